Context: an optimization exercise on an open-source flow, tuned for small area. The choices shown serve that exercise and are no tape-out recipe. RTL that was checked went through simulation tests only; none was proved equivalent to the original. Order is by start time. A run may have started before the one above it ended, and the first run may already hold edits. Some runs may be left out. An edit can pass the tests and still lose a function that they never use. For runs 4, 5 and 11, only the layout was checked, not whether the RTL still works. No activity file was given, so power comes from the tool's default toggle rates.

$ cat flow/run.sh
#!/bin/bash
# synth_recipe.tcl (not shown) runs the flow's synth.tcl, then flattens the netlist and writes it again
# the make line also repeats each setting of config.mk as NAME=value (left out here)
make -C /OpenROAD-flow-scripts/flow DESIGN_CONFIG=/design/flow/config.mk WORK_HOME=/design/flow/orfs CLKGATE_MAP_FILE= SYNTH_SCRIPT=/design/flow/synth_recipe.tcl finish
$ cat flow/config.mk
export PLATFORM = sky130hd
export DESIGN_NAME = fast_detector
export DESIGN_NICKNAME = fast_detector
export VERILOG_FILES = /design/flow/design.v
export SDC_FILE = /design/flow/constraint.sdc
export NUM_CORES = 4
export LEC_CHECK = 0
export CAP_MARGIN = 20
export CORE_MARGIN = 2
export CORE_UTILIZATION = 40
export SLEW_MARGIN = 20
$ cat flow/constraint.sdc
create_clock -name core_clock -period 5.0 [get_ports {clk}]
set_input_delay 1.0000 -clock core_clock [delete_from_list [all_inputs] [get_ports {clk}]]
set_output_delay 1.0000 -clock core_clock [all_outputs]
set_load 0.01 [all_outputs]
$ cat flow/design.v
`timescale 1ns / 1ps
module fast_detector(
    input clk,
    input en,
    input [7:0] row_cnt,
    input [8:0] col_cnt,
    input [7:0] f_6,
    input [7:0] f_5,
    input [7:0] f_4,
    input [7:0] f_3,
    input [7:0] f_2,
    input [7:0] f_1,
    input [7:0] f_0,
    output is_FAST
    );
parameter WIDTH = 8;
parameter ROW = 240;
parameter COL = 376;
parameter TH = 25;
reg [7:0] fast_row_cnt;
reg [8:0] fast_col_cnt;
reg start_cnt;
always @(posedge clk or negedge en) begin
    if (!en) begin
        fast_row_cnt <= 8'd7;
        fast_col_cnt <= 9'd6;
        start_cnt <= 1'b0;
    end
    else begin
        if (start_cnt) begin
            fast_col_cnt <= fast_col_cnt + 1'b1;
            if (fast_col_cnt == COL - 1) begin
                fast_col_cnt <= 1'b0;
            end
            else begin
                fast_col_cnt <= fast_col_cnt + 1'b1;
            end
            if (fast_row_cnt == ROW - 1 && fast_col_cnt == COL - 1) begin  
                fast_row_cnt <= 1'b0;    
                start_cnt <= 1'b0;
            end
            else begin
                if (fast_col_cnt == COL - 1) begin
                    fast_row_cnt <= fast_row_cnt + 1'b1;
                end
                else begin
                    fast_row_cnt <= fast_row_cnt;
                end
            end
        end
        else if (row_cnt == 8'd1 && col_cnt == 9'd33) begin
            fast_col_cnt <= 9'd7;
            start_cnt <= 1'b1;
        end
    end
end
reg [WIDTH-1:0] kernel [48:0];
always @(posedge clk or negedge en) begin
    if (!en) 
    begin: kernel_rst
        integer i;
        for(i=0;i<49;i=i+1) begin
            kernel[i] <= 1'b0;
        end
    end
    else 
        begin: kernel_inst
        integer i;
        kernel[48] <= f_6;
        kernel[41] <= f_5;
        kernel[34] <= f_4;
        kernel[27] <= f_3;
        kernel[20] <= f_2;
        kernel[13] <= f_1;
        kernel[6]  <= f_0;
        for(i=0;i<6;i=i+1) begin
            kernel[48-i-1] <= kernel[48-i];
            kernel[41-i-1] <= kernel[41-i];
            kernel[34-i-1] <= kernel[34-i];
            kernel[27-i-1] <= kernel[27-i];
            kernel[20-i-1] <= kernel[20-i];
            kernel[13-i-1] <= kernel[13-i];
            kernel[6-i-1]  <= kernel[6-i];
        end
    end
end
reg is_fast_before_8;
reg is_fast_before_9;
reg is_fast_before_10;
reg is_fast_before_11;
reg is_fast_before_12;
reg is_fast_before_13;
reg is_fast_before_14;
reg is_fast_before_15;
reg is_fast_before_16;
reg is_fast_before_17;
reg is_fast_before_18;
reg is_fast_before_19;
reg is_fast_before_20;
reg is_fast_before_21;
reg is_fast_before_22;
reg is_fast_before_23;
wire [7:0] pixel [15:0];
wire [7:0] center;
assign center = kernel[24];
assign pixel[0]  =  kernel[3];
assign pixel[1]  =  kernel[4];
assign pixel[2]  =  kernel[12];
assign pixel[3]  =  kernel[20];
assign pixel[4]  = kernel[27];
assign pixel[5]  = kernel[34];
assign pixel[6]  = kernel[40];
assign pixel[7]  = kernel[46];
assign pixel[8]  = kernel[45];
assign pixel[9]  = kernel[44];
assign pixel[10] = kernel[36];
assign pixel[11] = kernel[28];
assign pixel[12] = kernel[21];
assign pixel[13] = kernel[14];
assign pixel[14] = kernel[8];
assign pixel[15] = kernel[2];
wire [7:0] center_bright;
wire [7:0] center_dark;
assign center_bright = (8'd255 - TH) >= center ? (center + TH) : 8'd255;
assign center_dark = center >= TH ? (center - TH) : 8'd0;
reg [4:0] judge_cnt_0;
always @(posedge clk or negedge en) begin
    if (!en) begin
        judge_cnt_0 <= 1'b0;
    end
    else begin
        if (pixel[0] > center_bright || pixel[0] < center_dark) begin
            judge_cnt_0 <= 1'b1;
        end
        else begin
            judge_cnt_0 <= 1'b0;
        end
    end
end
reg [7:0] pixel_1[15:0];
reg [7:0] center_1;
reg [4:0] judge_cnt_1;
wire [7:0] center_bright_1;
wire [7:0] center_dark_1;
assign center_bright_1 = (8'd255 - TH) >= center_1 ? (center_1 + TH) : 8'd255;
assign center_dark_1 = center_1 >= TH ? (center_1 - TH) : 8'd0;
always @(posedge clk or negedge en) begin
    if (!en) begin: pipe_1
        integer i;
        for(i=0;i<16;i=i+1) begin
            pixel_1[i] <= 1'b0;
        end
    end
    else begin: pi_1
        integer i;
        for(i=0;i<16;i=i+1) begin
            pixel_1[i] <= pixel[i];
        end
    end
end
always @(posedge clk or negedge en) begin
    if (!en) begin
        judge_cnt_1 <= 1'b0;
    end
    else begin
        if ((judge_cnt_0 == 1'b0 && (pixel_1[1] > center_bright_1 || pixel_1[1] < center_dark_1)) || (pixel_1[0] < center_dark_1 && pixel_1[1] < center_dark_1) || (pixel_1[0] > center_bright_1 && pixel_1[1] > center_bright_1)) begin
            judge_cnt_1 <= judge_cnt_0 + 1'b1;
        end
        else begin
            judge_cnt_1 <= 1'b0;
        end
    end
end
reg [7:0] pixel_2[15:0];
reg [7:0] center_2;
reg [4:0] judge_cnt_2;
wire [7:0] center_bright_2;
wire [7:0] center_dark_2;
assign center_bright_2 = (8'd255 - TH) >= center_2 ? (center_2 + TH) : 8'd255;
assign center_dark_2 = center_2 >= TH ? (center_2 - TH) : 8'd0;
always @(posedge clk or negedge en) begin
    if (!en) begin: pipe_2
        integer i;
        for(i=0;i<16;i=i+1) begin
            pixel_2[i] <= 1'b0;
        end
    end
    else begin: pi_2
        integer i;
        for(i=0;i<16;i=i+1) begin
            pixel_2[i] <= pixel_1[i];
        end
    end
end
always @(posedge clk or negedge en) begin
    if (!en) begin
        judge_cnt_2 <= 1'b0;
    end
    else begin
        if ((judge_cnt_1 == 1'b0 && (pixel_2[2] > center_bright_2 || pixel_2[2] < center_dark_2)) || (pixel_2[1] < center_dark_2 && pixel_2[2] < center_dark_2) || (pixel_2[1] > center_bright_2 && pixel_2[2] > center_bright_2)) begin
            judge_cnt_2 <= judge_cnt_1 + 1'b1;
        end
        else begin
            judge_cnt_2 <= 1'b0;
        end
    end
end
reg [7:0] pixel_3[15:0];
reg [7:0] center_3;
reg [4:0] judge_cnt_3;
wire [7:0] center_bright_3;
wire [7:0] center_dark_3;
assign center_bright_3 = (8'd255 - TH) >= center_3 ? (center_3 + TH) : 8'd255;
assign center_dark_3 = center_3 >= TH ? (center_3 - TH) : 8'd0;
always @(posedge clk or negedge en) begin
    if (!en) begin: pipe_3
        integer i;
        for(i=0;i<16;i=i+1) begin
            pixel_3[i] <= 1'b0;
        end
    end
    else begin: pi_3
        integer i;
        for(i=0;i<16;i=i+1) begin
            pixel_3[i] <= pixel_2[i];
        end
    end
end
always @(posedge clk or negedge en) begin
    if (!en) begin
        judge_cnt_3 <= 1'b0;
    end
    else begin
        if ((judge_cnt_2 == 1'b0 && (pixel_3[3] > center_bright_3 || pixel_3[3] < center_dark_3)) || (pixel_3[2] < center_dark_3 && pixel_3[3] < center_dark_3) || (pixel_3[2] > center_bright_3 && pixel_3[3] > center_bright_3)) begin
            judge_cnt_3 <= judge_cnt_2 + 1'b1;
        end
        else begin
            judge_cnt_3 <= 1'b0;
        end
    end
end
reg [7:0] pixel_4[15:0];
reg [7:0] center_4;
reg [4:0] judge_cnt_4;
wire [7:0] center_bright_4;
wire [7:0] center_dark_4;
assign center_bright_4 = (8'd255 - TH) >= center_4 ? (center_4 + TH) : 8'd255;
assign center_dark_4 = center_4 >= TH ? (center_4 - TH) : 8'd0;
always @(posedge clk or negedge en) begin
    if (!en) begin: pipe_4
        integer i;
        for(i=0;i<16;i=i+1) begin
            pixel_4[i] <= 1'b0;
        end
    end
    else begin: pi_4
        integer i;
        for(i=0;i<16;i=i+1) begin
            pixel_4[i] <= pixel_3[i];
        end
    end
end
always @(posedge clk or negedge en) begin
    if (!en) begin
        judge_cnt_4 <= 1'b0;
    end
    else begin
        if ((judge_cnt_3 == 1'b0 && (pixel_4[4] > center_bright_4 || pixel_4[4] < center_dark_4)) || (pixel_4[3] < center_dark_4 && pixel_4[4] < center_dark_4) || (pixel_4[3] > center_bright_4 && pixel_4[4] > center_bright_4)) begin
            judge_cnt_4 <= judge_cnt_3 + 1'b1;
        end
        else begin
            judge_cnt_4 <= 1'b0;
        end
    end
end
reg [7:0] pixel_5[15:0];
reg [7:0] center_5;
reg [4:0] judge_cnt_5;
wire [7:0] center_bright_5;
wire [7:0] center_dark_5;
assign center_bright_5 = (8'd255 - TH) >= center_5 ? (center_5 + TH) : 8'd255;
assign center_dark_5 = center_5 >= TH ? (center_5 - TH) : 8'd0;
always @(posedge clk or negedge en) begin
    if (!en) begin: pipe_5
        integer i;
        for(i=0;i<16;i=i+1) begin
            pixel_5[i] <= 1'b0;
        end
    end
    else begin: pi_5
        integer i;
        for(i=0;i<16;i=i+1) begin
            pixel_5[i] <= pixel_4[i];
        end
    end
end
always @(posedge clk or negedge en) begin
    if (!en) begin
        judge_cnt_5 <= 1'b0;
    end
    else begin
        if ((judge_cnt_4 == 1'b0 && (pixel_5[5] > center_bright_5 || pixel_5[5] < center_dark_5)) || (pixel_5[4] < center_dark_5 && pixel_5[5] < center_dark_5) || (pixel_5[4] > center_bright_5 && pixel_5[5] > center_bright_5)) begin
            judge_cnt_5 <= judge_cnt_4 + 1'b1;
        end
        else begin
            judge_cnt_5 <= 1'b0;
        end
    end
end
reg [7:0] pixel_6[15:0];
reg [7:0] center_6;
reg [4:0] judge_cnt_6;
wire [7:0] center_bright_6;
wire [7:0] center_dark_6;
assign center_bright_6 = (8'd255 - TH) >= center_6 ? (center_6 + TH) : 8'd255;
assign center_dark_6 = center_6 >= TH ? (center_6 - TH) : 8'd0;
always @(posedge clk or negedge en) begin
    if (!en) begin: pipe_6
        integer i;
        for(i=0;i<16;i=i+1) begin
            pixel_6[i] <= 1'b0;
        end
    end
    else begin: pi_6
        integer i;
        for(i=0;i<16;i=i+1) begin
            pixel_6[i] <= pixel_5[i];
        end
    end
end
always @(posedge clk or negedge en) begin
    if (!en) begin
        judge_cnt_6 <= 1'b0;
    end
    else begin
        if ((judge_cnt_5 == 1'b0 && (pixel_6[6] > center_bright_6 || pixel_6[6] < center_dark_6)) || (pixel_6[5] < center_dark_6 && pixel_6[6] < center_dark_6) || (pixel_6[5] > center_bright_6 && pixel_6[6] > center_bright_6)) begin
            judge_cnt_6 <= judge_cnt_5 + 1'b1;
        end
        else begin
            judge_cnt_6 <= 1'b0;
        end
    end
end
reg [7:0] pixel_7[15:0];
reg [7:0] center_7;
reg [4:0] judge_cnt_7;
wire [7:0] center_bright_7;
wire [7:0] center_dark_7;
assign center_bright_7 = (8'd255 - TH) >= center_7 ? (center_7 + TH) : 8'd255;
assign center_dark_7 = center_7 >= TH ? (center_7 - TH) : 8'd0;
always @(posedge clk or negedge en) begin
    if (!en) begin: pipe_7
        integer i;
        for(i=0;i<16;i=i+1) begin
            pixel_7[i] <= 1'b0;
        end
    end
    else begin: pi_7
        integer i;
        for(i=0;i<16;i=i+1) begin
            pixel_7[i] <= pixel_6[i];
        end
    end
end
always @(posedge clk or negedge en) begin
    if (!en) begin
        judge_cnt_7 <= 1'b0;
    end
    else begin
        if ((judge_cnt_6 == 1'b0 && (pixel_7[7] > center_bright_7 || pixel_7[7] < center_dark_7)) || (pixel_7[6] < center_dark_7 && pixel_7[7] < center_dark_7) || (pixel_7[6] > center_bright_7 && pixel_7[7] > center_bright_7)) begin
            judge_cnt_7 <= judge_cnt_6 + 1'b1;
        end
        else begin
            judge_cnt_7 <= 1'b0;
        end
    end
end
reg [7:0] pixel_8[15:0];
reg [7:0] center_8;
reg [4:0] judge_cnt_8;
wire [7:0] center_bright_8;
wire [7:0] center_dark_8;
assign center_bright_8 = (8'd255 - TH) >= center_8 ? (center_8 + TH) : 8'd255;
assign center_dark_8 = center_8 >= TH ? (center_8 - TH) : 8'd0;
always @(posedge clk or negedge en) begin
    if (!en) begin: pipe_8
        integer i;
        for(i=0;i<16;i=i+1) begin
            pixel_8[i] <= 1'b0;
        end
    end
    else begin: pi_8
        integer i;
        for(i=0;i<16;i=i+1) begin
            pixel_8[i] <= pixel_7[i];
        end
    end
end
always @(posedge clk or negedge en) begin
    if (!en) begin
        judge_cnt_8 <= 1'b0;
        is_fast_before_8 <= 1'b0;
    end
    else begin
        if ((judge_cnt_7 == 1'b0 && (pixel_8[8] > center_bright_8 || pixel_8[8] < center_dark_8)) || (pixel_8[7] < center_dark_8 && pixel_8[8] < center_dark_8) || (pixel_8[7] > center_bright_8 && pixel_8[8] > center_bright_8)) begin
            judge_cnt_8 <= judge_cnt_7 + 1'b1;
            if (judge_cnt_7 + 1'b1 >= 4'd9) begin
                is_fast_before_8 <= 1'b1;
            end
            else begin
                is_fast_before_8 <= 1'b0;
            end
        end
        else begin
            is_fast_before_8 <= 1'b0;
            judge_cnt_8 <= 1'b0;
        end
    end
end
reg [7:0] pixel_9[15:0];
reg [7:0] center_9;
reg [4:0] judge_cnt_9;
wire [7:0] center_bright_9;
wire [7:0] center_dark_9;
assign center_bright_9 = (8'd255 - TH) >= center_9 ? (center_9 + TH) : 8'd255;
assign center_dark_9 = center_9 >= TH ? (center_9 - TH) : 8'd0;
always @(posedge clk or negedge en) begin
    if (!en) begin: pipe_9
        integer i;
        for(i=0;i<16;i=i+1) begin
            pixel_9[i] <= 1'b0;
        end
    end
    else begin: pi_9
        integer i;
        for(i=0;i<16;i=i+1) begin
            pixel_9[i] <= pixel_8[i];
        end
    end
end
always @(posedge clk or negedge en) begin
    if (!en) begin
        judge_cnt_9 <= 1'b0;
        is_fast_before_9 <= 1'b0;
    end
    else begin
        if ((judge_cnt_8 == 1'b0 && (pixel_9[9] > center_bright_9 || pixel_9[9] < center_dark_9)) || (pixel_9[8] < center_dark_9 && pixel_9[9] < center_dark_9) || (pixel_9[8] > center_bright_9 && pixel_9[9] > center_bright_9)) begin
            judge_cnt_9 <= judge_cnt_8 + 1'b1;
            if (judge_cnt_8 + 1'b1 >= 4'd9 || is_fast_before_8 == 1'b1) begin
                is_fast_before_9 <= 1'b1;
            end
            else begin
                is_fast_before_9 <= 1'b0;
            end
        end
        else begin
            if (is_fast_before_8 == 1'b1) begin
                is_fast_before_9 <= 1'b1;
            end
            else begin
                is_fast_before_9 <= 1'b0;
            end
            judge_cnt_9 <= 1'b0;
        end
    end
end
reg [7:0] pixel_10[15:0];
reg [7:0] center_10;
reg [4:0] judge_cnt_10;
wire [7:0] center_bright_10;
wire [7:0] center_dark_10;
assign center_bright_10 = (8'd255 - TH) >= center_10 ? (center_10 + TH) : 8'd255;
assign center_dark_10 = center_10 >= TH ? (center_10 - TH) : 8'd0;
always @(posedge clk or negedge en) begin
    if (!en) begin: pipe_10
        integer i;
        for(i=0;i<16;i=i+1) begin
            pixel_10[i] <= 1'b0;
        end
    end
    else begin: pi_10
        integer i;
        for(i=0;i<16;i=i+1) begin
            pixel_10[i] <= pixel_9[i];
        end
    end
end
always @(posedge clk or negedge en) begin
    if (!en) begin
        judge_cnt_10 <= 1'b0;
        is_fast_before_10 <= 1'b0;
    end
    else begin
        if ((judge_cnt_9 == 1'b0 && (pixel_10[10] > center_bright_10 || pixel_10[10] < center_dark_10)) || (pixel_10[9] < center_dark_10 && pixel_10[10] < center_dark_10) || (pixel_10[9] > center_bright_10 && pixel_10[10] > center_bright_10)) begin
            judge_cnt_10 <= judge_cnt_9 + 1'b1;
            if (judge_cnt_9 + 1'b1 >= 4'd9 || is_fast_before_9 == 1'b1) begin
                is_fast_before_10 <= 1'b1;
            end
            else begin
                is_fast_before_10 <= 1'b0;
            end
        end
        else begin
            if (is_fast_before_9 == 1'b1) begin
                is_fast_before_10 <= 1'b1;
            end
            else begin
                is_fast_before_10 <= 1'b0;
            end
            judge_cnt_10 <= 1'b0;
        end
    end
end
reg [7:0] pixel_11[15:0];
reg [7:0] center_11;
reg [4:0] judge_cnt_11;
wire [7:0] center_bright_11;
wire [7:0] center_dark_11;
assign center_bright_11 = (8'd255 - TH) >= center_11 ? (center_11 + TH) : 8'd255;
assign center_dark_11 = center_11 >= TH ? (center_11 - TH) : 8'd0;
always @(posedge clk or negedge en) begin
    if (!en) begin: pipe_11
        integer i;
        for(i=0;i<16;i=i+1) begin
            pixel_11[i] <= 1'b0;
        end
    end
    else begin: pi_11
        integer i;
        for(i=0;i<16;i=i+1) begin
            pixel_11[i] <= pixel_10[i];
        end
    end
end
always @(posedge clk or negedge en) begin
    if (!en) begin
        judge_cnt_11 <= 1'b0;
        is_fast_before_11 <= 1'b0;
    end
    else begin
        if ((judge_cnt_10 == 1'b0 && (pixel_11[11] > center_bright_11 || pixel_11[11] < center_dark_11)) || (pixel_11[10] < center_dark_11 && pixel_11[11] < center_dark_11) || (pixel_11[10] > center_bright_11 && pixel_11[11] > center_bright_11)) begin
            judge_cnt_11 <= judge_cnt_10 + 1'b1;
            if (judge_cnt_10 + 1'b1 >= 4'd9 || is_fast_before_10 == 1'b1) begin
                is_fast_before_11 <= 1'b1;
            end
            else begin
                is_fast_before_11 <= 1'b0;
            end
        end
        else begin
            if (is_fast_before_10 == 1'b1) begin
                is_fast_before_11 <= 1'b1;
            end
            else begin
                is_fast_before_11 <= 1'b0;
            end
            judge_cnt_11 <= 1'b0;
        end
    end
end
reg [7:0] pixel_12[15:0];
reg [7:0] center_12;
reg [4:0] judge_cnt_12;
wire [7:0] center_bright_12;
wire [7:0] center_dark_12;
assign center_bright_12 = (8'd255 - TH) >= center_12 ? (center_12 + TH) : 8'd255;
assign center_dark_12 = center_12 >= TH ? (center_12 - TH) : 8'd0;
always @(posedge clk or negedge en) begin
    if (!en) begin: pipe_12
        integer i;
        for(i=0;i<16;i=i+1) begin
            pixel_12[i] <= 1'b0;
        end
    end
    else begin: pi_12
        integer i;
        for(i=0;i<16;i=i+1) begin
            pixel_12[i] <= pixel_11[i];
        end
    end
end
always @(posedge clk or negedge en) begin
    if (!en) begin
        judge_cnt_12 <= 1'b0;
        is_fast_before_12 <= 1'b0;
    end
    else begin
        if ((judge_cnt_11 == 1'b0 && (pixel_12[12] > center_bright_12 || pixel_12[12] < center_dark_12)) || (pixel_12[11] < center_dark_12 && pixel_12[12] < center_dark_12) || (pixel_12[11] > center_bright_12 && pixel_12[12] > center_bright_12)) begin
            judge_cnt_12 <= judge_cnt_11 + 1'b1;
            if (judge_cnt_11 + 1'b1 >= 4'd9 || is_fast_before_11 == 1'b1) begin
                is_fast_before_12 <= 1'b1;
            end
            else begin
                is_fast_before_12 <= 1'b0;
            end
        end
        else begin
            if (is_fast_before_11 == 1'b1) begin
                is_fast_before_12 <= 1'b1;
            end
            else begin
                is_fast_before_12 <= 1'b0;
            end
            judge_cnt_12 <= 1'b0;
        end
    end
end
reg [7:0] pixel_13[15:0];
reg [7:0] center_13;
reg [4:0] judge_cnt_13;
wire [7:0] center_bright_13;
wire [7:0] center_dark_13;
assign center_bright_13 = (8'd255 - TH) >= center_13 ? (center_13 + TH) : 8'd255;
assign center_dark_13 = center_13 >= TH ? (center_13 - TH) : 8'd0;
always @(posedge clk or negedge en) begin
    if (!en) begin: pipe_13
        integer i;
        for(i=0;i<16;i=i+1) begin
            pixel_13[i] <= 1'b0;
        end
    end
    else begin: pi_13
        integer i;
        for(i=0;i<16;i=i+1) begin
            pixel_13[i] <= pixel_12[i];
        end
    end
end
always @(posedge clk or negedge en) begin
    if (!en) begin
        judge_cnt_13 <= 1'b0;
        is_fast_before_13 <= 1'b0;
    end
    else begin
        if ((judge_cnt_12 == 1'b0 && (pixel_13[13] > center_bright_13 || pixel_13[13] < center_dark_13)) || (pixel_13[12] < center_dark_13 && pixel_13[13] < center_dark_13) || (pixel_13[12] > center_bright_13 && pixel_13[13] > center_bright_13)) begin
            judge_cnt_13 <= judge_cnt_12 + 1'b1;
            if (judge_cnt_12 + 1'b1 >= 4'd9 || is_fast_before_12 == 1'b1) begin
                is_fast_before_13 <= 1'b1;
            end
            else begin
                is_fast_before_13 <= 1'b0;
            end
        end
        else begin
            if (is_fast_before_12 == 1'b1) begin
                is_fast_before_13 <= 1'b1;
            end
            else begin
                is_fast_before_13 <= 1'b0;
            end
            judge_cnt_13 <= 1'b0;
        end
    end
end
reg [7:0] pixel_14[15:0];
reg [7:0] center_14;
reg [4:0] judge_cnt_14;
wire [7:0] center_bright_14;
wire [7:0] center_dark_14;
assign center_bright_14 = (8'd255 - TH) >= center_14 ? (center_14 + TH) : 8'd255;
assign center_dark_14 = center_14 >= TH ? (center_14 - TH) : 8'd0;
always @(posedge clk or negedge en) begin
    if (!en) begin: pipe_14
        integer i;
        for(i=0;i<16;i=i+1) begin
            pixel_14[i] <= 1'b0;
        end
    end
    else begin: pi_14
        integer i;
        for(i=0;i<16;i=i+1) begin
            pixel_14[i] <= pixel_13[i];
        end
    end
end
always @(posedge clk or negedge en) begin
    if (!en) begin
        judge_cnt_14 <= 1'b0;
        is_fast_before_14 <= 1'b0;
    end
    else begin
        if ((judge_cnt_13 == 1'b0 && (pixel_14[14] > center_bright_14 || pixel_14[14] < center_dark_14)) || (pixel_14[13] < center_dark_14 && pixel_14[14] < center_dark_14) || (pixel_14[13] > center_bright_14 && pixel_14[14] > center_bright_14)) begin
            judge_cnt_14 <= judge_cnt_13 + 1'b1;
            if (judge_cnt_13 + 1'b1 >= 4'd9 || is_fast_before_13 == 1'b1) begin
                is_fast_before_14 <= 1'b1;
            end
            else begin
                is_fast_before_14 <= 1'b0;
            end
        end
        else begin
            if (is_fast_before_13 == 1'b1) begin
                is_fast_before_14 <= 1'b1;
            end
            else begin
                is_fast_before_14 <= 1'b0;
            end
            judge_cnt_14 <= 1'b0;
        end
    end
end
reg [7:0] pixel_15[15:0];
reg [7:0] center_15;
reg [4:0] judge_cnt_15;
wire [7:0] center_bright_15;
wire [7:0] center_dark_15;
assign center_bright_15 = (8'd255 - TH) >= center_15 ? (center_15 + TH) : 8'd255;
assign center_dark_15 = center_15 >= TH ? (center_15 - TH) : 8'd0;
always @(posedge clk or negedge en) begin
    if (!en) begin: pipe_15
        integer i;
        for(i=0;i<16;i=i+1) begin
            pixel_15[i] <= 1'b0;
        end
    end
    else begin: pi_15
        integer i;
        for(i=0;i<16;i=i+1) begin
            pixel_15[i] <= pixel_14[i];
        end
    end
end
always @(posedge clk or negedge en) begin
    if (!en) begin
        judge_cnt_15 <= 1'b0;
        is_fast_before_15 <= 1'b0;
    end
    else begin
        if ((judge_cnt_14 == 1'b0 && (pixel_15[15] > center_bright_15 || pixel_15[15] < center_dark_15)) || (pixel_15[14] < center_dark_15 && pixel_15[15] < center_dark_15) || (pixel_15[14] > center_bright_15 && pixel_15[15] > center_bright_15)) begin
            judge_cnt_15 <= judge_cnt_14 + 1'b1;
            if (judge_cnt_14 + 1'b1 >= 4'd9 || is_fast_before_14 == 1'b1) begin
                is_fast_before_15 <= 1'b1;
            end
            else begin
                is_fast_before_15 <= 1'b0;
            end
        end
        else begin
            if (is_fast_before_14 == 1'b1) begin
                is_fast_before_15 <= 1'b1;
            end
            else begin
                is_fast_before_15 <= 1'b0;
            end
            judge_cnt_15 <= 1'b0;
        end
    end
end
reg [7:0] pixel_16[15:0];
reg [7:0] center_16;
reg [4:0] judge_cnt_16;
wire [7:0] center_bright_16;
wire [7:0] center_dark_16;
assign center_bright_16 = (8'd255 - TH) >= center_16 ? (center_16 + TH) : 8'd255;
assign center_dark_16 = center_16 >= TH ? (center_16 - TH) : 8'd0;
always @(posedge clk or negedge en) begin
    if (!en) begin: pipe_16
        integer i;
        for(i=0;i<16;i=i+1) begin
            pixel_16[i] <= 1'b0;
        end
    end
    else begin: pi_16
        integer i;
        for(i=0;i<16;i=i+1) begin
            pixel_16[i] <= pixel_15[i];
        end
    end
end
always @(posedge clk or negedge en) begin
    if (!en) begin
        judge_cnt_16 <= 1'b0;
        is_fast_before_16 <= 1'b0;
    end
    else begin
        if ((judge_cnt_15 == 1'b0 && (pixel_16[0] > center_bright_16 || pixel_16[0] < center_dark_16)) || (pixel_16[15] < center_dark_16 && pixel_16[0] < center_dark_16) || (pixel_16[15] > center_bright_16 && pixel_16[0] > center_bright_16)) begin
            judge_cnt_16 <= judge_cnt_15 + 1'b1;
            if (judge_cnt_15 + 1'b1 >= 4'd9 || is_fast_before_15 == 1'b1) begin
                is_fast_before_16 <= 1'b1;
            end
            else begin
                is_fast_before_16 <= 1'b0;
            end
        end
        else begin
            if (is_fast_before_15 == 1'b1) begin
                is_fast_before_16 <= 1'b1;
            end
            else begin
                is_fast_before_16 <= 1'b0;
            end
            judge_cnt_16 <= 1'b0;
        end
    end
end
reg [7:0] pixel_17[15:0];
reg [7:0] center_17;
reg [4:0] judge_cnt_17;
wire [7:0] center_bright_17;
wire [7:0] center_dark_17;
assign center_bright_17 = (8'd255 - TH) >= center_17 ? (center_17 + TH) : 8'd255;
assign center_dark_17 = center_17 >= TH ? (center_17 - TH) : 8'd0;
always @(posedge clk or negedge en) begin
    if (!en) begin: pipe_17
        integer i;
        for(i=0;i<16;i=i+1) begin
            pixel_17[i] <= 1'b0;
        end
    end
    else begin: pi_17
        integer i;
        for(i=0;i<16;i=i+1) begin
            pixel_17[i] <= pixel_16[i];
        end
    end
end
always @(posedge clk or negedge en) begin
    if (!en) begin
        judge_cnt_17 <= 1'b0;
        is_fast_before_17 <= 1'b0;
    end
    else begin
        if ((judge_cnt_16 == 1'b0 && (pixel_17[1] > center_bright_17 || pixel_17[1] < center_dark_17)) || (pixel_17[0] < center_dark_17 && pixel_17[1] < center_dark_17) || (pixel_17[0] > center_bright_17 && pixel_17[1] > center_bright_17)) begin
            judge_cnt_17 <= judge_cnt_16 + 1'b1;
            if (judge_cnt_16 + 1'b1 >= 4'd9 || is_fast_before_16 == 1'b1) begin
                is_fast_before_17 <= 1'b1;
            end
            else begin
                is_fast_before_17 <= 1'b0;
            end
        end
        else begin
            if (is_fast_before_16 == 1'b1) begin
                is_fast_before_17 <= 1'b1;
            end
            else begin
                is_fast_before_17 <= 1'b0;
            end
            judge_cnt_17 <= 1'b0;
        end
    end
end
reg [7:0] pixel_18[15:0];
reg [7:0] center_18;
reg [4:0] judge_cnt_18;
wire [7:0] center_bright_18;
wire [7:0] center_dark_18;
assign center_bright_18 = (8'd255 - TH) >= center_18 ? (center_18 + TH) : 8'd255;
assign center_dark_18 = center_18 >= TH ? (center_18 - TH) : 8'd0;
always @(posedge clk or negedge en) begin
    if (!en) begin: pipe_18
        integer i;
        for(i=0;i<16;i=i+1) begin
            pixel_18[i] <= 1'b0;
        end
    end
    else begin: pi_18
        integer i;
        for(i=0;i<16;i=i+1) begin
            pixel_18[i] <= pixel_17[i];
        end
    end
end
always @(posedge clk or negedge en) begin
    if (!en) begin
        judge_cnt_18 <= 1'b0;
        is_fast_before_18 <= 1'b0;
    end
    else begin
        if ((judge_cnt_17 == 1'b0 && (pixel_18[2] > center_bright_18 || pixel_18[2] < center_dark_18)) || (pixel_18[1] < center_dark_18 && pixel_18[2] < center_dark_18) || (pixel_18[1] > center_bright_18 && pixel_18[2] > center_bright_18)) begin
            judge_cnt_18 <= judge_cnt_17 + 1'b1;
            if (judge_cnt_17 + 1'b1 >= 4'd9 || is_fast_before_17 == 1'b1) begin
                is_fast_before_18 <= 1'b1;
            end
            else begin
                is_fast_before_18 <= 1'b0;
            end
        end
        else begin
            if (is_fast_before_17 == 1'b1) begin
                is_fast_before_18 <= 1'b1;
            end
            else begin
                is_fast_before_18 <= 1'b0;
            end
            judge_cnt_18 <= 1'b0;
        end
    end
end
reg [7:0] pixel_19[15:0];
reg [7:0] center_19;
reg [4:0] judge_cnt_19;
wire [7:0] center_bright_19;
wire [7:0] center_dark_19;
assign center_bright_19 = (8'd255 - TH) >= center_19 ? (center_19 + TH) : 8'd255;
assign center_dark_19 = center_19 >= TH ? (center_19 - TH) : 8'd0;
always @(posedge clk or negedge en) begin
    if (!en) begin: pipe_19
        integer i;
        for(i=0;i<16;i=i+1) begin
            pixel_19[i] <= 1'b0;
        end
    end
    else begin: pi_19
        integer i;
        for(i=0;i<16;i=i+1) begin
            pixel_19[i] <= pixel_18[i];
        end
    end
end
always @(posedge clk or negedge en) begin
    if (!en) begin
        judge_cnt_19 <= 1'b0;
        is_fast_before_19 <= 1'b0;
    end
    else begin
        if ((judge_cnt_18 == 1'b0 && (pixel_19[3] > center_bright_19 || pixel_19[3] < center_dark_19)) || (pixel_19[2] < center_dark_19 && pixel_19[3] < center_dark_19) || (pixel_19[2] > center_bright_19 && pixel_19[3] > center_bright_19)) begin
            judge_cnt_19 <= judge_cnt_18 + 1'b1;
            if (judge_cnt_18 + 1'b1 >= 4'd9 || is_fast_before_18 == 1'b1) begin
                is_fast_before_19 <= 1'b1;
            end
            else begin
                is_fast_before_19 <= 1'b0;
            end
        end
        else begin
            if (is_fast_before_18 == 1'b1) begin
                is_fast_before_19 <= 1'b1;
            end
            else begin
                is_fast_before_19 <= 1'b0;
            end
            judge_cnt_19 <= 1'b0;
        end
    end
end
reg [7:0] pixel_20[15:0];
reg [7:0] center_20;
reg [4:0] judge_cnt_20;
wire [7:0] center_bright_20;
wire [7:0] center_dark_20;
assign center_bright_20 = (8'd255 - TH) >= center_20 ? (center_20 + TH) : 8'd255;
assign center_dark_20 = center_20 >= TH ? (center_20 - TH) : 8'd0;
always @(posedge clk or negedge en) begin
    if (!en) begin: pipe_20
        integer i;
        for(i=0;i<16;i=i+1) begin
            pixel_20[i] <= 1'b0;
        end
    end
    else begin: pi_20
        integer i;
        for(i=0;i<16;i=i+1) begin
            pixel_20[i] <= pixel_19[i];
        end
    end
end
always @(posedge clk or negedge en) begin
    if (!en) begin
        judge_cnt_20 <= 1'b0;
        is_fast_before_20 <= 1'b0;
    end
    else begin
        if ((judge_cnt_19 == 1'b0 && (pixel_20[4] > center_bright_20 || pixel_20[4] < center_dark_20)) || (pixel_20[3] < center_dark_20 && pixel_20[4] < center_dark_20) || (pixel_20[3] > center_bright_20 && pixel_20[4] > center_bright_20)) begin
            judge_cnt_20 <= judge_cnt_19 + 1'b1;
            if (judge_cnt_19 + 1'b1 >= 4'd9 || is_fast_before_19 == 1'b1) begin
                is_fast_before_20 <= 1'b1;
            end
            else begin
                is_fast_before_20 <= 1'b0;
            end
        end
        else begin
            if (is_fast_before_19 == 1'b1) begin
                is_fast_before_20 <= 1'b1;
            end
            else begin
                is_fast_before_20 <= 1'b0;
            end
            judge_cnt_20 <= 1'b0;
        end
    end
end
reg [7:0] pixel_21[15:0];
reg [7:0] center_21;
reg [4:0] judge_cnt_21;
wire [7:0] center_bright_21;
wire [7:0] center_dark_21;
assign center_bright_21 = (8'd255 - TH) >= center_21 ? (center_21 + TH) : 8'd255;
assign center_dark_21 = center_21 >= TH ? (center_21 - TH) : 8'd0;
always @(posedge clk or negedge en) begin
    if (!en) begin: pipe_21
        integer i;
        for(i=0;i<16;i=i+1) begin
            pixel_21[i] <= 1'b0;
        end
    end
    else begin: pi_21
        integer i;
        for(i=0;i<16;i=i+1) begin
            pixel_21[i] <= pixel_20[i];
        end
    end
end
always @(posedge clk or negedge en) begin
    if (!en) begin
        judge_cnt_21 <= 1'b0;
        is_fast_before_21 <= 1'b0;
    end
    else begin
        if ((judge_cnt_20 == 1'b0 && (pixel_21[5] > center_bright_21 || pixel_21[5] < center_dark_21)) || (pixel_21[4] < center_dark_21 && pixel_21[5] < center_dark_21) || (pixel_21[4] > center_bright_21 && pixel_21[5] > center_bright_21)) begin
            judge_cnt_21 <= judge_cnt_20 + 1'b1;
            if (judge_cnt_20 + 1'b1 >= 4'd9 || is_fast_before_20 == 1'b1) begin
                is_fast_before_21 <= 1'b1;
            end
            else begin
                is_fast_before_21 <= 1'b0;
            end
        end
        else begin
            if (is_fast_before_20 == 1'b1) begin
                is_fast_before_21 <= 1'b1;
            end
            else begin
                is_fast_before_21 <= 1'b0;
            end
            judge_cnt_21 <= 1'b0;
        end
    end
end
reg [7:0] pixel_22[15:0];
reg [7:0] center_22;
reg [4:0] judge_cnt_22;
wire [7:0] center_bright_22;
wire [7:0] center_dark_22;
assign center_bright_22 = (8'd255 - TH) >= center_22 ? (center_22 + TH) : 8'd255;
assign center_dark_22 = center_22 >= TH ? (center_22 - TH) : 8'd0;
always @(posedge clk or negedge en) begin
    if (!en) begin: pipe_22
        integer i;
        for(i=0;i<16;i=i+1) begin
            pixel_22[i] <= 1'b0;
        end
    end
    else begin: pi_22
        integer i;
        for(i=0;i<16;i=i+1) begin
            pixel_22[i] <= pixel_21[i];
        end
    end
end
always @(posedge clk or negedge en) begin
    if (!en) begin
        judge_cnt_22 <= 1'b0;
        is_fast_before_22 <= 1'b0;
    end
    else begin
        if ((judge_cnt_21 == 1'b0 && (pixel_22[6] > center_bright_22 || pixel_22[6] < center_dark_22)) || (pixel_22[5] < center_dark_22 && pixel_22[6] < center_dark_22) || (pixel_22[5] > center_bright_22 && pixel_22[6] > center_bright_22)) begin
            judge_cnt_22 <= judge_cnt_21 + 1'b1;
            if (judge_cnt_21 + 1'b1 >= 4'd9 || is_fast_before_21 == 1'b1) begin
                is_fast_before_22 <= 1'b1;
            end
            else begin
                is_fast_before_22 <= 1'b0;
            end
        end
        else begin
            if (is_fast_before_21 == 1'b1) begin
                is_fast_before_22 <= 1'b1;
            end
            else begin
                is_fast_before_22 <= 1'b0;
            end
            judge_cnt_22 <= 1'b0;
        end
    end
end
reg [7:0] pixel_23[15:0];
reg [7:0] center_23;
reg [4:0] judge_cnt_23;
wire [7:0] center_bright_23;
wire [7:0] center_dark_23;
assign center_bright_23 = (8'd255 - TH) >= center_23 ? (center_23 + TH) : 8'd255;
assign center_dark_23 = center_23 >= TH ? (center_23 - TH) : 8'd0;
always @(posedge clk or negedge en) begin
    if (!en) begin: pipe_23
        integer i;
        for(i=0;i<16;i=i+1) begin
            pixel_23[i] <= 1'b0;
        end
    end
    else begin: pi_23
        integer i;
        for(i=0;i<16;i=i+1) begin
            pixel_23[i] <= pixel_22[i];
        end
    end
end
always @(posedge clk or negedge en) begin
    if (!en) begin
        judge_cnt_23 <= 1'b0;
        is_fast_before_23 <= 1'b0;
    end
    else begin
        if ((judge_cnt_22 == 1'b0 && (pixel_23[7] > center_bright_23 || pixel_23[7] < center_dark_23)) || (pixel_23[6] < center_dark_23 && pixel_23[7] < center_dark_23) || (pixel_23[6] > center_bright_23 && pixel_23[7] > center_bright_23)) begin
            judge_cnt_23 <= judge_cnt_22 + 1'b1;
            if (judge_cnt_22 + 1'b1 >= 4'd9 || is_fast_before_22 == 1'b1) begin
                is_fast_before_23 <= 1'b1;
            end
            else begin
                is_fast_before_23 <= 1'b0;
            end
        end
        else begin
            if (is_fast_before_22 == 1'b1) begin
                is_fast_before_23 <= 1'b1;
            end
            else begin
                is_fast_before_23 <= 1'b0;
            end
            judge_cnt_23 <= 1'b0;
        end
    end
end
always @(posedge clk or negedge en) begin
    if (!en) begin
        center_1 <= 1'b0;
        center_2 <= 1'b0;
        center_3 <= 1'b0;
        center_4 <= 1'b0;
        center_5 <= 1'b0;
        center_6 <= 1'b0;
        center_7 <= 1'b0;
        center_8 <= 1'b0;
        center_9 <= 1'b0;
        center_10 <= 1'b0;
        center_11 <= 1'b0;
        center_12 <= 1'b0;
        center_13 <= 1'b0;
        center_14 <= 1'b0;
        center_15 <= 1'b0;
        center_16 <= 1'b0;
        center_17 <= 1'b0;
        center_18 <= 1'b0;
        center_19 <= 1'b0;
        center_20 <= 1'b0;
        center_21 <= 1'b0;
        center_22 <= 1'b0;
        center_23 <= 1'b0;
    end
    else begin
        center_1 <= center;
        center_2 <= center_1;
        center_3 <= center_2;
        center_4 <= center_3;
        center_5 <= center_4;
        center_6 <= center_5;
        center_7 <= center_6;
        center_8 <= center_7;
        center_9 <= center_8;
        center_10 <= center_9;
        center_11 <= center_10;
        center_12 <= center_11;
        center_13 <= center_12;
        center_14 <= center_13;
        center_15 <= center_14;
        center_16 <= center_15;
        center_17 <= center_16;
        center_18 <= center_17;
        center_19 <= center_18;
        center_20 <= center_19;
        center_21 <= center_20;
        center_22 <= center_21;
        center_23 <= center_22;
    end
end
assign is_FAST = (is_fast_before_23 || judge_cnt_23 >= 4'd9) && (fast_row_cnt >= 8'd7 && fast_row_cnt <= 8'd231 && fast_col_cnt >= 9'd7 && fast_col_cnt <= 9'd367) ? 1'b1 : 1'b0;
endmodule
==> impl_metrics.ini, run 1 <==
[run_status]
status = timing/DRC/antenna clean

[synth]
synth_ff_type = dfrtp_1
ys_seq_area_frac = 0.565
async_flop_share = 1.00
synth_top_area_cell = dfrtp_1
synth_area_leaders = dfrtp_1 56%, ha_1 16%, nor2_1 2.3%
yosysWarningCount = 25
synth_fp_nets = 6239
synth_edf_count = 0
syn_inst = 5340
synth_area_sq_um = 64500
avgSynthCellArea_sq_um = 12.1
yosys.area.top_type_share = 0.563
synth_seq_cells = 1456
ys_types = 102

[worst_setup_path]
critPathKind = reg2reg
critPathMostFrequentCell = ha_1
worst_ep_arrival_time_ps = 4500
cp_cell_sequence = inv_1, ha_1, nand3b_1, a211oi_2, nor2_1, ha_1, a21o_1, a21oi_1, nor2b_1, a2111oi_0, a22oi_1, a32oi_2, o21bai_1
critPathBufInv = 1
cp-start-kind = flop
crit_path_end_kind = flop
cp.required_ps = 5610
slowest_stage = dfrtp_1
max_stage_delay_ps = 610
crit_family = compound AO/OA/AOI/OAI gates
worstPathMaxFanout = 9

[routing]
drc = 0
routedWlPerCell_um = 16.6
avgViaCountPerCell = 5.06
first_pass_iters = 7
first_iter_violations = 2193
wirelength_um = 130000
via_count = 39500
antenna_left = 0

[floorplanning]
fp.coreArea_sq_um = 160000
start_util = 0.402
dieArea_sq_um = 165000
pin_count = 76
die_h_um = 406
fp-row-count = 147
die_w_um = 406

[finish]
multi_input_area_sq_um = 26900
final_nets = 6430
seq_area_sq_um = 36400
layout-area-overhead-vs-synth_pct = 13.5
fillers = 14500
layout-drive-gt1-share = 0.0653
post-route-util = 0.457

[cts]
htree_num_levels = 4
postCtsResizedCells = 0
clockBufferDepth = 3
clock_latency_ps = 780
hold_buffers = 0
cts_tree = done
cts_buffers = 153
clock_sinks = 1456
cts_root_buffer = clkbuf_16
clk_pin_slew_ps = 60
post_cts_buffers = 0

[timing]
rsz0062_at_grt = false
slew_headroom = 0.226
finalHoldViolCount = 0
fin_skew_ps = 30.3
finalMaxSlewViolations = 0
fmax_mhz = 257
hold_ws_ps = 254
final.setup.tns_ps = 0
timing.final.crit_period_ps = 3890
layout_worst_path_cycle_share = 0.779
tightest_slew_ps = 1140
setup_viol = 0
timing.final.ws_setup_ps = 1110

[placed_design]
gp_congestion = 0.880
dpl.hpwl_um = 95900
place_ws_ps = 1140
port_buffers = 75

[power]
switching_share = 0.274
leakage_uw = 0.0338
p_seq_frac = 0.460
powerDensity_nw_per_um2 = 396
pwr-share-clk = 0.392
internal-power_uw = 21100
ir_worst_vdd_uv = 361
p_comb_frac = 0.147
p_switching_uw = 7940

[global_routing]
grt_pass1_wl_um = 214000
grt_antenna_before_repair = 5
grt_max_degree = 144
grt_pass1_vias = 40500
gr-total-overflow = 0
grtUsageTotal = 0.162

[job]
max-cap-violations = 0

[worst_hold_path]
hold_path.class = in2async
[path summary, 6_finish.rpt]
| check | to | slack, ps | cells past startpoint | start |
|---|---|---|---|---|
| worst max-delay path | is_fast_before_18 | 1110 | 13 | center_18[0] |
| worst min-delay path | pixel_16[2][7] | 250 | 1 | en |
| worst max register to register | is_fast_before_18 | 1110 | 13 | center_18[0] |
| worst min register to register | pixel_16[7][1] | 330 | 0 | pixel_15[7][1] |
| max in group asynchronous | pixel_8[7][6] | 3530 | 2 | en |
| min in group core_clock | pixel_16[7][1] | 330 | 0 | pixel_15[7][1] |
[cell type report]
| type | instances | share of cell area |
|---|---|---|
| clock buffer | 206 | 0.0591 |
| antenna | 1 | 0.0000342 |
| multi-input combinational | 3575 | 0.367 |
| tap | 2160 | 0.0369 |
| inverter | 241 | 0.0124 |
| timing repair buffer | 104 | 0.0152 |
| sequential | 1456 | 0.498 |
| clock inverter | 68 | 0.0122 |
[layout by cell type (no fill, tap or decap), types with 39 or more instances in the layout]
cell and n:
nand2_1 348, nand3_1 167, dfrtp_1 1451, nor3_1 128
nand2b_1 56, o21ai_0 193, a211oi_1 39, xnor2_1 160
a21o_1 112, xor2_1 109, a21oi_1 238, ha_1 824
nor2b_1 123, nand4_1 52, o211ai_1 39, inv_1 241
a31oi_1 45, clkdlybuf4s50_1 74, nor2_1 395, clkbuf_16 155
[sequential cells by signal, summed over array words and instances, names as in the netlist, 16 cells and up]
signal / flops
pixel_22: 24
pixel_15: 24
pixel_19: 40
pixel_6: 64
pixel_20: 32
pixel_18: 40
pixel_23: 16
pixel_7: 40
pixel_13: 32
pixel_10: 32
pixel_4: 56
pixel_9: 64
pixel_14: 40
pixel_12: 48
kernel: 192
pixel_17: 48
pixel_11: 24
pixel_1: 48
pixel_8: 40
pixel_5: 56
pixel_16: 56
pixel_3: 88
pixel_2: 56
pixel_21: 24
[cells in the mapped netlist (29+ instances only)]
cell type  count
inv_1        241
a31oi_1       45
nor3_1       128
nand3_1      167
xor2_1       109
a21o_1       112
o211ai_1      39
nand4_1       52
a21oi_1      238
ha_1         824
and2_1        36
nor2_1       395
a211oi_1      39
dfrtp_1     1451
nor2b_1      123
o21ai_0      193
and4_1        33
maj3_1        30
buf_2         30
nand2b_1      56
o21a_1        29
xnor2_1      160
nand2_1      348
clkbuf_1      34
[cell families (layout without fill, tap and decap cells)]
logic type,Yosys count,count (layout),share of synthesized area
muxes,20,20,0.00314
xor gates and xnor gates,269,269,0.0365
adders and majority gates,858,858,0.165
DFF,1456,1456,0.565
AOI/OAI and AO/OA,930,930,0.0963
buffers and inverters,309,619,0.0189
and+or+nand+nor,1498,1498,0.115
other,0,1,0
[stage by stage]
step	instance area, sq um	power [uW]	instances
detailed placement	68000	17800	7536
floorplan	64500	16300	5340
global placement	68000	17700	7536
finish	73200	29000	7811
CTS	73200	29500	7810
global route	73200	30700	7810
[layer usage]
metal | wire length, um | track usage | part of all wire | up-vias
li1 | - | - | - | 19200
met1 | 59900 | 0.219 | 0.46 | 19400
met2 | 61300 | 0.267 | 0.47 | 665
met3 | 5000 | 0.0265 | 0.039 | 247
met4 | 3600 | 0.0533 | 0.028 | 0
met5 | 0 | 0 | 0 | -
[power by group through the flow]
stage / sequential, uW / combinational (uW) / clock, uW
3_3_place_gp: 13500 / 4140 / 0
5_1_grt: 13500 / 4920 / 12300
4_1_cts: 13400 / 4310 / 11800
3_5_place_dp: 13600 / 4270 / 0
2_1_floorplan: 13200 / 3050 / 0
6_report: 13400 / 4260 / 11400
==> inputs of run 2 (changes only) <==
==> flow/design.v (replaced) <==
`timescale 1ns / 1ps
module fast_detector(
    input clk,
    input en,
    input [7:0] row_cnt,
    input [8:0] col_cnt,
    input [7:0] f_6,
    input [7:0] f_5,
    input [7:0] f_4,
    input [7:0] f_3,
    input [7:0] f_2,
    input [7:0] f_1,
    input [7:0] f_0,
    output is_FAST
    );
parameter ROW = 240;
parameter COL = 376;
reg [7:0] fast_row_cnt;
reg [8:0] fast_col_cnt;
reg start_cnt;
always @(posedge clk or negedge en) begin
    if (!en) begin
        fast_row_cnt <= 8'd7;
        fast_col_cnt <= 9'd6;
        start_cnt <= 1'b0;
    end
    else begin
        if (start_cnt) begin
            if (fast_col_cnt == COL - 1)
                fast_col_cnt <= 9'd0;
            else
                fast_col_cnt <= fast_col_cnt + 1'b1;
            if (fast_row_cnt == ROW - 1 && fast_col_cnt == COL - 1) begin
                fast_row_cnt <= 8'd0;
                start_cnt <= 1'b0;
            end
            else if (fast_col_cnt == COL - 1)
                fast_row_cnt <= fast_row_cnt + 1'b1;
        end
        else if (row_cnt == 8'd1 && col_cnt == 9'd33) begin
            fast_col_cnt <= 9'd7;
            start_cnt <= 1'b1;
        end
    end
end
reg [7:0] r0_1, r6_1;
reg [7:0] r1_1, r1_2, r5_1, r5_2;
reg [7:0] r2_1, r2_2, r2_3, r3_1, r3_2, r3_3, r4_1, r4_2, r4_3;
always @(posedge clk or negedge en) begin
    if (!en) begin
        r0_1 <= 8'd0; r6_1 <= 8'd0;
        r1_1 <= 8'd0; r1_2 <= 8'd0; r5_1 <= 8'd0; r5_2 <= 8'd0;
        r2_1 <= 8'd0; r2_2 <= 8'd0; r2_3 <= 8'd0;
        r3_1 <= 8'd0; r3_2 <= 8'd0; r3_3 <= 8'd0;
        r4_1 <= 8'd0; r4_2 <= 8'd0; r4_3 <= 8'd0;
    end
    else begin
        r0_1 <= f_0; r6_1 <= f_6;
        r1_1 <= f_1; r1_2 <= r1_1; r5_1 <= f_5; r5_2 <= r5_1;
        r2_1 <= f_2; r2_2 <= r2_1; r2_3 <= r2_2;
        r3_1 <= f_3; r3_2 <= r3_1; r3_3 <= r3_2;
        r4_1 <= f_4; r4_2 <= r4_1; r4_3 <= r4_2;
    end
end
function [1:0] cls;    
    input [7:0] p;
    input [7:0] c;
    begin
        cls[1] = {1'b0, p} > ({1'b0, c} + 9'd25);
        cls[0] = ({1'b0, p} + 9'd25) < {1'b0, c};
    end
endfunction
wire [1:0] k0  = cls(f_0,  f_3);
wire [1:0] k8  = cls(f_6,  f_3);
wire [1:0] k9  = cls(r6_1, f_3);
wire [1:0] k15 = cls(r0_1, f_3);
wire [1:0] k10 = cls(r5_2, f_3);
wire [1:0] k14 = cls(r1_2, f_3);
wire [1:0] k11 = cls(r4_3, f_3);
wire [1:0] k12 = cls(r3_3, f_3);
wire [1:0] k13 = cls(r2_3, f_3);
wire [1:0] k1  = cls(f_0, r3_1);
wire [1:0] k7  = cls(f_6, r3_1);
wire [1:0] k2  = cls(f_1, r3_2);
wire [1:0] k6  = cls(f_5, r3_2);
wire [1:0] k3  = cls(f_2, r3_3);
wire [1:0] k4  = cls(f_3, r3_3);
wire [1:0] k5  = cls(f_4, r3_3);
reg [17:0] s0_1, s0_2, s0_3;    
reg [3:0]  s1_1, s1_2;          
reg [3:0]  s2_1;                
always @(posedge clk or negedge en) begin
    if (!en) begin
        s0_1 <= 18'd0; s0_2 <= 18'd0; s0_3 <= 18'd0;
        s1_1 <= 4'd0; s1_2 <= 4'd0; s2_1 <= 4'd0;
    end
    else begin
        s0_1 <= {k0, k15, k14, k13, k12, k11, k10, k9, k8};
        s0_2 <= s0_1; s0_3 <= s0_2;
        s1_1 <= {k7, k1}; s1_2 <= s1_1;
        s2_1 <= {k6, k2};
    end
end
wire [31:0] ring_w;
assign ring_w[1:0]   = s0_3[17:16];
assign ring_w[3:2]   = s1_2[1:0];
assign ring_w[5:4]   = s2_1[1:0];
assign ring_w[7:6]   = k3;
assign ring_w[9:8]   = k4;
assign ring_w[11:10] = k5;
assign ring_w[13:12] = s2_1[3:2];
assign ring_w[15:14] = s1_2[3:2];
assign ring_w[31:16] = s0_3[15:0];
wire [15:0] rb, rd;
genvar gi;
generate for (gi = 0; gi < 16; gi = gi + 1) begin: g_unpack
    assign rb[gi] = ring_w[2*gi+1];
    assign rd[gi] = ring_w[2*gi];
end endgenerate
function fast_f;
    input [15:0] b;
    input [15:0] d;
    integer j;
    reg [3:0] cnt;
    reg pb, pd, cb, cd, hit;
    begin
        cnt = 4'd0; hit = 1'b0; pb = 1'b0; pd = 1'b0;
        for (j = 0; j < 24; j = j + 1) begin
            cb = b[j % 16]; cd = d[j % 16];
            if (((cnt == 4'd0) && (cb | cd)) || (pb && cb) || (pd && cd))
                cnt = (cnt == 4'd9) ? 4'd9 : cnt + 4'd1;
            else
                cnt = 4'd0;
            if (cnt == 4'd9) hit = 1'b1;
            pb = cb; pd = cd;
        end
        fast_f = hit;
    end
endfunction
wire corner = fast_f(rb, rd);
reg [24:0] dly;
always @(posedge clk or negedge en) begin
    if (!en) dly <= 25'd0;
    else dly <= {dly[23:0], corner};
end
assign is_FAST = dly[24] && (fast_row_cnt >= 8'd7 && fast_row_cnt <= 8'd231 && fast_col_cnt >= 9'd7 && fast_col_cnt <= 9'd367);
endmodule
==> run 2 against run 1 <==
Net effect:
- via count shrank 59%
- register-to-register slack lost 14000 ps
- count of clock-buffer cells in the layout shrank 176
- synthesized cell count shrank 66%
- final cell count fell by 62%
- die area decreased by 72%
- worst setup slack lost 14000 ps
- sequential share of layout area shrank 27 points
- wire length is 59% lower
- global-route usage increased by 6.6 points
- sequential cell count shrank 1227
- highest routed layer unchanged
- critical path depth is 94 higher
- now fails the layout checks on negative setup slack
- critical endpoint is now dly[0]
==> impl_metrics.ini, run 2 <==
[run_status]
status = complete, but fails checks
failed_checks = negative setup slack

[worst_setup_path]
cp-startpoint = s1_2[0]
cp-start-kind = flop
ff2ff_setup_slack_ps = -12680
r2r_start = s1_2[0]
worst_ep_arrival_time_ps = 18140
worstPathMaxFanout = 6
slowest_stage = dfrtp_2
critPathKind = reg2reg
cp.required_ps = 5470
r2r-end = dly[0]
reg2reg_depth = 107
critPathMostFrequentCell = buf_4
crit_path_end_kind = flop
max_stage_delay_ps = 440

[routing]
avgViaCountPerCell = 5.39
first_iter_violations = 882
antenna_left = 0
routedWlPerCell_um = 17.7
via_count = 16100
drc = 0
first_pass_iters = 6
wirelength_um = 52900

[cts]
hold_buffers = 0
cts_tree = done
clock_latency_ps = 560
clk_pin_slew_ps = 70
clockBufferDepth = 3
htree_num_levels = 1
cts_root_buffer = clkbuf_16
cts_buffers = 25
clock_sinks = 229

[floorplanning]
start_util = 0.404
fp-row-count = 77
pin_count = 76
die_w_um = 215
die_h_um = 215
dieArea_sq_um = 46300
fp.coreArea_sq_um = 44100

[timing]
setup_viol = 1
finalMaxSlewViolations = 0
timing.final.crit_period_ps = 17680
fin_skew_ps = 20.8
timing.final.ws_setup_ps = -12680
finalHoldViolCount = 0
slew_headroom = 0.508
tightest_slew_ps = 731
layout_worst_path_cycle_share = 3.54
rsz0062_at_grt = true
fmax_mhz = 56.6

[finish]
layout-area-overhead-vs-synth_pct = 39.4
regMostFlops = dly
layout_common_cells = 461 x buf_4, 274 x ha_1, 220 x dfrtp_1, 101 x inv_1, 91 x o21ai_0
largest_register_ffs = 25
final_nets = 2763
final_common_cell = buf_4
fillers = 3906
layout-drive-gt1-share = 0.322
antenna_cells = 0
post-route-util = 0.563

[synth]
ys_types = 125
async_flop_share = 1.00
synth_area_sq_um = 17800
yosysWarningCount = 1
synth_area_leaders = dfrtp_1 31%, ha_1 21%, o21ai_0 2.9%
synth_top_area_cell = dfrtp_1
synth_ff_type = dfrtp_1
synth_common_cells = 303 x ha_1, 224 x dfrtp_1, 108 x inv_1, 104 x o21ai_0, 103 x a21oi_1
yosys.area.top_type_share = 0.314
synth_edf_count = 0
synth_fp_nets = 2203
yosysMostFrequentCell = ha_1
ys_seq_area_frac = 0.322
syn_inst = 1825
synth_seq_cells = 229
avgSynthCellArea_sq_um = 9.78

[job]
max-cap-violations = 0

[placed_design]
gp_congestion = 0.910
port_buffers = 75
dpl.hpwl_um = 41200
place_ws_ps = -13870

[worst_hold_path]
min_path_cells = 0
hold_path.class = reg2reg
min_to = s0_3[17]
holdCritStartpoint = s0_2[17]

[global_routing]
grt_max_degree = 104
grtUsageTotal = 0.228
grt_pass1_vias = 16900
grt_pass1_wl_um = 85700
grt_antenna_before_repair = 0
gr-total-overflow = 0
## run 2: kinds of logic (layout without fill, tap and decap cells)
kind of cell | after synthesis | count (layout) | share of synthesized area
muxes | 13 | 13 | 0.00870
DFF | 229 | 229 | 0.322
adders and majority gates | 303 | 303 | 0.212
buffers and inverters | 124 | 702 | 0.0268
xor gates and xnor gates | 118 | 118 | 0.0595
and+or+nand+nor | 559 | 559 | 0.176
AOI/OAI and AO/OA | 479 | 479 | 0.195
## run 2: worst max-delay path by stage
stage / to / slack [ps] / depth (start not counted)
6_report: dly[0] / -12680 / 107
5_1_grt: dly[0] / -13580 / 104
3_5_place_dp: dly[0] / -13870 / 99
2_1_floorplan: dly[0] / -13030 / 105
4_1_cts: dly[0] / -12460 / 103
3_3_place_gp: dly[0] / -13310 / 103
## run 2: repair_timing
| action | in CTS | in global routing |
|---|---|---|
| setup buffers | 62 | 5 |
| pin swaps | 85 | 39 |
| setup endpoints to repair | 1 | 1 |
| gates resized for setup | 99 | 31 |
## run 2: layout make-up
class | count | area (sq um) | share of cell area
sequential | 229 | 5740 | 0.231
clock buffer | 30 | 684 | 0.0275
clock inverter | 15 | 216 | 0.00871
inverter | 113 | 430 | 0.0173
timing repair buffer | 544 | 4300 | 0.173
multi-input combinational | 1472 | 12700 | 0.513
tap | 592 | 741 | 0.0298
## run 2: worst max-delay path, delay by kind of cell, from the launching register on
family / cells / cell delay [ps]
flops: 1 / 440
mux: 1 / 200
simple gates: 31 / 4630
fa+ha+maj: 13 / 2680
compound gates: 33 / 6310
buf+inv: 29 / 3260
## run 2: layer usage
metal / track usage / up-vias / wire length, um
met2: 0.408 / 347 / 25900
met1: 0.277 / 7754 / 22600
met5: 0 / - / 0
met4: 0.0966 / 0 / 2300
met3: 0.0259 / 127 / 2080
li1: - / 7918 / -
## run 2: stage by stage
| stage | instances | TNS, ps | hold slack (ps) | cell area (sq um) |
|---|---|---|---|---|
| floorplan | 1825 | -13030 | 331 | 18500 |
| global route | 2995 | -13580 | 353 | 24900 |
| CTS | 2990 | -12460 | 345 | 24700 |
| detailed placement | 2884 | -13870 | 335 | 23000 |
| finish | 2995 | -12680 | 343 | 24900 |
| global placement | 2884 | -13310 | 332 | 23000 |
Power of run 2 is left out: the tool's default activity adds up to more than one toggle a clock period on the data nets, which glitch-free logic cannot reach.
==> inputs of run 3 (changes only) <==
--- a/flow/design.v
+++ b/flow/design.v
@@ -62,30 +62,55 @@
         r4_1 <= f_4; r4_2 <= r4_1; r4_3 <= r4_2;
     end
 end
+function gt8;
+    input [7:0] a;
+    input [7:0] b;
+    integer i;
+    reg g;
+    begin
+        g = 1'b0;
+        for (i = 0; i < 8; i = i + 1)
+            g = (a[i] & ~b[i]) | ((a[i] | ~b[i]) & g);
+        gt8 = g;
+    end
+endfunction
+function [17:0] thr;
+    input [7:0] c;
+    reg [8:0] tb, td;
+    begin
+        tb = {1'b0, c} + 9'd25;
+        td = {1'b0, c} - 9'd26;
+        thr = {~tb[8], tb[7:0], ~td[8], td[7:0]};
+    end
+endfunction
 function [1:0] cls;    
     input [7:0] p;
-    input [7:0] c;
+    input [17:0] t;
     begin
-        cls[1] = {1'b0, p} > ({1'b0, c} + 9'd25);
-        cls[0] = ({1'b0, p} + 9'd25) < {1'b0, c};
+        cls[1] = t[17] & gt8(p, t[16:9]);
+        cls[0] = t[8] & ~gt8(p, t[7:0]);
     end
 endfunction
-wire [1:0] k0  = cls(f_0,  f_3);
-wire [1:0] k8  = cls(f_6,  f_3);
-wire [1:0] k9  = cls(r6_1, f_3);
-wire [1:0] k15 = cls(r0_1, f_3);
-wire [1:0] k10 = cls(r5_2, f_3);
-wire [1:0] k14 = cls(r1_2, f_3);
-wire [1:0] k11 = cls(r4_3, f_3);
-wire [1:0] k12 = cls(r3_3, f_3);
-wire [1:0] k13 = cls(r2_3, f_3);
-wire [1:0] k1  = cls(f_0, r3_1);
-wire [1:0] k7  = cls(f_6, r3_1);
-wire [1:0] k2  = cls(f_1, r3_2);
-wire [1:0] k6  = cls(f_5, r3_2);
-wire [1:0] k3  = cls(f_2, r3_3);
-wire [1:0] k4  = cls(f_3, r3_3);
-wire [1:0] k5  = cls(f_4, r3_3);
+wire [17:0] t0 = thr(f_3);
+wire [17:0] t1 = thr(r3_1);
+wire [17:0] t2 = thr(r3_2);
+wire [17:0] t3 = thr(r3_3);
+wire [1:0] k0  = cls(f_0, t0);
+wire [1:0] k8  = cls(f_6, t0);
+wire [1:0] k9  = cls(r6_1, t0);
+wire [1:0] k15 = cls(r0_1, t0);
+wire [1:0] k10 = cls(r5_2, t0);
+wire [1:0] k14 = cls(r1_2, t0);
+wire [1:0] k11 = cls(r4_3, t0);
+wire [1:0] k12 = cls(r3_3, t0);
+wire [1:0] k13 = cls(r2_3, t0);
+wire [1:0] k1  = cls(f_0, t1);
+wire [1:0] k7  = cls(f_6, t1);
+wire [1:0] k2  = cls(f_1, t2);
+wire [1:0] k6  = cls(f_5, t2);
+wire [1:0] k3  = cls(f_2, t3);
+wire [1:0] k4  = cls(f_3, t3);
+wire [1:0] k5  = cls(f_4, t3);
 reg [17:0] s0_1, s0_2, s0_3;    
 reg [3:0]  s1_1, s1_2;          
 reg [3:0]  s2_1;                
@@ -120,19 +145,22 @@
 function fast_f;
     input [15:0] b;
     input [15:0] d;
-    integer j;
-    reg [3:0] cnt;
-    reg pb, pd, cb, cd, hit;
+    integer i, j;
+    reg a, hit, allb, alld;
     begin
-        cnt = 4'd0; hit = 1'b0; pb = 1'b0; pd = 1'b0;
-        for (j = 0; j < 24; j = j + 1) begin
-            cb = b[j % 16]; cd = d[j % 16];
-            if (((cnt == 4'd0) && (cb | cd)) || (pb && cb) || (pd && cd))
-                cnt = (cnt == 4'd9) ? 4'd9 : cnt + 4'd1;
+        hit = 1'b0;
+        a = 1'b0;
+        for (i = 0; i < 16; i = i + 1) begin
+            if (i == 0)
+                a = b[0] | d[0];
             else
-                cnt = 4'd0;
-            if (cnt == 4'd9) hit = 1'b1;
-            pb = cb; pd = cd;
+                a = (b[i] | d[i]) & ~(a & ((b[i-1] & d[i]) | (d[i-1] & b[i])));
+            allb = 1'b1; alld = 1'b1;
+            for (j = 0; j < 9; j = j + 1) begin
+                allb = allb & b[(i + j) % 16];
+                alld = alld & d[(i + j) % 16];
+            end
+            hit = hit | (a & (allb | alld));
         end
         fast_f = hit;
     end
==> run 3 against run 2 <==
Net effect:
- now clean on timing, DRC and antenna
- via count decreased by 51%
- final cell count decreased by 51%
- core utilization decreased by 8.5 points
- sequential cell count unchanged
- clock skew decreased by 10 ps
- critical path depth decreased by 95
- maximum frequency increased to 4.1 times the previous value
- non-clock buffer count decreased by 457
- register-to-register slack improved by 13000 ps
- largest cell class is now flip-flops and latches
- highest routed layer unchanged
==> impl_metrics.ini, run 3 <==
[run_status]
status = timing/DRC/antenna clean

[synth]
synth_edf_count = 0
ys_seq_area_frac = 0.512
synth_common_cells = 224 x dfrtp_1, 109 x maj3_1, 73 x nand2_1, 66 x a21oi_1, 60 x nor2_1
async_flop_share = 1.00
synth_fp_nets = 1088
synth_ff_type = dfrtp_1
synth_top_area_cell = dfrtp_1
avgSynthCellArea_sq_um = 11.2
yosys.area.top_type_share = 0.501
yosysMostFrequentCell = dfrtp_1
synth_area_sq_um = 11200
synth_seq_cells = 229
synth_area_leaders = dfrtp_1 50%, maj3_1 9.7%, maj3_2 4.0%
yosysWarningCount = 1
syn_inst = 999
ys_types = 91

[finish]
regMostFlops = dly
final_area_sq_um = 13300
layout_common_cells = 224 x dfrtp_1, 109 x maj3_1, 74 x clkdlybuf4s50_1, 73 x nand2_1, 66 x a21oi_1
final_common_cell = dfrtp_1
antenna_cells = 0
layout-area-overhead-vs-synth_pct = 18.4
finalNonFillerCells = 1481
layout-drive-gt1-share = 0.132
final_nets = 1173
largest_register_ffs = 25

[cts]
clock_sinks = 229
cts_tree = done
post_cts_buffers = 0
cts_buffers = 27
clk_pin_slew_ps = 70
clockBufferDepth = 3
htree_num_levels = 1
hold_buffers = 0
postCtsResizedCells = 0
clock_latency_ps = 520
cts_root_buffer = clkbuf_16

[routing]
first_pass_iters = 5
via_count = 7933
wirelength_um = 27100
drc = 0
avgViaCountPerCell = 5.36
routedWlPerCell_um = 18.3
first_iter_violations = 508
antenna_left = 0

[timing]
finalMaxSlewViolations = 0
finalHoldViolCount = 0
timing.final.crit_period_ps = 4270
slew_headroom = 0.304
rsz0062_at_grt = false
fin_skew_ps = 10.7
final.setup.tns_ps = 0
setup_viol = 0
fmax_mhz = 234
layout_worst_path_cycle_share = 0.854
tightest_slew_ps = 1040

[power]
ir_worst_vdd_uv = 299
leakage_uw = 0.00522
powerDensity_nw_per_um2 = 380

[floorplanning]
die_w_um = 171
fp-row-count = 61
fp.coreArea_sq_um = 27700
die_h_um = 171
start_util = 0.404
pin_count = 76
dieArea_sq_um = 29400

[worst_setup_path]
worst_ep_arrival_time_ps = 4650
critPathKind = reg2reg
worstPathMaxFanout = 15
cp.required_ps = 5370
cp-start-kind = flop
crit_path_end_kind = flop

[global_routing]
grt_antenna_before_repair = 0
grt_pass1_wl_um = 43600
grt_max_degree = 116
gr-total-overflow = 0
grtUsageTotal = 0.189
grt_pass1_vias = 7911

[placed_design]
placed_cell_area_sq_um = 12300
dpl.hpwl_um = 20600
gp_congestion = 0.869
port_buffers = 75
dp_cells = 1433

[job]
max-cap-violations = 0

[worst_hold_path]
hold_path.class = reg2reg
-- run 3: cell types whose count changed after synthesis, sizes merged, moves of 48 or more --
| cell | previous run | this run |
|---|---|---|
| ha | 303 | 14 |
| inv | 111 | 19 |
| maj3 | 0 | 149 |
| nand2b | 67 | 4 |
| nor2b | 62 | 14 |
| o21ai | 115 | 43 |
-- run 3: final cells by class --
class | instances | area [sq um]
fillers | 2493 | 14400
flip-flops and latches | 229 | 5740
multi-input cells | 720 | 5200
repair buffers | 87 | 858
clock buffers | 30 | 697
well taps | 378 | 473
clock inverters | 18 | 228
inverters | 19 | 71.3
-- run 3: cell families after synthesis --
group                      Yosys count  synth area share
buffers and inverters               50            0.0238
muxes                                3           0.00279
DFF                                229             0.512
and+or+nand+nor                    271             0.124
AOI/OAI and AO/OA                  237             0.148
xor gates and xnor gates            46            0.0366
adders and majority gates          163             0.153
-- run 3: worst max-delay path, cell delays in order (launching register included) --
cell,delay (ps)
dfrtp_1,680
ha_1,390
a21oi_1,120
xnor2_1,530
maj3_1,260
o21ai_0,290
a221oi_4,590
a22o_2,270
o211ai_1,140
a2111oi_2,340
o211ai_1,150
nor4_1,250
o211ai_1,130
-- run 3: report_power, final --
group,internal [uW],switching (uW)
Clock,1220,770
Sequential,2090,174
Combinational,363,414
Total,3670,1360
-- run 3: final timing paths --
| kind | start | to | slack [ps] | cells after the start |
|---|---|---|---|---|
| min in group asynchronous | en | fast_row_cnt[4] | 540 | 1 |
| worst max-delay path | r3_3[1] | dly[0] | 730 | 12 |
| worst max register to register | r3_3[1] | dly[0] | 730 | 12 |
| worst min register to register | s0_2[12] | s0_3[12] | 340 | 0 |
| max in group asynchronous | en | r2_2[5] | 3460 | 2 |
| worst min-delay path | s0_2[12] | s0_3[12] | 340 | 0 |
-- run 3: stage by stage --
stage	power [uW]	util	hold WS, ps	setup slack [ps]
after global placement	3060	0.445	332	437
after detailed placement	3070	0.445	335	415
after floorplan	2760	-	331	1170
after CTS	5090	0.479	345	847
final	5030	0.479	342	728
after global routing	5270	0.479	350	517
-- run 3: per-layer routing --
metal / wire length (um) / global-route usage
met1: 11900 / 0.241
met2: 13200 / 0.328
met3: 1030 / 0.0274
met4: 1000 / 0.0693
met5: 0 / 0
==> inputs of run 4 (changes only) <==
--- a/flow/design.v
+++ b/flow/design.v
@@ -62,7 +62,7 @@
         r4_1 <= f_4; r4_2 <= r4_1; r4_3 <= r4_2;
     end
 end
-function gt8;
+function cy8;
     input [7:0] a;
     input [7:0] b;
     integer i;
@@ -70,8 +70,8 @@
     begin
         g = 1'b0;
         for (i = 0; i < 8; i = i + 1)
-            g = (a[i] & ~b[i]) | ((a[i] | ~b[i]) & g);
-        gt8 = g;
+            g = (a[i] & b[i]) | ((a[i] | b[i]) & g);
+        cy8 = g;
     end
 endfunction
 function [17:0] thr;
@@ -80,15 +80,15 @@
     begin
         tb = {1'b0, c} + 9'd25;
         td = {1'b0, c} - 9'd26;
-        thr = {~tb[8], tb[7:0], ~td[8], td[7:0]};
+        thr = {~tb[8], ~tb[7:0], ~td[8], ~td[7:0]};
     end
 endfunction
 function [1:0] cls;    
     input [7:0] p;
     input [17:0] t;
     begin
-        cls[1] = t[17] & gt8(p, t[16:9]);
-        cls[0] = t[8] & ~gt8(p, t[7:0]);
+        cls[1] = t[17] & cy8(p, t[16:9]);
+        cls[0] = t[8] & ~cy8(p, t[7:0]);
     end
 endfunction
 wire [17:0] t0 = thr(f_3);
@@ -102,7 +102,7 @@
 wire [1:0] k10 = cls(r5_2, t0);
 wire [1:0] k14 = cls(r1_2, t0);
 wire [1:0] k11 = cls(r4_3, t0);
-wire [1:0] k12 = cls(r3_3, t0);
+wire [1:0] k12;            
 wire [1:0] k13 = cls(r2_3, t0);
 wire [1:0] k1  = cls(f_0, t1);
 wire [1:0] k7  = cls(f_6, t1);
@@ -110,6 +110,7 @@
 wire [1:0] k6  = cls(f_5, t2);
 wire [1:0] k3  = cls(f_2, t3);
 wire [1:0] k4  = cls(f_3, t3);
+assign k12 = {k4[0], k4[1]};
 wire [1:0] k5  = cls(f_4, t3);
 reg [17:0] s0_1, s0_2, s0_3;    
 reg [3:0]  s1_1, s1_2;          
==> run 4 against run 3 <==
Net effect:
- largest power group unchanged
- via count grew 2.7%
- combinational power shrank 2.7%
- sequential share of layout area grew 0.44 points
- design area shrank 1.0%
- register-to-register slack lost 20 ps
- worst hold slack lost 0.50 ps
- count of clock-buffer cells in the layout shrank 1
- highest routed layer unchanged
- still clean
- power shrank 5.4%
- clock power shrank 9%
- clock skew shrank 3.4 ps
- critical endpoint unchanged
==> impl_metrics.ini, run 4 <==
[synth]
synth_area_sq_um = 11100
synth_edf_count = 0
yosys.area.top_type_share = 0.506
ys_seq_area_frac = 0.518
avgSynthCellArea_sq_um = 10.8
syn_inst = 1029
yosysMostFrequentCell = dfrtp_1
synth_fp_nets = 1118
synth_area_leaders = dfrtp_1 51%, maj3_1 12%, a21oi_1 3.2%
yosysWarningCount = 1
synth_top_area_cell = dfrtp_1
synth_seq_cells = 229
async_flop_share = 1.00
ys_types = 75
synth_common_cells = 224 x dfrtp_1, 130 x maj3_1, 83 x nand2_1, 71 x a21oi_1, 65 x nor2_1
synth_ff_type = dfrtp_1

[timing]
fmax_mhz = 231
rsz0062_at_grt = false
layout_worst_path_cycle_share = 0.867
final.setup.tns_ps = 0
setup_viol = 0
tightest_slew_ps = 955
finalMaxSlewViolations = 0
finalHoldViolCount = 0
fin_skew_ps = 7.28
timing.final.crit_period_ps = 4340
timing.final.ws_setup_ps = 664
slew_headroom = 0.362

[floorplanning]
fp.coreArea_sq_um = 27100
start_util = 0.408
die_w_um = 170
pin_count = 76
fp-row-count = 60
die_h_um = 170
dieArea_sq_um = 29000

[global_routing]
grtUsageTotal = 0.185
gr-total-overflow = 0
grt_antenna_before_repair = 0
grt_max_degree = 142
grt_pass1_wl_um = 43400
grt_pass1_vias = 8194

[routing]
drt-met1-wl_um = 11700
dr_wl_met2_um = 12500
routedWlPerCell_um = 17.3
maxUsedRoutingLayer = met4
first_pass_iters = 5
antenna_left = 0
avgViaCountPerCell = 5.41
wirelength_um = 26000
via_count = 8149
drc = 0
first_iter_violations = 536
met3RoutedLength_um = 1090

[power]
powerDensity_nw_per_um2 = 363
p_total_uw = 4760
leakage_uw = 0.00519
ir_worst_vdd_uv = 285

[finish]
largest_register_ffs = 25
fillers = 2504
antenna_cells = 0
layout-drive-gt1-share = 0.0741
layout_common_cells = 224 x dfrtp_1, 130 x maj3_1, 83 x nand2_1, 74 x clkdlybuf4s50_1, 71 x a21oi_1
final_common_cell = dfrtp_1
final_nets = 1206
regMostFlops = dly
layout-area-overhead-vs-synth_pct = 18.6

[worst_setup_path]
worst_ep_arrival_time_ps = 4710
crit_path_end_kind = flop
worstPathMaxFanout = 6
cp-start-kind = input pin
critPathKind = in2reg
cp.required_ps = 5370

[cts]
htree_num_levels = 1
cts_root_buffer = clkbuf_16
clock_sinks = 229
clk_pin_slew_ps = 60
hold_buffers = 0
cts_tree = done
postCtsResizedCells = 0
post_cts_buffers = 0
clockBufferDepth = 3
cts_buffers = 25
clock_latency_ps = 510

[placed_design]
port_buffers = 75
dpl.hpwl_um = 19400
gp_congestion = 0.962
place_ws_ps = 249

[worst_hold_path]
hold_path.class = reg2reg

[job]
max-cap-violations = 0

[run_status]
status = timing/DRC/antenna clean
-- run 4: cell types whose count changed after synthesis, sizes merged, moves of 5 or more --
cell | previous run | this run
a21oi | 66 | 71
nand3b | 9 | 4
nand4 | 18 | 9
and3 | 16 | 11
nor4 | 6 | 13
o221ai | 2 | 8
inv | 19 | 29
nor3 | 12 | 18
nand3 | 22 | 35
maj3 | 149 | 139
nand2 | 73 | 83
a22o | 8 | 3
-- run 4: cell families after synthesis --
group / after synthesis / share of synthesized area
AND/OR/NAND/NOR: 294 / 0.131
AO/OA/AOI/OAI: 243 / 0.143
flip-flops: 229 / 0.518
adder cells (fa/ha/maj): 153 / 0.143
buffers and inverters: 57 / 0.0214
XOR/XNOR: 48 / 0.0387
multiplexers: 5 / 0.00509
-- run 4: report_power, final --
group	internal [uW]	switching, uW	total [uW]
clock	1060	751	1820
combinational	340	416	756
sequential	2050	144	2190
-- run 4: metal layers --
metal / vias to the layer above / track usage
met5: - / 0
met1: 3947 / 0.251
met2: 205 / 0.313
met3: 47 / 0.0233
li1: 3950 / -
met4: 0 / 0.0531
-- run 4: layout make-up --
type / instances / area, sq um / area share
timing repair buffer: 89 / 893 / 0.0681
multi-input combinational: 743 / 5100 / 0.388
sequential: 229 / 5740 / 0.437
inverter: 29 / 109 / 0.00829
clock inverter: 15 / 165 / 0.0126
clock buffer: 29 / 661 / 0.0503
tap: 372 / 465 / 0.0355
-- run 4: path summary, 6_finish.rpt --
path | endpoint | depth (start not counted) | slack, ps | startpoint
min | s1_2[2] | 0 | 340 | s1_1[2]
min in group asynchronous | fast_row_cnt[7] | 1 | 430 | en
min reg2reg | s1_2[2] | 0 | 340 | s1_1[2]
max | dly[0] | 12 | 660 | f_2[0]
max in group asynchronous | fast_row_cnt[2] | 2 | 3740 | en
max reg2reg | dly[0] | 12 | 710 | r3_3[2]
-- run 4: critical path, stage by stage --
cell and delay (ps):
clkdlybuf4s50_1 480, nor2b_1 160, o221a_2 220, a2111oi_0 570
nor2_1 160, o41ai_1 710, nor2_1 290, o21bai_1 350
a211oi_4 110, o31ai_1 330, mux2i_1 230, nand4_1 110
-- run 4: metrics by stage --
stage / cells / cell area (sq um) / utilization / hold slack (ps)
2_1_floorplan: 1029 / 11100 / - / 331
3_3_place_gp: 1461 / 12300 / 0.453 / 331
3_5_place_dp: 1461 / 12300 / 0.453 / 335
4_1_cts: 1505 / 13100 / 0.483 / 346
5_1_grt: 1506 / 13100 / 0.484 / 350
6_report: 1506 / 13100 / 0.484 / 341
==> inputs of run 5 (changes only) <==
--- a/flow/config.mk
+++ b/flow/config.mk
@@ -8,4 +8,5 @@
 export CAP_MARGIN = 20
 export CORE_MARGIN = 2
 export CORE_UTILIZATION = 40
+export CTS_BUF_LIST = sky130_fd_sc_hd__clkbuf_4
 export SLEW_MARGIN = 20
==> run 5 against run 4 <==
Net effect:
- maximum frequency hardly changed
- global-route usage increased by 0.23 points
- register-to-register slack got worse by 40 ps
- worst setup slack gained 1.1 ps
- core utilization is 0.31 points lower
- critical endpoint unchanged
- largest cell class unchanged
- largest power group unchanged
- highest routed layer unchanged
==> impl_metrics.ini, run 5 <==
[worst_setup_path]
crit_family = compound AO/OA/AOI/OAI gates
slowest_stage = o41ai_1
reg2reg_depth = 12
critPathMostFrequentCell = nor2_1
critical_path_cell_count = 12
cp-startpoint = r3_3[2]
critPathKind = reg2reg
cp.required_ps = 5510
ff2ff_setup_slack_ps = 670
critPathBufInv = 1
r2r-end = dly[0]
worstPathMaxFanout = 9
crit_path_end_kind = flop
cp_cell_sequence = inv_1, ha_1, o221a_2, a2111oi_0, nor2_1, o41ai_1, nor2_1, o21bai_1, a211oi_4, o31ai_1, mux2i_1, nand4_1
max_stage_delay_ps = 710
worstSetupEndpoint = dly[0]
r2r_start = r3_3[2]
worst_ep_arrival_time_ps = 4840
cp-start-kind = flop

[routing]
wirelength_um = 26100
first_pass_iters = 5
via_count = 8356
antenna_left = 0
avgViaCountPerCell = 5.34
routedWlPerCell_um = 16.7
drc = 0
first_iter_violations = 538

[timing]
fmax_mhz = 231
layout_worst_path_cycle_share = 0.867
timing.final.crit_period_ps = 4330
finalHoldViolCount = 0
setup_viol = 0
final.setup.tns_ps = 0
finalMaxSlewViolations = 0
rsz0062_at_grt = false
tightest_slew_ps = 958
slew_headroom = 0.360
fin_skew_ps = 29.9

[cts]
postCtsResizedCells = 0
htree_num_levels = 2
clockBufferDepth = 3
cts_tree = done
cts_root_buffer = clkbuf_4
clk_pin_slew_ps = 70
clock_sinks = 229
clock_latency_ps = 670
post_cts_buffers = 0
hold_buffers = 0
cts_buffers = 59

[job]
max-cap-violations = 0

[synth]
synth_fp_nets = 1118
synth_top_area_cell = dfrtp_1
avgSynthCellArea_sq_um = 10.8
synth_ff_type = dfrtp_1
synth_area_leaders = dfrtp_1 51%, maj3_1 12%, a21oi_1 3.2%
yosysMostFrequentCell = dfrtp_1
async_flop_share = 1.00
ys_seq_area_frac = 0.518
yosysWarningCount = 1
synth_common_cells = 224 x dfrtp_1, 130 x maj3_1, 83 x nand2_1, 71 x a21oi_1, 65 x nor2_1
syn_inst = 1029
ys_types = 75
synth_edf_count = 0
synth_seq_cells = 229
yosys.area.top_type_share = 0.506
synth_area_sq_um = 11100

[floorplanning]
start_util = 0.408
fp.coreArea_sq_um = 27100
die_w_um = 170
die_h_um = 170
dieArea_sq_um = 29000
pin_count = 76
fp-row-count = 60

[global_routing]
gr-total-overflow = 0
grt_max_degree = 142
grt_pass1_vias = 8451
grtUsageTotal = 0.188
grt_antenna_before_repair = 0
grt_pass1_wl_um = 43700

[power]
leakage_uw = 0.00525
p_total_uw = 4480
ir_worst_vdd_uv = 191
powerDensity_nw_per_um2 = 344

[worst_hold_path]
hold_path.class = in2async

[placed_design]
dpl.hpwl_um = 19400
port_buffers = 75
gp_congestion = 0.962

[finish]
layout_common_cells = 224 x dfrtp_1, 130 x maj3_1, 90 x clkbuf_4, 83 x nand2_1, 74 x clkdlybuf4s50_1
layout-area-overhead-vs-synth_pct = 17.8
final_nets = 1240
regMostFlops = dly
layout-drive-gt1-share = 0.116
largest_register_ffs = 25
antenna_cells = 0
final_common_cell = dfrtp_1

[run_status]
status = timing/DRC/antenna clean
[run 5: changes by cell type in the layout (fill, tap and decap cells not counted), sizes merged]
cell / delta
bufinv: -2
clkinvlp: -5
clkbuf: +61
clkinv: +10
inv: -4
[run 5: worst min-delay path by stage]
| stage | startpoint | endpoint | slack [ps] | cells past startpoint |
|---|---|---|---|---|
| 6_report | en | fast_col_cnt[8] | 210 | 1 |
| 5_1_grt | en | fast_col_cnt[8] | 170 | 1 |
| 4_1_cts | dly[21] | dly[22] | 320 | 0 |
| 3_5_place_dp | dly[19] | dly[20] | 330 | 0 |
| 3_3_place_gp | r4_2[2] | r4_3[2] | 330 | 0 |
| 2_1_floorplan | dly[9] | dly[10] | 330 | 0 |
[run 5: through the flow]
stage | cells | utilization | instance area, sq um | setup WS [ps] | hold slack (ps)
2_1_floorplan | 1029 | - | 11100 | 1250 | 331
3_3_place_gp | 1461 | 0.453 | 12300 | 238 | 331
3_5_place_dp | 1461 | 0.453 | 12300 | 249 | 335
4_1_cts | 1565 | 0.480 | 13000 | 709 | 321
5_1_grt | 1566 | 0.481 | 13000 | 378 | 169
6_report | 1566 | 0.481 | 13000 | 665 | 205
[run 5: per-layer routing]
| layer | GRT usage | routed length, um | vias up |
|---|---|---|---|
| met1 | 0.248 | 11700 | 4005 |
| met5 | 0 | 0 | - |
| met2 | 0.312 | 12600 | 236 |
| li1 | - | - | 4060 |
| met4 | 0.0647 | 657 | 0 |
| met3 | 0.0319 | 1200 | 55 |
[run 5: where the power goes]
| group | total [uW] | switching [uW] | internal (uW) |
|---|---|---|---|
| Combinational | 756 | 416 | 340 |
| Clock | 1540 | 719 | 817 |
| Sequential | 2190 | 144 | 2050 |
[run 5: final cells by class]
| class | count | area (sq um) |
|---|---|---|
| Timing Repair Buffer | 89 | 893 |
| Sequential cell | 229 | 5740 |
| Clock buffer | 90 | 676 |
| Tap cell | 372 | 465 |
| Fill cell | 2571 | 14100 |
| Inverter | 29 | 109 |
| Clock inverter | 14 | 66.3 |
| Multi-Input combinational cell | 743 | 5100 |
[run 5: cells by family after synthesis]
logic type	Yosys count	synth area share
buf+inv	57	0.0214
fa+ha+maj	153	0.143
flops	229	0.518
mux	5	0.00509
xor+xnor	48	0.0387
simple gates	294	0.131
compound gates	243	0.143
==> inputs of run 6 (changes only) <==
--- a/flow/design.v
+++ b/flow/design.v
@@ -93,7 +93,6 @@
 endfunction
 wire [17:0] t0 = thr(f_3);
 wire [17:0] t1 = thr(r3_1);
-wire [17:0] t2 = thr(r3_2);
 wire [17:0] t3 = thr(r3_3);
 wire [1:0] k0  = cls(f_0, t0);
 wire [1:0] k8  = cls(f_6, t0);
@@ -106,35 +105,33 @@
 wire [1:0] k13 = cls(r2_3, t0);
 wire [1:0] k1  = cls(f_0, t1);
 wire [1:0] k7  = cls(f_6, t1);
-wire [1:0] k2  = cls(f_1, t2);
-wire [1:0] k6  = cls(f_5, t2);
+wire [1:0] k2  = cls(r1_1, t3);
+wire [1:0] k6  = cls(r5_1, t3);
 wire [1:0] k3  = cls(f_2, t3);
 wire [1:0] k4  = cls(f_3, t3);
 assign k12 = {k4[0], k4[1]};
 wire [1:0] k5  = cls(f_4, t3);
 reg [17:0] s0_1, s0_2, s0_3;    
 reg [3:0]  s1_1, s1_2;          
-reg [3:0]  s2_1;                
 always @(posedge clk or negedge en) begin
     if (!en) begin
         s0_1 <= 18'd0; s0_2 <= 18'd0; s0_3 <= 18'd0;
-        s1_1 <= 4'd0; s1_2 <= 4'd0; s2_1 <= 4'd0;
+        s1_1 <= 4'd0; s1_2 <= 4'd0;
     end
     else begin
         s0_1 <= {k0, k15, k14, k13, k12, k11, k10, k9, k8};
         s0_2 <= s0_1; s0_3 <= s0_2;
         s1_1 <= {k7, k1}; s1_2 <= s1_1;
-        s2_1 <= {k6, k2};
     end
 end
 wire [31:0] ring_w;
 assign ring_w[1:0]   = s0_3[17:16];
 assign ring_w[3:2]   = s1_2[1:0];
-assign ring_w[5:4]   = s2_1[1:0];
+assign ring_w[5:4]   = k2;
 assign ring_w[7:6]   = k3;
 assign ring_w[9:8]   = k4;
 assign ring_w[11:10] = k5;
-assign ring_w[13:12] = s2_1[3:2];
+assign ring_w[13:12] = k6;
 assign ring_w[15:14] = s1_2[3:2];
 assign ring_w[31:16] = s0_3[15:0];
 wire [15:0] rb, rd;
@@ -143,25 +140,42 @@
     assign rb[gi] = ring_w[2*gi+1];
     assign rd[gi] = ring_w[2*gi];
 end endgenerate
+function [15:0] all9;
+    input [15:0] v;
+    reg [7:0] sa, pb, sb, pa;    
+    integer i;
+    begin
+        sa[7] = v[7];  pa[0] = v[0];
+        sb[7] = v[15]; pb[0] = v[8];
+        for (i = 6; i >= 0; i = i - 1) begin
+            sa[i] = sa[i+1] & v[i];
+            sb[i] = sb[i+1] & v[i+8];
+        end
+        for (i = 1; i < 8; i = i + 1) begin
+            pa[i] = pa[i-1] & v[i];
+            pb[i] = pb[i-1] & v[i+8];
+        end
+        for (i = 0; i < 8; i = i + 1) begin
+            all9[i]   = sa[i] & pb[i];
+            all9[i+8] = sb[i] & pa[i];
+        end
+    end
+endfunction
 function fast_f;
     input [15:0] b;
     input [15:0] d;
-    integer i, j;
-    reg a, hit, allb, alld;
+    integer i;
+    reg [15:0] run, a;
+    reg hit;
     begin
+        run = all9(b) | all9(d);
         hit = 1'b0;
-        a = 1'b0;
         for (i = 0; i < 16; i = i + 1) begin
             if (i == 0)
-                a = b[0] | d[0];
+                a[i] = b[0] | d[0];
             else
-                a = (b[i] | d[i]) & ~(a & ((b[i-1] & d[i]) | (d[i-1] & b[i])));
-            allb = 1'b1; alld = 1'b1;
-            for (j = 0; j < 9; j = j + 1) begin
-                allb = allb & b[(i + j) % 16];
-                alld = alld & d[(i + j) % 16];
-            end
-            hit = hit | (a & (allb | alld));
+                a[i] = (b[i] | d[i]) & ~(a[i-1] & ((b[i-1] & d[i]) | (d[i-1] & b[i])));
+            hit = hit | (a[i] & run[i]);
         end
         fast_f = hit;
     end
==> flow/flow/run.sh (new file) <==
#!/bin/bash
# Standard layout, with two changes to how it is built:
#  - ports are buffered with the smallest buffer (buf_1) instead of the default pick
#  - clock tree: sink clusters sized for the flop clock-pin slew limit, no dummy loads
set -euo pipefail
export BUFFER_PORTS_ARGS="-buffer_cell sky130_fd_sc_hd__buf_1"
export CTS_ARGS="-sink_clustering_enable -repair_clock_nets -dont_use_dummy_load -buf_list sky130_fd_sc_hd__clkbuf_16 -sink_clustering_size 28 -sink_clustering_max_diameter 80"
bash standard.sh finish > standard_flow.log 2>&1
==> flow/standard.sh (new file) <==
#!/bin/bash
# synth_recipe.tcl (not shown) runs the flow's synth.tcl, then flattens the netlist and writes it again
# the make line also repeats each setting of config.mk as NAME=value (left out here)
make -C /OpenROAD-flow-scripts/flow DESIGN_CONFIG=/design/flow/config.mk WORK_HOME=/design/flow/orfs CLKGATE_MAP_FILE= SYNTH_SCRIPT=/design/flow/synth_recipe.tcl "${@:-finish}"
--- a/flow/config.mk
+++ b/flow/config.mk
@@ -8,5 +8,4 @@
 export CAP_MARGIN = 20
 export CORE_MARGIN = 2
 export CORE_UTILIZATION = 40
-export CTS_BUF_LIST = sky130_fd_sc_hd__clkbuf_4
 export SLEW_MARGIN = 20
removed: flow/run.sh
==> run 6 against run 5 <==
Net effect:
- clock power is 27% lower
- final cell count is 9.3% lower
- critical path depth is 1 higher
- critical endpoint unchanged
- power is 10% lower
- core utilization is 3.6 points lower
- critical path type unchanged
- register-to-register slack worse by 180 ps
- first-iteration DRC count is 18% lower
- via count is 3.9% lower
- still clean on timing, DRC and antenna
- largest cell class unchanged
- wire length is 2.6% higher
==> impl_metrics.ini, run 6 <==
[run_status]
status = timing/DRC/antenna clean

[synth]
ys_seq_area_frac = 0.516
synth_seq_cells = 225
synth_area_leaders = dfrtp_1 50%, maj3_1 11%, nand2_1 2.9%
ys_types = 92
avgSynthCellArea_sq_um = 10.8
synth_area_sq_um = 10900
async_flop_share = 1.00
synth_top_area_cell = dfrtp_1
synth_edf_count = 0
yosysWarningCount = 1
yosysMostFrequentCell = dfrtp_1
synth_ff_type = dfrtp_1
synth_fp_nets = 1100
yosys.area.top_type_share = 0.504
syn_inst = 1014
synth_common_cells = 220 x dfrtp_1, 115 x maj3_1, 85 x nand2_1, 71 x nor2_1, 57 x a21oi_1

[cts]
clk_pin_slew_ps = 100
clock_sinks = 225
htree_num_levels = 1
cts_buffers = 15
cts_tree = done
clockBufferDepth = 3
post_cts_buffers = 0
postCtsResizedCells = 0
cts_root_buffer = clkbuf_16
hold_buffers = 0
clock_latency_ps = 500

[routing]
antenna_left = 0
avgViaCountPerCell = 5.65
via_count = 8032
routedWlPerCell_um = 18.9
first_pass_iters = 6
drc = 0
wirelength_um = 26800
first_iter_violations = 443

[timing]
finalHoldViolCount = 0
fmax_mhz = 221
layout_worst_path_cycle_share = 0.904
final.setup.tns_ps = 0
slew_headroom = 0.321
fin_skew_ps = 52.0
finalMaxSlewViolations = 0
hold_ws_ps = 330
timing.final.crit_period_ps = 4520
tightest_slew_ps = 1010
setup_viol = 0
rsz0062_at_grt = false

[floorplanning]
die_w_um = 169
pin_count = 76
fp.coreArea_sq_um = 26900
dieArea_sq_um = 28600
die_h_um = 169
start_util = 0.406
fp-row-count = 60

[worst_setup_path]
critPathBufInv = 0
ff2ff_setup_slack_ps = 480
crit_path_end_kind = flop
slowest_stage = xnor2_1
crit_family = compound AO/OA/AOI/OAI gates
r2r-end = dly[0]
worst_ep_arrival_time_ps = 4890
r2r_start = r3_3[3]
critPathKind = reg2reg
reg2reg_depth = 13
cp_cell_sequence = o21ai_1, xnor2_1, nor2_1, a221oi_2, a21oi_2, and4b_1, o32a_1, a31o_1, a21oi_4, nor3_2, o311ai_4, mux2_2, o311ai_2
cp-start-kind = flop
cp.required_ps = 5370
worstPathMaxFanout = 14
max_stage_delay_ps = 780

[finish]
layout_common_cells = 220 x dfrtp_1, 115 x maj3_1, 85 x nand2_1, 74 x buf_1, 71 x nor2_1
antenna_cells = 0
final_common_cell = dfrtp_1
layout-area-overhead-vs-synth_pct = 9.65
final_nets = 1168
regMostFlops = dly
largest_register_ffs = 25
layout-drive-gt1-share = 0.0667

[global_routing]
grt_max_degree = 114
grt_antenna_before_repair = 0
grt_pass1_vias = 7864
grtUsageTotal = 0.192
grt_pass1_wl_um = 43600
gr-total-overflow = 0

[worst_hold_path]
hold_path.class = reg2reg
min_to = dly[10]
min_path_cells = 0
holdCritStartpoint = dly[9]

[placed_design]
port_buffers = 75
dpl.hpwl_um = 20200
gp_congestion = 0.881

[job]
max-cap-violations = 0

[power]
powerDensity_nw_per_um2 = 335
ir_worst_vdd_uv = 293
leakage_uw = 0.00478
## run 6: cell types whose count changed after synthesis, moves of 8 or more
cell,change
nand3_1,-16
maj3_1,-15
a21oi_1,-14
o22ai_1,-13
inv_1,+10
a22oi_1,+8
maj3_2,-8
## run 6: per-layer routing
metal	wire length, um	global-route usage	share of wire
met5	0	0	0
met4	794	0.0598	0.030
met3	1280	0.0280	0.048
met2	13000	0.322	0.49
met1	11700	0.257	0.44
## run 6: where the power goes
part | leakage (uW) | switching [uW] | total (uW) | internal (uW)
Sequential | 0.00266 | 146 | 2160 | 2020
Clock | 0.000185 | 582 | 1120 | 535
Combinational | 0.00193 | 431 | 732 | 300
## run 6: metrics by stage
stage / instance area [sq um] / std cells / utilization / setup slack [ps] / total power, uW
2_1_floorplan: 10900 / 1014 / - / 922 / 2660
3_3_place_gp: 11600 / 1406 / 0.430 / 467 / 2920
3_5_place_dp: 11600 / 1406 / 0.431 / 287 / 2930
4_1_cts: 12000 / 1421 / 0.445 / 243 / 4060
5_1_grt: 12000 / 1421 / 0.445 / 83.6 / 4230
6_report: 12000 / 1421 / 0.445 / 481 / 4010
## run 6: cell families after synthesis
kind of cell               synth area share
AOI/OAI and AO/OA                     0.172
xor gates and xnor gates             0.0333
adders and majority gates             0.119
buffers and inverters                0.0274
DFF                                   0.516
muxes                               0.00676
and+or+nand+nor                       0.125
## run 6: final cells by class
| class | instances | area [sq um] |
|---|---|---|
| Multi-Input combinational cell | 716 | 5010 |
| Sequential cell | 225 | 5640 |
| Fill cell | 2560 | 14900 |
| Timing Repair Buffer | 86 | 380 |
| Clock buffer | 15 | 375 |
| Tap cell | 341 | 427 |
| Inverter | 38 | 143 |
## run 6: worst max path at each step
stage / from / to / slack (ps) / depth (start not counted)
5_1_grt: r3_3[1] / dly[0] / 80 / 13
6_report: r3_3[3] / dly[0] / 480 / 13
2_1_floorplan: f_3[1] / s0_1[0] / 920 / 11
3_5_place_dp: r3_3[1] / dly[0] / 290 / 15
3_3_place_gp: r3_3[1] / dly[0] / 470 / 15
4_1_cts: r3_3[1] / dly[0] / 240 / 15
==> inputs of run 7 (changes only) <==
==> flow/flow/run.sh (replaced) <==
#!/bin/bash
# Standard layout, with two changes to how it is built:
#  - ports are buffered with the smallest buffer (buf_1) instead of the default pick
#  - clock tree: sink clusters sized for the flop clock-pin slew limit, no dummy loads
set -euo pipefail
export BUFFER_PORTS_ARGS="-buffer_cell sky130_fd_sc_hd__buf_1"
export CTS_ARGS="-sink_clustering_enable -repair_clock_nets -dont_use_dummy_load -buf_list sky130_fd_sc_hd__clkbuf_8 -sink_clustering_size 16 -sink_clustering_max_diameter 60"
bash standard.sh finish > standard_flow.log 2>&1
==> run 7 against run 6 <==
Net effect:
- still clean
- synthesized cell count unchanged
- first-iteration DRC count rose by 18%
- critical path depth up 2
- die area unchanged
- count of clock-buffer cells in the layout up 9
- critical endpoint unchanged
==> impl_metrics.ini, run 7 <==
[run_status]
status = timing/DRC/antenna clean

[routing]
routedWlPerCell_um = 18.9
drc = 0
via_count = 8059
avgViaCountPerCell = 5.64
first_pass_iters = 6
first_iter_violations = 524
wirelength_um = 27000
antenna_left = 0

[synth]
synth_seq_cells = 225
yosysWarningCount = 1
yosys.area.top_type_share = 0.504
synth_top_area_cell = dfrtp_1
ys_types = 92
synth_ff_type = dfrtp_1
yosysMostFrequentCell = dfrtp_1
synth_area_sq_um = 10900
async_flop_share = 1.00
synth_fp_nets = 1100
synth_area_leaders = dfrtp_1 50%, maj3_1 11%, nand2_1 2.9%
syn_inst = 1014
ys_seq_area_frac = 0.516
synth_edf_count = 0
avgSynthCellArea_sq_um = 10.8
synth_common_cells = 220 x dfrtp_1, 115 x maj3_1, 85 x nand2_1, 71 x nor2_1, 57 x a21oi_1

[placed_design]
place_ws_ps = 287
gp_congestion = 0.881
port_buffers = 75
dpl.hpwl_um = 20200

[cts]
cts_buffers = 24
clock_latency_ps = 570
hold_buffers = 0
cts_tree = done
clk_pin_slew_ps = 100
clockBufferDepth = 3
htree_num_levels = 1
cts_root_buffer = clkbuf_8
postCtsResizedCells = 0
post_cts_buffers = 0
clock_sinks = 225

[worst_setup_path]
worst_ep_arrival_time_ps = 4930
crit_path_end_kind = flop
cp-start-kind = flop
cp.required_ps = 5430
r2r_start = r3_3[2]
critPathKind = reg2reg
cp-startpoint = r3_3[2]
worstPathMaxFanout = 12

[floorplanning]
fp-row-count = 60
pin_count = 76
start_util = 0.406
die_w_um = 169
dieArea_sq_um = 28600
fp.coreArea_sq_um = 26900
die_h_um = 169

[global_routing]
gr-total-overflow = 0
grt_pass1_wl_um = 43900
grt_pass1_vias = 7915
grtUsageTotal = 0.193
grt_antenna_before_repair = 0
grt_max_degree = 114

[worst_hold_path]
hold_path.class = reg2reg
holdCritStartpoint = r4_2[7]

[finish]
antenna_cells = 0
seq_area_sq_um = 5640
layout-drive-gt1-share = 0.0744
layout-area-overhead-vs-synth_pct = 9.24
largest_register_ffs = 25
fillers = 2579
multi_input_area_sq_um = 5010
final_nets = 1177
regMostFlops = dly
final_common_cell = dfrtp_1
layout_common_cells = 220 x dfrtp_1, 115 x maj3_1, 85 x nand2_1, 74 x buf_1, 71 x nor2_1

[power]
leakage_uw = 0.00477
internal-power_uw = 2740
p_switching_uw = 1160
powerDensity_nw_per_um2 = 327
pwr-share-clk = 0.258
p_comb_frac = 0.187
ir_worst_vdd_uv = 265
p_seq_frac = 0.555
switching_share = 0.297

[timing]
setup_viol = 0
timing.final.crit_period_ps = 4500
final.setup.tns_ps = 0
finalHoldViolCount = 0
fmax_mhz = 222
layout_worst_path_cycle_share = 0.900
finalMaxSlewViolations = 0
timing.final.ws_setup_ps = 501
rsz0062_at_grt = false
fin_skew_ps = 62.2
tightest_slew_ps = 1020
slew_headroom = 0.317

[job]
max-cap-violations = 0
## run 7: cell counts after synthesis
Identical to the previous run, type by type.
## run 7: final timing paths
check	end	slack (ps)	cells past startpoint
worst max register to register	dly[0]	500	15
worst min-delay path	r4_3[7]	300	0
worst max-delay path	dly[0]	500	15
max in group asynchronous	r3_3[5]	3620	2
min in group asynchronous	fast_col_cnt[3]	370	1
worst min register to register	r4_3[7]	300	0
## run 7: per-layer routing
| layer | global-route usage | up-vias | wire length [um] |
|---|---|---|---|
| li1 | - | 3850 | - |
| met1 | 0.258 | 3937 | 11700 |
| met2 | 0.325 | 212 | 13100 |
| met3 | 0.0245 | 60 | 1240 |
| met4 | 0.0647 | 0 | 902 |
| met5 | 0 | - | 0 |
## run 7: stage by stage
stage | std cells | util | hold WS (ps) | cell area (sq um) | total power [uW]
5_1_grt | 1430 | 0.444 | 296 | 11900 | 4130
4_1_cts | 1430 | 0.443 | 294 | 11900 | 3960
6_report | 1430 | 0.444 | 300 | 11900 | 3900
2_1_floorplan | 1014 | - | 331 | 10900 | 2660
3_3_place_gp | 1406 | 0.430 | 331 | 11600 | 2920
3_5_place_dp | 1406 | 0.431 | 335 | 11600 | 2930
## run 7: cells by family after synthesis
| group | count (synthesis) | share of synthesized area |
|---|---|---|
| AO/OA/AOI/OAI | 264 | 0.172 |
| adder cells (fa/ha/maj) | 127 | 0.119 |
| multiplexers | 7 | 0.00676 |
| buffers and inverters | 73 | 0.0274 |
| AND/OR/NAND/NOR | 279 | 0.125 |
| XOR/XNOR | 39 | 0.0333 |
| flip-flops | 225 | 0.516 |
## run 7: critical path, stage by stage (launching register included)
cell       delay, ps
dfrtp_1          560
inv_1             80
ha_1             280
nand3b_2         320
xnor2_2          530
a211oi_1         150
a2111oi_0        510
a211oi_2         240
o21bai_1         230
o311a_1          150
a31o_1           250
a21oi_4          220
nor3_2           110
o311ai_4         320
mux2_2           380
o311ai_2          70
## run 7: layout make-up
cell class                      instances  area share
Timing Repair Buffer                   86      0.0319
Inverter                               38      0.0120
Multi-Input combinational cell        716       0.420
Clock buffer                           24      0.0277
Tap cell                              341      0.0358
Sequential cell                       225       0.473
## run 7: power groups by stage
| stage | clock network [uW] | registers [uW] | logic, uW |
|---|---|---|---|
| floorplan | 0 | 2120 | 532 |
| global placement | 0 | 2200 | 717 |
| detailed placement | 0 | 2200 | 726 |
| CTS | 1060 | 2170 | 729 |
| global route | 1130 | 2190 | 807 |
| finish | 1010 | 2160 | 730 |
==> inputs of run 8 (changes only) <==
==> flow/flow/run.sh (replaced) <==
#!/bin/bash
# Standard layout, with two changes to how it is built:
#  - ports are buffered with the smallest buffer (buf_1) instead of the default pick
#  - cells on paths with slack are downsized after global routing
#  - clock tree: sink clusters sized for the flop clock-pin slew limit, no dummy loads
set -euo pipefail
export BUFFER_PORTS_ARGS="-buffer_cell sky130_fd_sc_hd__buf_1"
export CTS_ARGS="-sink_clustering_enable -repair_clock_nets -dont_use_dummy_load -buf_list sky130_fd_sc_hd__clkbuf_8 -sink_clustering_size 16 -sink_clustering_max_diameter 60"
export RECOVER_POWER=100
bash standard.sh finish > standard_flow.log 2>&1
==> run 8 against run 7 <==
Net effect:
- now fails the layout checks on max-capacitance violations, max-slew violations
- synthesized area stayed put
- synthesized cell count stayed put
- die area stayed put
- maximum frequency is 1.7% lower
- sequential power hardly changed
==> impl_metrics.ini, run 8 <==
[run_status]
status = complete, but fails checks
failed_checks = max-capacitance violations, max-slew violations

[worst_setup_path]
critPathKind = reg2reg
r2r-end = dly[0]
cp-start-kind = flop
worst_ep_arrival_time_ps = 5010
ff2ff_setup_slack_ps = 420
cp.required_ps = 5430
reg2reg_depth = 14
worstPathMaxFanout = 12
crit_path_end_kind = flop
worstSetupEndpoint = dly[0]
r2r_start = r3_3[1]
cp-startpoint = r3_3[1]

[floorplanning]
pin_count = 76
die_h_um = 169
dieArea_sq_um = 28600
fp.coreArea_sq_um = 26900
start_util = 0.406
fp-row-count = 60
die_w_um = 169

[timing]
fin_skew_ps = 65.1
fmax_mhz = 219
rsz0062_at_grt = false
tightest_slew_ps = 2430
setup_viol = 0
layout_worst_path_cycle_share = 0.915
slew_headroom = -0.620
timing.final.crit_period_ps = 4580
finalMaxSlewViolations = 232
finalHoldViolCount = 0
final.setup.tns_ps = 0

[synth]
ys_seq_area_frac = 0.516
synth_top_family_by_area = compound AO/OA/AOI/OAI gates
avgSynthCellArea_sq_um = 10.8
syn_inst = 1014
synth_area_sq_um = 10900
async_flop_share = 1.00
yosys.area.top_type_share = 0.504
synth_edf_count = 0
synth_xor_xnor_area_share = 0.0333
synth_common_cells = 220 x dfrtp_1, 115 x maj3_1, 85 x nand2_1, 71 x nor2_1, 57 x a21oi_1
synth_area_leaders = dfrtp_1 50%, maj3_1 11%, nand2_1 2.9%
synthMuxAreaShare = 0.00676
synth_ff_type = dfrtp_1
yosysMostFrequentCell = dfrtp_1
synth-adder-area-share = 0.119
synth_top_area_cell = dfrtp_1
synth_seq_cells = 225
yosys.area_share.simple = 0.125
ys_types = 92
synth_compound_area_frac = 0.172
yosysWarningCount = 1
synth_fp_nets = 1100

[finish]
finalNonFillerCells = 1430
multi_input_area_sq_um = 4990
largest_register_ffs = 25
final_common_cell = dfrtp_1
fillers = 2594
seq_area_sq_um = 5640
layout-drive-gt1-share = 0.0661
layout-area-overhead-vs-synth_pct = 8.76
final_nets = 1177
regMostFlops = dly
layout_common_cells = 220 x dfrtp_1, 115 x maj3_1, 85 x nand2_1, 71 x nor2_1, 58 x a21oi_1
antenna_cells = 0

[power]
p_total_uw = 3900
ir_worst_vdd_uv = 266
powerDensity_nw_per_um2 = 328
leakage_uw = 0.00474

[routing]
first_iter_violations = 481
wirelength_um = 27000
antenna_left = 0
drc = 0
first_pass_iters = 5
avgViaCountPerCell = 5.67
via_count = 8108
routedWlPerCell_um = 18.9

[placed_design]
port_buffers = 75
gp_congestion = 0.881
dpl.hpwl_um = 20200
dp_cells = 1406

[global_routing]
gr-total-overflow = 0
grt_antenna_before_repair = 0
grtUsageTotal = 0.193
grt_pass1_vias = 7915
grt_pass1_wl_um = 43900
grt_max_degree = 114

[cts]
cts_tree = done
cts_root_buffer = clkbuf_8
clock_latency_ps = 570
clk_pin_slew_ps = 100
clockBufferDepth = 3
cts_buffers = 24
htree_num_levels = 1
clock_sinks = 225
post_cts_buffers = 0

[worst_hold_path]
hold_path.class = reg2reg
min_path_cells = 0

[job]
max-cap-violations = 4
run 8: metrics by stage:
| stage | util | setup WS [ps] | area (sq um) | hold slack, ps |
|---|---|---|---|---|
| 4_1_cts | 0.443 | 288 | 11900 | 294 |
| 3_3_place_gp | 0.430 | 467 | 11600 | 331 |
| 3_5_place_dp | 0.431 | 287 | 11600 | 335 |
| 6_report | 0.442 | 423 | 11900 | 298 |
| 2_1_floorplan | - | 922 | 10900 | 331 |
| 5_1_grt | 0.442 | 60.8 | 11900 | 296 |
run 8: layout make-up:
cell class,instances,share of cell area
Sequential cell,225,0.475
Tap cell,341,0.0359
Timing Repair Buffer,86,0.0292
Inverter,38,0.0120
Multi-Input combinational cell,716,0.420
Clock buffer,24,0.0278
run 8: power by group:
| part | internal, uW | total, uW | switching, uW |
|---|---|---|---|
| clock | 425 | 1010 | 584 |
| sequential | 2020 | 2160 | 147 |
| combinational | 296 | 724 | 428 |
run 8: cell families (layout without fill, tap and decap cells):
family	after synthesis	count (layout)
AO/OA/AOI/OAI	264	264
XOR/XNOR	39	39
adder cells (fa/ha/maj)	127	127
buffers and inverters	73	148
flip-flops	225	225
multiplexers	7	7
AND/OR/NAND/NOR	279	279
run 8: worst min path at each step:
stage | from | end
detailed placement | dly[21] | dly[22]
CTS | r4_2[7] | r4_3[7]
global route | r4_1[4] | r4_2[4]
floorplan | dly[9] | dly[10]
global placement | s0_2[7] | s0_3[7]
finish | r4_2[7] | r4_3[7]
run 8: critical path: stages, from the launching register on:
cell and delay, ps:
dfrtp_1 550, ha_1 300, a21oi_1 140, xnor2_1 850, o22ai_1 190, o221ai_1 290
a32oi_1 260, nand2b_1 290, o31a_1 280, a31o_1 230, a21oi_4 220, nor3_2 110
o311ai_4 320, mux2_2 380, o311ai_2 70
run 8: metal layers:
| layer | global-route usage | vias to the layer above | share of wire |
|---|---|---|---|
| met5 | 0 | - | 0 |
| met4 | 0.0647 | 0 | 0.031 |
| met3 | 0.0245 | 55 | 0.045 |
| met2 | 0.325 | 218 | 0.49 |
| met1 | 0.258 | 3982 | 0.43 |
| li1 | - | 3853 | - |
run 8: repair_timing:
action,4_1_cts,5_1_grt
resized for setup,0,1
hold buffers,0,0
hold endpoints to repair,0,0
setup endpoints to repair,0,1
==> inputs of run 9 (changes only) <==
--- a/flow/design.v
+++ b/flow/design.v
@@ -140,41 +140,40 @@
     assign rb[gi] = ring_w[2*gi+1];
     assign rd[gi] = ring_w[2*gi];
 end endgenerate
-function [15:0] all9;
-    input [15:0] v;
-    reg [7:0] sa, pb, sb, pa;    
-    integer i;
-    begin
-        sa[7] = v[7];  pa[0] = v[0];
-        sb[7] = v[15]; pb[0] = v[8];
-        for (i = 6; i >= 0; i = i - 1) begin
-            sa[i] = sa[i+1] & v[i];
-            sb[i] = sb[i+1] & v[i+8];
-        end
-        for (i = 1; i < 8; i = i + 1) begin
-            pa[i] = pa[i-1] & v[i];
-            pb[i] = pb[i-1] & v[i+8];
-        end
-        for (i = 0; i < 8; i = i + 1) begin
-            all9[i]   = sa[i] & pb[i];
-            all9[i+8] = sb[i] & pa[i];
-        end
-    end
-endfunction
 function fast_f;
     input [15:0] b;
     input [15:0] d;
     integer i;
-    reg [15:0] run, a;
+    reg [15:0] n, e, a, run;
+    reg [7:0] sa, pb, sb, pa;    
     reg hit;
     begin
-        run = all9(b) | all9(d);
+        for (i = 0; i < 16; i = i + 1) begin
+            n[i] = b[i] | d[i];
+            e[i] = (b[i] & b[(i + 1) % 16]) | (d[i] & d[(i + 1) % 16]);
+        end
+        sa[7] = e[7];  pa[0] = e[0];
+        sb[7] = e[15]; pb[0] = e[8];
+        for (i = 6; i >= 0; i = i - 1) begin
+            sa[i] = sa[i+1] & e[i];
+            sb[i] = sb[i+1] & e[i+8];
+        end
+        for (i = 1; i < 8; i = i + 1) begin
+            pa[i] = pa[i-1] & e[i];
+            pb[i] = pb[i-1] & e[i+8];
+        end
+        run[0] = pa[7];
+        run[8] = pb[7];
+        for (i = 1; i < 8; i = i + 1) begin
+            run[i]   = sa[i] & pb[i-1];
+            run[i+8] = sb[i] & pa[i-1];
+        end
         hit = 1'b0;
         for (i = 0; i < 16; i = i + 1) begin
             if (i == 0)
-                a[i] = b[0] | d[0];
+                a[i] = n[0];
             else
-                a[i] = (b[i] | d[i]) & ~(a[i-1] & ((b[i-1] & d[i]) | (d[i-1] & b[i])));
+                a[i] = n[i] & (e[i-1] | ~a[i-1]);
             hit = hit | (a[i] & run[i]);
         end
         fast_f = hit;
==> flow/flow/run.sh (replaced) <==
#!/bin/bash
# Standard layout with these changes to how it is built:
#  - after the standard synthesis, its combinational logic is re-mapped for
#    area with ABC (registers, their names and cells are left untouched)
#  - ports are buffered with the smallest buffer (buf_1) instead of the default pick
#  - clock tree: sink clusters sized for the flop clock-pin slew limit, no dummy loads
set -euo pipefail
here=$(pwd)
res=$here/orfs/results/$FLOW_PLATFORM/fast_detector/base
lib=$FLOW_HOME/platforms/$FLOW_PLATFORM/lib/sky130_fd_sc_hd__tt_025C_1v80.lib
yosys_bin=$FLOW_HOME/../tools/install/yosys/bin/yosys
[ -x "$yosys_bin" ] || yosys_bin=yosys

export BUFFER_PORTS_ARGS="-buffer_cell sky130_fd_sc_hd__buf_1"
export CTS_ARGS="-sink_clustering_enable -repair_clock_nets -dont_use_dummy_load -buf_list sky130_fd_sc_hd__clkbuf_8 -sink_clustering_size 16 -sink_clustering_max_diameter 60"

# 1. standard synthesis
bash standard.sh synth > synth_flow.log 2>&1

# 2. area re-mapping of the combinational logic
cp "$res/1_2_yosys.v" "$here/standard_synth.v"
sed -e "s#LIBFILE#$lib#g" -e "s#INFILE#$here/standard_synth.v#" \
    -e "s#ABCSCRIPT#$here/flow/abc_area.script#" -e "s#OUTFILE#$here/resynth.v#" \
    -e "s#TOPNAME#$FLOW_TOP#" flow/resynth.ys > resynth_run.ys
"$yosys_bin" -s resynth_run.ys > resynth.log 2>&1
cp "$here/resynth.v" "$res/1_2_yosys.v"
rm -f "$res/1_synth.odb" "$res/1_synth.sdc"
touch "$res/1_2_yosys.v"

# 3. the rest of the standard layout on the re-mapped netlist
bash standard.sh finish > layout_flow.log 2>&1
==> flow/flow/abc_area.script (new file) <==
strash
&get -n
&st
&deepsyn -T 60
&put
dc2
&get -n
&st
&dch -f
&nf -a
&st
&dch -f
&nf -a
&put
topo
dnsize
==> flow/flow/resynth.ys (new file) <==
# Re-map the combinational logic of the standard synthesis netlist for area.
# Registers (and tie cells) are kept as they are: same instances, names and cells.
read_liberty -ignore_miss_func LIBFILE
read_verilog INFILE
hierarchy -top TOPNAME
setattr -mod -set keep_hierarchy 1 sky130_fd_sc_hd__df* sky130_fd_sc_hd__conb*
flatten
opt_clean -purge
techmap
opt -fast -purge
abc -liberty LIBFILE -script ABCSCRIPT -dont_use sky130_fd_sc_hd__lpflow_bleeder_1 -dont_use sky130_fd_sc_hd__lpflow_clkbufkapwr_1 -dont_use sky130_fd_sc_hd__lpflow_clkbufkapwr_16 -dont_use sky130_fd_sc_hd__lpflow_clkbufkapwr_2 -dont_use sky130_fd_sc_hd__lpflow_clkbufkapwr_4 -dont_use sky130_fd_sc_hd__lpflow_clkbufkapwr_8 -dont_use sky130_fd_sc_hd__lpflow_clkinvkapwr_1 -dont_use sky130_fd_sc_hd__lpflow_clkinvkapwr_16 -dont_use sky130_fd_sc_hd__lpflow_clkinvkapwr_2 -dont_use sky130_fd_sc_hd__lpflow_clkinvkapwr_4 -dont_use sky130_fd_sc_hd__lpflow_clkinvkapwr_8 -dont_use sky130_fd_sc_hd__lpflow_decapkapwr_12 -dont_use sky130_fd_sc_hd__lpflow_decapkapwr_3 -dont_use sky130_fd_sc_hd__lpflow_decapkapwr_4 -dont_use sky130_fd_sc_hd__lpflow_decapkapwr_6 -dont_use sky130_fd_sc_hd__lpflow_decapkapwr_8 -dont_use sky130_fd_sc_hd__lpflow_inputiso0n_1 -dont_use sky130_fd_sc_hd__lpflow_inputiso0p_1 -dont_use sky130_fd_sc_hd__lpflow_inputiso1n_1 -dont_use sky130_fd_sc_hd__lpflow_inputiso1p_1 -dont_use sky130_fd_sc_hd__lpflow_inputisolatch_1 -dont_use sky130_fd_sc_hd__lpflow_isobufsrc_1 -dont_use sky130_fd_sc_hd__lpflow_isobufsrc_16 -dont_use sky130_fd_sc_hd__lpflow_isobufsrc_2 -dont_use sky130_fd_sc_hd__lpflow_isobufsrc_4 -dont_use sky130_fd_sc_hd__lpflow_isobufsrc_8 -dont_use sky130_fd_sc_hd__lpflow_isobufsrckapwr_16 -dont_use sky130_fd_sc_hd__lpflow_lsbuf_lh_hl_isowell_tap_1 -dont_use sky130_fd_sc_hd__lpflow_lsbuf_lh_hl_isowell_tap_2 -dont_use sky130_fd_sc_hd__lpflow_lsbuf_lh_hl_isowell_tap_4 -dont_use sky130_fd_sc_hd__lpflow_lsbuf_lh_isowell_4 -dont_use sky130_fd_sc_hd__lpflow_lsbuf_lh_isowell_tap_1 -dont_use sky130_fd_sc_hd__lpflow_lsbuf_lh_isowell_tap_2 -dont_use sky130_fd_sc_hd__lpflow_lsbuf_lh_isowell_tap_4 -dont_use sky130_fd_sc_hd__probe_p_8 -dont_use sky130_fd_sc_hd__probec_p_8 
opt_clean -purge
hilomap -singleton -hicell sky130_fd_sc_hd__conb_1 HI -locell sky130_fd_sc_hd__conb_1 LO
insbuf -buf sky130_fd_sc_hd__buf_4 A X
splitnets
opt_clean -purge
blackbox sky130_fd_sc_hd__*
stat -liberty LIBFILE
write_verilog -noattr -nohex -nodec OUTFILE
==> run 9 against run 8 <==
Net effect:
- synthesized area down 14%
- die area down 14%
- worst setup slack worse by 76 ps
- maximum frequency down 1.6%
- now clean on timing, DRC and antenna
- register-to-register slack worse by 80 ps
- clock skew down 37 ps
- synthesized cell count down 18%
- critical path type unchanged
==> impl_metrics.ini, run 9 <==
[run_status]
status = timing/DRC/antenna clean

[cts]
clock_latency_ps = 520
clockBufferDepth = 3
htree_num_levels = 1
cts_tree = done
hold_buffers = 0
clock_sinks = 225
cts_buffers = 20
cts_root_buffer = clkbuf_8
clk_pin_slew_ps = 80

[floorplanning]
start_util = 0.404
fp-row-count = 56
pin_count = 76
die_h_um = 157
die_w_um = 157
fp.coreArea_sq_um = 23300
dieArea_sq_um = 24800

[worst_hold_path]
hold_path.class = reg2reg

[timing]
layout_worst_path_cycle_share = 0.931
fin_skew_ps = 28.1
final.setup.tns_ps = 0
timing.final.crit_period_ps = 4650
hold_ws_ps = 331
slew_headroom = 0.356
finalHoldViolCount = 0
setup_viol = 0
finalMaxSlewViolations = 0
fmax_mhz = 215
tightest_slew_ps = 963

[worst_setup_path]
critPathKind = reg2reg
crit_family = compound AO/OA/AOI/OAI gates
cp-start-kind = flop
crit_path_end_kind = flop
cp-startpoint = r3_3[1]
r2r-end = dly[0]
critical_path_cell_count = 19
reg2reg_depth = 19
slowest_stage = dfrtp_2
r2r_start = r3_3[1]
cp.required_ps = 5400
worstSetupEndpoint = dly[0]
worst_ep_arrival_time_ps = 5050
worstPathMaxFanout = 13
max_stage_delay_ps = 490
critPathBufInv = 1
ff2ff_setup_slack_ps = 350
cp_cell_sequence = buf_4, nand3_1, nand2_1, maj3_1, a21oi_1, a2bb2oi_1, o21ai_0, a222oi_1, o21ai_1, a21o_1, a21o_1, a211o_1, a31o_1, a21oi_2, o21ai_0, a22oi_2, o221ai_1, a21bo_1, a311o_1

[finish]
fillers = 2240
regMostFlops = dly
largest_register_ffs = 25
multi_input_area_sq_um = 3720
final_nets = 1032
antenna_cells = 0
final_common_cell = dfrtp_1
layout_common_cells = 218 x dfrtp_1, 74 x buf_1, 69 x nand2_1, 68 x o21ai_0, 58 x a21oi_1
seq_area_sq_um = 5640
layout-area-overhead-vs-synth_pct = 12.9
layout-drive-gt1-share = 0.0639
post-route-util = 0.456

[synth]
syn_inst = 832
avgSynthCellArea_sq_um = 11.3
synth_fp_nets = 907
yosysWarningCount = 1
synth_area_sq_um = 9410

[power]
p_comb_frac = 0.168
leakage_uw = 0.00423
internal-power_uw = 2550
powerDensity_nw_per_um2 = 333
switching_share = 0.280
ir_worst_vdd_uv = 187
p_seq_frac = 0.578
p_switching_uw = 993
pwr-share-clk = 0.254

[global_routing]
grt_max_degree = 123
grtUsageTotal = 0.184
grt_pass1_wl_um = 36100
grt_antenna_before_repair = 0
gr-total-overflow = 0
grt_pass1_vias = 6565

[routing]
avgViaCountPerCell = 5.53
drc = 0
first_iter_violations = 524
wirelength_um = 22500
via_count = 7048
routedWlPerCell_um = 17.6
first_pass_iters = 8
antenna_left = 0

[job]
max-cap-violations = 0

[placed_design]
gp_congestion = 0.891
dpl.hpwl_um = 16400
port_buffers = 75
[run 9: final cells by class]
cell class / count / share of cell area
inverter: 21 / 0.00742
clock buffer: 20 / 0.0259
multi-input combinational: 586 / 0.350
sequential: 225 / 0.531
timing repair buffer: 103 / 0.0478
tap: 319 / 0.0376
[run 9: power groups by stage]
| stage | logic [uW] | registers (uW) | clock network (uW) |
|---|---|---|---|
| 2_1_floorplan | 370 | 2040 | 0 |
| 3_3_place_gp | 579 | 2080 | 0 |
| 3_5_place_dp | 583 | 2080 | 0 |
| 4_1_cts | 587 | 2050 | 945 |
| 5_1_grt | 666 | 2060 | 1030 |
| 6_report | 596 | 2040 | 899 |
[run 9: worst register-to-register path, stage by stage (launching register included)]
cell and delay [ps]:
dfrtp_2 490, buf_4 200, nand3_1 100, nand2_1 150, maj3_1 370, a21oi_1 130
a2bb2oi_1 220, o21ai_0 150, a222oi_1 440, o21ai_1 160, a21o_1 200, a21o_1 190
a211o_1 300, a31o_1 220, a21oi_2 180, o21ai_0 130, a22oi_2 230, o221ai_1 150
a21bo_1 230, a311o_1 310
[run 9: how the worst min path moves through the flow]
stage,start,end,slack [ps],cells past startpoint
2_1_floorplan,dly[9],dly[10],330,0
3_3_place_gp,r4_2[3],r4_3[3],330,0
3_5_place_dp,r2_1[4],r2_2[4],330,0
4_1_cts,s0_2[9],s0_3[9],320,0
5_1_grt,s0_2[9],s0_3[9],340,0
6_report,s0_2[9],s0_3[9],330,0
[run 9: metrics by stage]
stage / cells / worst slack [ps] / cell area [sq um] / total power, uW
detailed placement: 1254 / 164 / 10300 / 2670
finish: 1274 / 347 / 10600 / 3540
CTS: 1274 / 176 / 10600 / 3580
global route: 1274 / -14.2 / 10600 / 3760
global placement: 1254 / 270 / 10300 / 2660
floorplan: 832 / 571 / 9410 / 2410
[run 9: repair_timing]
item | 4_1_cts | 5_1_grt
resized for setup | 0 | 8
hold endpoints to repair | 0 | 0
setup buffers | 0 | 0
setup endpoints to repair | 0 | 1
[run 9: per-layer routing]
layer / vias up / GRT usage / part of all wire
li1: 3427 / - / -
met4: 0 / 0.0411 / 0.020
met3: 29 / 0.0242 / 0.042
met1: 3396 / 0.258 / 0.45
met5: - / 0 / 0
met2: 196 / 0.308 / 0.49
==> inputs of run 10 (changes only) <==
--- a/flow/config.mk
+++ b/flow/config.mk
@@ -8,4 +8,5 @@
 export CAP_MARGIN = 20
 export CORE_MARGIN = 2
 export CORE_UTILIZATION = 40
+export GPL_TIMING_DRIVEN = 0
 export SLEW_MARGIN = 20
==> run 10 against run 9 <==
Net effect:
- still clean
- worst hold slack lost 21 ps
- core utilization grew 0.44 points
- clock skew is 29 ps higher
- combinational power up 0.8%
- via count decreased by 0.26%
- global-route usage is 0.20 points lower
- synthesized cell count unchanged
==> impl_metrics.ini, run 10 <==
[run_status]
status = timing/DRC/antenna clean

[power]
ir_worst_vdd_uv = 227
p_comb_frac = 0.168
internal-power_uw = 2570
switching_share = 0.283
p_switching_uw = 1010
p_seq_frac = 0.570
powerDensity_nw_per_um2 = 334
leakage_uw = 0.00426
pwr-share-clk = 0.262
p_total_uw = 3580

[routing]
first_pass_iters = 5
antenna_left = 0
wirelength_um = 22000
routedWlPerCell_um = 17.5
via_count = 7030
avgViaCountPerCell = 5.57
drc = 0
first_iter_violations = 626

[worst_setup_path]
cp.required_ps = 5420
critPathKind = reg2reg
crit_path_end_kind = flop
worstPathMaxFanout = 14
worst_ep_arrival_time_ps = 5140
cp-start-kind = flop

[global_routing]
grtUsageTotal = 0.182
grt_max_degree = 35
grt_antenna_before_repair = 0
grt_pass1_vias = 6653
grt_pass1_wl_um = 35800
gr-total-overflow = 0

[floorplanning]
die_w_um = 157
pin_count = 76
start_util = 0.404
fp.coreArea_sq_um = 23300
dieArea_sq_um = 24800
die_h_um = 157
fp-row-count = 56

[cts]
clock_sinks = 225
hold_buffers = 0
clock_latency_ps = 530
cts_root_buffer = clkbuf_8
cts_buffers = 21
clockBufferDepth = 3
clk_pin_slew_ps = 100
cts_tree = done
htree_num_levels = 1

[finish]
layout-drive-gt1-share = 0.0700
final_nets = 1020
largest_register_ffs = 25
layout_common_cells = 217 x dfrtp_1, 72 x buf_1, 68 x nand2_1, 66 x o21ai_0, 58 x a21oi_1
regMostFlops = dly
fillers = 2204
antenna_cells = 0
layout-area-overhead-vs-synth_pct = 14.0
final_common_cell = dfrtp_1

[placed_design]
dpl.hpwl_um = 15900
place_ws_ps = -564
gp_congestion = 0.798
port_buffers = 75

[timing]
fin_skew_ps = 57.6
tightest_slew_ps = 1020
fmax_mhz = 212
timing.final.ws_setup_ps = 279
slew_headroom = 0.322
setup_viol = 0
final.setup.tns_ps = 0
finalMaxSlewViolations = 0
timing.final.crit_period_ps = 4720
layout_worst_path_cycle_share = 0.944
finalHoldViolCount = 0

[synth]
synth_area_sq_um = 9410
syn_inst = 832
synth_fp_nets = 907
avgSynthCellArea_sq_um = 11.3
yosysWarningCount = 1

[job]
max-cap-violations = 0

[worst_hold_path]
hold_path.class = reg2reg
[run 10: stage by stage]
step	util	cells	hold slack, ps	instance area [sq um]
floorplan	-	832	331	9410
global placement	0.434	1226	331	10100
detailed placement	0.442	1233	335	10300
CTS	0.456	1254	301	10600
global route	0.461	1262	303	10700
finish	0.461	1262	310	10700
[run 10: path summary, 6_finish.rpt]
path | slack [ps] | startpoint | to | cells past startpoint
max in group asynchronous | 3450 | en | r5_1[0] | 4
hold reg to reg | 310 | r3_2[6] | r3_3[6] | 0
setup / recovery | 280 | r3_3[1] | dly[0] | 19
setup reg to reg | 280 | r3_3[1] | dly[0] | 19
hold / removal | 310 | r3_2[6] | r3_3[6] | 0
min in group asynchronous | 480 | en | dly[24] | 1
[run 10: power groups by stage]
stage	Clock, uW	Sequential [uW]	Combinational [uW]
CTS	980	2040	581
floorplan	0	2040	370
global placement	0	2070	550
detailed placement	0	2080	575
finish	936	2040	601
global route	1050	2060	669
[run 10: worst max-delay path: stages (launching register included)]
cell      delay [ps]
dfrtp_4          570
o211ai_1         320
buf_4            180
xnor2_2          180
o22ai_1          140
a21o_1           180
a21oi_1          210
o22ai_2          150
a222oi_1         320
o21ai_1          150
a21o_1           210
a21o_1           190
a211o_1          300
a31o_1           230
a21oi_2          190
o21ai_0          120
a22oi_1          270
o221ai_1         190
a21bo_1          220
a311o_1          300
[run 10: layer usage]
metal	GRT usage	wire [um]	vias up
li1	-	-	3421
met1	0.258	10200	3398
met2	0.302	10500	182
met3	0.0259	965	29
met4	0.0355	376	0
met5	0	0	-
[run 10: timing repair]
action,in CTS,in global routing
setup endpoints to repair,1,1
resized for setup,5,19
buffers inserted,0,8
pin swaps,0,5
[run 10: final cells by class]
| type | count | area [sq um] | share of cell area |
|---|---|---|---|
| Timing Repair Buffer | 90 | 493 | 0.0460 |
| Sequential cell | 225 | 5640 | 0.526 |
| Multi-Input combinational cell | 586 | 3820 | 0.356 |
| Tap cell | 319 | 399 | 0.0372 |
| Inverter | 21 | 78.8 | 0.00735 |
| Clock buffer | 21 | 289 | 0.0270 |
==> inputs of run 11 (changes only) <==
--- a/flow/design.v
+++ b/flow/design.v
@@ -18,6 +18,9 @@
 reg [7:0] fast_row_cnt;
 reg [8:0] fast_col_cnt;
 reg start_cnt;
+wire col_end = (fast_col_cnt == COL - 1);
+wire row_end = (fast_row_cnt == ROW - 1);
+wire trig = (row_cnt == 8'd1) && (col_cnt == 9'd33);
 always @(posedge clk or negedge en) begin
     if (!en) begin
         fast_row_cnt <= 8'd7;
@@ -25,22 +28,24 @@
         start_cnt <= 1'b0;
     end
     else begin
+        if (!start_cnt && trig)
+            fast_col_cnt <= 9'd7;
+        else if (col_end)
+            fast_col_cnt <= 9'd0;
+        else
+            fast_col_cnt <= fast_col_cnt + 1'b1;
         if (start_cnt) begin
-            if (fast_col_cnt == COL - 1)
-                fast_col_cnt <= 9'd0;
-            else
-                fast_col_cnt <= fast_col_cnt + 1'b1;
-            if (fast_row_cnt == ROW - 1 && fast_col_cnt == COL - 1) begin
-                fast_row_cnt <= 8'd0;
-                start_cnt <= 1'b0;
+            if (col_end) begin
+                if (row_end) begin
+                    fast_row_cnt <= 8'd0;
+                    start_cnt <= 1'b0;
+                end
+                else
+                    fast_row_cnt <= fast_row_cnt + 1'b1;
             end
-            else if (fast_col_cnt == COL - 1)
-                fast_row_cnt <= fast_row_cnt + 1'b1;
         end
-        else if (row_cnt == 8'd1 && col_cnt == 9'd33) begin
-            fast_col_cnt <= 9'd7;
+        else if (trig)
             start_cnt <= 1'b1;
-        end
     end
 end
 reg [7:0] r0_1, r6_1;
@@ -185,5 +190,5 @@
     if (!en) dly <= 25'd0;
     else dly <= {dly[23:0], corner};
 end
-assign is_FAST = dly[24] && (fast_row_cnt >= 8'd7 && fast_row_cnt <= 8'd231 && fast_col_cnt >= 9'd7 && fast_col_cnt <= 9'd367);
+assign is_FAST = dly[24] && start_cnt && (fast_row_cnt >= 8'd7 && fast_row_cnt <= 8'd231 && fast_col_cnt >= 9'd7 && fast_col_cnt <= 9'd367);
 endmodule
==> flow/flow/run.sh (replaced) <==
#!/bin/bash
# Standard layout with these changes to how it is built:
#  - the netlist is our own Yosys synthesis of the RTL (-nofsm -noshare,
#    flattened), mapped for area with ABC; its registers get the names of the
#    standard synthesis's registers (paired by the RTL register bit on their Q
#    pin, same cell types).  If they do not pair up one to one, the standard
#    synthesis netlist is used, with only its combinational logic re-mapped.
#  - ports are buffered with the smallest buffer (buf_1) instead of the default pick
#  - clock tree: sink clusters sized for the flop clock-pin slew limit, no dummy loads
set -euo pipefail
here=$(pwd)
res=$here/orfs/results/$FLOW_PLATFORM/fast_detector/base
lib=$FLOW_HOME/platforms/$FLOW_PLATFORM/lib/sky130_fd_sc_hd__tt_025C_1v80.lib
yosys_bin=$FLOW_HOME/../tools/install/yosys/bin/yosys
[ -x "$yosys_bin" ] || yosys_bin=yosys

export BUFFER_PORTS_ARGS="-buffer_cell sky130_fd_sc_hd__buf_1"
export CTS_ARGS="-sink_clustering_enable -repair_clock_nets -dont_use_dummy_load -buf_list sky130_fd_sc_hd__clkbuf_8 -sink_clustering_size 16 -sink_clustering_max_diameter 60"

bash standard.sh synth > synth_flow.log 2>&1
cp "$res/1_2_yosys.v" "$here/standard_synth.v"

subst() {
  sed -e "s#LIBFILE#$lib#g" -e "s#INFILE#$here/standard_synth.v#" \
      -e "s#DESIGNFILE#$FLOW_DESIGN#" -e "s#ABCSCRIPT#$here/flow/abc_area.script#" \
      -e "s#OUTFILE#$2#" -e "s#TOPNAME#$FLOW_TOP#g" "$1"
}

# 2a. own synthesis from the RTL, registers renamed to the standard names
use=""
subst flow/ownsynth.ys "$here/own_synth.v" > ownsynth_run.ys
if "$yosys_bin" -s ownsynth_run.ys > ownsynth.log 2>&1 &&
   python3 flow/rename_regs.py "$here/standard_synth.v" "$here/own_synth.v" "$here/own_renamed.v" > rename.log 2>&1; then
  use="$here/own_renamed.v"
fi
# 2b. fallback: re-map only the combinational logic of the standard netlist
if [ -z "$use" ]; then
  subst flow/resynth.ys "$here/resynth.v" > resynth_run.ys
  "$yosys_bin" -s resynth_run.ys > resynth.log 2>&1
  use="$here/resynth.v"
fi
echo "netlist used: $use" > netlist_choice.log
cp "$use" "$res/1_2_yosys.v"
rm -f "$res/1_synth.odb" "$res/1_synth.sdc"
touch "$res/1_2_yosys.v"

# 3. the rest of the standard layout on that netlist
bash standard.sh finish > layout_flow.log 2>&1
==> flow/flow/ownsynth.ys (new file) <==
# Our own synthesis of the design straight from the RTL, mapped for area.
# Register names are then matched to the standard synthesis (rename_regs.py).
read_verilog -defer DESIGNFILE
hierarchy -check -top TOPNAME
synth -top TOPNAME -flatten -nofsm -noshare
opt_clean -purge
dfflibmap -liberty LIBFILE -dont_use sky130_fd_sc_hd__lpflow_bleeder_1 -dont_use sky130_fd_sc_hd__lpflow_clkbufkapwr_1 -dont_use sky130_fd_sc_hd__lpflow_clkbufkapwr_16 -dont_use sky130_fd_sc_hd__lpflow_clkbufkapwr_2 -dont_use sky130_fd_sc_hd__lpflow_clkbufkapwr_4 -dont_use sky130_fd_sc_hd__lpflow_clkbufkapwr_8 -dont_use sky130_fd_sc_hd__lpflow_clkinvkapwr_1 -dont_use sky130_fd_sc_hd__lpflow_clkinvkapwr_16 -dont_use sky130_fd_sc_hd__lpflow_clkinvkapwr_2 -dont_use sky130_fd_sc_hd__lpflow_clkinvkapwr_4 -dont_use sky130_fd_sc_hd__lpflow_clkinvkapwr_8 -dont_use sky130_fd_sc_hd__lpflow_decapkapwr_12 -dont_use sky130_fd_sc_hd__lpflow_decapkapwr_3 -dont_use sky130_fd_sc_hd__lpflow_decapkapwr_4 -dont_use sky130_fd_sc_hd__lpflow_decapkapwr_6 -dont_use sky130_fd_sc_hd__lpflow_decapkapwr_8 -dont_use sky130_fd_sc_hd__lpflow_inputiso0n_1 -dont_use sky130_fd_sc_hd__lpflow_inputiso0p_1 -dont_use sky130_fd_sc_hd__lpflow_inputiso1n_1 -dont_use sky130_fd_sc_hd__lpflow_inputiso1p_1 -dont_use sky130_fd_sc_hd__lpflow_inputisolatch_1 -dont_use sky130_fd_sc_hd__lpflow_isobufsrc_1 -dont_use sky130_fd_sc_hd__lpflow_isobufsrc_16 -dont_use sky130_fd_sc_hd__lpflow_isobufsrc_2 -dont_use sky130_fd_sc_hd__lpflow_isobufsrc_4 -dont_use sky130_fd_sc_hd__lpflow_isobufsrc_8 -dont_use sky130_fd_sc_hd__lpflow_isobufsrckapwr_16 -dont_use sky130_fd_sc_hd__lpflow_lsbuf_lh_hl_isowell_tap_1 -dont_use sky130_fd_sc_hd__lpflow_lsbuf_lh_hl_isowell_tap_2 -dont_use sky130_fd_sc_hd__lpflow_lsbuf_lh_hl_isowell_tap_4 -dont_use sky130_fd_sc_hd__lpflow_lsbuf_lh_isowell_4 -dont_use sky130_fd_sc_hd__lpflow_lsbuf_lh_isowell_tap_1 -dont_use sky130_fd_sc_hd__lpflow_lsbuf_lh_isowell_tap_2 -dont_use sky130_fd_sc_hd__lpflow_lsbuf_lh_isowell_tap_4 -dont_use sky130_fd_sc_hd__probe_p_8 -dont_use sky130_fd_sc_hd__probec_p_8 
opt
abc -liberty LIBFILE -script ABCSCRIPT -dont_use sky130_fd_sc_hd__lpflow_bleeder_1 -dont_use sky130_fd_sc_hd__lpflow_clkbufkapwr_1 -dont_use sky130_fd_sc_hd__lpflow_clkbufkapwr_16 -dont_use sky130_fd_sc_hd__lpflow_clkbufkapwr_2 -dont_use sky130_fd_sc_hd__lpflow_clkbufkapwr_4 -dont_use sky130_fd_sc_hd__lpflow_clkbufkapwr_8 -dont_use sky130_fd_sc_hd__lpflow_clkinvkapwr_1 -dont_use sky130_fd_sc_hd__lpflow_clkinvkapwr_16 -dont_use sky130_fd_sc_hd__lpflow_clkinvkapwr_2 -dont_use sky130_fd_sc_hd__lpflow_clkinvkapwr_4 -dont_use sky130_fd_sc_hd__lpflow_clkinvkapwr_8 -dont_use sky130_fd_sc_hd__lpflow_decapkapwr_12 -dont_use sky130_fd_sc_hd__lpflow_decapkapwr_3 -dont_use sky130_fd_sc_hd__lpflow_decapkapwr_4 -dont_use sky130_fd_sc_hd__lpflow_decapkapwr_6 -dont_use sky130_fd_sc_hd__lpflow_decapkapwr_8 -dont_use sky130_fd_sc_hd__lpflow_inputiso0n_1 -dont_use sky130_fd_sc_hd__lpflow_inputiso0p_1 -dont_use sky130_fd_sc_hd__lpflow_inputiso1n_1 -dont_use sky130_fd_sc_hd__lpflow_inputiso1p_1 -dont_use sky130_fd_sc_hd__lpflow_inputisolatch_1 -dont_use sky130_fd_sc_hd__lpflow_isobufsrc_1 -dont_use sky130_fd_sc_hd__lpflow_isobufsrc_16 -dont_use sky130_fd_sc_hd__lpflow_isobufsrc_2 -dont_use sky130_fd_sc_hd__lpflow_isobufsrc_4 -dont_use sky130_fd_sc_hd__lpflow_isobufsrc_8 -dont_use sky130_fd_sc_hd__lpflow_isobufsrckapwr_16 -dont_use sky130_fd_sc_hd__lpflow_lsbuf_lh_hl_isowell_tap_1 -dont_use sky130_fd_sc_hd__lpflow_lsbuf_lh_hl_isowell_tap_2 -dont_use sky130_fd_sc_hd__lpflow_lsbuf_lh_hl_isowell_tap_4 -dont_use sky130_fd_sc_hd__lpflow_lsbuf_lh_isowell_4 -dont_use sky130_fd_sc_hd__lpflow_lsbuf_lh_isowell_tap_1 -dont_use sky130_fd_sc_hd__lpflow_lsbuf_lh_isowell_tap_2 -dont_use sky130_fd_sc_hd__lpflow_lsbuf_lh_isowell_tap_4 -dont_use sky130_fd_sc_hd__probe_p_8 -dont_use sky130_fd_sc_hd__probec_p_8 
opt_clean -purge
setundef -zero
hilomap -singleton -hicell sky130_fd_sc_hd__conb_1 HI -locell sky130_fd_sc_hd__conb_1 LO
insbuf -buf sky130_fd_sc_hd__buf_4 A X
splitnets
opt_clean -purge
rename -hide w:*$func$*
stat -liberty LIBFILE
write_verilog -noattr -nohex -nodec OUTFILE
==> flow/flow/rename_regs.py (new file) <==
#!/usr/bin/env python3
"""Give the registers of our own synthesis netlist the instance names the
standard synthesis gave them, matching each register by the net on its Q pin
(both netlists name it after the RTL register bit).  Refuses (exit 1) unless
the registers pair up one to one with the same cell type (drive strength may
differ)."""
import re, sys

CELL = re.compile(r'^\s*(sky130_fd_sc_hd__\w+)\s+(\\\S+\s|\S+)\s*\((.*?)\);', re.M | re.S)
PIN = re.compile(r'\.(\w+)\(\s*([^()]*?)\s*\)')

def norm(n):
    n = n.strip()
    if n.startswith('\\'):
        n = n[1:]
    return n.strip()

def regs(text):
    out = {}
    for m in CELL.finditer(text):
        cell, inst, body = m.group(1), m.group(2), m.group(3)
        if not re.match(r'sky130_fd_sc_hd__(df|sdf|edf|dl)', cell):
            continue
        pins = dict((p, v) for p, v in PIN.findall(body))
        q = pins.get('Q') or pins.get('Q_N')
        if q is None:
            raise SystemExit('register without Q: %s' % inst)
        key = norm(q)
        if key in out:
            raise SystemExit('two registers drive %s' % key)
        out[key] = (cell, inst, m.start(2), m.end(2))
    return out

def base(cell):
    return re.sub(r'_\d+$', '', cell)

std = open(sys.argv[1]).read()
own = open(sys.argv[2]).read()
rs, ro = regs(std), regs(own)
if set(rs) != set(ro):
    print('register sets differ: only standard %s, only own %s' % (sorted(set(rs) - set(ro))[:10], sorted(set(ro) - set(rs))[:10]))
    sys.exit(1)
for k in rs:
    if base(rs[k][0]) != base(ro[k][0]):
        print('cell type differs for %s: %s vs %s' % (k, rs[k][0], ro[k][0]))
        sys.exit(1)
# rename from the end so that offsets stay valid
edits = sorted(((ro[k][2], ro[k][3], rs[k][1]) for k in ro), reverse=True)
names = set(m.group(2).strip() for m in CELL.finditer(own))
for s, e, new in edits:
    own = own[:s] + new.rstrip() + ' ' + own[e:]
# no other instance may already carry one of the new names
newnames = set(rs[k][1].strip() for k in rs)
oldregnames = set(ro[k][1].strip() for k in ro)
if (names - oldregnames) & newnames:
    print('name clash')
    sys.exit(1)
if re.search(r'\\[^\s]*[/:]', own):
    print('identifier with / or : left')
    sys.exit(1)
open(sys.argv[3], 'w').write(own)
print('renamed %d registers' % len(rs))
--- a/flow/config.mk
+++ b/flow/config.mk
@@ -8,5 +8,4 @@
 export CAP_MARGIN = 20
 export CORE_MARGIN = 2
 export CORE_UTILIZATION = 40
-export GPL_TIMING_DRIVEN = 0
 export SLEW_MARGIN = 20
==> run 11 against run 10 <==
Net effect:
- sequential power hardly changed
- still clean on timing, DRC and antenna
- worst setup slack worse by 43 ps
- register-to-register slack got worse by 40 ps
- via count shrank 0.27%
- maximum frequency is 0.90% lower
- combinational power rose by 6.0%
- non-clock buffer count up 21
- critical endpoint unchanged
- clock skew up 1.3 ps
- core utilization increased by 0.75 points
- worst hold slack lost 8.2 ps
- power up 0.85%
==> impl_metrics.ini, run 11 <==
[run_status]
status = timing/DRC/antenna clean

[floorplanning]
fp-row-count = 55
fp.coreArea_sq_um = 22800
pin_count = 76
die_h_um = 157
dieArea_sq_um = 24500
die_w_um = 157
start_util = 0.409

[timing]
timing.final.ws_setup_ps = 236
hold_ws_ps = 302
timing.final.crit_period_ps = 4760
tightest_slew_ps = 974
finalMaxSlewViolations = 0
finalHoldViolCount = 0
fin_skew_ps = 58.9
setup_viol = 0
slew_headroom = 0.348
layout_worst_path_cycle_share = 0.953
fmax_mhz = 210

[worst_setup_path]
critPathKind = reg2reg
worstPathMaxFanout = 8
crit_path_end_kind = flop
cp-start-kind = flop
ff2ff_setup_slack_ps = 240
reg2reg_depth = 19
r2r-end = dly[0]
cp.required_ps = 5360
r2r_start = r3_3[1]
worst_ep_arrival_time_ps = 5120

[routing]
first_pass_iters = 5
wirelength_um = 22700
dr_wl_met2_um = 11200
routedWlPerCell_um = 17.9
drt-met1-wl_um = 9970
via_count = 7011
antenna_left = 0
drc = 0
met3RoutedLength_um = 929
maxUsedRoutingLayer = met4
avgViaCountPerCell = 5.55
first_iter_violations = 535

[cts]
cts_buffers = 21
clock_sinks = 225
clock_latency_ps = 540
clk_pin_slew_ps = 100
cts_root_buffer = clkbuf_8
hold_buffers = 0
cts_tree = done
htree_num_levels = 1
clockBufferDepth = 3

[global_routing]
grt_antenna_before_repair = 0
grt_max_degree = 99
grt_pass1_vias = 6755
gr-total-overflow = 0
grtUsageTotal = 0.190
grt_pass1_wl_um = 36800

[finish]
finalNonFillerCells = 1263
layout_common_cells = 218 x dfrtp_1, 92 x o21ai_0, 74 x buf_1, 64 x nand2_1, 53 x a21oi_1
layout-drive-gt1-share = 0.0821
layout-area-overhead-vs-synth_pct = 14.6
final_common_cell = dfrtp_1
fillers = 2124
final_area_sq_um = 10700
final_nets = 1027
regMostFlops = dly
antenna_cells = 0
largest_register_ffs = 25

[power]
internal-power_uw = 2580
p_switching_uw = 1020
pwr-share-clk = 0.258
ir_worst_vdd_uv = 218
leakage_uw = 0.00433
switching_share = 0.283
p_comb_frac = 0.177
powerDensity_nw_per_um2 = 338
p_seq_frac = 0.565

[placed_design]
placed_cell_area_sq_um = 10200
dp_cells = 1237
dpl.hpwl_um = 16200
place_ws_ps = -97.1
port_buffers = 75
gp_congestion = 0.849

[worst_hold_path]
hold_path.class = reg2reg
min_to = dly[1]
holdCritStartpoint = dly[0]
min_path_cells = 0

[synth]
avgSynthCellArea_sq_um = 11.4
syn_inst = 818
synth_fp_nets = 893
yosysWarningCount = 1
synth_area_sq_um = 9310

[job]
max-cap-violations = 0
==> run 11: layer usage <==
metal | vias up | GRT usage
met1 | 3389 | 0.260
met2 | 182 | 0.316
met4 | 0 | 0.0542
li1 | 3402 | -
met5 | - | 0
met3 | 38 | 0.0274
==> run 11: how the worst max path moves through the flow <==
stage	startpoint	end	slack [ps]	cells after the start
4_1_cts	r3_3[0]	dly[0]	120	19
5_1_grt	r3_3[1]	dly[0]	-70	20
2_1_floorplan	r3_3[1]	dly[0]	470	17
3_3_place_gp	f_2[1]	dly[0]	70	19
6_report	r3_3[1]	dly[0]	240	19
3_5_place_dp	f_2[1]	dly[0]	-100	19
==> run 11: power by group through the flow <==
| stage | clock, uW | combinational [uW] | sequential (uW) |
|---|---|---|---|
| floorplan | 0 | 376 | 2040 |
| global placement | 0 | 595 | 2070 |
| detailed placement | 0 | 601 | 2080 |
| CTS | 980 | 606 | 2040 |
| global route | 1060 | 714 | 2060 |
| finish | 931 | 637 | 2040 |
==> run 11: what timing repair did <==
item / in CTS / in global routing
resized for setup: 1 / 22
cloned: 0 / 0
pin swaps: 0 / 15
hold endpoints to repair: 0 / 0
setup endpoints to repair: 1 / 1
setup buffers: 0 / 5
==> run 11: final cells by class <==
type                       count  area (sq um)  area share
multi-input combinational    582          3730       0.349
inverter                      11          41.3     0.00387
sequential                   225          5640       0.529
timing repair buffer         111           581      0.0544
clock buffer                  21           289      0.0271
tap                          313           392      0.0367
==> run 11: worst max-delay path, cell delays in order (launching register included) <==
cell,delay (ps)
dfrtp_2,410
buf_4,150
and3_1,190
or2_1,350
a222oi_1,450
nor3_1,80
a221oi_1,280
nor2_1,90
a221oi_1,300
a2bb2oi_2,250
mux2_1,250
a31oi_2,140
a211oi_2,330
o311ai_2,190
a311oi_2,370
o22a_1,190
a21oi_1,90
and3_1,160
a311oi_1,190
nand3_1,100
==> run 11: metrics by stage <==
| stage | setup TNS, ps | utilization | total power [uW] |
|---|---|---|---|
| after detailed placement | -97.1 | 0.450 | 2680 |
| after global routing | -71.7 | 0.468 | 3820 |
| after floorplan | 0 | - | 2410 |
| after global placement | 0 | 0.450 | 2670 |
| final | 0 | 0.468 | 3610 |
| after CTS | 0 | 0.463 | 3630 |
==> inputs of run 12 (changes only) <==
--- a/flow/design.v
+++ b/flow/design.v
@@ -99,8 +99,6 @@
 wire [17:0] t0 = thr(f_3);
 wire [17:0] t1 = thr(r3_1);
 wire [17:0] t3 = thr(r3_3);
-wire [1:0] k0  = cls(f_0, t0);
-wire [1:0] k8  = cls(f_6, t0);
 wire [1:0] k9  = cls(r6_1, t0);
 wire [1:0] k15 = cls(r0_1, t0);
 wire [1:0] k10 = cls(r5_2, t0);
@@ -108,6 +106,8 @@
 wire [1:0] k11 = cls(r4_3, t0);
 wire [1:0] k12;            
 wire [1:0] k13 = cls(r2_3, t0);
+wire [1:0] k0  = cls(r0_1, t1);
+wire [1:0] k8  = cls(r6_1, t1);
 wire [1:0] k1  = cls(f_0, t1);
 wire [1:0] k7  = cls(f_6, t1);
 wire [1:0] k2  = cls(r1_1, t3);
@@ -116,29 +116,30 @@
 wire [1:0] k4  = cls(f_3, t3);
 assign k12 = {k4[0], k4[1]};
 wire [1:0] k5  = cls(f_4, t3);
-reg [17:0] s0_1, s0_2, s0_3;    
-reg [3:0]  s1_1, s1_2;          
+reg [13:0] s0_1, s0_2, s0_3;    
+reg [7:0]  s1_1, s1_2;          
 always @(posedge clk or negedge en) begin
     if (!en) begin
-        s0_1 <= 18'd0; s0_2 <= 18'd0; s0_3 <= 18'd0;
-        s1_1 <= 4'd0; s1_2 <= 4'd0;
+        s0_1 <= 14'd0; s0_2 <= 14'd0; s0_3 <= 14'd0;
+        s1_1 <= 8'd0; s1_2 <= 8'd0;
     end
     else begin
-        s0_1 <= {k0, k15, k14, k13, k12, k11, k10, k9, k8};
+        s0_1 <= {k15, k14, k13, k12, k11, k10, k9};
         s0_2 <= s0_1; s0_3 <= s0_2;
-        s1_1 <= {k7, k1}; s1_2 <= s1_1;
+        s1_1 <= {k8, k7, k1, k0}; s1_2 <= s1_1;
     end
 end
 wire [31:0] ring_w;
-assign ring_w[1:0]   = s0_3[17:16];
-assign ring_w[3:2]   = s1_2[1:0];
+assign ring_w[1:0]   = s1_2[1:0];
+assign ring_w[3:2]   = s1_2[3:2];
 assign ring_w[5:4]   = k2;
 assign ring_w[7:6]   = k3;
 assign ring_w[9:8]   = k4;
 assign ring_w[11:10] = k5;
 assign ring_w[13:12] = k6;
-assign ring_w[15:14] = s1_2[3:2];
-assign ring_w[31:16] = s0_3[15:0];
+assign ring_w[15:14] = s1_2[5:4];
+assign ring_w[17:16] = s1_2[7:6];
+assign ring_w[31:18] = s0_3;
 wire [15:0] rb, rd;
 genvar gi;
 generate for (gi = 0; gi < 16; gi = gi + 1) begin: g_unpack
==> run 12 against run 11 <==
Net effect:
- global-route usage is 0.24 points lower
- synthesized cell count is 0.98% lower
- worst hold slack worse by 3.2 ps
- still clean on timing, DRC and antenna
- highest routed layer unchanged
- combinational power is 5.0% higher
- final cell count is 1.9% lower
- critical path depth stayed put
- critical path type unchanged
- first-iteration DRC count is 1.7% lower
- design area is 0.81% lower
==> impl_metrics.ini, run 12 <==
[timing]
fin_skew_ps = 72.3
timing.final.crit_period_ps = 4770
slew_headroom = 0.347
tightest_slew_ps = 976
hold_ws_ps = 299
setup_viol = 0
layout_worst_path_cycle_share = 0.954
fmax_mhz = 210
finalHoldViolCount = 0
finalMaxSlewViolations = 0

[worst_setup_path]
cp-start-kind = flop
cp.required_ps = 5460
crit_path_end_kind = flop
critPathKind = reg2reg
worstPathMaxFanout = 18
max_stage_delay_ps = 500
worst_ep_arrival_time_ps = 5230
critPathMostFrequentCell = buf_4
cp_cell_sequence = buf_4, o211ai_1, nand2b_1, xor2_1, buf_4, o22ai_1, o21ai_0, maj3_1, mux2_1, a211oi_2, o32a_1, a221o_1, a311oi_2, o311a_1, o221ai_1, o21a_1, a21oi_1, or4b_1, nand3_1
slowest_stage = or4b_1

[floorplanning]
fp-row-count = 55
fp.coreArea_sq_um = 22600
dieArea_sq_um = 24200
die_w_um = 156
pin_count = 76
start_util = 0.406
die_h_um = 156

[finish]
layout_common_cells = 216 x dfrtp_1, 83 x o21ai_0, 74 x buf_1, 58 x nand2_1, 56 x nor2_1
largest_register_ffs = 25
layout-area-overhead-vs-synth_pct = 15.0
regMostFlops = dly
final_common_cell = dfrtp_1
final_nets = 1031
layout-drive-gt1-share = 0.0933
antenna_cells = 0
final_area_sq_um = 10600

[global_routing]
gr-total-overflow = 0
grt_max_degree = 121
busiest_layer = met2
groute.layer.met2.usage = 0.289
grt_pass1_wl_um = 36300
grt_antenna_before_repair = 0
use_met3 = 0.0225
grtUsageTotal = 0.187
use_met1 = 0.277
grt_pass1_vias = 6703

[power]
leakage_uw = 0.00433
ir_worst_vdd_uv = 236
powerDensity_nw_per_um2 = 343
p_total_uw = 3630

[placed_design]
port_buffers = 75
gp_congestion = 0.855
placed_cell_area_sq_um = 10200
dpl.hpwl_um = 16100

[routing]
avgViaCountPerCell = 5.71
wirelength_um = 22500
drc = 0
antenna_left = 0
routedWlPerCell_um = 18.2
first_iter_violations = 526
first_pass_iters = 5
via_count = 7073

[cts]
clk_pin_slew_ps = 100
cts_root_buffer = clkbuf_8
htree_num_levels = 1
clock_latency_ps = 540
clockBufferDepth = 3
hold_buffers = 0
cts_tree = done
cts_buffers = 22
clock_sinks = 221

[synth]
syn_inst = 810
synth_fp_nets = 885
yosysWarningCount = 1
avgSynthCellArea_sq_um = 11.4
synth_area_sq_um = 9200

[job]
max-cap-violations = 0

[run_status]
status = timing/DRC/antenna clean

[worst_hold_path]
hold_path.class = reg2reg
==> run 12: layout make-up <==
class | count | area (sq um)
multi-input combinational | 581 | 3710
inverter | 8 | 30.0
clock buffer | 22 | 303
timing repair buffer | 122 | 651
tap | 285 | 357
sequential | 221 | 5540
fill | 2084 | 12100
==> run 12: through the flow <==
stage | setup TNS (ps) | setup WS (ps) | util | cells
6_report | 0 | 231 | 0.467 | 1239
5_1_grt | -51.3 | -51.3 | 0.467 | 1239
3_3_place_gp | -24.5 | -24.5 | 0.449 | 1213
3_5_place_dp | -120 | -120 | 0.449 | 1213
2_1_floorplan | 0 | 369 | - | 810
4_1_cts | 0 | 40.8 | 0.463 | 1235
==> run 12: critical path: cells and delay by family (launching register included) <==
| family | cells | cell delay (ps) |
|---|---|---|
| simple gates | 3 | 750 |
| buf+inv | 2 | 400 |
| fa+ha+maj | 1 | 380 |
| mux | 1 | 350 |
| compound gates | 11 | 2190 |
| flops | 1 | 390 |
| xor+xnor | 1 | 220 |
==> run 12: final timing paths <==
check / slack [ps] / depth (start not counted) / startpoint / end
worst max-delay path: 230 / 19 / r3_3[1] / dly[0]
worst min-delay path: 300 / 0 / s1_1[6] / s1_2[6]
worst max register to register: 230 / 19 / r3_3[1] / dly[0]
worst min register to register: 300 / 0 / s1_1[6] / s1_2[6]
max in group asynchronous: 3340 / 2 / en / r0_1[7]
min in group asynchronous: 530 / 1 / en / r2_3[6]
==> run 12: report_power, final <==
group          total, uW  switching, uW  leakage [uW]  internal [uW]
Combinational        669            385       0.00152            284
Sequential          2010            100       0.00266           1910
Clock                951            559      0.000158            392
==> run 12: metal layers <==
layer	vias to the layer above	wire, um
met4	0	658
met1	3391	10500
met2	201	10300
met3	42	1010
li1	3439	-
met5	-	0
==> run 12: timing repair <==
item | 4_1_cts | 5_1_grt
pin swaps | 0 | 6
resized for setup | 3 | 18
buffers inserted | 0 | 4
endpoints found under the setup margin | 1 | 1
==> inputs of run 13 (changes only) <==
--- a/flow/flow/run.sh
+++ b/flow/flow/run.sh
@@ -15,7 +15,7 @@
 [ -x "$yosys_bin" ] || yosys_bin=yosys
 
 export BUFFER_PORTS_ARGS="-buffer_cell sky130_fd_sc_hd__buf_1"
-export CTS_ARGS="-sink_clustering_enable -repair_clock_nets -dont_use_dummy_load -buf_list sky130_fd_sc_hd__clkbuf_8 -sink_clustering_size 16 -sink_clustering_max_diameter 60"
+export CTS_ARGS="-sink_clustering_enable -repair_clock_nets -dont_use_dummy_load -buf_list sky130_fd_sc_hd__clkbuf_8 -sink_clustering_size 20 -sink_clustering_max_diameter 60"
 
 bash standard.sh synth > synth_flow.log 2>&1
 cp "$res/1_2_yosys.v" "$here/standard_synth.v"
--- a/flow/config.mk
+++ b/flow/config.mk
@@ -5,7 +5,7 @@
 export SDC_FILE = /design/flow/constraint.sdc
 export NUM_CORES = 4
 export LEC_CHECK = 0
-export CAP_MARGIN = 20
+export CAP_MARGIN = 5
 export CORE_MARGIN = 2
 export CORE_UTILIZATION = 40
-export SLEW_MARGIN = 20
+export SLEW_MARGIN = 5
==> run 13 against run 12 <==
Net effect:
- still clean
- wire length is 0.13% lower
- clock skew is 16 ps lower
- via count is 0.48% higher
- non-clock buffer count stayed put
- count of clock-buffer cells in the layout is 2 lower
- worst setup slack better by 28 ps
- worst hold slack better by 3.7 ps
- final cell count is 0.16% lower
- core utilization is 0.12 points lower
- sequential power hardly changed
- register-to-register slack better by 30 ps
- critical path type unchanged
- largest power group unchanged
==> impl_metrics.ini, run 13 <==
[run_status]
status = timing/DRC/antenna clean

[timing]
setup_viol = 0
timing.final.ws_setup_ps = 259
timing.final.crit_period_ps = 4740
final.setup.tns_ps = 0
slew_headroom = 0.354
layout_worst_path_cycle_share = 0.948
finalHoldViolCount = 0
finalMaxSlewViolations = 0
tightest_slew_ps = 966
fin_skew_ps = 56.7
fmax_mhz = 211

[routing]
wirelength_um = 22500
antenna_left = 0
avgViaCountPerCell = 5.75
first_pass_iters = 6
first_iter_violations = 475
routedWlPerCell_um = 18.2
via_count = 7107
drc = 0

[floorplanning]
dieArea_sq_um = 24200
pin_count = 76
fp-row-count = 55
fp.coreArea_sq_um = 22600
die_h_um = 156
start_util = 0.406
die_w_um = 156

[cts]
clock_latency_ps = 540
cts_buffers = 20
clock_sinks = 221
clk_pin_slew_ps = 110
cts_tree = done
cts_root_buffer = clkbuf_8
htree_num_levels = 1
clockBufferDepth = 3

[global_routing]
grtUsageTotal = 0.187
grt_max_degree = 121
grt_antenna_before_repair = 0
gr-total-overflow = 0
grt_pass1_wl_um = 36300
grt_pass1_vias = 6680

[finish]
antenna_cells = 0
layout-drive-gt1-share = 0.0914
largest_register_ffs = 25
layout_common_cells = 216 x dfrtp_1, 83 x o21ai_0, 74 x buf_1, 58 x nand2_1, 56 x nor2_1
final_nets = 1029
regMostFlops = dly
fillers = 2083
final_common_cell = dfrtp_1
layout-area-overhead-vs-synth_pct = 14.7

[placed_design]
place_ws_ps = -120
dpl.hpwl_um = 16100
port_buffers = 75
gp_congestion = 0.855

[worst_hold_path]
hold_path.class = reg2reg

[synth]
synth_fp_nets = 885
synth_area_sq_um = 9200
avgSynthCellArea_sq_um = 11.4
yosysWarningCount = 1
syn_inst = 810

[worst_setup_path]
critPathKind = reg2reg
cp.required_ps = 5460
cp_cell_sequence = buf_4, o211ai_1, nand2b_1, xor2_1, buf_4, o22ai_1, o21ai_0, maj3_1, mux2_1, a211oi_2, o32a_1, a221o_1, a311oi_2, o311a_1, o221ai_1, o21a_1, a21oi_1, or4b_1, nand3_1
critPathMostFrequentCell = buf_4
worst_ep_arrival_time_ps = 5210
max_stage_delay_ps = 500
worstPathMaxFanout = 18
slowest_stage = or4b_1
cp-start-kind = flop
crit_path_end_kind = flop

[job]
max-cap-violations = 0

[power]
ir_worst_vdd_uv = 236
powerDensity_nw_per_um2 = 340
leakage_uw = 0.00432
run 13: final timing paths:
check	from	endpoint	slack, ps	cells after the start
worst max-delay path	r3_3[1]	dly[0]	260	19
worst min-delay path	s0_1[12]	s0_2[12]	300	0
worst max register to register	r3_3[1]	dly[0]	260	19
worst min register to register	s0_1[12]	s0_2[12]	300	0
max in group asynchronous	en	r3_2[7]	3340	2
min in group asynchronous	en	fast_col_cnt[3]	540	1
run 13: layer usage:
layer,part of all wire,global-route usage,up-vias,routed length (um)
met1,0.47,0.277,3401,10500
li1,-,-,3436,-
met4,0.031,0.0599,0,704
met3,0.047,0.0219,44,1060
met2,0.45,0.288,226,10200
met5,0,0,-,0
run 13: final cells by class:
cell class | count | area [sq um] | share of cell area
flip-flops and latches | 221 | 5540 | 0.525
clock buffers | 20 | 275 | 0.0261
well taps | 285 | 357 | 0.0338
repair buffers | 122 | 651 | 0.0616
multi-input cells | 581 | 3710 | 0.351
inverters | 8 | 30.0 | 0.00284
run 13: power breakdown:
group	leakage [uW]	switching, uW	internal, uW
Combinational	0.00152	385	284
Sequential	0.00266	99.1	1910
Clock	0.000144	548	358
Total	0.00432	1030	2550
run 13: critical path: cells and delay by family, from the launching register on:
kind            cells  cell delay (ps)
buf+inv             2              400
fa+ha+maj           1              380
xor+xnor            1              210
flops               1              390
simple gates        3              750
compound gates     11             2200
mux                 1              350
run 13: metrics by stage:
| stage | util | instances | total power, uW | hold slack [ps] | cell area, sq um |
|---|---|---|---|---|---|
| finish | 0.466 | 1237 | 3590 | 302 | 10600 |
| global route | 0.466 | 1237 | 3790 | 294 | 10600 |
| CTS | 0.462 | 1233 | 3600 | 303 | 10500 |
| detailed placement | 0.449 | 1213 | 2680 | 335 | 10200 |
| global placement | 0.449 | 1213 | 2670 | 331 | 10200 |
| floorplan | - | 810 | 2390 | 331 | 9200 |
run 13: timing repair:
| action | CTS | global route |
|---|---|---|
| setup buffers | 0 | 4 |
| pin swaps | 0 | 6 |
| hold buffers | 0 | 0 |
| endpoints found under the setup margin | 1 | 1 |
| resized for setup | 2 | 19 |
==> inputs of run 14 (changes only) <==
--- a/flow/design.v
+++ b/flow/design.v
@@ -15,6 +15,7 @@
     );
 parameter ROW = 240;
 parameter COL = 376;
+localparam [17:0] THR0 = {1'b1, 8'hE6, 1'b0, 8'h19};
 reg [7:0] fast_row_cnt;
 reg [8:0] fast_col_cnt;
 reg start_cnt;
@@ -50,20 +51,21 @@
 end
 reg [7:0] r0_1, r6_1;
 reg [7:0] r1_1, r1_2, r5_1, r5_2;
-reg [7:0] r2_1, r2_2, r2_3, r3_1, r3_2, r3_3, r4_1, r4_2, r4_3;
+reg [7:0] r2_1, r2_2, r2_3, r3_1, r3_2, r4_1, r4_2, r4_3;
+reg [17:0] t3;    
 always @(posedge clk or negedge en) begin
     if (!en) begin
         r0_1 <= 8'd0; r6_1 <= 8'd0;
         r1_1 <= 8'd0; r1_2 <= 8'd0; r5_1 <= 8'd0; r5_2 <= 8'd0;
         r2_1 <= 8'd0; r2_2 <= 8'd0; r2_3 <= 8'd0;
-        r3_1 <= 8'd0; r3_2 <= 8'd0; r3_3 <= 8'd0;
+        r3_1 <= 8'd0; r3_2 <= 8'd0; t3 <= THR0;
         r4_1 <= 8'd0; r4_2 <= 8'd0; r4_3 <= 8'd0;
     end
     else begin
         r0_1 <= f_0; r6_1 <= f_6;
         r1_1 <= f_1; r1_2 <= r1_1; r5_1 <= f_5; r5_2 <= r5_1;
         r2_1 <= f_2; r2_2 <= r2_1; r2_3 <= r2_2;
-        r3_1 <= f_3; r3_2 <= r3_1; r3_3 <= r3_2;
+        r3_1 <= f_3; r3_2 <= r3_1; t3 <= thr(r3_2);
         r4_1 <= f_4; r4_2 <= r4_1; r4_3 <= r4_2;
     end
 end
@@ -98,7 +100,6 @@
 endfunction
 wire [17:0] t0 = thr(f_3);
 wire [17:0] t1 = thr(r3_1);
-wire [17:0] t3 = thr(r3_3);
 wire [1:0] k9  = cls(r6_1, t0);
 wire [1:0] k15 = cls(r0_1, t0);
 wire [1:0] k10 = cls(r5_2, t0);
==> flow/flow/abc_area.script (replaced) <==
strash
&get -n
&st
&deepsyn -T 60
&put
dc2
&get -n
&st
&dch -f
&nf -R 1000
&put
topo
dnsize
==> run 14 against run 13 <==
Net effect:
- still clean on timing, DRC and antenna
- sequential power up 6%
- worst hold slack better by 35 ps
- non-clock buffer count down 27
- first-iteration DRC count up 7.2%
- count of clock-buffer cells in the layout down 1
- core utilization down 0.57 points
- clock skew up 10 ps
- via count down 2.0%
- critical path type is now in2reg
- critical endpoint unchanged
==> impl_metrics.ini, run 14 <==
[cts]
htree_num_levels = 1
cts_tree = done
hold_buffers = 0
cts_root_buffer = clkbuf_8
clockBufferDepth = 3
clock_sinks = 231
clk_pin_slew_ps = 90
clock_latency_ps = 530
cts_buffers = 19

[finish]
regMostFlops = dly
layout-area-overhead-vs-synth_pct = 12.2
fillers = 2119
final_area_sq_um = 10500
largestRegisters = dly (25), t3 (18)
layout-drive-gt1-share = 0.0662
finalNonFillerCells = 1235
final_nets = 999
antenna_cells = 0
largest_register_ffs = 25
final_common_cell = dfrtp_1
layout_common_cells = 215 x dfrtp_1, 74 x buf_1, 69 x nand2_1, 58 x nor2_1, 56 x o21ai_0
multi_input_area_sq_um = 3530
seq_area_sq_um = 5800

[worst_setup_path]
cp-startpoint = f_2[1]
crit_family = compound AO/OA/AOI/OAI gates
cp-start-kind = input pin
max_stage_delay_ps = 320
cp.required_ps = 5420
slowest_stage = a221oi_1
critical_path_cell_count = 25
critPathKind = in2reg
reg2reg_depth = 24
worstPathMaxFanout = 5
worst_ep_arrival_time_ps = 4930
critPathBufInv = 3
r2r_start = t3[10]
crit_path_end_kind = flop

[routing]
avgViaCountPerCell = 5.64
first_iter_violations = 509
routedWlPerCell_um = 17.7
drc = 0
via_count = 6964
first_pass_iters = 5
antenna_left = 0
wirelength_um = 21800

[worst_hold_path]
hold_path.class = reg2reg
min_path_cells = 0
holdCritStartpoint = s0_2[6]

[floorplanning]
start_util = 0.410
die_w_um = 157
dieArea_sq_um = 24600
die_h_um = 157
fp-row-count = 55
fp.coreArea_sq_um = 22800
pin_count = 76

[global_routing]
grt_pass1_wl_um = 35800
grt_pass1_vias = 6663
grt_max_degree = 106
grt_antenna_before_repair = 0
grtUsageTotal = 0.181
gr-total-overflow = 0

[timing]
finalMaxSlewViolations = 0
tightest_slew_ps = 1100
finalHoldViolCount = 0
hold_ws_ps = 338
slew_headroom = 0.258
layout_worst_path_cycle_share = 0.901
fin_skew_ps = 67.1
timing.final.crit_period_ps = 4500
setup_viol = 0
fmax_mhz = 222
rsz0062_at_grt = false
final.setup.tns_ps = 0

[power]
leakage_uw = 0.00421
p_total_uw = 3600
ir_worst_vdd_uv = 179
powerDensity_nw_per_um2 = 343

[placed_design]
placed_cell_area_sq_um = 10200
dpl.hpwl_um = 15500
dp_cells = 1214
gp_congestion = 0.858
port_buffers = 75

[synth]
avgSynthCellArea_sq_um = 11.6
yosysWarningCount = 1
synth_fp_nets = 883
synth_area_sq_um = 9350
syn_inst = 808

[job]
max-cap-violations = 0

[run_status]
status = timing/DRC/antenna clean
==> run 14: cell type report <==
cell class	instances	share of cell area
Tap cell	313	0.0373
Sequential cell	231	0.553
Timing Repair Buffer	95	0.0439
Multi-Input combinational cell	564	0.336
Inverter	13	0.00465
Clock buffer	19	0.0249
==> run 14: metrics by stage <==
stage / setup slack (ps) / util
3_5_place_dp: -133 / 0.447
2_1_floorplan: 696 / -
5_1_grt: 0.997 / 0.461
4_1_cts: 345 / 0.459
3_3_place_gp: 67.9 / 0.447
6_report: 496 / 0.461
==> run 14: metal layers <==
layer	GRT usage	part of all wire	wire, um	vias up
li1	-	-	-	3354
met1	0.270	0.48	10400	3345
met2	0.280	0.45	9880	226
met3	0.0246	0.050	1080	39
met4	0.0459	0.020	433	0
met5	0	0	0	-
==> run 14: power by group <==
part           switching [uW]  internal (uW)  leakage (uW)
clock network             555            342      0.000137
logic                     333            238       0.00131
registers                 126           2000       0.00276
total                    1010           2580       0.00421
==> run 14: worst reg2reg max path: stages, from the launching register on <==
cell and delay (ps):
dfstp_2 660, o211a_1 190, a221oi_1 40, o21ai_0 280, o21ai_0 160, a21oi_1 210, a221oi_1 90, nor2_2 220
a22oi_1 120, nand3_1 120, o21ai_0 120, a221oi_2 260, o22ai_2 140, o22ai_1 180, nor2_1 90, o32ai_2 300
nor2_1 90, o22ai_1 170, a221oi_1 90, o22ai_1 180, clkinv_1 120, a21oi_2 170, a21oi_1 90, mux2i_1 130
o21ai_0 170
==> run 14: timing repair <==
action / in CTS / in global routing
resized for setup: 0 / 8
setup buffers: 0 / 2
endpoints found under the setup margin: 0 / 1
==> run 14: final timing paths <==
kind / slack (ps) / to
hold reg to reg: 340 / s0_3[6]
hold / removal: 340 / s0_3[6]
max in group asynchronous: 3340 / r3_1[5]
setup reg to reg: 530 / dly[0]
setup / recovery: 500 / dly[0]
min in group asynchronous: 580 / fast_col_cnt[3]
==> inputs of run 15 (changes only) <==
--- a/flow/flow/run.sh
+++ b/flow/flow/run.sh
@@ -15,7 +15,7 @@
 [ -x "$yosys_bin" ] || yosys_bin=yosys
 
 export BUFFER_PORTS_ARGS="-buffer_cell sky130_fd_sc_hd__buf_1"
-export CTS_ARGS="-sink_clustering_enable -repair_clock_nets -dont_use_dummy_load -buf_list sky130_fd_sc_hd__clkbuf_8 -sink_clustering_size 20 -sink_clustering_max_diameter 60"
+export CTS_ARGS="-sink_clustering_enable -repair_clock_nets -dont_use_dummy_load -buf_list sky130_fd_sc_hd__clkbuf_4 -sink_clustering_size 9 -sink_clustering_max_diameter 60"
 
 bash standard.sh synth > synth_flow.log 2>&1
 cp "$res/1_2_yosys.v" "$here/standard_synth.v"
==> run 15 against run 14 <==
Net effect:
- synthesized area stayed put
- power is 1.7% lower
- register-to-register slack lost 30 ps
- largest power group unchanged
- sequential share of layout area is 0.21 points higher
- final cell count up 0.97%
- count of clock-buffer cells in the layout rose by 11
- still clean
- design area shrank 0.38%
- sequential cell count unchanged
- die area did not move
- synthesized cell count stayed put
- wire length increased by 0.70%
==> impl_metrics.ini, run 15 <==
[power]
switching_share = 0.289
p_seq_frac = 0.602
powerDensity_nw_per_um2 = 338
pwr-share-clk = 0.237
ir_worst_vdd_uv = 175
p_comb_frac = 0.161
internal-power_uw = 2520
leakage_uw = 0.00420
p_switching_uw = 1020

[worst_setup_path]
crit_path_end_kind = flop
cp-start-kind = flop
cp.required_ps = 5560
worst_ep_arrival_time_ps = 5050
critPathKind = reg2reg
worstPathMaxFanout = 10
reg2reg_depth = 24

[finish]
final_common_cell = dfrtp_1
final_area_sq_um = 10500
largestRegisters = dly (25), t3 (18)
layout-drive-gt1-share = 0.0761
layout-area-overhead-vs-synth_pct = 11.8
regMostFlops = dly
layout_common_cells = 215 x dfrtp_1, 74 x buf_1, 69 x nand2_1, 58 x nor2_1, 55 x o21ai_0
final_nets = 1010
largest_register_ffs = 25

[cts]
clk_pin_slew_ps = 90
cts_root_buffer = clkbuf_4
clockBufferDepth = 3
htree_num_levels = 1
cts_tree = done
clock_latency_ps = 670
clock_sinks = 231
cts_buffers = 30

[global_routing]
grt_max_degree = 106
gr-total-overflow = 0
grt_pass1_wl_um = 36200
grtUsageTotal = 0.183
grt_antenna_before_repair = 1
grt_pass1_vias = 6733

[timing]
fin_skew_ps = 62.6
finalHoldViolCount = 0
tightest_slew_ps = 1110
slew_headroom = 0.256
hold_ws_ps = 329
fmax_mhz = 222
setup_viol = 0
finalMaxSlewViolations = 0
rsz0062_at_grt = false
timing.final.ws_setup_ps = 503
layout_worst_path_cycle_share = 0.899
timing.final.crit_period_ps = 4500

[job]
max-cap-violations = 0

[routing]
maxUsedRoutingLayer = met4
dr_wl_met2_um = 9990
wirelength_um = 22000
met3RoutedLength_um = 1090
drt-met1-wl_um = 10400
antenna_left = 0
first_iter_violations = 528
via_count = 7094
drc = 0
first_pass_iters = 5
avgViaCountPerCell = 5.69
routedWlPerCell_um = 17.6

[placed_design]
port_buffers = 75
placed_cell_area_sq_um = 10200
dpl.hpwl_um = 15500
place_ws_ps = -133
gp_congestion = 0.858

[floorplanning]
start_util = 0.410
die_h_um = 157
dieArea_sq_um = 24600
fp-row-count = 55
pin_count = 76
fp.coreArea_sq_um = 22800
die_w_um = 157

[worst_hold_path]
hold_path.class = reg2reg
min_path_cells = 0

[synth]
yosysWarningCount = 1
synth_fp_nets = 883
synth_area_sq_um = 9350
syn_inst = 808
avgSynthCellArea_sq_um = 11.6

[run_status]
status = timing/DRC/antenna clean
==> run 15: final cells by class <==
class,count,area (sq um)
tap,313,392
clock buffer,30,225
antenna,1,2.50
inverter,13,48.8
timing repair buffer,95,460
fill,2132,12300
multi-input combinational,564,3520
sequential,231,5800
==> run 15: path summary, 6_finish.rpt <==
kind	from	end	slack, ps
worst min register to register	r4_2[1]	r4_3[1]	330
min in group asynchronous	en	fast_col_cnt[0]	470
worst min-delay path	r4_2[1]	r4_3[1]	330
max in group asynchronous	en	t3[1]	3490
worst max register to register	t3[1]	dly[0]	500
worst max-delay path	t3[1]	dly[0]	500
==> run 15: worst max-delay path: stages, from the launching register on <==
cell,delay (ps)
dfrtp_2,500
a22oi_1,190
o21ai_0,110
o221ai_1,100
a21oi_1,110
a221oi_1,310
o21ai_1,120
a21oi_1,300
a22oi_1,180
nand2b_1,130
nand3_1,70
o21ai_0,140
a221oi_2,80
o22ai_1,220
o22ai_1,130
nor2_1,170
o32ai_2,120
nor2_1,130
o22ai_1,110
a221oi_1,270
o22ai_1,160
or4b_1,510
nand4_1,80
a31oi_1,40
o21ai_0,90
==> run 15: repair_timing <==
item                                    in CTS  in global routing
hold buffers                                 0                  0
resized for setup                            0                  8
endpoints found under the setup margin       0                  1
buffers inserted                             0                  2
==> run 15: stage by stage <==
stage / instances / utilization / setup TNS (ps) / power, uW
global placement: 1214 / 0.447 / 0 / 2710
detailed placement: 1214 / 0.447 / -133 / 2720
CTS: 1244 / 0.457 / 0 / 3580
floorplan: 808 / - / 0 / 2470
global route: 1247 / 0.459 / 0 / 3760
finish: 1247 / 0.459 / 0 / 3540
==> run 15: power groups by stage <==
stage	clock, uW	sequential (uW)	combinational (uW)
floorplan	0	2120	344
global placement	0	2170	544
detailed placement	0	2170	551
CTS	891	2130	554
global route	973	2150	640
finish	839	2130	569
==> run 15: routing by layer <==
| layer | track usage | vias up |
|---|---|---|
| li1 | - | 3396 |
| met1 | 0.268 | 3429 |
| met2 | 0.282 | 231 |
| met3 | 0.0307 | 38 |
| met4 | 0.0494 | 0 |
| met5 | 0 | - |
==> inputs of run 16 (changes only) <==
--- a/flow/config.mk
+++ b/flow/config.mk
@@ -8,4 +8,5 @@
 export CAP_MARGIN = 5
 export CORE_MARGIN = 2
 export CORE_UTILIZATION = 40
+export GPL_TIMING_DRIVEN = 0
 export SLEW_MARGIN = 5
==> run 16 against run 15 <==
Net effect:
- power is 1.2% lower
- clock skew is 38 ps lower
- global-route usage is 0.25 points lower
- clock power is 2% lower
- critical endpoint unchanged
- largest power group unchanged
==> impl_metrics.ini, run 16 <==
[floorplanning]
fp.coreArea_sq_um = 22800
fp-row-count = 55
dieArea_sq_um = 24600
pin_count = 76
start_util = 0.410
die_w_um = 157
die_h_um = 157

[power]
ir_worst_vdd_uv = 194
pwr-share-clk = 0.236
p_comb_frac = 0.154
leakage_uw = 0.00416
internal-power_uw = 2490
p_seq_frac = 0.609
powerDensity_nw_per_um2 = 336
switching_share = 0.288
p_total_uw = 3500
p_switching_uw = 1010

[cts]
htree_num_levels = 1
cts_buffers = 29
postCtsResizedCells = 0
clk_pin_slew_ps = 110
cts_tree = done
clockBufferDepth = 3
post_cts_buffers = 0
hold_buffers = 0
cts_root_buffer = clkbuf_4
clock_latency_ps = 660
clock_sinks = 231

[worst_hold_path]
hold_path.class = in2async

[global_routing]
use_met1 = 0.267
grtUsageTotal = 0.180
grt_max_degree = 42
grt_pass1_wl_um = 35700
gr-total-overflow = 0
groute.layer.met2.usage = 0.279
use_met3 = 0.0280
grt_antenna_before_repair = 1
grt_pass1_vias = 6675
busiest_layer = met2

[finish]
layout-area-overhead-vs-synth_pct = 11.2
final_common_cell = dfrtp_1
seq_area_sq_um = 5800
layout_common_cells = 215 x dfrtp_1, 72 x buf_1, 69 x nand2_1, 58 x nor2_1, 57 x o21ai_0
finalNonFillerCells = 1232
largestRegisters = dly (25), t3 (18)
regMostFlops = dly
fillers = 2179
largest_register_ffs = 25
multi_input_area_sq_um = 3530
final_nets = 995
layout-drive-gt1-share = 0.0643

[worst_setup_path]
critPathKind = in2reg
crit_family = compound AO/OA/AOI/OAI gates
crit_path_end_kind = flop
cp-start-kind = input pin
critical_path_cell_count = 24
cp-startpoint = f_2[2]
worst_ep_arrival_time_ps = 5040
critPathMostFrequentCell = o22ai_1
critPathBufInv = 2
cp.required_ps = 5550
worstSetupEndpoint = dly[0]
max_stage_delay_ps = 300
r2r-end = dly[0]
slowest_stage = o32ai_2
cp_cell_sequence = buf_1, a22oi_1, a21oi_1, a221oi_1, nor2_1, a221oi_1, o211a_1, a22oi_1, nand3_1, o21ai_0, a221oi_2, o22ai_1, o22ai_1, nor2_1, o32ai_2, nor2_1, o22ai_1, a221oi_2, o22ai_1, clkinv_1, a21oi_1, a21oi_1, mux2i_1, o21ai_0
worstPathMaxFanout = 5
reg2reg_depth = 23
ff2ff_setup_slack_ps = 520
r2r_start = t3[2]

[timing]
finalMaxSlewViolations = 0
hold_ws_ps = 172
final.setup.tns_ps = 0
tightest_slew_ps = 1090
setup_viol = 0
slew_headroom = 0.268
timing.final.ws_setup_ps = 511
timing.final.crit_period_ps = 4490
fin_skew_ps = 24.2
layout_worst_path_cycle_share = 0.898
rsz0062_at_grt = false
fmax_mhz = 223
finalHoldViolCount = 0

[placed_design]
dpl.hpwl_um = 15100
place_ws_ps = -462
dp_cells = 1202
port_buffers = 75
gp_congestion = 0.850

[synth]
avgSynthCellArea_sq_um = 11.6
yosysWarningCount = 1
syn_inst = 808
synth_fp_nets = 883
synth_area_sq_um = 9350

[job]
max-cap-violations = 0

[routing]
routedWlPerCell_um = 17.4
via_count = 6847
first_pass_iters = 5
avgViaCountPerCell = 5.56
drc = 0
wirelength_um = 21400
first_iter_violations = 460
antenna_left = 0

[run_status]
status = timing/DRC/antenna clean
[run 16: layout make-up]
type / instances / share of cell area
diodes: 1 / 0.000241
well taps: 313 / 0.0377
multi-input cells: 564 / 0.339
repair buffers: 81 / 0.0390
inverters: 13 / 0.00469
clock buffers: 29 / 0.0209
flip-flops and latches: 231 / 0.558
[run 16: worst min path at each step]
stage	startpoint	slack (ps)	end
after global routing	en	110	fast_col_cnt[0]
after floorplan	dly[9]	330	dly[10]
after CTS	en	110	fast_col_cnt[0]
final	en	170	fast_col_cnt[0]
after global placement	r2_1[5]	330	r2_2[5]
after detailed placement	dly[20]	330	dly[21]
[run 16: through the flow]
stage	util	cell area [sq um]
global placement	0.440	10000
detailed placement	0.445	10100
global route	0.456	10400
CTS	0.455	10400
finish	0.456	10400
floorplan	-	9350
[run 16: power groups by stage]
stage	combinational, uW	sequential [uW]	clock, uW
2_1_floorplan	344	2120	0
3_3_place_gp	511	2160	0
3_5_place_dp	526	2170	0
4_1_cts	529	2130	876
5_1_grt	615	2150	957
6_report	539	2130	826
[run 16: metal layers]
layer / vias to the layer above / part of all wire
met1: 3254 / 0.48
met5: - / 0
met2: 194 / 0.45
met3: 34 / 0.046
met4: 0 / 0.019
li1: 3365 / -
==> inputs of run 17 (changes only) <==
--- a/flow/config.mk
+++ b/flow/config.mk
@@ -7,6 +7,5 @@
 export LEC_CHECK = 0
 export CAP_MARGIN = 5
 export CORE_MARGIN = 2
-export CORE_UTILIZATION = 40
-export GPL_TIMING_DRIVEN = 0
+export CORE_UTILIZATION = 55
 export SLEW_MARGIN = 5
==> run 17 against run 16 <==
Net effect:
- via count is 5.9% higher
- final cell count is 7.0% lower
- first-iteration DRC count is 27% higher
- core utilization is 16 points higher
- clock power hardly changed
- combinational power is 4.5% higher
- count of clock-buffer cells in the layout stayed put
- maximum frequency is 3.7% lower
- critical path type unchanged
- highest routed layer unchanged
==> impl_metrics.ini, run 17 <==
[placed_design]
gp_congestion = 0.919
port_buffers = 75
dpl.hpwl_um = 15600

[timing]
tightest_slew_ps = 1090
finalHoldViolCount = 0
fmax_mhz = 214
layout_worst_path_cycle_share = 0.933
timing.final.crit_period_ps = 4660
finalMaxSlewViolations = 0
rsz0062_at_grt = false
fin_skew_ps = 26.8
slew_headroom = 0.265
setup_viol = 0

[power]
p_total_uw = 3520
powerDensity_nw_per_um2 = 343
leakage_uw = 0.00417
ir_worst_vdd_uv = 218

[floorplanning]
die_w_um = 134
die_h_um = 134
fp.coreArea_sq_um = 16600
dieArea_sq_um = 18100
fp-row-count = 47
pin_count = 76
start_util = 0.564

[worst_setup_path]
worstPathMaxFanout = 5
crit_path_end_kind = flop
cp-start-kind = input pin
critPathKind = in2reg
worst_ep_arrival_time_ps = 5230
cp.required_ps = 5570

[global_routing]
grt_max_degree = 91
grt_pass1_vias = 6993
grt_pass1_wl_um = 35900
gr-total-overflow = 0
grt_antenna_before_repair = 1
grtUsageTotal = 0.247

[finish]
final_common_cell = dfrtp_1
layout-area-overhead-vs-synth_pct = 9.86
post-route-util = 0.619
largest_register_ffs = 25
largestRegisters = dly (25), t3 (18)
regMostFlops = dly
layout_common_cells = 215 x dfrtp_1, 74 x buf_1, 69 x nand2_1, 58 x nor2_1, 57 x o21ai_0
final_nets = 1002
layout-drive-gt1-share = 0.0670

[synth]
avgSynthCellArea_sq_um = 11.6
synth_fp_nets = 883
syn_inst = 808
synth_area_sq_um = 9350
yosysWarningCount = 1

[routing]
routedWlPerCell_um = 19.2
wirelength_um = 21900
first_iter_violations = 586
antenna_left = 0
avgViaCountPerCell = 6.33
drc = 0
first_pass_iters = 5
via_count = 7253

[worst_hold_path]
hold_path.class = reg2reg

[cts]
cts_root_buffer = clkbuf_4
clock_latency_ps = 660
cts_buffers = 29
clock_sinks = 231
clk_pin_slew_ps = 90
cts_tree = done
htree_num_levels = 1
clockBufferDepth = 3

[job]
max-cap-violations = 0

[run_status]
status = timing/DRC/antenna clean
==> run 17: worst paths after layout <==
kind	startpoint	endpoint	slack, ps	cells past startpoint
min	r4_2[0]	r4_3[0]	340	0
max	f_2[1]	dly[0]	340	24
max in group asynchronous	en	t3[10]	3440	2
min in group asynchronous	en	r2_2[5]	540	1
min reg2reg	r4_2[0]	r4_3[0]	340	0
max reg2reg	t3[10]	dly[0]	350	23
==> run 17: metrics by stage <==
| step | cell area, sq um | hold WS [ps] | TNS [ps] | std cells | setup WS (ps) |
|---|---|---|---|---|---|
| after CTS | 10200 | 337 | 0 | 1145 | 391 |
| after global placement | 10000 | 331 | 0 | 1116 | 40.9 |
| after global routing | 10300 | 327 | 0 | 1146 | 7.45 |
| after floorplan | 9350 | 331 | 0 | 808 | 696 |
| after detailed placement | 10000 | 335 | -212 | 1116 | -212 |
| final | 10300 | 340 | 0 | 1146 | 337 |
==> run 17: cell type report <==
| type | instances | area [sq um] |
|---|---|---|
| repair buffers | 88 | 408 |
| clock buffers | 29 | 218 |
| well taps | 220 | 275 |
| multi-input cells | 564 | 3520 |
| diodes | 1 | 2.50 |
| flip-flops and latches | 231 | 5800 |
| fillers | 1411 | 6310 |
| inverters | 13 | 48.8 |
==> run 17: timing repair <==
item	4_1_cts	5_1_grt
gates resized for setup	0	5
hold buffers	0	0
setup buffers	0	0
endpoints found under the setup margin	0	1
endpoints found under the hold margin	0	0
==> run 17: layer usage <==
layer | routed length [um] | up-vias | track usage | share of wire
met5 | 0 | - | 0 | 0
met4 | 432 | 0 | 0.0626 | 0.020
met3 | 1340 | 36 | 0.0465 | 0.061
met2 | 10600 | 300 | 0.403 | 0.48
met1 | 9540 | 3554 | 0.346 | 0.43
li1 | - | 3363 | - | -
==> run 17: worst max-delay path, stage by stage <==
cell      delay, ps
buf_1           120
o211a_1         220
a221oi_1        260
o21ai_0         190
o21ai_0         120
a21oi_1         110
a221oi_1        290
nor2_2          110
a22oi_1         250
nand3_1         110
o21ai_0         150
a221oi_2         80
o22ai_1         230
o22ai_1         130
nor2_1          180
o32ai_2         130
nor2_1          160
o22ai_1         130
a221oi_1        310
o22ai_1         180
or4b_1          540
nand4_1          90
a31oi_1          40
o21ai_0          90
==> run 17: power breakdown <==
part	switching [uW]	leakage, uW	internal, uW	total, uW
combinational	333	0.00127	230	563
clock	558	0.000133	266	824
sequential	129	0.00276	2000	2130
==> inputs of run 18 (changes only) <==
--- a/flow/config.mk
+++ b/flow/config.mk
@@ -7,5 +7,6 @@
 export LEC_CHECK = 0
 export CAP_MARGIN = 5
 export CORE_MARGIN = 2
-export CORE_UTILIZATION = 55
+export CORE_UTILIZATION = 60
+export GPL_TIMING_DRIVEN = 0
 export SLEW_MARGIN = 5
==> run 18 against run 17 <==
Net effect:
- highest routed layer unchanged
- clock power decreased by 0.7%
- worst setup slack lost 81 ps
- power shrank 0.54%
- register-to-register slack got worse by 60 ps
- still clean
- largest power group unchanged
==> impl_metrics.ini, run 18 <==
[synth]
syn_inst = 808
synth_fp_nets = 883
yosysWarningCount = 1
synth_area_sq_um = 9350
avgSynthCellArea_sq_um = 11.6

[cts]
post_cts_buffers = 0
clock_latency_ps = 640
clk_pin_slew_ps = 110
clock_sinks = 231
clockBufferDepth = 3
cts_tree = done
cts_root_buffer = clkbuf_4
cts_buffers = 29
htree_num_levels = 1

[timing]
layout_worst_path_cycle_share = 0.949
fin_skew_ps = 27.9
finalHoldViolCount = 0
timing.final.crit_period_ps = 4740
setup_viol = 0
fmax_mhz = 211
hold_ws_ps = 334
timing.final.ws_setup_ps = 256
slew_headroom = 0.276
finalMaxSlewViolations = 0
tightest_slew_ps = 1080

[power]
ir_worst_vdd_uv = 256
internal-power_uw = 2490
pwr-share-clk = 0.234
p_seq_frac = 0.608
p_switching_uw = 1010
p_comb_frac = 0.158
switching_share = 0.288
powerDensity_nw_per_um2 = 342
leakage_uw = 0.00416
p_total_uw = 3500

[routing]
avgViaCountPerCell = 6.51
drc = 0
first_iter_violations = 654
wirelength_um = 21300
antenna_left = 0
first_pass_iters = 7
via_count = 7204
routedWlPerCell_um = 19.3

[floorplanning]
pin_count = 76
dieArea_sq_um = 16600
start_util = 0.615
fp-row-count = 45
die_w_um = 129
fp.coreArea_sq_um = 15200
die_h_um = 129

[worst_setup_path]
cp-startpoint = f_2[2]
worstPathMaxFanout = 5
crit_path_end_kind = flop
cp-start-kind = input pin
worst_ep_arrival_time_ps = 5280
cp.required_ps = 5530
r2r_start = t3[2]
reg2reg_depth = 23
ff2ff_setup_slack_ps = 290
critPathKind = in2reg

[job]
max-cap-violations = 0

[finish]
final_common_cell = dfrtp_1
layout_common_cells = 215 x dfrtp_1, 72 x buf_1, 69 x nand2_1, 58 x nor2_1, 55 x o21ai_0
seq_area_sq_um = 5800
layout-area-overhead-vs-synth_pct = 9.64
multi_input_area_sq_um = 3530
finalNonFillerCells = 1107
final_nets = 995
fillers = 1166
layout-drive-gt1-share = 0.0654
final_area_sq_um = 10200
largestRegisters = dly (25), t3 (18)
largest_register_ffs = 25
regMostFlops = dly

[global_routing]
grt_max_degree = 44
grtUsageTotal = 0.266
grt_pass1_wl_um = 35300
grt_antenna_before_repair = 1
grt_pass1_vias = 6852
gr-total-overflow = 0

[worst_hold_path]
hold_path.class = reg2reg
holdCritStartpoint = s0_2[7]
min_path_cells = 0

[placed_design]
gp_congestion = 0.897
port_buffers = 75
dpl.hpwl_um = 15400
dp_cells = 1077
placed_cell_area_sq_um = 9990
place_ws_ps = -554

[run_status]
status = timing/DRC/antenna clean
## run 18: path summary, 6_finish.rpt
check,end
worst max-delay path,dly[0]
worst min-delay path,s0_3[7]
worst max register to register,dly[0]
worst min register to register,s0_3[7]
max in group asynchronous,t3[10]
min in group asynchronous,s0_3[7]
## run 18: area by class of cell
cell class / count / area share
flip-flops and latches: 231 / 0.566
multi-input cells: 564 / 0.345
repair buffers: 81 / 0.0403
well taps: 188 / 0.0230
clock buffers: 29 / 0.0212
inverters: 13 / 0.00476
diodes: 1 / 0.000244
## run 18: critical path: stages
cell and delay [ps]:
buf_1 140, a22oi_1 220, a21oi_1 110, a221oi_1 320
nor2_1 100, a221oi_1 310, o211a_1 320, a22oi_1 160
nand3_1 120, o21ai_0 140, a221oi_2 280, o22ai_2 150
o22ai_1 190, nor2_1 90, o32ai_2 300, nor2_1 100
o22ai_1 190, a221oi_1 100, o22ai_1 200, clkinv_1 90
a21oi_1 220, a21oi_1 120, mux2i_1 180, o21ai_0 100
## run 18: timing repair
item | 4_1_cts | 5_1_grt
endpoints found under the setup margin | 0 | 1
hold buffers | 0 | 0
gates resized for setup | 0 | 14
## run 18: routing by layer
layer	wire, um	GRT usage	vias to the layer above	share of wire
li1	-	-	3349	-
met1	9370	0.392	3481	0.44
met2	10200	0.429	333	0.48
met3	1340	0.0383	41	0.063
met4	417	0.0620	0	0.020
met5	0	0	-	0
## run 18: stage by stage
| stage | TNS [ps] | utilization |
|---|---|---|
| global route | -22.8 | 0.674 |
| finish | 0 | 0.674 |
| floorplan | 0 | - |
| global placement | -1639820 | 0.649 |
| detailed placement | -554 | 0.657 |
| CTS | 0 | 0.672 |
## run 18: power groups by stage
stage	Clock, uW	Sequential, uW	Combinational (uW)
2_1_floorplan	0	2120	344
3_3_place_gp	0	2160	506
3_5_place_dp	0	2160	535
4_1_cts	851	2130	538
5_1_grt	938	2150	618
6_report	818	2130	554
==> inputs of run 19 (changes only) <==
--- a/flow/config.mk
+++ b/flow/config.mk
@@ -7,6 +7,5 @@
 export LEC_CHECK = 0
 export CAP_MARGIN = 5
 export CORE_MARGIN = 2
-export CORE_UTILIZATION = 60
-export GPL_TIMING_DRIVEN = 0
+export CORE_UTILIZATION = 76
 export SLEW_MARGIN = 5
==> run 19 against run 18 <==
Net effect:
- worst setup slack gained 19 ps
- core utilization is 17 points higher
- critical path depth is 1 higher
- via count increased by 6.7%
- maximum frequency is 0.40% higher
- combinational power grew 3.8%
- worst hold slack got worse by 16 ps
- power rose by 1.4%
- die area is 20% lower
- critical path type is now reg2reg
- critical endpoint unchanged
- largest cell class unchanged
- highest routed layer unchanged
==> impl_metrics.ini, run 19 <==
[run_status]
status = timing/DRC/antenna clean

[timing]
timing.final.crit_period_ps = 4730
final.setup.tns_ps = 0
tightest_slew_ps = 1020
hold_ws_ps = 318
finalMaxSlewViolations = 0
setup_viol = 0
timing.final.ws_setup_ps = 275
fin_skew_ps = 36.5
finalHoldViolCount = 0
slew_headroom = 0.317
layout_worst_path_cycle_share = 0.945
fmax_mhz = 212

[finish]
final_common_cell = dfrtp_1
fillers = 637
regMostFlops = dly
final_nets = 1000
layout_common_cells = 216 x dfrtp_1, 74 x buf_1, 69 x nand2_1, 59 x nor2_1, 57 x o21ai_0
layout-drive-gt1-share = 0.0661
layout-area-overhead-vs-synth_pct = 8.83
largestRegisters = dly (25), t3 (18)
antenna_cells = 0
post-route-util = 0.847
largest_register_ffs = 25

[worst_setup_path]
slowest_stage = dfrtp_1
cp.required_ps = 5580
critPathBufInv = 1
cp-start-kind = flop
critPathKind = reg2reg
crit_family = compound AO/OA/AOI/OAI gates
crit_path_end_kind = flop
worstPathMaxFanout = 10
max_stage_delay_ps = 600
worst_ep_arrival_time_ps = 5310

[power]
powerDensity_nw_per_um2 = 349
leakage_uw = 0.00416
ir_worst_vdd_uv = 242

[cts]
cts_root_buffer = clkbuf_4
clk_pin_slew_ps = 90
clockBufferDepth = 3
clock_sinks = 231
cts_buffers = 29
hold_buffers = 0
clock_latency_ps = 670
cts_tree = done
htree_num_levels = 1

[routing]
avgViaCountPerCell = 7.18
drc = 0
antenna_left = 0
via_count = 7685
wirelength_um = 23200
first_iter_violations = 1190
first_pass_iters = 8
routedWlPerCell_um = 21.7

[global_routing]
grtUsageTotal = 0.359
grt_max_degree = 85
grt_pass1_vias = 7559
grt_pass1_wl_um = 37400
gr-total-overflow = 0
grt_antenna_before_repair = 0

[placed_design]
gp_congestion = 0.965
place_ws_ps = -279
port_buffers = 75
dpl.hpwl_um = 16300

[synth]
syn_inst = 808
synth_area_sq_um = 9350
yosysWarningCount = 1
avgSynthCellArea_sq_um = 11.6
synth_fp_nets = 883

[floorplanning]
fp-row-count = 40
dieArea_sq_um = 13200
start_util = 0.778
fp.coreArea_sq_um = 12000
die_w_um = 115
pin_count = 76
die_h_um = 115

[job]
max-cap-violations = 0

[worst_hold_path]
hold_path.class = reg2reg
run 19: report_power, final:
| group | switching [uW] | leakage [uW] | internal, uW |
|---|---|---|---|
| sequential | 139 | 0.00276 | 2000 |
| clock | 564 | 0.000133 | 266 |
| combinational | 348 | 0.00126 | 226 |
run 19: layout make-up:
| cell class | instances | area (sq um) | share of cell area |
|---|---|---|---|
| inverters | 13 | 48.8 | 0.00480 |
| repair buffers | 86 | 393 | 0.0386 |
| multi-input cells | 564 | 3530 | 0.347 |
| flip-flops and latches | 231 | 5800 | 0.570 |
| clock buffers | 29 | 218 | 0.0214 |
| well taps | 147 | 184 | 0.0181 |
run 19: worst paths after layout:
path                         start      end  slack, ps  cells after the start
setup / recovery             t3[2]   dly[0]        270                     25
hold / removal             r4_2[1]  r4_3[1]        320                      0
setup reg to reg             t3[2]   dly[0]        270                     25
hold reg to reg            r4_2[1]  r4_3[1]        320                      0
max in group asynchronous       en   t3[10]       3510                      2
min in group asynchronous       en  dly[22]        520                      1
run 19: routing by layer:
metal	wire, um	global-route usage
met4	980	0.157
met2	11500	0.597
met3	1740	0.0633
met1	8960	0.473
met5	0	0
run 19: timing repair:
action,CTS,global route
setup buffers,0,1
setup endpoints to repair,0,1
resized for setup,0,6
run 19: metrics by stage:
step	power, uW	instances	instance area, sq um
after floorplan	2470	808	9350
after global placement	2670	1040	9920
after CTS	3520	1069	10100
final	3550	1070	10200
after detailed placement	2710	1040	9920
after global routing	3710	1070	10200
==> inputs of run 20 (changes only) <==
--- a/flow/config.mk
+++ b/flow/config.mk
@@ -7,5 +7,5 @@
 export LEC_CHECK = 0
 export CAP_MARGIN = 5
 export CORE_MARGIN = 2
-export CORE_UTILIZATION = 76
+export CORE_UTILIZATION = 68
 export SLEW_MARGIN = 5
==> run 20 against run 19 <==
Net effect:
- design area about the same
- combinational power down 3%
- core utilization down 8.5 points
- worst setup slack better by 96 ps
- critical path depth down 1
- count of clock-buffer cells in the layout unchanged
- die area up 11%
- register-to-register slack better by 96 ps
- first-iteration DRC count down 34%
- largest power group unchanged
==> impl_metrics.ini, run 20 <==
[run_status]
status = timing/DRC/antenna clean

[timing]
finalHoldViolCount = 0
fin_skew_ps = 46.8
setup_viol = 0
final.setup.tns_ps = 0
tightest_slew_ps = 1100
slew_headroom = 0.263
fmax_mhz = 216
timing.final.crit_period_ps = 4630
rsz0062_at_grt = false
finalMaxSlewViolations = 0
layout_worst_path_cycle_share = 0.926

[finish]
layout-drive-gt1-share = 0.0642
post-route-util = 0.762
final_area_sq_um = 10200
finalNonFillerCells = 1095
layout_common_cells = 215 x dfrtp_1, 74 x buf_1, 69 x nand2_1, 58 x nor2_1, 56 x o21ai_0
final_nets = 996
final_common_cell = dfrtp_1
regMostFlops = dly
antenna_cells = 0
largestRegisters = dly (25), t3 (18)
layout-area-overhead-vs-synth_pct = 8.82
largest_register_ffs = 25

[cts]
clk_pin_slew_ps = 100
cts_buffers = 29
htree_num_levels = 1
cts_root_buffer = clkbuf_4
clock_sinks = 231
hold_buffers = 0
cts_tree = done
clock_latency_ps = 650
clockBufferDepth = 3

[placed_design]
dp_cells = 1065
gp_congestion = 0.947
port_buffers = 75
dpl.hpwl_um = 15400
placed_cell_area_sq_um = 9910

[floorplanning]
dieArea_sq_um = 14700
die_h_um = 121
fp.coreArea_sq_um = 13300
pin_count = 76
start_util = 0.700
die_w_um = 121
fp-row-count = 42

[synth]
syn_inst = 808
synth_area_sq_um = 9350
yosysWarningCount = 1
avgSynthCellArea_sq_um = 11.6
synth_fp_nets = 883

[routing]
routedWlPerCell_um = 19.9
wirelength_um = 21800
first_iter_violations = 782
first_pass_iters = 8
avgViaCountPerCell = 6.77
antenna_left = 0
drc = 0
via_count = 7414

[worst_setup_path]
r2r-end = dly[0]
ff2ff_setup_slack_ps = 370
critPathKind = reg2reg
crit_path_end_kind = flop
worstPathMaxFanout = 10
reg2reg_depth = 24
cp.required_ps = 5530
worst_ep_arrival_time_ps = 5160
cp-start-kind = flop
r2r_start = t3[10]

[global_routing]
grtUsageTotal = 0.309
grt_pass1_vias = 7183
grt_pass1_wl_um = 36100
grt_antenna_before_repair = 0
gr-total-overflow = 0
grt_max_degree = 160

[power]
ir_worst_vdd_uv = 287
leakage_uw = 0.00414
p_total_uw = 3510
powerDensity_nw_per_um2 = 345

[worst_hold_path]
hold_path.class = in2async

[job]
max-cap-violations = 0
[run 20: worst max-delay path by stage]
stage	startpoint	endpoint	slack, ps	cells after the start
floorplan	f_2[2]	dly[0]	700	23
global placement	f_2[2]	dly[0]	70	24
detailed placement	f_2[2]	dly[0]	-330	24
CTS	t3[2]	dly[0]	200	24
global route	t3[0]	dly[0]	50	25
finish	t3[10]	dly[0]	370	24
[run 20: layout make-up]
| type | count | area (sq um) |
|---|---|---|
| Sequential cell | 231 | 5800 |
| Multi-Input combinational cell | 564 | 3530 |
| Fill cell | 891 | 3180 |
| Timing Repair Buffer | 82 | 350 |
| Tap cell | 176 | 220 |
| Clock buffer | 29 | 218 |
| Inverter | 13 | 48.8 |
[run 20: through the flow]
stage                     hold slack (ps)  setup slack [ps]
after floorplan                       331               696
after global placement                331              65.4
after detailed placement              335              -331
after CTS                             159               203
after global routing                  156              49.0
final                                 209               370
[run 20: metal layers]
metal | track usage | wire (um)
met1 | 0.433 | 8810
met2 | 0.505 | 10900
met3 | 0.0432 | 1570
met4 | 0.102 | 593
met5 | 0 | 0
[run 20: critical path, cell delays in order, from the launching register on]
cell and delay (ps):
dfstp_2 660, o211a_1 190, a221oi_1 50, o21ai_0 250, o21ai_0 140, a21oi_1 230
a221oi_1 90, nor2_2 240, a22oi_2 120, nand3_1 110, o21ai_0 120, a221oi_2 230
o22ai_1 150, o22ai_1 180, nor2_1 100, o32ai_2 300, nor2_1 90, o22ai_1 220
a221oi_2 80, o22ai_2 160, clkinv_1 110, a21oi_1 220, a21oi_1 140, mux2i_1 140
o21ai_0 190
[run 20: timing repair]
item                       CTS  global route
resized for setup            0             9
buffers inserted             0             1
setup endpoints to repair    0             1
[run 20: power by group]
group / internal (uW) / switching, uW / total, uW
combinational: 217 / 338 / 555
clock: 266 / 550 / 816
sequential: 2000 / 132 / 2140
total: 2490 / 1020 / 3510
==> inputs of run 21 (changes only) <==
--- a/flow/flow/run.sh
+++ b/flow/flow/run.sh
@@ -15,7 +15,7 @@
 [ -x "$yosys_bin" ] || yosys_bin=yosys
 
 export BUFFER_PORTS_ARGS="-buffer_cell sky130_fd_sc_hd__buf_1"
-export CTS_ARGS="-sink_clustering_enable -repair_clock_nets -dont_use_dummy_load -buf_list sky130_fd_sc_hd__clkbuf_4 -sink_clustering_size 9 -sink_clustering_max_diameter 60"
+export CTS_ARGS="-sink_clustering_enable -repair_clock_nets -dont_use_dummy_load -buf_list sky130_fd_sc_hd__clkbuf_4 -sink_clustering_size 10 -sink_clustering_max_diameter 60"
 
 bash standard.sh synth > synth_flow.log 2>&1
 cp "$res/1_2_yosys.v" "$here/standard_synth.v"
==> run 21 against run 20 <==
Net effect:
- still clean
- worst hold slack got worse by 4.2 ps
- synthesized area unchanged
- wire length up 0.63%
- power fell by 0.76%
- clock skew grew 13 ps
- synthesized cell count did not move
- first-iteration DRC count is 14% higher
- sequential power barely moved
- via count grew 0.51%
- critical path depth did not move
- largest power group unchanged
- highest routed layer unchanged
==> impl_metrics.ini, run 21 <==
[worst_setup_path]
worstPathMaxFanout = 10
r2r-end = dly[0]
crit_path_end_kind = flop
cp-start-kind = flop
r2r_start = t3[10]
cp.required_ps = 5530
ff2ff_setup_slack_ps = 300
reg2reg_depth = 24
worst_ep_arrival_time_ps = 5240
critPathKind = reg2reg

[placed_design]
port_buffers = 75
gp_congestion = 0.947
dpl.hpwl_um = 15400
placed_cell_area_sq_um = 9910

[finish]
layout-area-overhead-vs-synth_pct = 8.63
largestRegisters = dly (25), t3 (18)
largest_register_ffs = 25
final_common_cell = dfrtp_1
layout_common_cells = 215 x dfrtp_1, 74 x buf_1, 69 x nand2_1, 58 x nor2_1, 56 x o21ai_0
final_nets = 994
fillers = 901
final_area_sq_um = 10200
layout-drive-gt1-share = 0.0611
post-route-util = 0.761
regMostFlops = dly

[floorplanning]
start_util = 0.700
pin_count = 76
die_h_um = 121
fp.coreArea_sq_um = 13300
dieArea_sq_um = 14700
die_w_um = 121
fp-row-count = 42

[power]
p_total_uw = 3480
p_switching_uw = 1010
leakage_uw = 0.00413
ir_worst_vdd_uv = 227
internal-power_uw = 2470
powerDensity_nw_per_um2 = 343
p_comb_frac = 0.159
switching_share = 0.291
pwr-share-clk = 0.226
p_seq_frac = 0.614

[timing]
slew_headroom = 0.271
setup_viol = 0
fmax_mhz = 213
finalHoldViolCount = 0
layout_worst_path_cycle_share = 0.941
hold_ws_ps = 205
final.setup.tns_ps = 0
rsz0062_at_grt = false
tightest_slew_ps = 1090
finalMaxSlewViolations = 0
fin_skew_ps = 59.6
timing.final.crit_period_ps = 4700

[synth]
avgSynthCellArea_sq_um = 11.6
syn_inst = 808
yosysWarningCount = 1
synth_fp_nets = 883
synth_area_sq_um = 9350

[routing]
first_iter_violations = 894
via_count = 7452
routedWlPerCell_um = 20.1
drc = 0
wirelength_um = 22000
first_pass_iters = 6
antenna_left = 0
avgViaCountPerCell = 6.81

[cts]
clock_latency_ps = 640
cts_buffers = 27
clockBufferDepth = 3
htree_num_levels = 1
cts_root_buffer = clkbuf_4
clock_sinks = 231
cts_tree = done
clk_pin_slew_ps = 100

[global_routing]
gr-total-overflow = 0
grtUsageTotal = 0.310
grt_antenna_before_repair = 1
grt_pass1_wl_um = 36200
grt_pass1_vias = 7219
grt_max_degree = 160

[worst_hold_path]
hold_path.class = in2async

[job]
max-cap-violations = 0

[run_status]
status = timing/DRC/antenna clean
run 21: final cells by class:
type	instances	area, sq um	share of cell area
flip-flops and latches	231	5800	0.571
multi-input cells	564	3530	0.348
repair buffers	82	350	0.0345
well taps	176	220	0.0217
clock buffers	27	203	0.0200
inverters	13	48.8	0.00481
diodes	1	2.50	0.000246
run 21: through the flow:
stage / cells / setup slack [ps]
floorplan: 808 / 696
global placement: 1065 / 65.4
detailed placement: 1065 / -331
CTS: 1092 / 148
global route: 1094 / 45.8
finish: 1094 / 296
run 21: critical path: stages, from the launching register on:
cell,delay [ps]
dfstp_2,670
o211a_1,190
a221oi_1,50
o21ai_0,260
o21ai_0,140
a21oi_1,220
a221oi_1,90
nor2_2,220
a22oi_1,160
nand3_1,120
o21ai_0,130
a221oi_2,230
o22ai_1,150
o22ai_1,200
nor2_1,110
o32ai_2,300
nor2_1,90
o22ai_1,200
a221oi_2,80
o22ai_2,170
clkinv_1,110
a21oi_1,250
a21oi_1,150
mux2i_1,150
o21ai_0,180
run 21: worst max-delay path by stage:
stage	from	endpoint	slack, ps	depth (start not counted)
floorplan	f_2[2]	dly[0]	700	23
global placement	f_2[2]	dly[0]	70	24
detailed placement	f_2[2]	dly[0]	-330	24
CTS	t3[2]	dly[0]	150	24
global route	t3[3]	dly[0]	50	24
finish	t3[10]	dly[0]	300	24
run 21: power groups by stage:
stage | clock (uW) | combinational (uW) | sequential, uW
2_1_floorplan | 0 | 344 | 2120
3_3_place_gp | 0 | 496 | 2160
3_5_place_dp | 0 | 527 | 2170
4_1_cts | 815 | 531 | 2130
5_1_grt | 891 | 612 | 2150
6_report | 788 | 555 | 2140
run 21: layer usage:
layer  up-vias  track usage  part of all wire
met4         0        0.108             0.036
li1       3348            -                 -
met1      3585        0.431              0.40
met3        91       0.0432             0.070
met2       428        0.510              0.49
met5         -            0                 0
run 21: what timing repair did:
action                     CTS  global route
resized for setup            0             8
buffers inserted             0             1
hold buffers                 0             0
setup endpoints to repair    0             1

re-timing with driven ports:
How much do the figures lean on ideal ports? The routed layouts below were timed once more, with nothing changed but the port constraints. Step 1 assumes that a clkbuf_16 drives the clock port and a buf_2 every other input. Step 2 times the ports against the registers' clock, not the clock port: input delays grow and output delays shrink by t, the midpoint of the rising clock arrivals with the driver on. Slacks: no drivers / after step 1 / after step 2; pairs: no drivers / after step 1.
run	t, ns	setup WS [ns]	worst setup path after step 2	worst register clock-pin slew, ns
run 1	0.830	1.106 / 1.106 / 1.106	register to register	0.06 / 0.06
run 2	0.597	-12.676 / -12.676 / -13.218	input to register	0.07 / 0.07
run 3	0.562	0.728 / 0.728 / 0.408	input to register	0.07 / 0.07
run 4	0.548	0.664 / 0.686 / 0.138	input to register	0.07 / 0.07
run 5	0.695	0.665 / 0.665 / 0.106	input to register	0.07 / 0.07
run 6	0.526	0.481 / 0.481 / 0.481	register to register	0.10 / 0.10
run 7	0.577	0.501 / 0.501 / 0.501	register to register	0.10 / 0.10
run 8	0.577	0.423 / 0.423 / 0.303	input to register	0.10 / 0.10
run 9	0.544	0.347 / 0.347 / 0.199	input to register	0.10 / 0.10
run 10	0.549	0.279 / 0.279 / -0.197	input to register	0.10 / 0.10
run 11	0.551	0.236 / 0.236 / 0.091	input to register	0.10 / 0.10
run 12	0.554	0.231 / 0.231 / -0.019	input to register	0.10 / 0.10
run 13	0.554	0.259 / 0.259 / -0.011	input to register	0.11 / 0.11
run 14	0.535	0.496 / 0.515 / -0.020	input to register	0.11 / 0.11
run 15	0.684	0.503 / 0.503 / -0.017	input to register	0.10 / 0.10
run 16	0.690	0.511 / 0.515 / -0.160	input to register	0.11 / 0.11
run 17	0.688	0.337 / 0.350 / -0.332	input to register	0.12 / 0.12
run 18	0.661	0.256 / 0.271 / -0.390	input to register	0.11 / 0.11
run 19	0.678	0.275 / 0.275 / -0.269	input to register	0.12 / 0.12
run 20	0.666	0.370 / 0.370 / -0.218	input to register	0.11 / 0.11
run 21	0.652	0.296 / 0.296 / -0.291	input to register	0.12 / 0.12
Met with ideal ports but missed after step 2: setup timing in 11 of these runs. The setup slack of run 16, which loses most, moves by +0.004 ns with the drivers and by -0.671 ns with both steps.
